Context: an optimization exercise on an open-source flow, tuned for small area and few clock cycles per item. The choices shown serve that exercise and are no tape-out recipe. At most, simulation tests tie the RTL to the original design; equivalence was not proved. Order is by start time. A run may have started before the one above it ended, and the first run may already hold edits. The series may have gaps, and a smaller design here may also do less where the tests do not look. Function not checked in runs 3 to 6: the RTL went through the layout flow alone.

==> design.v <==
module CRC8(CRC, BITVAL, BITSTRB, ENABLE, CLEAR);
   input        BITVAL;                             
   input        BITSTRB;                            
   input        CLEAR;                              
   input 		ENABLE;
   output [7:0] CRC;                                
   reg    [7:0] CRC;                                
   wire         inv;
   assign inv = BITVAL ^ CRC[7];                    
   always @(posedge BITSTRB) begin
      if (CLEAR) begin
         CRC <= 0;                                  
         end
      else if(ENABLE) begin
         CRC[7] <= CRC[6];
         CRC[6] <= CRC[5];
         CRC[5] <= CRC[4];
         CRC[4] <= CRC[3];
         CRC[3] <= CRC[2];
         CRC[2] <= CRC[1] ^ inv;
         CRC[1] <= CRC[0] ^ inv;
         CRC[0] <= inv;
      end
   end
endmodule
module FIFO(dataIn, dataOut, count, isEmpty, isBusy, isFull, re, we, clk, reset);
  parameter MEM_SIZE = 8;
	input [7:0] dataIn;
  output [7:0] dataOut;
  output reg [MEM_SIZE:0] count;
  output isEmpty;
  output isBusy;
  output isFull;
  input re;
  input we;
  input clk;
  input reset;
  reg [7:0] mem [0:(1<<MEM_SIZE)-1];
  reg [MEM_SIZE-1:0] first;
  reg [MEM_SIZE-1:0] last;
	assign isEmpty = (count == 0);
  assign dataOut = mem[first];  
  assign isBusy = (re == 1 || we == 1);
  assign isFull = (count == (1<<MEM_SIZE));
  wire doWrite = we && !isFull;
  wire doRead = re && !isEmpty;
  always @(posedge clk) begin
    if(doWrite && !reset) begin
      mem[last] <= dataIn;
    end
  end
  always @(posedge clk) begin
    if(reset) begin
      first <= 0;
      last <= 0;
			count <= 0;
    end
    else begin
      if(doWrite) begin
        last <= last + 1;
      end
			if(doRead) begin
        first <= first + 1;
      end
      count <= count + doWrite - doRead;
    end
  end
endmodule
module Between_to_FIFO(
  output reg isFinish,
  output [7:0] CRC,
  output [3:0] error,
  output reg [7:0] forSent,
  output reg fifo_we,
  output reg trecieve,
  input t0,
  input t1,
  input t2,
  input t3,
  input t4,
  input t5,
  input t6,
  input t7,
  input tsent,
  input fifo_busy,
  input fifo_full,
  input clk,
  input enable,
  input reset );
  reg [2:0] state;
  reg crcEnable;
  reg crcBit;
  reg [2:0] i;
  assign error = 4'b0;
  CRC8 crc(CRC, crcBit, clk, crcEnable, reset);
  always @(posedge clk) begin
    if(reset) begin
      state <= 0;
      crcEnable <= 0;
      fifo_we <= 0;
      trecieve <= 0;
      isFinish <= 1;
    end
    else if(enable) begin
			case(state)
			0 : begin
				crcEnable <= 0;
				fifo_we <= 0;
				trecieve <= 0;
				isFinish <= 1;
				state <= 1;
			end
			1 : begin
				if(tsent == 1) begin
          trecieve <= 0;
          i <= 7;
					isFinish <= 0;
          forSent <= {t0,t1,t2,t3,t4,t5,t6,t7};
          state <= 2;
        end
			end
			2 : begin
				crcBit <= forSent[i]; 
				crcEnable <= 1;
        if(i == 0) begin
          state <= 3;
        end
        else i <= i - 1;
			end
			3 : begin
				crcEnable <= 0;
        if(!fifo_busy && !fifo_full) begin
          fifo_we <= 1;
          state <= 4;
        end
			end
			4 : begin
				fifo_we <= 0;
        state <= 5;
				trecieve <= 1;
			end
			5 : begin
				if(tsent == 0) begin
					state <= 0;
					trecieve <= 0;
				end
			end
			default : state <= 0;
			endcase
    end
  end
endmodule
module FIFO_to_out(
  output reg isFinish,
  output reg fifo_re,
  output reg [7:0] out_data,
  output reg out_start,
  input fifo_busy,
  input fifo_empty,
  input [7:0] fifo_data,
  input out_finish,
  input clk,
  input enable,
  input reset,
	output reg [2:0] state );
  wire take = fifo_busy == 0 && fifo_empty == 0 && out_finish;
  always @(posedge clk) begin
    if(reset) begin
      state <= 0;
      fifo_re <= 0;
      out_start <= 0;
      isFinish <= 1;
    end
    else if(enable) begin
      if(state == 0 || state == 1) begin
				if(take) begin
					isFinish <= 0;
					fifo_re <= 1;
					out_data <= fifo_data;
					state <= 2;        
				end
				else if(state == 0) begin
					fifo_re <= 0;
					isFinish <= 1;
					state <= 1;
				end
      end
      else if(state == 2) begin
        fifo_re <= 0;
        out_start <= 1;
        state <= 3;
      end
      else if(state == 3) begin
        if(out_finish) begin
          out_start <= 0;
          state <= 0;
        end
      end
      else begin
				state <= 0;
      end
    end
  end
endmodule
module Out_to_com(
  output reg isFinish,
  output reg tx,
  input isStart,
  input [7:0] data_raw,
  input clk,
  input enable,
  input reset );
  reg [2:0] state;
  wire parBit;
	reg [7:0] data;
  reg [2:0] i;
  assign parBit = ^data;
  always @(posedge clk) begin
    if(reset) begin
      state <= 0;
      tx <= 1;
      isFinish <= 1;
    end
    else if(enable) begin
      if(state == 0) begin
        isFinish <= 1;
        if(isStart) begin
          isFinish <= 0;
					data <= data_raw;
          state <= 1;
        end
      end
      else if(state == 1) begin
        tx <= 0;
        state <= 2;        
        i <= 0;
      end
      else if(state == 2) begin
        tx <= data[i];
        if(i == 7) begin
          state <= 3;
        end
        else i <= i + 1;
      end
      else if(state == 3) begin
        tx <= parBit;
        state <= 4;
      end
      else if(state == 4) begin
        tx <= 1;
        state <= 5;
      end
      else begin
        tx <= 1;
				isFinish <= 1;
        state <= 0;
      end
    end
  end
endmodule
module Task1B(
  input clk,
  input reset,
  input t0,
  input t1,
  input t2,
  input t3,
  input t4,
  input t5,
  input t6,
  input t7,
  input tsent,
  output trecieve,
  output tx,
  output [7:0] crc );
  wire isFifoEmpty;
  wire isFifoBusy;
  wire isFifoFull;
  wire [8:0] fifoCount;
  wire fifoRe;
  wire fifoWe;
  wire isFifoToOutFinish;
  wire isOutToComFinish;
  wire isBetweenToFifoFinish;
  wire [7:0] outData;
  wire [3:0] dataError;
  wire [2:0] fifoToOutState;
  wire isOutStart;
  wire [7:0] fifoDataIn;
  wire [7:0] fifoDataOut;
  localparam UART_COUNTER_RATE = 8;
  reg [$clog2(UART_COUNTER_RATE)-1:0] clkUARTcount;
  wire uartTick = (clkUARTcount == UART_COUNTER_RATE - 1);
  wire fifoReTick = fifoRe & uartTick;
  always @(posedge clk) begin
    if(reset || uartTick) begin
      clkUARTcount <= 0;
    end
    else begin
      clkUARTcount <= clkUARTcount + 1;
    end
  end
  Between_to_FIFO betweenToFifo(
    .isFinish(isBetweenToFifoFinish),
    .CRC(crc),
    .error(dataError),
    .forSent(fifoDataIn),
    .fifo_we(fifoWe),
    .trecieve(trecieve),
    .t0(t0), .t1(t1), .t2(t2), .t3(t3), .t4(t4), .t5(t5), .t6(t6), .t7(t7),
    .tsent(tsent),
    .fifo_busy(isFifoBusy),
    .fifo_full(isFifoFull),
    .clk(clk),
    .enable(1'b1),
    .reset(reset)
  );
  FIFO_to_out fifoToOut(
    .isFinish(isFifoToOutFinish), 
    .fifo_re(fifoRe), 
    .out_data(outData), 
    .out_start(isOutStart), 
    .fifo_busy(isFifoBusy), 
    .fifo_empty(isFifoEmpty), 
    .fifo_data(fifoDataOut), 
    .out_finish(isOutToComFinish), 
    .clk(clk), 
    .enable(uartTick),
    .reset(reset),
    .state(fifoToOutState)
  );
	Out_to_com outToCom(
    .isFinish(isOutToComFinish), 
    .tx(tx), 
    .isStart(isOutStart), 
    .data_raw(outData), 
    .clk(clk), 
    .enable(uartTick),
    .reset(reset)
  );
  FIFO #(.MEM_SIZE(8)) fo(
    .dataIn(fifoDataIn), 
    .dataOut(fifoDataOut), 
    .count(fifoCount), 
    .isEmpty(isFifoEmpty), 
    .isBusy(isFifoBusy), 
    .isFull(isFifoFull), 
    .re(fifoReTick), 
    .we(fifoWe), 
    .clk(clk), 
    .reset(reset)
  );
endmodule
==> run.sh <==
#!/bin/bash
# synth_recipe.tcl (not shown) runs the flow's synth.tcl, then flattens the netlist and writes it again
# the make line also repeats each setting of config.mk as NAME=value (left out here)
make -C /OpenROAD-flow-scripts/flow DESIGN_CONFIG=/design/flow/config.mk WORK_HOME=/design/flow/orfs CLKGATE_MAP_FILE= SYNTH_SCRIPT=/design/flow/synth_recipe.tcl finish
==> config.mk <==
export PLATFORM = sky130hd
export DESIGN_NAME = Task1B
export DESIGN_NICKNAME = Task1B
export VERILOG_FILES = /design/flow/design.v
export SDC_FILE = /design/flow/constraint.sdc
export NUM_CORES = 4
export LEC_CHECK = 0
export CAP_MARGIN = 20
export CORE_MARGIN = 2
export CORE_UTILIZATION = 40
export PLACE_DENSITY = 0.6
export SLEW_MARGIN = 20
==> constraint.sdc <==
create_clock -name core_clock -period 8.0 [get_ports {clk}]
set_input_delay 1.6000 -clock core_clock [delete_from_list [all_inputs] [get_ports {clk}]]
set_output_delay 1.6000 -clock core_clock [all_outputs]
set_load 0.01 [all_outputs]
==> results of run 1 <==
-- sequential cells by signal (all words and copies together), names as in the netlist, 8 cells and up --
register / count
betweenToFifo.crc.CRC: 8
betweenToFifo.forSent: 8
fifoToOut.out_data: 8
fo.count: 9
fo.first: 8
fo.last: 8
fo.mem: 2048
outToCom.data: 8
-- logic make-up (layout without fill, tap and decap cells) --
kind of cell	Yosys count	in the layout	share of synthesized area (%)
DFF	2130	2130	76.06
muxes	665	665	14.59
and+or+nand+nor	621	621	3.204
AOI/OAI and AO/OA	436	436	3.621
buffers and inverters	276	528	1.849
xor gates and xnor gates	30	30	0.3150
adders and majority gates	24	24	0.3690
other	0	2	0
-- metrics by stage --
step | util [%] | area, um2 | worst slack (ns) | std cells | hold WS (ns)
final | 44.95 | 93180 | 3.193 | 7224 | 0.4339
after global routing | 44.95 | 93170 | 3.112 | 7222 | 0.4538
after CTS | 44.94 | 93140 | 3.249 | 7221 | 0.4387
after detailed placement | 41.81 | 86670 | 3.130 | 6834 | 0.4238
after global placement | 41.80 | 86640 | 2.843 | 6833 | 0.4087
after floorplan | - | 83430 | 3.646 | 4182 | 0.4003
-- worst max-delay path, delay by kind of cell (launching register included) --
kind	cells	cell delay, ns
simple gates	1	0.10
mux	1	0.61
buf+inv	2	1.15
flops	1	0.69
compound gates	5	1.83
-- layout by cell type, fill, tap and decap left out, types with 11 or more instances in the layout --
| master | netlist | routed |
|---|---|---|
| edfxtp_1 | 2079 | 2079 |
| mux4_2 | 433 | 433 |
| nor2_1 | 345 | 340 |
| mux2i_1 | 217 | 217 |
| clkbuf_16 | 0 | 216 |
| nand2_1 | 124 | 120 |
| a21oi_1 | 100 | 100 |
| buf_4 | 35 | 80 |
| clkinv_1 | 2 | 64 |
| a22oi_1 | 51 | 51 |
| clkbuf_1 | 108 | 50 |
| o21ai_0 | 47 | 47 |
| dfxtp_1 | 51 | 45 |
| o22ai_1 | 37 | 37 |
| a221oi_1 | 37 | 37 |
| nand3_1 | 39 | 34 |
| clkinv_2 | 0 | 33 |
| a211oi_1 | 25 | 25 |
| ha_1 | 23 | 23 |
| inv_1 | 23 | 21 |
| xnor2_1 | 21 | 21 |
| o211ai_1 | 20 | 20 |
| nand2b_1 | 19 | 19 |
| a22o_1 | 19 | 19 |
| o221ai_1 | 19 | 19 |
| clkdlybuf4s50_1 | 0 | 19 |
| nor2b_1 | 22 | 18 |
| nor3_1 | 17 | 16 |
| a31oi_1 | 14 | 14 |
| buf_12 | 1 | 13 |
| nand4_1 | 11 | 11 |
-- per-layer routing --
metal  global-route usage (%)  vias up  share of wire, %
met4                    8.696        8               4.4
li1                         -    17350                 -
met1                    31.00    22810                40
met3                    5.150      487                10
met5                   0.2526        -             0.049
met2                    33.52     2380                46
-- cell type report --
| cell class | count | share of cell area, % |
|---|---|---|
| antenna | 2 | 0.005371 |
| sequential | 2130 | 68.12 |
| tap | 2788 | 3.744 |
| timing repair buffer | 116 | 1.186 |
| clock inverter | 118 | 0.9024 |
| multi-input combinational | 1776 | 19.89 |
| inverter | 25 | 0.1034 |
| clock buffer | 269 | 6.047 |
-- Yosys cell counts (all sizes together), types with 6 or more instances --
| cell | n |
|---|---|
| mux2 | 10 |
| nand4 | 11 |
| dfxtp | 51 |
| mux2i | 217 |
| a21oi | 100 |
| nor2 | 345 |
| ha | 23 |
| o22ai | 37 |
| inv | 23 |
| nor3 | 17 |
| xnor2 | 21 |
| nand2b | 19 |
| o221ai | 19 |
| xor2 | 9 |
| a211oi | 25 |
| edfxtp | 2079 |
| mux4 | 438 |
| a2111oi | 7 |
| a31oi | 14 |
| a22oi | 51 |
| and2 | 11 |
| a32oi | 6 |
| nor3b | 7 |
| o21ai | 48 |
| or3 | 6 |
| clkbuf | 111 |
| nor2b | 22 |
| o211ai | 20 |
| a22o | 19 |
| nand3 | 39 |
| nand2 | 124 |
| buf | 140 |
| a221oi | 37 |
| o31ai | 8 |
-- worst max-delay path by stage --
| stage | from | to | slack, ns | cells after the start |
|---|---|---|---|---|
| final | fo.first[0] | fifoToOut.out_data[1] | 3.19 | 9 |
| after global routing | fo.first[0] | fifoToOut.out_data[1] | 3.11 | 9 |
| after global placement | fo.first[0] | fifoToOut.out_data[1] | 2.84 | 9 |
| after floorplan | betweenToFifo.forSent[1] | betweenToFifo.crcBit | 3.65 | 2 |
| after CTS | fo.first[0] | fifoToOut.out_data[1] | 3.25 | 9 |
| after detailed placement | reset | fo.mem[134][2] | 3.13 | 7 |
==> results.txt, run 1 <==
Reg clk slew, reported paths=0.06 ns; CTS tree=yes; Die ar.=212200 um2; Synth Register Bits=2130; Fin. Hold Viols=0; slew margin rel.=15.99%; first-pass GRT wire length=roughly 330 mm; initial antenna violation count=10; synthesized area per cell=between 15 and 20 um2; Max Clock Freq=approximately 0.21 GHz; syn nets=4217; Reg2Reg Depth=9; hold depth=1; Slowest-stage cell, CP=a2111oi_1; DR iter-0 viols=5911; minimum clock period after layout=~4.8 ns; Final #Nets=approximately 4300; skew final=0.04286 ns; core area=approximately 210000 um2; vias per cell=5.957; most frequent CP cell=a21oi_1; Hold EP=clkUARTcount[0]; wire length per cell=32.63 um; period utilization=60.09%; synth top area cells=edfxtp_1 (75%), mux4_2 (12%), mux2i_1 (2.6%); Worst Path Max Fanout=77; clock root cell=clkbuf_16; post-route ant nets=0; CP Class=reg -> reg; Starting Density=40.25%; post-CTS resize count=0; GP Congestion=0.9002; Post-synth EDFFs=2079; share of layout cells above drive strength 1=19.28%; Die Wd=460.7 um; Yosys top cell area share=74.83%; Synth cell types=78; largest net degree at the start of global routing=185; GRT Util Overall=roughly 22%; clk latency of the worst-skew pair=0.86 ns; crit end category=flip-flop; Crit path arrival time=roughly 5.4 ns; final wirelength=roughly 240 mm; maximum clock path buffer count=3; Netlist Area Pre-Place=83430 um2; postcts setup bufs=0; max cap viols=0; worst min-delay path category=reg -> reg; reg2reg start=fo.first[0]; Seq/Total Area, Yosys=76.06%; # IOs=21; DIE HEIGHT=about 460 um; FF/Latch Area=63470 um2; CTS H-Tree Depth=4; Async SR Flop Fraction=0%; vias in the first global route=41980; total iterations of the first detailed-routing run=6; Synth area leader=edfxtp_1; reg-to-reg endpoint=fifoToOut.out_data[1]; YS warnings=6; Final Slew Violations=0; Reg2Reg Setup Slack=3.19 ns; startpoint types=flip-flop; Vias=approximately 43000; Layout area overhead=11.69%; Post-DP HPWL=140.2 mm; multi-input logic area=18540 um2; crit path cell chain=buf_12 -> buf_4 -> mux4_2 -> nand2_1 -> a21oi_1 -> a2111oi_1 -> a211oi_1 -> a21oi_1 -> o41ai_1; top_reg_cell synth=edfxtp_1; status=no timing/DRC/antenna violations; hold path startpoint=clkUARTcount[0]; worst slew pin tran=1.253 ns; WP data required=about 8.6 ns; Port Buffers=20; RSZ-0062 raised after global routing=false; Gate Count Post-Synth=4182; endpoints failing setup=0; Worst path max stage delay=roughly 0.84 ns; hold buffers post-CTS=0; GRT Residual Overflow=0; CTS Buf Count=214; final setup TNS=0 ns; Rows=167; DRC viols=0; Clock Sinks=between 2000 and 2500; Filler cells=roughly 18000
Testbench counts, summed over its fixed seeds: cycles 575,984, bytes 4,800.
Power of run 1 is not shown: the default activity estimate is doubtful for this run.
==> run 2, diff against run 1 <==
==> design.v (replaced) <==
module CRC8(
  input  [7:0] crc_in,
  input  [7:0] data,
  output [7:0] crc_out );
  function [7:0] step;
    input [7:0] c;
    input [7:0] b;
    integer k;
    reg [7:0] r;
    begin
      r = c;
      for (k = 7; k >= 0; k = k - 1)
        r = {r[6:0], 1'b0} ^ ((b[k] ^ r[7]) ? 8'h07 : 8'h00);
      step = r;
    end
  endfunction
  assign crc_out = step(crc_in, data);
endmodule
module FIFO(
  input        clk,
  input        reset,
  input  [7:0] dataIn,
  input        we,           
  input        re,           
  output       wready,       
  output       rready,       
  output [7:0] dataOut );
  reg [2047:0] ring;
  reg [7:0]    wpos;
  reg [7:0]    hpos;
  reg [8:0]    count;
  wire full  = count[8];
  wire empty = (count == 9'd0);
  assign wready = (wpos[3:0] == 4'd0) && !full;
  assign rready = (hpos[4:0] == 5'd0) && !empty;
  wire doWrite = we && wready;
  wire doRead  = re && rready;
  wire [7:0] rport [0:7];
  genvar k;
  generate
    for (k = 0; k < 8; k = k + 1) begin : rp
      assign rport[k] = ring[256*k +: 8];
    end
    for (k = 0; k < 256; k = k + 1) begin : st
      if (k % 16 == 0) begin : wp
        always @(posedge clk)
          ring[8*k +: 8] <= (doWrite && wpos[7:4] == k/16) ? dataIn : ring[8*((k+255)%256) +: 8];
      end else begin : sh
        always @(posedge clk)
          ring[8*k +: 8] <= ring[8*(k-1) +: 8];
      end
    end
  endgenerate
  assign dataOut = rport[hpos[7:5]];
  always @(posedge clk) begin
    if (reset) begin
      wpos  <= 8'd1;
      hpos  <= 8'd0;
      count <= 9'd0;
    end else begin
      wpos  <= wpos + {7'd0, !doWrite};
      hpos  <= hpos + {7'd0, !doRead};
      count <= count + {8'd0, doWrite} - {8'd0, doRead};
    end
  end
endmodule
module Task1B(
  input clk,
  input reset,
  input t0,
  input t1,
  input t2,
  input t3,
  input t4,
  input t5,
  input t6,
  input t7,
  input tsent,
  output reg trecieve,
  output reg tx,
  output reg [7:0] crc );
  wire [7:0] din = {t0, t1, t2, t3, t4, t5, t6, t7};
  wire       wready, rready;
  wire [7:0] fifoOut;
  wire [7:0] crcNext;
  wire accept = tsent && !trecieve && wready;
  always @(posedge clk) begin
    if (reset) begin
      trecieve <= 1'b0;
      crc      <= 8'd0;
    end else begin
      if (accept) begin
        trecieve <= 1'b1;
        crc      <= crcNext;
      end else if (!tsent) begin
        trecieve <= 1'b0;
      end
    end
  end
  CRC8 crc8(.crc_in(crc), .data(din), .crc_out(crcNext));
  reg  [2:0] sub;         
  reg        busy;        
  reg  [3:0] bitn;        
  reg        loaded;      
  reg  [7:0] sh;
  reg        par;
  wire       tick = (sub == 3'd7);
  wire       load = !loaded && (!busy || bitn[3]) && rready;
  wire       start = tick && loaded && (!busy || bitn == 4'd11);
  always @(posedge clk) begin
    if (reset) begin
      sub    <= 3'd0;
      busy   <= 1'b0;
      bitn   <= 4'd0;
      loaded <= 1'b0;
      tx     <= 1'b1;
    end else begin
      sub <= sub + 3'd1;
      if (load) begin
        sh     <= fifoOut;
        loaded <= 1'b1;
      end
      if (start) begin
        busy   <= 1'b1;
        bitn   <= 4'd0;
        loaded <= 1'b0;
        tx     <= 1'b0;
      end else if (tick && busy) begin
        bitn <= bitn + 4'd1;
        if (bitn == 4'd11) begin
          busy <= 1'b0;
        end else if (bitn[3]) begin
          tx <= (bitn == 4'd8) ? par : 1'b1;
        end else begin
          tx  <= sh[0];
          par <= (bitn == 4'd0 ? 1'b0 : par) ^ sh[0];
          sh  <= {1'b0, sh[7:1]};
        end
      end
    end
  end
  FIFO fo(
    .clk(clk), .reset(reset),
    .dataIn(din), .we(tsent && !trecieve), .re(load),
    .wready(wready), .rready(rready), .dataOut(fifoOut));
endmodule
==> run 2 against run 1 <==
Against the previous run:
- core utilization increased by 2.3 points
- clock skew decreased by 0.023 ns
- final cell count shrank 39%
- still clean on timing, DRC and antenna
- sequential share of layout area grew 10 points
- first-iteration DRC count shrank 85%
- die area fell by 45%
- sequential cell count down 29
- final area decreased by 42%
- wire length is 73% lower
- critical endpoint is now fo.count[8]
- count of clock-buffer cells in the layout shrank 24
- synthesized area decreased by 45%
- setup slack gained 0.51 ns
==> results.txt, run 2 <==
status=no timing/DRC/antenna violations (unchanged); Port Buffers=20 (unchanged); DRC viols=0 (unchanged); CTS tree=yes (unchanged); Reg2Reg Depth=16 (was 9); startpoint types=input port (was flip-flop); Worst Path Max Fanout=13 (was 77); Post-DP HPWL=37.29 mm (was 140.2 mm); post-CTS resize count=0 (unchanged); Crit path arrival time=4.97 ns (was 5.38 ns); biggest regs=fo.ring x2048, fo.count x9 (was fo.mem x2048, fo.count x9); Synth Register Bits=2101 (was 2130); final setup TNS=0 ns (unchanged); Reg2Reg Setup Slack=4.40 ns (was 3.19 ns); clk latency of the worst-skew pair=0.75 ns (was 0.86 ns); Die ar.=117500 um2 (was 212200 um2); worst min-delay path category=reg -> reg (unchanged); Gate Count Post-Synth=2591 (was 4182); Die Wd=342.8 um (was 460.7 um); postcts setup bufs=0 (unchanged); Post-synth top cells=dfxtp_1 (2092), mux2_2 (122), nor2_1 (45), clkbuf_1 (27), xnor2_1 (25) (was edfxtp_1 (2079), mux4_2 (433), nor2_1 (345), mux2i_1 (217), nand2_1 (124)); Hold EP=fo.ring[460] (was clkUARTcount[0]); CP Class=in -> reg (was reg -> reg); Final Cell Area=53840 um2 (was 93180 um2); max layer used=met4 (was met5); dpl cells=4096 (was 6834); largest net degree at the start of global routing=41 (was 185); max reg flops=2048 (unchanged); RSZ-0062 raised after global routing=false (unchanged); DR WL met2=26.57 mm (was 107.5 mm); GRT Residual Overflow=0 (unchanged); final core utilization=47.21% (was 44.95%); met3 routed WL=3.161 mm (was 23.79 mm); total iterations of the first detailed-routing run=5 (was 6); Max Clock Freq=0.2325 GHz (was 0.2080 GHz); syn nets=2623 (was 4217); met1 WL=32.99 mm (was 94.05 mm); first-pass GRT wire length=100.3 mm (was 330.7 mm); Seq/Total Area, Yosys=91.82% (was 76.06%); Placed Area=47930 um2 (was 86670 um2); reg-to-reg endpoint=fo.count[8] (was fifoToOut.out_data[1]); initial antenna violation count=8 (was 10); wire length per cell=14.59 um (was 32.63 um); Clock Sinks=2101 (was 2130); # IOs=21 (unchanged); commonest cells after routing, fill and taps aside=dfxtp_1 (2092), clkbuf_16 (175), mux2_2 (122) (was edfxtp_1 (2079), mux4_2 (433), nor2_1 (340)); top_reg_cell synth=dfxtp_1 (was edfxtp_1); synth top area cells=dfxtp_1 (91%), mux2_2 (3.0%), edfxtp_1 (0.59%) (was edfxtp_1 (75%), mux4_2 (12%), mux2i_1 (2.6%)); Filler cells=9483 (was 17590); hold depth=0 (was 1); Async SR Flop Fraction=0% (unchanged); WP data required=8.66 ns (was 8.57 ns); vias per cell=3.935 (was 5.957); core area=114000 um2 (was 207300 um2); final wirelength=64.43 mm (was 235.7 mm); reg2reg start=fo.count[7] (was fo.first[0]); Reg clk slew, reported paths=0.07 ns (was 0.06 ns); Netlist Area Pre-Place=45910 um2 (was 83430 um2); hold buffers post-CTS=0 (unchanged); post-route ant nets=0 (unchanged); GP Congestion=0.7901 (was 0.9002); share of layout cells above drive strength 1=15.03% (was 19.28%); Synth area leader=dfxtp_1 (was edfxtp_1); skew final=0.01998 ns (was 0.04286 ns); CTS Buf Count=172 (was 214); Starting Density=40.26% (was 40.25%); vias in the first global route=17880 (was 41980); clock root cell=clkbuf_16 (unchanged); Post-synth EDFFs=9 (was 2079); hold path startpoint=fo.ring[452] (was clkUARTcount[0]); CTS H-Tree Depth=4 (unchanged); worst slew pin tran=0.7549 ns (was 1.253 ns); Rows=124 (was 167); slew margin rel.=49.60% (was 15.99%); crit end category=flip-flop (unchanged); Layout area overhead=17.28% (was 11.69%); max cap viols=0 (unchanged); Yosys top cell area share=91.23% (was 74.83%); Post-Layout Cell Count=4416 (was 7224); minimum clock period after layout=4.301 ns (was 4.807 ns); Final #Nets=2790 (was 4298); Final Slew Violations=0 (unchanged); Synth cell types=54 (was 78); DIE HEIGHT=342.8 um (was 460.7 um); GRT Util Overall=11.17% (was 22.12%); most flop-heavy register=fo.ring (was fo.mem); maximum clock path buffer count=3 (unchanged); endpoints failing setup=0 (unchanged); YS warnings=3 (was 6); period utilization=53.76% (was 60.09%); cell with the most instances after synthesis=dfxtp_1 (was edfxtp_1); Fin. Hold Viols=0 (unchanged); Vias=17380 (was 43030); most common cell after layout, fill and taps aside=dfxtp_1 (was edfxtp_1); synthesized area per cell=17.72 um2 (was 19.95 um2); FF/Latch Area=42150 um2 (was 63470 um2); multi-input logic area=3527 um2 (was 18540 um2); DR iter-0 viols=863 (was 5911)
run 2: changes by cell type after synthesis, sizes merged, moves of 34 or more:
cell	delta
buf	-130
a21oi	-82
mux4	-438
dfxtp	+2041
mux2i	-204
clkbuf	-83
nor2	-300
a221oi	-34
nand2	-88
a22oi	-48
mux2	+120
edfxtp	-2070
o21ai	-41
run 2: worst max-delay path: stages:
cell	delay (ns)
clkdlybuf4s50_1	0.67
nor4b_2	0.26
nand2_1	0.37
inv_2	0.26
ha_1	0.20
inv_1	0.07
fa_1	0.41
nand2b_1	0.17
a21oi_1	0.19
o21ai_0	0.16
a211oi_1	0.31
o21ai_0	0.13
a21oi_1	0.15
run 2: kinds of logic (layout without fill, tap and decap cells):
logic type,Yosys count,after routing,share of synthesized area [%]
AOI/OAI and AO/OA,74,74,1.063
xor gates and xnor gates,44,44,0.8558
adders and majority gates,21,21,0.5887
buffers and inverters,58,367,0.5015
DFF,2101,2101,91.82
muxes,143,143,3.472
other,0,4,0
and+or+nand+nor,150,150,1.703
run 2: area by class of cell:
type,count,area share [%]
Clock buffer,245,9.254
Sequential cell,2101,78.29
Antenna cell,4,0.01859
Timing Repair Buffer,31,0.5252
Clock inverter,71,1.708
Tap cell,1512,3.514
Multi-Input combinational cell,432,6.551
Inverter,20,0.1394
run 2: how the worst max path moves through the flow:
stage | startpoint | end
2_1_floorplan | tsent | fo.count[8]
3_3_place_gp | tsent | fo.count[8]
3_5_place_dp | tsent | fo.count[8]
4_1_cts | tsent | fo.count[8]
5_1_grt | tsent | fo.count[8]
6_report | tsent | fo.count[8]
run 2: stage by stage:
step / setup WS [ns] / hold slack (ns)
after global placement: 2.992 / 0.3097
after floorplan: 4.376 / 0.3096
after detailed placement: 3.012 / 0.3121
final: 3.699 / 0.3079
after CTS: 3.813 / 0.3007
after global routing: 3.507 / 0.3052
run 2: routing by layer:
| layer | track usage [%] | vias up |
|---|---|---|
| met3 | 2.743 | 144 |
| met5 | 0 | - |
| li1 | - | 8622 |
| met2 | 16.00 | 347 |
| met4 | 4.560 | 0 |
| met1 | 16.13 | 8263 |
Testbench counts for the RTL of run 2, summed over its fixed seeds: cycles 465,776, bytes 4,800.
Power of run 2 is not shown: the default activity estimate is doubtful for this run.
==> run 3, diff against run 2 <==
--- a/design.v
+++ b/design.v
@@ -105,7 +105,7 @@
   reg  [7:0] sh;
   reg        par;
   wire       tick = (sub == 3'd7);
-  wire       load = !loaded && (!busy || bitn[3]) && rready;
+  wire       load = !loaded && (!busy || bitn[3] || (bitn == 4'd7 && tick)) && rready;
   wire       start = tick && loaded && (!busy || bitn == 4'd11);
   always @(posedge clk) begin
     if (reset) begin
@@ -134,7 +134,7 @@
         end else begin
           tx  <= sh[0];
           par <= (bitn == 4'd0 ? 1'b0 : par) ^ sh[0];
-          sh  <= {1'b0, sh[7:1]};
+          if (!load) sh <= {1'b0, sh[7:1]};
         end
       end
     end
--- a/config.mk
+++ b/config.mk
@@ -7,6 +7,8 @@
 export LEC_CHECK = 0
 export CAP_MARGIN = 20
 export CORE_MARGIN = 2
-export CORE_UTILIZATION = 40
-export PLACE_DENSITY = 0.6
+export CORE_UTILIZATION = 70
+export CTS_BUF_LIST = sky130_fd_sc_hd__clkbuf_8
+export CTS_CLUSTER_SIZE = 40
+export PLACE_DENSITY = 0.8
 export SLEW_MARGIN = 20
==> run 3 against run 2 <==
Against the previous run:
- first-iteration DRC count increased by 18%
- worst hold slack got worse by 0.037 ns
- wire length increased by 27%
- setup slack got worse by 0.38 ns
- final area decreased by 2.3%
- count of clock-buffer cells in the layout increased by 113
- final cell count decreased by 12%
- largest cell class unchanged
==> results.txt, run 3 <==
first-pass GRT wire length=125.4 mm (was 100.3 mm); period utilization=58.50% (was 53.76%); endpoints failing setup=0 (unchanged); most frequent CP cell=ha_1; top_reg_cell synth=dfxtp_1 (unchanged); Gate Count Post-Synth=2572 (was 2591); final wirelength=81.90 mm (was 64.43 mm); CTS Buf Count=293 (was 172); DRC viols=0 (unchanged); synthesized area per cell=17.83 um2 (was 17.72 um2); skew final=0.05969 ns (was 0.01998 ns); Simple-Gate Fraction of Synth Area=1.482% (was 1.703%); Async SR Flop Fraction=0% (unchanged); final setup TNS=0 ns (unchanged); crit end category=flip-flop (unchanged); Clock Sinks=2101 (unchanged); DIE HEIGHT=260.0 um (was 342.8 um); minimum clock period after layout=4.680 ns (was 4.301 ns); Starting Density=71.01% (was 40.26%); Netlist Area Pre-Place=45860 um2 (was 45910 um2); Worst Path Max Fanout=19 (was 13); clock root cell=clkbuf_8 (was clkbuf_16); synth top area cells=dfxtp_1 (91%), mux2_2 (3.4%), edfxtp_1 (0.59%) (was dfxtp_1 (91%), mux2_2 (3.0%), edfxtp_1 (0.59%)); Slowest-stage cell, CP=or4_4 (was clkdlybuf4s50_1); DR iter-0 viols=1020 (was 863); Port Buffers=20 (unchanged); biggest regs=fo.ring x2048, fo.count x9 (unchanged); startpoint types=flip-flop (was input port); clk latency of the worst-skew pair=0.89 ns (was 0.75 ns); YS warnings=3 (unchanged); Vias=19090 (was 17380); largest net degree at the start of global routing=40 (was 41); total iterations of the first detailed-routing run=5 (unchanged); vias in the first global route=21600 (was 17880); Crit path arrival time=5.48 ns (was 4.97 ns); post-synthesis adder-cell area fraction=0.5893% (was 0.5887%); xor and xnor area share after synthesis=0.8403% (was 0.8558%); Die ar.=67580 um2 (was 117500 um2); CP top delay family=compound AO/OA/AOI/OAI gates (was buffers and inverters); worst min-delay path category=reg -> reg (unchanged); Post-synth top cells=dfxtp_1 (2092), mux2_2 (138), nor2_1 (46), nand2_1 (32), clkbuf_1 (27) (was dfxtp_1 (2092), mux2_2 (122), nor2_1 (45), clkbuf_1 (27), xnor2_1 (25)); cell with the most instances after synthesis=dfxtp_1 (unchanged); Rows=93 (was 124); Synth area leader=dfxtp_1 (unchanged); Worst path max stage delay=0.53 ns (was 0.67 ns); hold buffers post-CTS=0 (unchanged); Post-synth EDFFs=9 (unchanged); Synth Area in Compound Gates=0.8240% (was 1.063%); initial antenna violation count=5 (was 8); syn nets=2604 (was 2623); GRT Residual Overflow=0 (unchanged); Fin. Hold Viols=0 (unchanged); post-route ant nets=0 (unchanged); crit path cell chain=ha_1 -> ha_1 -> a31oi_1 -> or4_4 -> a31oi_4 -> ha_1 -> inv_1 -> ha_1 -> inv_1 -> fa_1 -> nand2b_1 -> a21oi_1 -> o21ai_0 -> a211oi_1 -> o21ai_0 -> a21oi_1 (was clkdlybuf4s50_1 -> nor4b_2 -> nand2_1 -> inv_2 -> ha_1 -> inv_1 -> fa_1 -> nand2b_1 -> a21oi_1 -> o21ai_0 -> a211oi_1 -> o21ai_0 -> a21oi_1); CTS H-Tree Depth=5 (was 4); postcts setup bufs=0 (unchanged); worst path bufs/invs=2 (was 3); Final Cell Area=52590 um2 (was 53840 um2); max reg flops=2048 (unchanged); post-CTS resize count=0 (unchanged); Post-DP HPWL=40.07 mm (was 37.29 mm); Placed Area=47010 um2 (was 47930 um2); Max Clock Freq=0.2137 GHz (was 0.2325 GHz); core area=64580 um2 (was 114000 um2); Synth Register Bits=2101 (unchanged); Final Slew Violations=0 (unchanged); Layout area overhead=14.68% (was 17.28%); vias per cell=4.889 (was 3.935); most common cell after layout, fill and taps aside=dfxtp_1 (unchanged); most flop-heavy register=fo.ring (unchanged); wire length per cell=20.98 um (was 14.59 um); Final #Nets=2889 (was 2790); GRT Util Overall=25.27% (was 11.17%); WP data required=8.80 ns (was 8.66 ns); Filler cells=2533 (was 9483); mux share of post-synthesis cell area=3.863% (was 3.472%); CP Class=reg -> reg (was in -> reg); commonest cells after routing, fill and taps aside=dfxtp_1 (2092), clkbuf_8 (358), mux2_2 (138) (was dfxtp_1 (2092), clkbuf_16 (175), mux2_2 (122)); share of layout cells above drive strength 1=18.37% (was 15.03%); # IOs=21 (unchanged); CTS tree=yes (unchanged); slew margin rel.=23.22% (was 49.60%); max cap viols=0 (unchanged); combinational family with the most area after synthesis=multiplexers (unchanged); RSZ-0062 raised after global routing=false (unchanged); status=no timing/DRC/antenna violations (unchanged); GP Congestion=0.7695 (was 0.7901); Yosys top cell area share=91.32% (was 91.23%); Synth cell types=50 (was 54); worst slew pin tran=1.148 ns (was 0.7549 ns); Seq/Total Area, Yosys=91.91% (was 91.82%); Reg clk slew, reported paths=0.07 ns (about the same); Die Wd=260.0 um (was 342.8 um); maximum clock path buffer count=4 (was 3)
==> run 3: cell count changes after synthesis, sizes merged, moves of 4 or more <==
cell / previous run / this run
o21ai: 7 / 21
a31oi: 10 / 2
mux2i: 13 / 6
nor2b: 19 / 10
mux2: 130 / 138
nand2b: 9 / 5
nand2: 36 / 32
mux4: 0 / 7
o22ai: 9 / 5
o221ai: 7 / 1
==> run 3: cell type report <==
cell class                      count  area (um2)  area share (%)
Clock inverter                    128       658.1           1.251
Antenna cell                        1       2.502        0.004758
Timing Repair Buffer               25       222.7          0.4235
Inverter                           20       75.07          0.1427
Tap cell                          855        1070           2.034
Sequential cell                  2101       42150           80.15
Clock buffer                      358        4927           9.369
Multi-Input combinational cell    416        3485           6.626
==> run 3: cells by family after synthesis <==
kind of cell             Yosys count
XOR/XNOR                          44
adder cells (fa/ha/maj)           21
buffers and inverters             55
multiplexers                     151
AO/OA/AOI/OAI                     63
flip-flops                      2101
AND/OR/NAND/NOR                  137
==> run 3: stage by stage <==
stage | worst slack (ns) | util [%] | std cells | hold slack [ns]
6_report | 3.320 | 81.43 | 3904 | 0.2712
5_1_grt | 3.140 | 81.43 | 3904 | 0.2754
4_1_cts | 3.522 | 81.45 | 3903 | 0.2674
3_5_place_dp | 3.187 | 72.80 | 3417 | 0.3121
3_3_place_gp | 3.382 | 72.80 | 3417 | 0.3096
2_1_floorplan | 4.376 | - | 2572 | 0.3096
==> run 3: worst register-to-register path, stage by stage (launching register included) <==
cell and delay (ns):
dfxtp_1 0.36, ha_1 0.17, ha_1 0.35, a31oi_1 0.14
or4_4 0.53, a31oi_4 0.53, ha_1 0.36, inv_1 0.08
ha_1 0.19, inv_1 0.08, fa_1 0.44, nand2b_1 0.17
a21oi_1 0.22, o21ai_0 0.19, a211oi_1 0.45, o21ai_0 0.17
a21oi_1 0.17
==> run 3: per-layer routing <==
metal | routed length (um) | up-vias | track usage, %
li1 | - | 8786 | -
met1 | 34000 | 9348 | 31.25
met2 | 40320 | 698 | 41.42
met3 | 4212 | 255 | 6.306
met4 | 3366 | 0 | 13.01
met5 | 0 | - | 0
==> run 3: final timing paths <==
path / from / end / slack [ns] / depth (start not counted)
setup reg to reg: sub[0] / fo.count[8] / 3.32 / 16
setup / recovery: sub[0] / fo.count[8] / 3.32 / 16
hold / removal: fo.ring[824] / fo.ring[832] / 0.27 / 0
hold reg to reg: fo.ring[824] / fo.ring[832] / 0.27 / 0
Power of run 3 is not shown: the default activity estimate is doubtful for this run.
==> run 4, diff against run 3 <==
--- a/config.mk
+++ b/config.mk
@@ -9,6 +9,7 @@
 export CORE_MARGIN = 2
 export CORE_UTILIZATION = 70
 export CTS_BUF_LIST = sky130_fd_sc_hd__clkbuf_8
-export CTS_CLUSTER_SIZE = 40
+export CTS_CLUSTER_DIAMETER = 50
+export CTS_CLUSTER_SIZE = 20
 export PLACE_DENSITY = 0.8
 export SLEW_MARGIN = 20
==> run 4 against run 3 <==
Against the previous run:
- still clean on timing, DRC and antenna
- final area shrank 6.9%
- non-clock buffer count unchanged
- maximum frequency rose by 5.1%
- synthesized cell count unchanged
- setup slack gained 0.23 ns
- critical path type unchanged
- critical endpoint unchanged
- largest cell class unchanged
- highest routed layer unchanged
==> results.txt, run 4 <==
worst slew pin tran=1.170 ns (was 1.148 ns); Seq/Total Area, Yosys=91.91% (unchanged); clk latency of the worst-skew pair=0.78 ns (was 0.89 ns); skew final=0.04572 ns (was 0.05969 ns); WP data required=8.70 ns (was 8.80 ns); largest net degree at the start of global routing=40 (unchanged); syn nets=2604 (unchanged); Slowest-stage cell, CP=or4_4 (unchanged); most frequent CP cell=ha_1 (unchanged); vias in the first global route=18030 (was 21600); share of layout cells above drive strength 1=11.10% (was 18.37%); post-route ant nets=0 (unchanged); clock root cell=clkbuf_8 (unchanged); GP Congestion=0.7695 (unchanged); CP Class=reg -> reg (unchanged); max reg flops=2048 (unchanged); maximum clock path buffer count=3 (was 4); Fin. Hold Viols=0 (unchanged); final setup TNS=0 ns (unchanged); CTS tree=yes (unchanged); Post-DP HPWL=40.07 mm (unchanged); CTS Buf Count=119 (was 293); Final #Nets=2715 (was 2889); startpoint types=flip-flop (unchanged); period utilization=55.67% (was 58.50%); Die ar.=67580 um2 (unchanged); max cap viols=0 (unchanged); Max Clock Freq=0.2245 GHz (was 0.2137 GHz); initial antenna violation count=4 (was 5); most common cell after layout, fill and taps aside=dfxtp_1 (unchanged); Crit path arrival time=5.15 ns (was 5.48 ns); Die Wd=260.0 um (unchanged); Synth cell types=50 (unchanged); vias per cell=4.770 (was 4.889); Worst path max stage delay=0.53 ns (about the same); first-pass GRT wire length=101.3 mm (was 125.4 mm); Reg clk slew, reported paths=0.12 ns (was 0.07 ns); postcts setup bufs=0 (unchanged); top_reg_cell synth=dfxtp_1 (unchanged); biggest regs=fo.ring x2048, fo.count x9 (unchanged); synthesized area per cell=17.83 um2 (unchanged); most flop-heavy register=fo.ring (unchanged); synth top area cells=dfxtp_1 (91%), mux2_2 (3.4%), edfxtp_1 (0.59%) (unchanged); # IOs=21 (unchanged); DIE HEIGHT=260.0 um (unchanged); slew margin rel.=21.77% (was 23.22%); Worst Path Max Fanout=19 (unchanged); hold path startpoint=fo.ring[1041] (was fo.ring[824]); wire length per cell=18.51 um (was 20.98 um); total iterations of the first detailed-routing run=5 (unchanged); DR iter-0 viols=778 (was 1020); commonest cells after routing, fill and taps aside=dfxtp_1 (2092), mux2_2 (138), clkbuf_8 (125) (was dfxtp_1 (2092), clkbuf_8 (358), mux2_2 (138)); GRT Util Overall=20.07% (was 25.27%); Async SR Flop Fraction=0% (unchanged); Netlist Area Pre-Place=45860 um2 (unchanged); Clock Sinks=2101 (unchanged); DRC viols=0 (unchanged); Port Buffers=20 (unchanged); crit path cell chain=ha_1 -> ha_1 -> a31oi_1 -> or4_4 -> a31oi_4 -> ha_1 -> inv_1 -> ha_1 -> inv_1 -> fa_1 -> nand2b_1 -> a21oi_1 -> o21ai_0 -> a211oi_1 -> o21ai_0 -> a21oi_1 (unchanged); worst setup path start=sub[0] (unchanged); Gate Count Post-Synth=2572 (unchanged); endpoints failing setup=0 (unchanged); Starting Density=71.01% (unchanged); GRT Residual Overflow=0 (unchanged); crit end category=flip-flop (unchanged); core area=64580 um2 (unchanged); Post-synth top cells=dfxtp_1 (2092), mux2_2 (138), nor2_1 (46), nand2_1 (32), clkbuf_1 (27) (unchanged); Synth Register Bits=2101 (unchanged); minimum clock period after layout=4.454 ns (was 4.680 ns); Vias=17030 (was 19090); Yosys top cell area share=91.32% (unchanged); hold buffers post-CTS=0 (unchanged); status=no timing/DRC/antenna violations (unchanged); worst min-delay path category=reg -> reg (unchanged); cell with the most instances after synthesis=dfxtp_1 (unchanged); reg2reg start=sub[0] (unchanged); Final Slew Violations=0 (unchanged); post-CTS resize count=0 (unchanged); YS warnings=3 (unchanged); Rows=93 (unchanged); Layout area overhead=6.756% (was 14.68%); RSZ-0062 raised after global routing=false (unchanged); Post-synth EDFFs=9 (unchanged); CTS H-Tree Depth=3 (was 5); final wirelength=66.09 mm (was 81.90 mm); Synth area leader=dfxtp_1 (unchanged)
run 4: layer usage:
layer,vias to the layer above,GRT usage [%],wire [um]
li1,8290,-,-
met1,8285,27.34,30470
met2,324,32.68,31100
met3,130,3.402,2554
met4,0,7.583,1958
met5,-,0,0
run 4: worst paths after layout:
| check | endpoint | slack [ns] | cells after the start |
|---|---|---|---|
| setup / recovery | fo.count[8] | 3.55 | 16 |
| hold / removal | fo.ring[1049] | 0.31 | 0 |
| setup reg to reg | fo.count[8] | 3.55 | 16 |
| hold reg to reg | fo.ring[1049] | 0.31 | 0 |
run 4: logic make-up after synthesis:
family / after synthesis / share of synthesized area, %
muxes: 151 / 3.863
buffers and inverters: 55 / 0.4883
and+or+nand+nor: 137 / 1.482
AOI/OAI and AO/OA: 63 / 0.8240
xor gates and xnor gates: 44 / 0.8403
adders and majority gates: 21 / 0.5893
DFF: 2101 / 91.91
run 4: cell type report:
class	instances	area [um2]
diodes	4	10.01
clock buffers	125	1720
clock inverters	24	214.0
fillers	3307	15620
inverters	20	75.07
multi-input cells	416	3485
flip-flops and latches	2101	42150
well taps	855	1070
repair buffers	25	232.7
run 4: per-stage QoR:
stage	std cells	setup WS, ns	instance area (um2)	util [%]	hold slack (ns)
global route	3567	3.245	48950	75.80	0.3010
global placement	3417	3.382	47020	72.80	0.3096
finish	3570	3.546	48960	75.81	0.3052
CTS	3566	3.782	48950	75.79	0.2949
floorplan	2572	4.376	45860	-	0.3096
detailed placement	3417	3.187	47010	72.80	0.3121
run 4: critical path: cells and delay by family (launching register included):
family	cells	cell delay [ns]
AOI/OAI and AO/OA	7	1.83
DFF	1	0.37
buffers and inverters	2	0.13
adders and majority gates	5	1.35
and+or+nand+nor	2	0.69
Power of run 4 is not shown: the default activity estimate is doubtful for this run.
==> run 5, diff against run 4 <==
--- a/design.v
+++ b/design.v
@@ -26,12 +26,13 @@
   output       rready,       
   output [7:0] dataOut );
   reg [2047:0] ring;
-  reg [7:0]    wpos;
+  reg [7:0]    tpos;
   reg [7:0]    hpos;
-  reg [8:0]    count;
-  wire full  = count[8];
-  wire empty = (count == 9'd0);
-  assign wready = (wpos[3:0] == 4'd0) && !full;
+  reg          wlast;
+  wire same  = (tpos == hpos);
+  wire full  = same && wlast;
+  wire empty = same && !wlast;
+  assign wready = (tpos[3:0] == 4'd15) && !full;
   assign rready = (hpos[4:0] == 5'd0) && !empty;
   wire doWrite = we && wready;
   wire doRead  = re && rready;
@@ -44,7 +45,7 @@
     for (k = 0; k < 256; k = k + 1) begin : st
       if (k % 16 == 0) begin : wp
         always @(posedge clk)
-          ring[8*k +: 8] <= (doWrite && wpos[7:4] == k/16) ? dataIn : ring[8*((k+255)%256) +: 8];
+          ring[8*k +: 8] <= (doWrite && tpos[7:4] == (k+255)%256/16) ? dataIn : ring[8*((k+255)%256) +: 8];
       end else begin : sh
         always @(posedge clk)
           ring[8*k +: 8] <= ring[8*(k-1) +: 8];
@@ -54,13 +55,13 @@
   assign dataOut = rport[hpos[7:5]];
   always @(posedge clk) begin
     if (reset) begin
-      wpos  <= 8'd1;
+      tpos  <= 8'd0;
       hpos  <= 8'd0;
-      count <= 9'd0;
+      wlast <= 1'b0;
     end else begin
-      wpos  <= wpos + {7'd0, !doWrite};
+      tpos  <= tpos + {7'd0, !doWrite};
       hpos  <= hpos + {7'd0, !doRead};
-      count <= count + {8'd0, doWrite} - {8'd0, doRead};
+      if (doWrite != doRead) wlast <= doWrite;
     end
   end
 endmodule
--- a/config.mk
+++ b/config.mk
@@ -7,9 +7,9 @@
 export LEC_CHECK = 0
 export CAP_MARGIN = 20
 export CORE_MARGIN = 2
-export CORE_UTILIZATION = 70
+export CORE_UTILIZATION = 85
 export CTS_BUF_LIST = sky130_fd_sc_hd__clkbuf_8
-export CTS_CLUSTER_DIAMETER = 50
-export CTS_CLUSTER_SIZE = 20
-export PLACE_DENSITY = 0.8
+export CTS_CLUSTER_DIAMETER = 45
+export CTS_CLUSTER_SIZE = 24
+export PLACE_DENSITY = 0.9
 export SLEW_MARGIN = 20
==> run 5 against run 4 <==
Against the previous run:
- the run now fails in detailed placement
- synthesized cell count down 1.1%
- synthesized area fell by 0.28%
==> results.txt, run 5 <==
Port Buffers=20 (unchanged); status=stopped before the end (was no timing/DRC/antenna violations); GP Congestion=0.8692 (was 0.7695); cell with the most instances after synthesis=dfxtp_1 (unchanged); Synth Register Bits=2093 (was 2101); Seq/Total Area, Yosys=91.82% (was 91.91%); Err=Error: detail_place.tcl, 38 bad optional access; Async SR Flop Fraction=0% (unchanged); top_reg_cell synth=dfxtp_1 (unchanged); Post-synth top cells=dfxtp_1 (2084), mux2_2 (124), nor2_1 (42), xnor2_1 (24), a21oi_1 (22) (was dfxtp_1 (2092), mux2_2 (138), nor2_1 (46), nand2_1 (32), clkbuf_1 (27)); synthesized area per cell=17.98 um2 (was 17.83 um2); Synth cell types=62 (was 50); Fail Step=detailed placement; Post-synth EDFFs=9 (unchanged); Rows=85 (was 93); YS warnings=3 (unchanged); Synth area leader=dfxtp_1 (unchanged); Yosys top cell area share=91.23% (was 91.32%); Die Wd=236.0 um (was 260.0 um); Starting Density=85.48% (was 71.01%); # IOs=21 (unchanged); synth top area cells=dfxtp_1 (91%), mux2_2 (3.1%), edfxtp_1 (0.59%) (was dfxtp_1 (91%), mux2_2 (3.4%), edfxtp_1 (0.59%)); Gate Count Post-Synth=2543 (was 2572); Netlist Area Pre-Place=45730 um2 (was 45860 um2); syn nets=2562 (was 2604); DIE HEIGHT=236.0 um (was 260.0 um)
## run 5: changes by cell type after synthesis, moves of 11 or more
cell	previous run	this run
mux2_4	0	11
clkbuf_1	27	14
nand2_1	32	15
ha_1	20	8
mux2_2	138	124
## run 5: how the worst max path moves through the flow
stage / cells past startpoint / slack (ns) / endpoint / startpoint
after floorplan: 10 / 4.79 / fo.tpos[6] / tsent
after global placement: 10 / 3.40 / fo.tpos[6] / tsent
## run 5: metrics by stage
stage | std cells | cell area, um2 | hold slack, ns
after floorplan | 2543 | 45730 | 0.3096
after global placement | 3227 | 46580 | 0.3097
## run 5: cell families after synthesis
group                      synth area share [%]
buffers and inverters                    0.6977
xor gates and xnor gates                 0.8673
muxes                                     3.590
and+or+nand+nor                           1.647
AOI/OAI and AO/OA                         1.157
DFF                                       91.82
adders and majority gates                0.2189
==> run 6, diff against run 5 <==
--- a/config.mk
+++ b/config.mk
@@ -9,7 +9,7 @@
 export CORE_MARGIN = 2
 export CORE_UTILIZATION = 85
 export CTS_BUF_LIST = sky130_fd_sc_hd__clkbuf_8
-export CTS_CLUSTER_DIAMETER = 45
-export CTS_CLUSTER_SIZE = 24
+export CTS_CLUSTER_DIAMETER = 50
+export CTS_CLUSTER_SIZE = 20
 export PLACE_DENSITY = 0.9
 export SLEW_MARGIN = 20
==> run 6 against run 5 <==
Against the previous run:
- synthesized area unchanged
- synthesized cell count unchanged
- the run again fails in detailed placement
==> results.txt, run 6 <==
top_reg_cell synth=dfxtp_1 (unchanged); Post-synth EDFFs=9 (unchanged); Fail Step=detailed placement (unchanged); synth top area cells=dfxtp_1 (91%), mux2_2 (3.1%), edfxtp_1 (0.59%) (unchanged); # IOs=21 (unchanged); post-synthesis adder-cell area fraction=0.2189% (unchanged); Die Wd=236.0 um (unchanged); Post-synth top cells=dfxtp_1 (2084), mux2_2 (124), nor2_1 (42), xnor2_1 (24), a21oi_1 (22) (unchanged); Netlist Area Pre-Place=45730 um2 (unchanged); Port Buffers=20 (unchanged); YS warnings=3 (unchanged); GP Congestion=0.8692 (unchanged); syn nets=2562 (unchanged); DIE HEIGHT=236.0 um (unchanged); status=stopped before the end (unchanged); xor and xnor area share after synthesis=0.8673% (unchanged); Starting Density=85.48% (unchanged); Synth cell types=62 (unchanged); Async SR Flop Fraction=0% (unchanged); combinational family with the most area after synthesis=multiplexers (unchanged); Seq/Total Area, Yosys=91.82% (unchanged); synthesized area per cell=17.98 um2 (unchanged); mux share of post-synthesis cell area=3.590% (unchanged); Simple-Gate Fraction of Synth Area=1.647% (unchanged); Err=Error: detail_place.tcl, 38 bad optional access (unchanged); Synth Area in Compound Gates=1.157% (unchanged); cell with the most instances after synthesis=dfxtp_1 (unchanged); Synth area leader=dfxtp_1 (unchanged); Synth Register Bits=2093 (unchanged); Rows=85 (unchanged); Yosys top cell area share=91.23% (unchanged); Gate Count Post-Synth=2543 (unchanged)
## run 6: cell counts after synthesis
Identical to the previous run, type by type.
## run 6: cell families after synthesis
| logic type | Yosys count |
|---|---|
| DFF | 2093 |
| muxes | 143 |
| and+or+nand+nor | 128 |
| AOI/OAI and AO/OA | 78 |
| buffers and inverters | 51 |
| xor gates and xnor gates | 42 |
| adders and majority gates | 8 |
## run 6: worst max path at each step
stage | to | slack [ns] | start
3_3_place_gp | fo.tpos[6] | 3.40 | tsent
2_1_floorplan | fo.tpos[6] | 4.79 | tsent
## run 6: per-stage QoR
stage	cells	setup slack [ns]	hold slack, ns
after global placement	3227	3.397	0.3097
after floorplan	2543	4.785	0.3096
==> run 7, diff against run 6 <==
--- a/design.v
+++ b/design.v
@@ -43,9 +43,12 @@
       assign rport[k] = ring[256*k +: 8];
     end
     for (k = 0; k < 256; k = k + 1) begin : st
-      if (k % 16 == 0) begin : wp
+      if (k % 32 == 0) begin : wpe
         always @(posedge clk)
-          ring[8*k +: 8] <= (doWrite && tpos[7:4] == (k+255)%256/16) ? dataIn : ring[8*((k+255)%256) +: 8];
+          ring[8*k +: 8] <= ~((doWrite && tpos[7:4] == (k+255)%256/16) ? ~dataIn : ring[8*((k+255)%256) +: 8]);
+      end else if (k % 16 == 0) begin : wpo
+        always @(posedge clk)
+          ring[8*k +: 8] <= ~((doWrite && tpos[7:4] == (k+255)%256/16) ? dataIn : ring[8*((k+255)%256) +: 8]);
       end else begin : sh
         always @(posedge clk)
           ring[8*k +: 8] <= ring[8*(k-1) +: 8];
==> config.mk (replaced) <==
export PLATFORM = sky130hd
export DESIGN_NAME = Task1B
export DESIGN_NICKNAME = Task1B
export VERILOG_FILES = /design/flow/design.v
export SDC_FILE = /design/flow/constraint.sdc
export NUM_CORES = 4
export LEC_CHECK = 0
export ABC_AREA = 1
export CAP_MARGIN = 20
export CORE_MARGIN = 2
export CORE_UTILIZATION = 70
export CTS_BUF_LIST = sky130_fd_sc_hd__clkbuf_16
export CTS_CLUSTER_DIAMETER = 40
export CTS_CLUSTER_SIZE = 30
export PLACE_DENSITY = 0.8
export SLEW_MARGIN = 20
==> run 7 against run 6 <==
Against the previous run:
- now clean on timing, DRC and antenna
- synthesized area grew 0.89%
- synthesized cell count grew 17%
==> results.txt, run 7 <==
status=no timing/DRC/antenna violations (was stopped before the end); Die Wd=260.7 um (was 236.0 um); hold buffers post-CTS=0; CP Class=reg -> reg; most common cell after layout, fill and taps aside=dfxtp_1; crit end category=flip-flop; post-synthesis adder-cell area fraction=0.2169% (was 0.2189%); hold_ws=~0.29 ns; syn nets=2999 (was 2562); slew margin rel.=18.09%; vias in the first global route=21560; GRT Util Overall=26.18%; post-CTS resize count=0; Synth Area in Compound Gates=1.774% (was 1.157%); largest net degree at the start of global routing=27; Gate Count Post-Synth=2980 (was 2543); commonest cells after routing, fill and taps aside=dfxtp_1 (2084), nand2_1 (302), inv_1 (193); max cap viols=0; first-pass GRT wire length=129.0 mm; core area=about 66000 um2; Port Buffers=20 (unchanged); Crit path arrival time=between 4 and 5 ns; Post-synth EDFFs=9 (unchanged); Layout area overhead=13.02%; Filler cells=3107; Post-DP HPWL=roughly 43 mm; Seq/Total Area, Yosys=91.01% (was 91.82%); Final Slew Violations=0; CTS Buf Count=138; share of layout cells above drive strength 1=around 8.3%; dpl cells=3837; Placed Area=between 40000 and 50000 um2; Starting Density=70.43% (was 85.48%); # IOs=21 (unchanged); top_reg_cell synth=dfxtp_1 (unchanged); CTS tree=yes; Yosys top cell area share=90.42% (was 91.23%); YS warnings=3 (unchanged); wire length per cell=21.17 um; Max Clock Freq=around 0.27 GHz; xor and xnor area share after synthesis=0.3417% (was 0.8673%); DR iter-0 viols=between 1000 and 1500; Synth Register Bits=2093 (unchanged); Fin. Hold Viols=0; Simple-Gate Fraction of Synth Area=4.591% (was 1.647%); GP Congestion=0.8279 (was 0.8692); Synth cell types=29 (was 62); worst min-delay path category=reg -> reg; RSZ-0062 raised after global routing=false; Final Cell Area=around 52000 um2; clock root cell=clkbuf_16; max reg flops=2048; cell with the most instances after synthesis=dfxtp_1 (unchanged); Synth area leader=dfxtp_1 (unchanged); Rows=94 (was 85); minimum clock period after layout=3.690 ns; Final #Nets=between 3000 and 4000; clk latency of the worst-skew pair=between 0.7 and 0.8 ns; Reg2Reg Depth=13; CTS H-Tree Depth=4; post-route ant nets=0; final setup TNS=0 ns; most flop-heavy register=fo.ring; Clock Sinks=between 2000 and 2500; total iterations of the first detailed-routing run=5; hold depth=0; initial antenna violation count=4; skew final=0.06638 ns; worst slew pin tran=1.224 ns; synthesized area per cell=15.48 um2 (was 17.98 um2); endpoints failing setup=0; Vias=19950; period utilization=46.13%; DIE HEIGHT=260.7 um (was 236.0 um); final wirelength=86.64 mm; mux share of post-synthesis cell area=0% (was 3.590%); Post-Layout Cell Count=4092; vias per cell=4.875; DRC viols=0; Netlist Area Pre-Place=46140 um2 (was 45730 um2); maximum clock path buffer count=3; GRT Residual Overflow=0; startpoint types=flip-flop; WP data required=8.60 ns; Async SR Flop Fraction=0% (unchanged); combinational family with the most area after synthesis=simple AND/OR/NAND/NOR gates (was multiplexers); Reg clk slew, reported paths=0.08 ns; Post-synth top cells=dfxtp_1 (2084), nand2_1 (302), inv_1 (186), o21ai_0 (107), nor2_1 (79) (was dfxtp_1 (2084), mux2_2 (124), nor2_1 (42), xnor2_1 (24), a21oi_1 (22)); Worst Path Max Fanout=23; postcts setup bufs=0; Die ar.=67980 um2; synth top area cells=dfxtp_1 (90%), nand2_1 (2.5%), inv_1 (1.5%) (was dfxtp_1 (91%), mux2_2 (3.1%), edfxtp_1 (0.59%))
==> run 7: cell types whose count changed after synthesis, sizes merged, moves of 6 or more <==
cell,change
buf,+7
nand4,+7
nor2b,-18
clkbuf,-6
o21ai,+118
xor2,-8
nor2,+37
mux2,-135
inv,+176
or3,-6
mux2i,-8
nand3,+45
xnor2,-14
nand2,+289
==> run 7: per-layer routing <==
metal	wire [um]	track usage [%]
met2	43720	45.70
met3	3833	5.099
met1	35580	31.67
met4	3508	11.43
met5	0	0
==> run 7: cells by family (layout without fill, tap and decap cells) <==
kind of cell,count (synthesis),count (layout)
DFF,2093,2093
other,0,1
buffers and inverters,223,470
xor gates and xnor gates,18,18
and+or+nand+nor,476,476
adders and majority gates,8,8
AOI/OAI and AO/OA,162,162
==> run 7: area by class of cell <==
type / instances / area [um2] / area share [%]
Sequential cell: 2093 / 41990 / 80.52
Clock buffer: 146 / 3654 / 7.006
Multi-Input combinational cell: 664 / 3197 / 6.130
Clock inverter: 108 / 1257 / 2.411
Tap cell: 864 / 1081 / 2.073
Inverter: 188 / 705.7 / 1.353
Timing Repair Buffer: 28 / 260.3 / 0.4991
Antenna cell: 1 / 2.502 / 0.004799
==> run 7: critical path, cell delays in order (launching register included) <==
cell and delay (ns):
dfxtp_1 0.55, inv_1 0.35, nand2_1 0.08, nand2_1 0.07, nand2_1 0.05, nor2_1 0.18, nand3_2 0.73, nand2_2 0.43
ha_1 0.24, nand3_1 0.15, nor4_1 0.35, nand2_1 0.12, o21ai_0 0.17, a21oi_1 0.06
==> run 7: final timing paths <==
path	start	to	slack [ns]
max	fo.hpos[5]	fo.tpos[7]	4.31
max reg2reg	fo.hpos[5]	fo.tpos[7]	4.31
min	fo.ring[579]	fo.ring[587]	0.29
min reg2reg	fo.ring[579]	fo.ring[587]	0.29
==> run 7: through the flow <==
stage                     worst slack [ns]  utilization, %
after global placement               3.834           72.10
final                                4.310           79.60
after global routing                 4.072           79.60
after CTS                            4.378           79.60
after detailed placement             3.832           72.10
after floorplan                      4.814               -
Testbench counts for the RTL of run 7, summed over its fixed seeds: cycles 460,976, bytes 4,800.
Power of run 7 is not shown: the default activity estimate is doubtful for this run.
==> run 8, diff against run 7 <==
--- a/config.mk
+++ b/config.mk
@@ -9,8 +9,8 @@
 export CAP_MARGIN = 20
 export CORE_MARGIN = 2
 export CORE_UTILIZATION = 70
-export CTS_BUF_LIST = sky130_fd_sc_hd__clkbuf_16
+export CTS_BUF_LIST = sky130_fd_sc_hd__clkbuf_8
 export CTS_CLUSTER_DIAMETER = 40
-export CTS_CLUSTER_SIZE = 30
+export CTS_CLUSTER_SIZE = 16
 export PLACE_DENSITY = 0.8
 export SLEW_MARGIN = 20
==> run 8 against run 7 <==
Against the previous run:
- core utilization fell by 3.1 points
- critical path depth did not move
- via count fell by 3.4%
- synthesized cell count did not move
==> results.txt, run 8 <==
status=no timing/DRC/antenna violations (unchanged); CP Class=reg -> reg (unchanged); minimum clock period after layout=3.735 ns (was 3.690 ns); clock root cell=clkbuf_8 (was clkbuf_16); Final #Nets=3155 (was 3132); Crit path arrival time=4.40 ns (was 4.29 ns); Async SR Flop Fraction=0% (unchanged); endpoints failing setup=0 (unchanged); GP Congestion=0.8279 (unchanged); max reg flops=2048 (unchanged); crit end category=flip-flop (unchanged); Seq/Total Area, Yosys=91.01% (unchanged); Worst Path Max Fanout=23 (unchanged); post-route ant nets=0 (unchanged); largest net degree at the start of global routing=27 (unchanged); Netlist Area Pre-Place=46140 um2 (unchanged); worst slew pin tran=1.196 ns (was 1.224 ns); syn nets=2999 (unchanged); Synth Register Bits=2093 (unchanged); synth top area cells=dfxtp_1 (90%), nand2_1 (2.5%), inv_1 (1.5%) (unchanged); DIE HEIGHT=260.7 um (unchanged); most flop-heavy register=fo.ring (unchanged); CTS H-Tree Depth=4 (unchanged); first-pass GRT wire length=113.2 mm (was 129.0 mm); core area=65510 um2 (unchanged); final wirelength=75.53 mm (was 86.64 mm); top_reg_cell synth=dfxtp_1 (unchanged); WP data required=8.67 ns (was 8.60 ns); total iterations of the first detailed-routing run=5 (unchanged); most common cell after layout, fill and taps aside=dfxtp_1 (unchanged); Port Buffers=20 (unchanged); RSZ-0062 raised after global routing=false (unchanged); slew margin rel.=19.96% (was 18.09%); synthesized area per cell=15.48 um2 (unchanged); Rows=94 (unchanged); hold_ws=0.2943 ns (was 0.2921 ns); Clock Sinks=2093 (unchanged); Yosys top cell area share=90.42% (unchanged); # IOs=21 (unchanged); Final Slew Violations=0 (unchanged); Post-synth EDFFs=9 (unchanged); Reg clk slew, reported paths=0.09 ns (was 0.08 ns); share of layout cells above drive strength 1=7.512% (was 8.336%); initial antenna violation count=6 (was 4); Gate Count Post-Synth=2980 (unchanged); Die ar.=67980 um2 (unchanged); skew final=0.05727 ns (was 0.06638 ns); GRT Residual Overflow=0 (unchanged); maximum clock path buffer count=3 (unchanged); Die Wd=260.7 um (unchanged); postcts setup bufs=0 (unchanged); Vias=19260 (was 19950); YS warnings=3 (unchanged); commonest cells after routing, fill and taps aside=dfxtp_1 (2084), nand2_1 (302), inv_1 (195) (was dfxtp_1 (2084), nand2_1 (302), inv_1 (193)); final setup TNS=0 ns (unchanged); Synth cell types=29 (unchanged); DR iter-0 viols=1111 (was 1363); vias per cell=4.745 (was 4.875); Max Clock Freq=0.2677 GHz (was 0.2710 GHz); startpoint types=flip-flop (unchanged); vias in the first global route=20110 (was 21560); cell with the most instances after synthesis=dfxtp_1 (unchanged); wire length per cell=18.60 um (was 21.17 um); GRT Util Overall=22.82% (was 26.18%); max cap viols=0 (unchanged); period utilization=46.69% (was 46.13%); Starting Density=70.43% (unchanged); DRC viols=0 (unchanged); Layout area overhead=8.678% (was 13.02%); Fin. Hold Viols=0 (unchanged); Post-synth top cells=dfxtp_1 (2084), nand2_1 (302), inv_1 (186), o21ai_0 (107), nor2_1 (79) (unchanged); hold buffers post-CTS=0 (unchanged); clk latency of the worst-skew pair=0.83 ns (was 0.76 ns); Synth area leader=dfxtp_1 (unchanged); CTS Buf Count=161 (was 138); CTS tree=yes (unchanged); worst min-delay path category=reg -> reg (unchanged); Post-DP HPWL=43.40 mm (unchanged); post-CTS resize count=0 (unchanged)
[run 8: cell counts after synthesis]
Identical to the previous run, type by type.
[run 8: stage by stage]
step | cell area, um2 | worst slack [ns] | cells | utilization, %
floorplan | 46140 | 4.814 | 2980 | -
global route | 50140 | 4.013 | 4060 | 76.54
detailed placement | 47230 | 3.832 | 3837 | 72.10
finish | 50140 | 4.265 | 4060 | 76.54
global placement | 47230 | 3.834 | 3837 | 72.10
CTS | 50140 | 4.321 | 4059 | 76.54
[run 8: worst max-delay path: stages (launching register included)]
cell and delay, ns:
dfxtp_1 0.55, inv_1 0.34, nand2_1 0.08, nand2_1 0.07, nand2_1 0.05, nor2_1 0.18, nand3_2 0.73, nand2_2 0.44
ha_1 0.24, nand3_1 0.14, nor4_1 0.37, nand2_1 0.13, o21ai_0 0.17, a21oi_1 0.06
[run 8: kinds of logic after synthesis]
group | share of synthesized area [%]
adders and majority gates | 0.2170
DFF | 91.01
and+or+nand+nor | 4.591
buffers and inverters | 2.069
xor gates and xnor gates | 0.3417
AOI/OAI and AO/OA | 1.774
[run 8: area by class of cell]
type                            count  area (um2)
Antenna cell                        1       2.502
Multi-Input combinational cell    664        3197
Sequential cell                  2093       41990
Inverter                          188       705.7
Clock inverter                     45       470.5
Timing Repair Buffer               28       260.3
Fill cell                        3411       15370
Tap cell                          864        1081
Clock buffer                      177        2436
[run 8: final timing paths]
| kind | start | slack [ns] | to | cells after the start |
|---|---|---|---|---|
| worst min-delay path | fo.ring[1611] | 0.29 | fo.ring[1619] | 0 |
| worst min register to register | fo.ring[1611] | 0.29 | fo.ring[1619] | 0 |
| worst max register to register | fo.hpos[5] | 4.26 | fo.tpos[7] | 13 |
| worst max-delay path | fo.hpos[5] | 4.26 | fo.tpos[7] | 13 |
[run 8: per-layer routing]
metal  wire, um  GRT usage (%)  vias to the layer above
li1           -              -                     9428
met1      32840          29.12                     9261
met2      36470          37.60                      410
met3       3433          4.944                      165
met4       2782          10.37                        0
met5          0              0                        -
Power of run 8 is not shown: the default activity estimate is doubtful for this run.
==> run 9, diff against run 8 <==
==> config.mk (replaced) <==
export PLATFORM = sky130hd
export DESIGN_NAME = Task1B
export DESIGN_NICKNAME = Task1B
export VERILOG_FILES = /design/flow/design.v
export SDC_FILE = /design/flow/constraint.sdc
export NUM_CORES = 4
export LEC_CHECK = 0
export CAP_MARGIN = 20
export CORE_MARGIN = 2
export CORE_UTILIZATION = 60
export CTS_BUF_LIST = sky130_fd_sc_hd__clkbuf_8
export CTS_CLUSTER_DIAMETER = 50
export CTS_CLUSTER_SIZE = 20
export PLACE_DENSITY = 0.7
export SLEW_MARGIN = 20
==> run 9 against run 8 <==
Against the previous run:
- setup slack improved by 0.19 ns
- sequential cell count stayed put
- final area down 1.9%
- synthesized area decreased by 1.3%
- die area rose by 15%
- global-route usage decreased by 6.6 points
- critical path depth down 12
==> results.txt, run 9 <==
Post-synth top cells=dfxtp_1 (2084), mux2i_1 (148), nor2_1 (36), xnor2_1 (22), inv_1 (21) (was dfxtp_1 (2084), nand2_1 (302), inv_1 (186), o21ai_0 (107), nor2_1 (79)); hold buffers post-CTS=0 (unchanged); Starting Density=60.24% (was 70.43%); synth top area cells=dfxtp_1 (92%), mux2i_1 (3.3%), edfxtp_1 (0.59%) (was dfxtp_1 (90%), nand2_1 (2.5%), inv_1 (1.5%)); syn nets=2560 (was 2999); hold path startpoint=fo.ring[1349] (was fo.ring[1611]); CP top delay family=buffers and inverters (was simple AND/OR/NAND/NOR gates); Worst path max stage delay=0.64 ns (was 0.73 ns); crit path cell chain=clkdlybuf4s50_1 (was inv_1 -> nand2_1 -> nand2_1 -> nand2_1 -> nor2_1 -> nand3_2 -> nand2_2 -> ha_1 -> nand3_1 -> nor4_1 -> nand2_1 -> o21ai_0 -> a21oi_1); initial antenna violation count=9 (was 6); max reg flops=2048 (unchanged); status=no timing/DRC/antenna violations (unchanged); post-route ant nets=0 (unchanged); crit end category=output port (was flip-flop); Max Clock Freq=0.2818 GHz (was 0.2677 GHz); CTS Buf Count=131 (was 161); Gate Count Post-Synth=2541 (was 2980); wire length per cell=16.65 um (was 18.60 um); commonest cells after routing, fill and taps aside=dfxtp_1 (2084), mux2i_1 (148), clkbuf_8 (141) (was dfxtp_1 (2084), nand2_1 (302), inv_1 (195)); Async SR Flop Fraction=0% (unchanged); worst slew pin tran=0.7431 ns (was 1.196 ns); endpoints failing setup=0 (unchanged); Port Buffers=20 (unchanged); Rows=101 (was 94); Final #Nets=2691 (was 3155); vias in the first global route=16920 (was 20110); Post-synth EDFFs=9 (unchanged); Slowest-stage cell, CP=clkdlybuf4s50_1 (was nand3_2); GP Congestion=0.8078 (was 0.8279); xor and xnor area share after synthesis=0.9097% (was 0.3417%); Synth cell types=49 (was 29); mux share of post-synthesis cell area=3.254% (was 0%); clock root cell=clkbuf_8 (unchanged); synthesized area per cell=17.92 um2 (was 15.48 um2); total iterations of the first detailed-routing run=7 (was 5); most common cell after layout, fill and taps aside=dfxtp_1 (unchanged); CP Class=reg -> out (was reg -> reg); first-pass GRT wire length=93.94 mm (was 113.2 mm); post-CTS resize count=0 (unchanged); final setup TNS=0 ns (unchanged); Worst Path Max Fanout=3 (was 23); reg-to-reg endpoint=fo.hpos[6] (was fo.tpos[7]); multi-input logic area=3264 um2 (was 3197 um2); Reg2Reg Depth=11 (was 13); Filler cells=5108 (was 3411); combinational family with the most area after synthesis=multiplexers (was simple AND/OR/NAND/NOR gates); Reg2Reg Setup Slack=4.94 ns (was 4.26 ns); DRC viols=0 (unchanged); Fin. Hold Viols=0 (unchanged); slew margin rel.=50.36% (was 19.96%); CTS H-Tree Depth=4 (unchanged); Synth area leader=dfxtp_1 (unchanged); hold depth=0 (unchanged); worst path bufs/invs=1 (unchanged); Clock Sinks=2093 (unchanged); core area=75570 um2 (was 65510 um2); top_reg_cell synth=dfxtp_1 (unchanged); max cap viols=0 (unchanged); GRT Residual Overflow=0 (unchanged); CTS tree=yes (unchanged); most flop-heavy register=fo.ring (unchanged); Synth Register Bits=2093 (unchanged); RSZ-0062 raised after global routing=false (unchanged); maximum clock path buffer count=3 (unchanged); skew final=0.03714 ns (was 0.05727 ns); Layout area overhead=8.037% (was 8.678%); Crit path arrival time=1.95 ns (was 4.40 ns); clk latency of the worst-skew pair=0.81 ns (was 0.83 ns); Synth Area in Compound Gates=1.053% (was 1.774%); Simple-Gate Fraction of Synth Area=1.715% (was 4.591%); final wirelength=61.63 mm (was 75.53 mm); post-synthesis adder-cell area fraction=0.2199% (was 0.2169%); WP data required=6.40 ns (was 8.67 ns); Yosys top cell area share=91.64% (was 90.42%); Hold EP=fo.ring[1357] (was fo.ring[1619]); worst min-delay path category=reg -> reg (unchanged); Post-DP HPWL=37.92 mm (was 43.40 mm); period utilization=44.35% (was 46.69%); Die ar.=78090 um2 (was 67980 um2); Die Wd=279.5 um (was 260.7 um); Reg clk slew, reported paths=0.11 ns (was 0.09 ns); DIE HEIGHT=279.5 um (was 260.7 um); DR iter-0 viols=875 (was 1111); FF/Latch Area=41990 um2 (unchanged); startpoint types=flip-flop (unchanged); GRT Util Overall=16.24% (was 22.82%); minimum clock period after layout=3.548 ns (was 3.735 ns); YS warnings=3 (unchanged); cell with the most instances after synthesis=dfxtp_1 (unchanged); Vias=16580 (was 19260); postcts setup bufs=0 (unchanged); vias per cell=4.481 (was 4.745); Final Slew Violations=0 (unchanged); share of layout cells above drive strength 1=7.650% (was 7.512%); Netlist Area Pre-Place=45520 um2 (was 46140 um2); reg2reg start=sub[0] (was fo.hpos[5]); # IOs=21 (unchanged); largest net degree at the start of global routing=33 (was 27); Seq/Total Area, Yosys=92.24% (was 91.01%)
[run 9: metal layers]
layer | share of wire [%] | wire (um) | vias up | GRT usage [%]
met1 | 49 | 30190 | 7887 | 22.41
met4 | 3.2 | 1982 | 0 | 7.185
li1 | - | - | 8274 | -
met2 | 44 | 26910 | 280 | 24.76
met5 | 0 | 0 | - | 0
met3 | 4.1 | 2544 | 142 | 3.720
[run 9: cells by family (layout without fill, tap and decap cells)]
kind of cell | count (synthesis) | in the layout
AOI/OAI and AO/OA | 67 | 67
xor gates and xnor gates | 44 | 44
other | 0 | 4
DFF | 2093 | 2093
and+or+nand+nor | 126 | 126
buffers and inverters | 55 | 233
muxes | 148 | 148
adders and majority gates | 8 | 8
[run 9: worst max-delay path by stage]
| stage | startpoint | end | slack [ns] | depth (start not counted) |
|---|---|---|---|---|
| after global placement | tsent | fo.tpos[6] | 3.85 | 11 |
| after floorplan | t6 | crc[2] | 4.99 | 6 |
| after detailed placement | tsent | fo.ring[1926] | 3.85 | 7 |
| final | trecieve | trecieve | 4.45 | 1 |
| after global routing | trecieve | trecieve | 4.36 | 1 |
| after CTS | trecieve | trecieve | 4.35 | 1 |
[run 9: cell type report]
cell class	instances	share of cell area (%)
Antenna cell	4	0.02035
Sequential cell	2093	85.38
Clock inverter	39	0.7963
Tap cell	978	2.488
Inverter	23	0.1755
Timing Repair Buffer	30	0.5597
Multi-Input combinational cell	393	6.637
Clock buffer	141	3.946
[run 9: metrics by stage]
| step | setup slack, ns | instance area [um2] | utilization [%] | hold WS (ns) | std cells |
|---|---|---|---|---|---|
| 4_1_cts | 4.354 | 49170 | 65.07 | 0.3102 | 3697 |
| 5_1_grt | 4.357 | 49170 | 65.07 | 0.2991 | 3698 |
| 3_3_place_gp | 3.853 | 46840 | 61.98 | 0.3096 | 3517 |
| 2_1_floorplan | 4.985 | 45520 | - | 0.3096 | 2541 |
| 6_report | 4.452 | 49180 | 65.08 | 0.3103 | 3701 |
| 3_5_place_dp | 3.849 | 46840 | 61.98 | 0.3121 | 3517 |
Power of run 9 is not shown: the default activity estimate is doubtful for this run.
==> run 10, diff against run 9 <==
--- a/config.mk
+++ b/config.mk
@@ -7,9 +7,9 @@
 export LEC_CHECK = 0
 export CAP_MARGIN = 20
 export CORE_MARGIN = 2
-export CORE_UTILIZATION = 60
+export CORE_UTILIZATION = 70
 export CTS_BUF_LIST = sky130_fd_sc_hd__clkbuf_8
 export CTS_CLUSTER_DIAMETER = 50
-export CTS_CLUSTER_SIZE = 20
-export PLACE_DENSITY = 0.7
+export CTS_CLUSTER_SIZE = 18
+export PLACE_DENSITY = 0.8
 export SLEW_MARGIN = 20
==> run 10 against run 9 <==
Against the previous run:
- register-to-register slack got worse by 0.12 ns
- via count is 2.0% higher
- sequential cell count stayed put
- setup slack better by 0.11 ns
- count of clock-buffer cells in the layout increased by 6
- sequential share of layout area up 0.54 points
- global-route usage rose by 5.7 points
- non-clock buffer count down 2
- synthesized area is the same
- core utilization is 11 points higher
- wire length increased by 16%
==> results.txt, run 10 <==
CP top delay family=buffers and inverters (unchanged); Rows=93 (was 101); period utilization=42.94% (was 44.35%); CTS tree=yes (unchanged); first-pass GRT wire length=107.0 mm (was 93.94 mm); Port Buffers=20 (unchanged); initial antenna violation count=11 (was 9); startpoint types=flip-flop (unchanged); Die ar.=67090 um2 (was 78090 um2); synth top area cells=dfxtp_1 (92%), mux2i_1 (3.3%), edfxtp_1 (0.59%) (unchanged); vias in the first global route=18220 (was 16920); Netlist Area Pre-Place=45520 um2 (unchanged); YS warnings=3 (unchanged); combinational family with the most area after synthesis=multiplexers (unchanged); final wirelength=71.60 mm (was 61.63 mm); post-synthesis adder-cell area fraction=0.2199% (unchanged); cell with the most instances after synthesis=dfxtp_1 (unchanged); GP Congestion=0.8238 (was 0.8078); Synth Register Bits=2093 (unchanged); CP Class=reg -> out (unchanged); commonest cells after routing, fill and taps aside=dfxtp_1 (2084), mux2i_1 (148), clkbuf_8 (147) (was dfxtp_1 (2084), mux2i_1 (148), clkbuf_8 (141)); DIE HEIGHT=259.0 um (was 279.5 um); post-CTS resize count=0 (unchanged); Gate Count Post-Synth=2541 (unchanged); largest net degree at the start of global routing=33 (unchanged); worst setup path start=crc[6] (was trecieve); GRT Util Overall=21.97% (was 16.24%); mux share of post-synthesis cell area=3.254% (unchanged); Vias=16920 (was 16580); total iterations of the first detailed-routing run=5 (was 7); Post-synth EDFFs=9 (unchanged); Slowest-stage cell, CP=clkdlybuf4s50_1 (unchanged); # IOs=21 (unchanged); reg2reg start=sub[0] (unchanged); CTS H-Tree Depth=4 (unchanged); worst min-delay path category=reg -> reg (unchanged); Layout area overhead=7.363% (was 8.037%); Synth area leader=dfxtp_1 (unchanged); Synth cell types=49 (unchanged); Yosys top cell area share=91.64% (unchanged); clk latency of the worst-skew pair=0.80 ns (was 0.81 ns); minimum clock period after layout=3.435 ns (was 3.548 ns); post-route ant nets=0 (unchanged); maximum clock path buffer count=3 (unchanged); Reg clk slew, reported paths=0.12 ns (was 0.11 ns); Clock Sinks=2093 (unchanged); vias per cell=4.747 (was 4.481); Post-DP HPWL=42.92 mm (was 37.92 mm); Final #Nets=2695 (was 2691); share of layout cells above drive strength 1=7.280% (was 7.650%); endpoints failing setup=0 (unchanged); Fin. Hold Viols=0 (unchanged); DRC viols=0 (unchanged); Max Clock Freq=0.2911 GHz (was 0.2818 GHz); top_reg_cell synth=dfxtp_1 (unchanged); final setup TNS=0 ns (unchanged); skew final=0.03397 ns (was 0.03714 ns); clock root cell=clkbuf_8 (unchanged); most flop-heavy register=fo.ring (unchanged); worst path bufs/invs=1 (unchanged); Post-synth top cells=dfxtp_1 (2084), mux2i_1 (148), nor2_1 (36), xnor2_1 (22), inv_1 (21) (unchanged); Final Slew Violations=0 (unchanged); max cap viols=0 (unchanged); status=no timing/DRC/antenna violations (unchanged); Post-Layout Cell Count=3564 (was 3701); Async SR Flop Fraction=0% (unchanged); CTS Buf Count=137 (was 131); RSZ-0062 raised after global routing=false (unchanged); worst slew pin tran=0.9140 ns (was 0.7431 ns); Seq/Total Area, Yosys=92.24% (unchanged); xor and xnor area share after synthesis=0.9097% (unchanged); DR iter-0 viols=952 (was 875); hold buffers post-CTS=0 (unchanged); crit path cell chain=clkdlybuf4s50_1 (unchanged); wire length per cell=20.09 um (was 16.65 um); postcts setup bufs=0 (unchanged); Worst path max stage delay=0.59 ns (was 0.64 ns); most common cell after layout, fill and taps aside=dfxtp_1 (unchanged); synthesized area per cell=17.92 um2 (unchanged); WP data required=6.40 ns (about the same); Starting Density=70.75% (was 60.24%); Simple-Gate Fraction of Synth Area=1.715% (unchanged); Crit path arrival time=1.84 ns (was 1.95 ns); Synth Area in Compound Gates=1.053% (unchanged); hold path startpoint=fo.ring[543] (was fo.ring[1349]); Worst Path Max Fanout=5 (was 3); GRT Residual Overflow=0 (unchanged); max reg flops=2048 (unchanged); core area=64350 um2 (was 75570 um2); syn nets=2560 (unchanged); crit end category=output port (unchanged); Die Wd=259.0 um (was 279.5 um); slew margin rel.=38.88% (was 50.36%); dpl cells=3391 (was 3517)
-- run 10: cell count changes in the layout (fill, tap and decap cells not counted), moves of 2 or more --
cell / delta
inv_6: -4
clkinv_2: -3
clkbuf_8: +6
buf_4: -3
clkinv_8: -4
inv_8: -6
inv_4: +2
clkinvlp_4: +4
inv_12: -3
inv_1: -2
-- run 10: cell type report --
cell class	instances	area (um2)
sequential	2093	41990
antenna	3	7.507
clock inverter	22	153.9
clock buffer	147	2023
timing repair buffer	28	280.3
tap	855	1070
inverter	23	86.33
fill	3218	15470
multi-input combinational	393	3264
-- run 10: worst paths after layout --
path | cells after the start | end | slack [ns]
worst min register to register | 0 | fo.ring[551] | 0.30
worst min-delay path | 0 | fo.ring[551] | 0.30
worst max register to register | 11 | fo.hpos[6] | 4.82
worst max-delay path | 1 | crc[6] | 4.56
-- run 10: layer usage --
| layer | part of all wire, % | up-vias | wire, um | global-route usage, % |
|---|---|---|---|---|
| li1 | - | 8261 | - | - |
| met3 | 3.4 | 128 | 2454 | 4.003 |
| met1 | 43 | 8209 | 31010 | 27.65 |
| met2 | 51 | 317 | 36290 | 37.92 |
| met5 | 0.018 | - | 13 | 0 |
| met4 | 2.6 | 2 | 1838 | 8.590 |
-- run 10: through the flow --
stage                     setup WS (ns)  instance area (um2)  hold slack [ns]  util (%)
final                             4.565                48880           0.3014     75.96
after global routing              4.475                48870           0.3248     75.95
after CTS                         4.200                48840           0.3078     75.90
after detailed placement          3.344                46660           0.3121     72.52
after global placement            3.454                46660           0.3097     72.52
after floorplan                   4.985                45520           0.3096         -
-- run 10: cell families (layout without fill, tap and decap cells) --
family | after synthesis | after routing
muxes | 148 | 148
AOI/OAI and AO/OA | 67 | 67
and+or+nand+nor | 126 | 126
DFF | 2093 | 2093
other | 0 | 3
xor gates and xnor gates | 44 | 44
adders and majority gates | 8 | 8
buffers and inverters | 55 | 220
Power of run 10 is not shown: the default activity estimate is doubtful for this run.
==> run 11, diff against run 10 <==
--- a/config.mk
+++ b/config.mk
@@ -8,8 +8,8 @@
 export CAP_MARGIN = 20
 export CORE_MARGIN = 2
 export CORE_UTILIZATION = 70
-export CTS_BUF_LIST = sky130_fd_sc_hd__clkbuf_8
-export CTS_CLUSTER_DIAMETER = 50
-export CTS_CLUSTER_SIZE = 18
+export CTS_BUF_LIST = sky130_fd_sc_hd__clkbuf_16
+export CTS_CLUSTER_DIAMETER = 60
+export CTS_CLUSTER_SIZE = 32
 export PLACE_DENSITY = 0.8
 export SLEW_MARGIN = 20
==> run 11 against run 10 <==
Against the previous run:
- synthesized cell count unchanged
- critical path depth increased by 6
- core utilization about the same
- maximum frequency decreased by 1.7%
- non-clock buffer count unchanged
- wire length increased by 6.3%
- final area about the same
- sequential share of layout area about the same
- via count decreased by 0.89%
- setup slack got worse by 0.060 ns
- still clean on timing, DRC and antenna
- die area unchanged
- count of clock-buffer cells in the layout decreased by 66
- highest routed layer unchanged
==> results.txt, run 11 <==
status=no timing/DRC/antenna violations (unchanged); top_reg_cell synth=dfxtp_1 (unchanged); commonest cells after routing, fill and taps aside=dfxtp_1 (2084), mux2i_1 (148), clkbuf_16 (81) (was dfxtp_1 (2084), mux2i_1 (148), clkbuf_8 (147)); DR iter-0 viols=1079 (was 952); Filler cells=3291 (was 3218); Gate Count Post-Synth=2541 (unchanged); Crit path arrival time=4.08 ns (was 1.84 ns); Synth area leader=dfxtp_1 (unchanged); max reg flops=2048 (unchanged); clk latency of the worst-skew pair=0.67 ns (was 0.80 ns); Worst Path Max Fanout=17 (was 5); hold depth=0 (unchanged); clock root cell=clkbuf_16 (was clkbuf_8); post-CTS resize count=0 (unchanged); skew final=0.03856 ns (was 0.03397 ns); Post-synth top cells=dfxtp_1 (2084), mux2i_1 (148), nor2_1 (36), xnor2_1 (22), inv_1 (21) (unchanged); synth top area cells=dfxtp_1 (92%), mux2i_1 (3.3%), edfxtp_1 (0.59%) (unchanged); GRT Residual Overflow=0 (unchanged); n_diodes=0 (was 3); max cap viols=0 (unchanged); hold buffers post-CTS=0 (unchanged); CTS tree=yes (unchanged); first-pass GRT wire length=112.4 mm (was 107.0 mm); Final Slew Violations=0 (unchanged); vias per cell=4.805 (was 4.747); synthesized area per cell=17.92 um2 (unchanged); startpoint types=input port (was flip-flop); Netlist Area Pre-Place=45520 um2 (unchanged); Starting Density=70.75% (unchanged); maximum clock path buffer count=3 (unchanged); Synth cell types=49 (unchanged); Clock Sinks=2093 (unchanged); Synth Register Bits=2093 (unchanged); vias in the first global route=18170 (was 18220); syn nets=2560 (unchanged); period utilization=43.70% (was 42.94%); GP Congestion=0.8238 (unchanged); Die Wd=259.0 um (unchanged); slew margin rel.=38.99% (was 38.88%); Yosys top cell area share=91.64% (unchanged); Fin. Hold Viols=0 (unchanged); Reg clk slew, reported paths=0.11 ns (was 0.12 ns); largest net degree at the start of global routing=34 (was 33); worst min-delay path category=reg -> reg (unchanged); post-route ant nets=0 (unchanged); minimum clock period after layout=3.496 ns (was 3.435 ns); # IOs=21 (unchanged); Async SR Flop Fraction=0% (unchanged); Port Buffers=20 (unchanged); hold path startpoint=fo.ring[570] (was fo.ring[543]); initial antenna violation count=8 (was 11); Final #Nets=2635 (was 2695); crit end category=flip-flop (was output port); YS warnings=3 (unchanged); multi-input logic area=3264 um2 (unchanged); worst slew pin tran=0.9122 ns (was 0.9140 ns); core area=64350 um2 (unchanged); share of layout cells above drive strength 1=4.670% (was 7.280%); DIE HEIGHT=259.0 um (unchanged); Post-synth EDFFs=9 (unchanged); cell with the most instances after synthesis=dfxtp_1 (unchanged); reg2reg start=sub[0] (unchanged); Post-DP HPWL=42.92 mm (unchanged); CTS H-Tree Depth=3 (was 4); RSZ-0062 raised after global routing=false (unchanged); postcts setup bufs=0 (unchanged); Reg2Reg Depth=11 (unchanged); WP data required=8.58 ns (was 6.40 ns); Layout area overhead=7.360% (was 7.363%); Max Clock Freq=0.2860 GHz (was 0.2911 GHz); final setup TNS=0 ns (unchanged); CTS Buf Count=77 (was 137); worst setup path start=tsent (was crc[6]); most common cell after layout, fill and taps aside=dfxtp_1 (unchanged); FF/Latch Area=41990 um2 (unchanged); CP Class=in -> reg (was reg -> out); DRC viols=0 (unchanged); Rows=93 (unchanged); total iterations of the first detailed-routing run=5 (unchanged); Die ar.=67090 um2 (unchanged); GRT Util Overall=23.19% (was 21.97%); wire length per cell=21.82 um (was 20.09 um); Seq/Total Area, Yosys=92.24% (unchanged); endpoints failing setup=0 (unchanged); Vias=16770 (was 16920); most flop-heavy register=fo.ring (unchanged); final wirelength=76.13 mm (was 71.60 mm)
[run 11: path summary, 6_finish.rpt]
path,end,slack (ns)
max,fo.ring[1926],4.50
min,fo.ring[578],0.32
max reg2reg,fo.hpos[6],4.85
min reg2reg,fo.ring[578],0.32
[run 11: metrics by stage]
stage | instance area [um2] | instances | util, % | hold WS, ns | worst slack [ns]
6_report | 48870 | 3489 | 75.95 | 0.3177 | 4.504
5_1_grt | 48870 | 3489 | 75.95 | 0.3180 | 4.439
4_1_cts | 48850 | 3488 | 75.91 | 0.3243 | 4.013
3_5_place_dp | 46660 | 3391 | 72.52 | 0.3121 | 3.344
3_3_place_gp | 46660 | 3391 | 72.52 | 0.3097 | 3.454
2_1_floorplan | 45520 | 2541 | - | 0.3096 | 4.985
[run 11: logic make-up (layout without fill, tap and decap cells)]
family / Yosys count / after routing / synth area share, %
adder cells (fa/ha/maj): 8 / 8 / 0.2199
flip-flops: 2093 / 2093 / 92.24
buffers and inverters: 55 / 148 / 0.6102
multiplexers: 148 / 148 / 3.254
XOR/XNOR: 44 / 44 / 0.9097
AND/OR/NAND/NOR: 126 / 126 / 1.715
AO/OA/AOI/OAI: 67 / 67 / 1.053
[run 11: per-layer routing]
layer	GRT usage, %	vias to the layer above	share of wire, %
met4	7.820	2	3.2
met1	28.98	8203	42
met5	0	-	0.016
met2	41.53	265	52
met3	3.310	152	2.8
li1	-	8144	-
[run 11: layout make-up]
type                       count  area share, %
tap                          855          2.189
inverter                      23         0.1766
timing repair buffer          28         0.5734
clock buffer                  81          4.147
sequential                  2093          85.91
multi-input combinational    393          6.679
clock inverter                16         0.3200
[run 11: worst max-delay path, cell delays in order]
cell             delay (ns)
clkdlybuf4s50_1        0.48
and4b_1                0.23
nand2_1                0.11
a31oi_4                0.46
buf_16                 0.24
nand4_2                0.56
mux2i_1                0.38
Power of run 11 is not shown: the default activity estimate is doubtful for this run.
==> run 12, diff against run 11 <==
==> flow/run.sh (new file) <==
#!/bin/bash
# Standard layout, with the clock tree options passed straight to CTS.
cp standard.sh standard_copy.sh.txt
export CTS_ARGS="-sink_clustering_enable -repair_clock_nets -sink_clustering_size 18 -sink_clustering_max_diameter 50 -buf_list sky130_fd_sc_hd__clkbuf_8"
bash standard.sh > standard.log 2>&1
==> standard.sh (new file) <==
#!/bin/bash
# synth_recipe.tcl (not shown) runs the flow's synth.tcl, then flattens the netlist and writes it again
# the make line also repeats each setting of config.mk as NAME=value (left out here)
make -C /OpenROAD-flow-scripts/flow DESIGN_CONFIG=/design/flow/config.mk WORK_HOME=/design/flow/orfs CLKGATE_MAP_FILE= SYNTH_SCRIPT=/design/flow/synth_recipe.tcl "${@:-finish}"
--- a/config.mk
+++ b/config.mk
@@ -8,8 +8,8 @@
 export CAP_MARGIN = 20
 export CORE_MARGIN = 2
 export CORE_UTILIZATION = 70
-export CTS_BUF_LIST = sky130_fd_sc_hd__clkbuf_16
-export CTS_CLUSTER_DIAMETER = 60
-export CTS_CLUSTER_SIZE = 32
+export CTS_BUF_LIST = sky130_fd_sc_hd__clkbuf_8
+export CTS_CLUSTER_DIAMETER = 50
+export CTS_CLUSTER_SIZE = 18
 export PLACE_DENSITY = 0.8
 export SLEW_MARGIN = 20
removed: run.sh
==> run 12 against run 11 <==
Against the previous run:
- still clean
- count of clock-buffer cells in the layout up 66
- final cell count is 2.1% higher
- sequential share of layout area hardly changed
- first-iteration DRC count fell by 12%
- core utilization about the same
- synthesized area did not move
- sequential cell count is the same
- final area barely moved
- setup slack improved by 0.060 ns
==> results.txt, run 12 <==
syn nets=2560 (unchanged); max cap viols=0 (unchanged); crit path cell chain=clkdlybuf4s50_1 (was clkdlybuf4s50_1 -> and4b_1 -> nand2_1 -> a31oi_4 -> buf_16 -> nand4_2 -> mux2i_1); Port Buffers=20 (unchanged); Fin. Hold Viols=0 (unchanged); Max Clock Freq=0.2911 GHz (was 0.2860 GHz); DIE HEIGHT=259.0 um (unchanged); max reg flops=2048 (unchanged); Crit path arrival time=1.84 ns (was 4.08 ns); hold buffers post-CTS=0 (unchanged); postcts setup bufs=0 (unchanged); Worst path max stage delay=0.59 ns (was 0.56 ns); Die ar.=67090 um2 (unchanged); final setup TNS=0 ns (unchanged); Post-synth EDFFs=9 (unchanged); Synth Register Bits=2093 (unchanged); first-pass GRT wire length=107.0 mm (was 112.4 mm); most common cell after layout, fill and taps aside=dfxtp_1 (unchanged); dpl cells=3391 (unchanged); vias per cell=4.747 (was 4.805); CTS Buf Count=137 (was 77); worst slew pin tran=0.9140 ns (was 0.9122 ns); maximum clock path buffer count=3 (unchanged); post-route ant nets=0 (unchanged); skew final=0.03397 ns (was 0.03856 ns); initial antenna violation count=11 (was 8); RSZ-0062 raised after global routing=false (unchanged); Vias=16920 (was 16770); WP data required=6.40 ns (was 8.58 ns); CTS H-Tree Depth=4 (was 3); most flop-heavy register=fo.ring (unchanged); largest net degree at the start of global routing=33 (was 34); Gate Count Post-Synth=2541 (unchanged); cell with the most instances after synthesis=dfxtp_1 (unchanged); synth top area cells=dfxtp_1 (92%), mux2i_1 (3.3%), edfxtp_1 (0.59%) (unchanged); # IOs=21 (unchanged); Synth area leader=dfxtp_1 (unchanged); clk latency of the worst-skew pair=0.80 ns (was 0.67 ns); status=no timing/DRC/antenna violations (unchanged); final wirelength=71.60 mm (was 76.13 mm); CTS tree=yes (unchanged); Layout area overhead=7.363% (was 7.360%); commonest cells after routing, fill and taps aside=dfxtp_1 (2084), mux2i_1 (148), clkbuf_8 (147) (was dfxtp_1 (2084), mux2i_1 (148), clkbuf_16 (81)); startpoint types=flip-flop (was input port); share of layout cells above drive strength 1=7.280% (was 4.670%); slew margin rel.=38.88% (was 38.99%); reg-to-reg endpoint=fo.hpos[6] (unchanged); DR iter-0 viols=952 (was 1079); wire length per cell=20.09 um (was 21.82 um); DRC viols=0 (unchanged); Netlist Area Pre-Place=45520 um2 (unchanged); Starting Density=70.75% (unchanged); clock root cell=clkbuf_8 (was clkbuf_16); Reg2Reg Depth=11 (unchanged); Die Wd=259.0 um (unchanged); CP top delay family=buffers and inverters (was simple AND/OR/NAND/NOR gates); Worst Path Max Fanout=5 (was 17); GP Congestion=0.8238 (unchanged); Slowest-stage cell, CP=clkdlybuf4s50_1 (was nand4_2); minimum clock period after layout=3.435 ns (was 3.496 ns); synthesized area per cell=17.92 um2 (unchanged); setup slack at placement=3.344 ns (unchanged); total iterations of the first detailed-routing run=5 (unchanged); worst path bufs/invs=1 (was 2); GRT Residual Overflow=0 (unchanged); reg2reg start=sub[0] (unchanged); vias in the first global route=18220 (was 18170); Async SR Flop Fraction=0% (unchanged); endpoints failing setup=0 (unchanged); Post-Layout Cell Count=3564 (was 3489); Hold EP=fo.ring[551] (was fo.ring[578]); Reg clk slew, reported paths=0.12 ns (was 0.11 ns); Yosys top cell area share=91.64% (unchanged); Rows=93 (unchanged); post-CTS resize count=0 (unchanged); worst min-delay path category=reg -> reg (unchanged); hold path startpoint=fo.ring[543] (was fo.ring[570]); crit end category=output port (was flip-flop); period utilization=42.94% (was 43.70%); Seq/Total Area, Yosys=92.24% (unchanged); Final Slew Violations=0 (unchanged); GRT Util Overall=21.97% (was 23.19%); Final #Nets=2695 (was 2635); top_reg_cell synth=dfxtp_1 (unchanged); Reg2Reg Setup Slack=4.82 ns (was 4.85 ns); YS warnings=3 (unchanged); CP Class=reg -> out (was in -> reg); final worst slack=4.565 ns (was 4.504 ns); Clock Sinks=2093 (unchanged); Post-DP HPWL=42.92 mm (unchanged); hold depth=0 (unchanged); core area=64350 um2 (unchanged); Synth cell types=49 (unchanged); Post-synth top cells=dfxtp_1 (2084), mux2i_1 (148), nor2_1 (36), xnor2_1 (22), inv_1 (21) (unchanged); worst setup path start=crc[6] (was tsent)
run 12: cell counts after synthesis:
No cell type changed its count.
run 12: how the worst max path moves through the flow:
stage / end / slack, ns / cells past startpoint
floorplan: crc[2] / 4.99 / 6
global placement: fo.tpos[6] / 3.45 / 10
detailed placement: fo.tpos[6] / 3.34 / 10
CTS: fo.tpos[6] / 4.20 / 10
global route: crc[6] / 4.47 / 1
finish: crc[6] / 4.56 / 1
run 12: cell type report:
cell class	count	area [um2]
Clock buffer	147	2023
Inverter	23	86.33
Antenna cell	3	7.507
Clock inverter	22	153.9
Tap cell	855	1070
Multi-Input combinational cell	393	3264
Timing Repair Buffer	28	280.3
Fill cell	3218	15470
Sequential cell	2093	41990
run 12: cell families after synthesis:
logic type | after synthesis | share of synthesized area, %
flip-flops | 2093 | 92.24
buffers and inverters | 55 | 0.6102
adder cells (fa/ha/maj) | 8 | 0.2199
AND/OR/NAND/NOR | 126 | 1.715
XOR/XNOR | 44 | 0.9097
multiplexers | 148 | 3.254
AO/OA/AOI/OAI | 67 | 1.053
run 12: metrics by stage:
step,util [%],area [um2],hold WS [ns]
2_1_floorplan,-,45520,0.3096
3_3_place_gp,72.52,46660,0.3097
3_5_place_dp,72.52,46660,0.3121
4_1_cts,75.90,48840,0.3078
5_1_grt,75.95,48870,0.3248
6_report,75.96,48880,0.3014
run 12: layer usage:
| layer | vias to the layer above | wire length [um] | GRT usage, % |
|---|---|---|---|
| li1 | 8261 | - | - |
| met1 | 8209 | 31010 | 27.65 |
| met2 | 317 | 36290 | 37.92 |
| met3 | 128 | 2454 | 4.003 |
| met4 | 2 | 1838 | 8.590 |
| met5 | - | 13 | 0 |
Power of run 12 is not shown: the default activity estimate is doubtful for this run.
==> run 13, diff against run 12 <==
==> flow/run.sh (replaced) <==
#!/bin/bash
# Standard layout; the port buffers are the smallest buffer cell instead of
# clkdlybuf4s50_1. Each tool's output goes to standard.log.
export BUFFER_PORTS_ARGS="-buffer_cell sky130_fd_sc_hd__buf_1"
bash standard.sh > standard.log 2>&1
==> run 13 against run 12 <==
Against the previous run:
- still clean on timing, DRC and antenna
- non-clock buffer count up 3
- final cell count up 0.20%
- core utilization about the same
- register-to-register slack better by 0.09 ns
- count of clock-buffer cells in the layout down 4
- synthesized cell count unchanged
- setup slack better by 0.35 ns
- critical path depth up 10
- via count down 0.38%
- critical path type is now reg -> reg
==> results.txt, run 13 <==
Async SR Flop Fraction=0% (unchanged); GP Congestion=0.8314 (was 0.8238); RSZ-0062 raised after global routing=false (unchanged); Vias=16850 (was 16920); Starting Density=70.75% (unchanged); clock root cell=clkbuf_8 (unchanged); Final Slew Violations=0 (unchanged); Reg2Reg Depth=11 (unchanged); vias in the first global route=18100 (was 18220); # IOs=21 (unchanged); Yosys top cell area share=91.64% (unchanged); postcts setup bufs=0 (unchanged); most common cell after layout, fill and taps aside=dfxtp_1 (unchanged); largest net degree at the start of global routing=33 (unchanged); initial antenna violation count=12 (was 11); Max Clock Freq=0.3239 GHz (was 0.2911 GHz); top_reg_cell synth=dfxtp_1 (unchanged); worst min-delay path category=reg -> reg (unchanged); Die Wd=259.0 um (unchanged); YS warnings=3 (unchanged); GRT met1 Usage=27.73% (was 27.65%); DIE HEIGHT=259.0 um (unchanged); period utilization=38.60% (was 42.94%); final core utilization=75.94% (was 75.96%); status=no timing/DRC/antenna violations (unchanged); GRT Residual Overflow=0 (unchanged); Worst path max stage delay=0.48 ns (was 0.59 ns); Final #Nets=2699 (was 2695); hold buffers post-CTS=0 (unchanged); maximum clock path buffer count=3 (unchanged); DR iter-0 viols=865 (was 952); Netlist Area Pre-Place=45520 um2 (unchanged); endpoints failing setup=0 (unchanged); Die ar.=67090 um2 (unchanged); Gate Count Post-Synth=2541 (unchanged); DRC viols=0 (unchanged); synthesized area per cell=17.92 um2 (unchanged); share of layout cells above drive strength 1=7.377% (was 7.280%); Worst Path Max Fanout=12 (was 5); syn nets=2560 (unchanged); Rows=93 (unchanged); wire length per cell=19.63 um (was 20.09 um); cell with the most instances after synthesis=dfxtp_1 (unchanged); total iterations of the first detailed-routing run=5 (unchanged); core area=64350 um2 (unchanged); startpoint types=flip-flop (unchanged); commonest cells after routing, fill and taps aside=dfxtp_1 (2084), mux2i_1 (148), clkbuf_8 (143) (was dfxtp_1 (2084), mux2i_1 (148), clkbuf_8 (147)); Fin. Hold Viols=0 (unchanged); GRT Util Overall=21.59% (was 21.97%); Layout area overhead=7.341% (was 7.363%); most frequent CP cell=ha_1; max reg flops=2048 (unchanged); hold depth=0 (unchanged); Reg clk slew, reported paths=0.11 ns (was 0.12 ns); crit path cell chain=ha_1 -> ha_1 -> and3_1 -> o311ai_0 -> a31o_2 -> ha_1 -> ha_1 -> and3_1 -> nand3_1 -> xor2_1 -> nor2_1 (was clkdlybuf4s50_1); post-route ant nets=0 (unchanged); final wirelength=70.08 mm (was 71.60 mm); synth top area cells=dfxtp_1 (92%), mux2i_1 (3.3%), edfxtp_1 (0.59%) (unchanged); dpl cells=3394 (was 3391); CTS Buf Count=138 (was 137); WP data required=8.68 ns (was 6.40 ns); Seq/Total Area, Yosys=92.24% (unchanged); Synth Register Bits=2093 (unchanged); final setup TNS=0 ns (unchanged); Crit path arrival time=3.76 ns (was 1.84 ns); Post-Layout Cell Count=3571 (was 3564); crit end category=flip-flop (was output port); most flop-heavy register=fo.ring (unchanged); GRT Max-Usage Layer=met2 (unchanged); M3 GR Usage=4.364% (was 4.003%); CTS tree=yes (unchanged); Slowest-stage cell, CP=a31o_2 (was clkdlybuf4s50_1); Synth cell types=49 (unchanged); Clock Sinks=2093 (unchanged); minimum clock period after layout=3.088 ns (was 3.435 ns); clk latency of the worst-skew pair=0.81 ns (was 0.80 ns); first-pass GRT wire length=105.5 mm (was 107.0 mm); post-CTS resize count=0 (unchanged); Post-DP HPWL=41.86 mm (was 42.92 mm); CP Class=reg -> reg (was reg -> out); vias per cell=4.719 (was 4.747); Post-synth top cells=dfxtp_1 (2084), mux2i_1 (148), nor2_1 (36), xnor2_1 (22), inv_1 (21) (unchanged); met2 Use GR=36.52% (was 37.92%); Post-synth EDFFs=9 (unchanged); Synth area leader=dfxtp_1 (unchanged); max cap viols=0 (unchanged); Port Buffers=20 (unchanged); worst slew pin tran=0.8759 ns (was 0.9140 ns); CTS H-Tree Depth=4 (unchanged); slew margin rel.=41.61% (was 38.88%); skew final=0.02988 ns (was 0.03397 ns)
run 13: path summary, 6_finish.rpt:
check | startpoint | end | slack, ns
setup reg to reg | sub[0] | fo.hpos[6] | 4.91
hold reg to reg | fo.ring[733] | fo.ring[741] | 0.30
setup / recovery | sub[0] | fo.hpos[6] | 4.91
hold / removal | fo.ring[733] | fo.ring[741] | 0.30
run 13: kinds of logic (layout without fill, tap and decap cells):
| logic type | after synthesis | after routing | share of synthesized area [%] |
|---|---|---|---|
| multiplexers | 148 | 148 | 3.254 |
| buffers and inverters | 55 | 225 | 0.6102 |
| other | 0 | 5 | 0 |
| AO/OA/AOI/OAI | 67 | 67 | 1.053 |
| XOR/XNOR | 44 | 44 | 0.9097 |
| flip-flops | 2093 | 2093 | 92.24 |
| AND/OR/NAND/NOR | 126 | 126 | 1.715 |
| adder cells (fa/ha/maj) | 8 | 8 | 0.2199 |
run 13: routing by layer:
metal  vias up  part of all wire, %
met4         4                  2.4
met2       305                   50
li1       8284                    -
met3       118                  3.7
met1      8142                   44
met5         -                0.066
run 13: worst max-delay path: cells and delay by family (launching register included):
kind,cells,cell delay (ns)
AND/OR/NAND/NOR,4,0.60
flip-flops,1,0.33
adder cells (fa/ha/maj),4,0.94
AO/OA/AOI/OAI,2,0.94
XOR/XNOR,1,0.16
run 13: stage by stage:
step / worst slack, ns / hold WS, ns / cell area (um2)
after floorplan: 4.985 / 0.3096 / 45520
after global placement: 3.830 / 0.3095 / 46560
after detailed placement: 3.698 / 0.3121 / 46560
after CTS: 4.571 / 0.3104 / 48830
after global routing: 4.636 / 0.3120 / 48860
final: 4.912 / 0.3041 / 48870
run 13: final cells by class:
cell class              count  area (um2)
diodes                      5       12.51
clock buffers             143        1968
clock inverters            28       296.5
fillers                  3182       15480
inverters                  23       86.33
multi-input cells         393        3264
flip-flops and latches   2093       41990
well taps                 855        1070
repair buffers             31       177.7
Power of run 13 is not shown: the default activity estimate is doubtful for this run.
==> run 14, diff against run 13 <==
==> run.sh (new file) <==
#!/bin/bash
# synth_recipe.tcl (not shown) runs the flow's synth.tcl, then flattens the netlist and writes it again
# the make line also repeats each setting of config.mk as NAME=value (left out here)
make -C /OpenROAD-flow-scripts/flow DESIGN_CONFIG=/design/flow/config.mk WORK_HOME=/design/flow/orfs CLKGATE_MAP_FILE= SYNTH_SCRIPT=/design/flow/synth_recipe.tcl finish
--- a/config.mk
+++ b/config.mk
@@ -5,11 +5,11 @@
 export SDC_FILE = /design/flow/constraint.sdc
 export NUM_CORES = 4
 export LEC_CHECK = 0
-export CAP_MARGIN = 20
+export CAP_MARGIN = 0
 export CORE_MARGIN = 2
 export CORE_UTILIZATION = 70
 export CTS_BUF_LIST = sky130_fd_sc_hd__clkbuf_8
 export CTS_CLUSTER_DIAMETER = 50
 export CTS_CLUSTER_SIZE = 18
 export PLACE_DENSITY = 0.8
-export SLEW_MARGIN = 20
+export SLEW_MARGIN = 0
removed: flow/run.sh
removed: standard.sh
==> run 14 against run 13 <==
Against the previous run:
- worst hold slack about the same
- non-clock buffer count fell by 4
- final cell count decreased by 0.25%
==> results.txt, run 14 <==
GP Congestion=0.8238 (was 0.8314); crit end category=flip-flop (unchanged); most frequent CP cell=ha_1 (unchanged); Worst Path Max Fanout=29 (was 12); synthesized area per cell=17.92 um2 (unchanged); GRT Util Overall=21.97% (was 21.59%); Final #Nets=2694 (was 2699); Post-synth EDFFs=9 (unchanged); # IOs=21 (unchanged); most common cell after layout, fill and taps aside=dfxtp_1 (unchanged); wire length per cell=20.07 um (was 19.63 um); RSZ-0062 raised after global routing=false (unchanged); maximum clock path buffer count=3 (unchanged); worst path bufs/invs=2 (was 0); CTS tree=yes (unchanged); worst slew pin tran=1.162 ns (was 0.8759 ns); commonest cells after routing, fill and taps aside=dfxtp_1 (2084), mux2i_1 (148), clkbuf_8 (147) (was dfxtp_1 (2084), mux2i_1 (148), clkbuf_8 (143)); Filler cells=3220 (was 3182); Gate Count Post-Synth=2541 (unchanged); post-route ant nets=0 (unchanged); Netlist Area Pre-Place=45520 um2 (unchanged); Worst path max stage delay=0.92 ns (was 0.48 ns); final wirelength=71.51 mm (was 70.08 mm); Reg clk slew, reported paths=0.11 ns (about the same); vias per cell=4.748 (was 4.719); total iterations of the first detailed-routing run=8 (was 5); skew final=0.03234 ns (was 0.02988 ns); DIE HEIGHT=259.0 um (unchanged); max reg flops=2048 (unchanged); Layout area overhead=7.297% (was 7.341%); WP data required=8.67 ns (was 8.68 ns); Final Slew Violations=0 (unchanged); syn nets=2560 (unchanged); Synth Register Bits=2093 (unchanged); Max Clock Freq=0.2583 GHz (was 0.3239 GHz); CP top delay family=compound AO/OA/AOI/OAI gates (was adder cells); GRT Residual Overflow=0 (unchanged); Die Wd=259.0 um (unchanged); clk latency of the worst-skew pair=0.80 ns (was 0.81 ns); initial antenna violation count=11 (was 12); minimum clock period after layout=3.871 ns (was 3.088 ns); clock root cell=clkbuf_8 (unchanged); CTS Buf Count=137 (was 138); Post-DP HPWL=42.92 mm (was 41.86 mm); vias in the first global route=18220 (was 18100); Port Buffers=20 (unchanged); DR iter-0 viols=856 (was 865); Seq/Total Area, Yosys=92.24% (unchanged); Post-synth top cells=dfxtp_1 (2084), mux2i_1 (148), nor2_1 (36), xnor2_1 (22), inv_1 (21) (unchanged); post-CTS resize count=0 (unchanged); synth top area cells=dfxtp_1 (92%), mux2i_1 (3.3%), edfxtp_1 (0.59%) (unchanged); Clock Sinks=2093 (unchanged); hold_ws=0.3046 ns (was 0.3041 ns); startpoint types=input port (was flip-flop); most flop-heavy register=fo.ring (unchanged); first-pass GRT wire length=107.0 mm (was 105.5 mm); share of layout cells above drive strength 1=7.246% (was 7.377%); status=no timing/DRC/antenna violations (unchanged); largest net degree at the start of global routing=33 (unchanged); crit path cell chain=clkdlybuf4s50_1 -> and4b_1 -> nand2_1 -> a31oi_4 -> inv_1 -> ha_1 -> ha_1 -> nand3_1 -> xor2_1 -> nor2_1 (was ha_1 -> ha_1 -> and3_1 -> o311ai_0 -> a31o_2 -> ha_1 -> ha_1 -> and3_1 -> nand3_1 -> xor2_1 -> nor2_1); Yosys top cell area share=91.64% (unchanged); Rows=93 (unchanged); period utilization=48.39% (was 38.60%); CTS H-Tree Depth=4 (unchanged); Die ar.=67090 um2 (unchanged); Synth cell types=49 (unchanged); cell with the most instances after synthesis=dfxtp_1 (unchanged); core area=64350 um2 (unchanged); Starting Density=70.75% (unchanged); Fin. Hold Viols=0 (unchanged); CP Class=in -> reg (was reg -> reg); Slowest-stage cell, CP=a31oi_4 (was a31o_2); Crit path arrival time=4.54 ns (was 3.76 ns); top_reg_cell synth=dfxtp_1 (unchanged); Async SR Flop Fraction=0% (unchanged); max cap viols=0 (unchanged); final setup TNS=0 ns (unchanged); YS warnings=3 (unchanged); slew margin rel.=22.55% (was 41.61%); Vias=16910 (was 16850); endpoints failing setup=0 (unchanged); postcts setup bufs=0 (unchanged); DRC viols=0 (unchanged); worst min-delay path category=reg -> reg (unchanged); Synth area leader=dfxtp_1 (unchanged); hold buffers post-CTS=0 (unchanged)
-- run 14: changes by cell type in the layout (fill, tap and decap cells not counted), sizes merged, moves of 3 or more --
cell / change
bufinv: -4
clkdlybuf4s50: +20
buf: -24
clkbuf: +4
diode: -3
-- run 14: final timing paths --
kind,to,cells past startpoint,start,slack [ns]
worst max-delay path,fo.tpos[6],10,tsent,4.13
worst min-delay path,fo.ring[551],0,fo.ring[543],0.30
worst max register to register,fo.tpos[6],10,fo.hpos[7],4.75
worst min register to register,fo.ring[551],0,fo.ring[543],0.30
-- run 14: through the flow --
stage | worst slack (ns) | cells | util [%] | cell area (um2)
floorplan | 4.985 | 2541 | - | 45520
global placement | 3.454 | 3391 | 72.52 | 46660
detailed placement | 3.344 | 3391 | 72.52 | 46660
CTS | 4.200 | 3560 | 75.90 | 48840
global route | 3.941 | 3561 | 75.90 | 48840
finish | 4.129 | 3562 | 75.91 | 48850
-- run 14: area by class of cell --
class / count / area (um2) / share of cell area, %
timing repair buffer: 27 / 252.7 / 0.5174
inverter: 23 / 86.33 / 0.1767
clock buffer: 147 / 2023 / 4.142
clock inverter: 22 / 153.9 / 0.3151
antenna: 2 / 5.005 / 0.01025
multi-input combinational: 393 / 3264 / 6.683
tap: 855 / 1070 / 2.190
sequential: 2093 / 41990 / 85.97
-- run 14: worst register-to-register path, stage by stage, from the launching register on --
cell,delay [ns]
dfxtp_1,0.32
buf_4,0.36
xor2_1,0.22
nor4_2,0.10
a31oi_4,0.94
inv_1,0.31
ha_1,0.32
ha_1,0.25
nand3_1,0.10
xor2_1,0.18
nor2_1,0.05
-- run 14: cells by family (layout without fill, tap and decap cells) --
logic type | count (synthesis) | count (layout) | synth area share [%]
AOI/OAI and AO/OA | 67 | 67 | 1.053
xor gates and xnor gates | 44 | 44 | 0.9097
adders and majority gates | 8 | 8 | 0.2199
buffers and inverters | 55 | 219 | 0.6102
DFF | 2093 | 2093 | 92.24
muxes | 148 | 148 | 3.254
other | 0 | 2 | 0
and+or+nand+nor | 126 | 126 | 1.715
-- run 14: layer usage --
metal | GRT usage, % | up-vias | share of wire (%)
met5 | 0 | - | 0.018
met4 | 8.590 | 2 | 2.7
met3 | 4.003 | 137 | 3.3
met2 | 37.92 | 310 | 51
met1 | 27.65 | 8205 | 43
li1 | - | 8257 | -
Power of run 14 is not shown: the default activity estimate is doubtful for this run.
==> run 15, diff against run 14 <==
--- a/config.mk
+++ b/config.mk
@@ -9,7 +9,7 @@
 export CORE_MARGIN = 2
 export CORE_UTILIZATION = 70
 export CTS_BUF_LIST = sky130_fd_sc_hd__clkbuf_8
-export CTS_CLUSTER_DIAMETER = 50
-export CTS_CLUSTER_SIZE = 18
-export PLACE_DENSITY = 0.8
+export CTS_CLUSTER_DIAMETER = 45
+export CTS_CLUSTER_SIZE = 20
+export PLACE_DENSITY = 0.9
 export SLEW_MARGIN = 0
==> run 15 against run 14 <==
Against the previous run:
- maximum frequency up 12%
- synthesized area unchanged
- non-clock buffer count up 1
- sequential share of layout area down 1.0 points
- worst hold slack better by 0.012 ns
- register-to-register slack worse by 0.14 ns
- sequential cell count unchanged
- final cell count up 1.1%
- critical path depth down 9
- synthesized cell count unchanged
- clock skew down 0.0038 ns
- via count up 4.7%
==> results.txt, run 15 <==
most common cell after layout, fill and taps aside=dfxtp_1 (unchanged); total iterations of the first detailed-routing run=8 (unchanged); Layout area overhead=8.561% (was 7.297%); wire length per cell=22.60 um (was 20.07 um); GRT Residual Overflow=0 (unchanged); core area=64350 um2 (unchanged); Reg clk slew, reported paths=0.11 ns (about the same); postcts setup bufs=0 (unchanged); Vias=17700 (was 16910); multi-input logic area=3264 um2 (unchanged); max cap viols=0 (unchanged); WP data required=6.40 ns (was 8.67 ns); Port Buffers=20 (unchanged); endpoints failing setup=0 (unchanged); crit end category=output port (was flip-flop); most flop-heavy register=fo.ring (unchanged); Rows=93 (unchanged); Synth area leader=dfxtp_1 (unchanged); Synth cell types=49 (unchanged); CP Class=reg -> out (was in -> reg); Reg2Reg Setup Slack=4.61 ns (was 4.75 ns); Die ar.=67090 um2 (unchanged); slew margin rel.=39.32% (was 22.55%); Seq/Total Area, Yosys=92.24% (unchanged); CTS H-Tree Depth=4 (unchanged); share of layout cells above drive strength 1=8.197% (was 7.246%); Yosys top cell area share=91.64% (unchanged); vias per cell=4.915 (was 4.748); clock root cell=clkbuf_8 (unchanged); combinational family with the most area after synthesis=multiplexers (unchanged); worst slew pin tran=0.9084 ns (was 1.162 ns); final wirelength=81.41 mm (was 71.51 mm); worst path bufs/invs=1 (was 2); Post-synth top cells=dfxtp_1 (2084), mux2i_1 (148), nor2_1 (36), xnor2_1 (22), inv_1 (21) (unchanged); DR iter-0 viols=1158 (was 856); Post-synth EDFFs=9 (unchanged); Hold EP=fo.ring[1360] (was fo.ring[551]); CTS tree=yes (unchanged); Crit path arrival time=1.84 ns (was 4.54 ns); Filler cells=2931 (was 3220); Simple-Gate Fraction of Synth Area=1.715% (unchanged); initial antenna violation count=7 (was 11); largest net degree at the start of global routing=33 (unchanged); Max Clock Freq=0.2903 GHz (was 0.2583 GHz); clk latency of the worst-skew pair=0.81 ns (was 0.80 ns); hold buffers post-CTS=0 (unchanged); first-pass GRT wire length=120.2 mm (was 107.0 mm); Final Slew Violations=0 (unchanged); Worst path max stage delay=0.59 ns (was 0.92 ns); Die Wd=259.0 um (unchanged); top_reg_cell synth=dfxtp_1 (unchanged); CP top delay family=buffers and inverters (was compound AO/OA/AOI/OAI gates); reg-to-reg endpoint=fo.hpos[6] (was fo.tpos[6]); mux share of post-synthesis cell area=3.254% (unchanged); syn nets=2560 (unchanged); Netlist Area Pre-Place=45520 um2 (unchanged); Gate Count Post-Synth=2541 (unchanged); GRT Util Overall=24.99% (was 21.97%); Worst Path Max Fanout=4 (was 29); minimum clock period after layout=3.444 ns (was 3.871 ns); synth top area cells=dfxtp_1 (92%), mux2i_1 (3.3%), edfxtp_1 (0.59%) (unchanged); # IOs=21 (unchanged); Starting Density=70.75% (unchanged); Async SR Flop Fraction=0% (unchanged); Post-DP HPWL=49.20 mm (was 42.92 mm); YS warnings=3 (unchanged); startpoint types=flip-flop (was input port); post-synthesis adder-cell area fraction=0.2199% (unchanged); FF/Latch Area=41990 um2 (unchanged); period utilization=43.05% (was 48.39%); RSZ-0062 raised after global routing=false (unchanged); post-CTS resize count=0 (unchanged); post-route ant nets=0 (unchanged); Synth Area in Compound Gates=1.053% (unchanged); maximum clock path buffer count=3 (unchanged); commonest cells after routing, fill and taps aside=dfxtp_1 (2084), clkbuf_8 (155), mux2i_1 (148) (was dfxtp_1 (2084), mux2i_1 (148), clkbuf_8 (147)); Fin. Hold Viols=0 (unchanged); Clock Sinks=2093 (unchanged); Reg2Reg Depth=9 (was 10); final setup TNS=0 ns (unchanged); DIE HEIGHT=259.0 um (unchanged); hold path startpoint=fo.ring[1352] (was fo.ring[543]); worst min-delay path category=reg -> reg (unchanged); CTS Buf Count=134 (was 137); status=no timing/DRC/antenna violations (unchanged); max reg flops=2048 (unchanged); hold depth=0 (unchanged); Final #Nets=2692 (was 2694); Synth Register Bits=2093 (unchanged); DRC viols=0 (unchanged); cell with the most instances after synthesis=dfxtp_1 (unchanged); vias in the first global route=19210 (was 18220); xor and xnor area share after synthesis=0.9097% (unchanged); synthesized area per cell=17.92 um2 (unchanged); reg2reg start=fo.hpos[5] (was fo.hpos[7]); skew final=0.02856 ns (was 0.03234 ns); Slowest-stage cell, CP=clkdlybuf4s50_1 (was a31oi_4); GP Congestion=0.8092 (was 0.8238); crit path cell chain=clkdlybuf4s50_1 (was clkdlybuf4s50_1 -> and4b_1 -> nand2_1 -> a31oi_4 -> inv_1 -> ha_1 -> ha_1 -> nand3_1 -> xor2_1 -> nor2_1)
==> run 15: cell type report <==
| cell class | instances | share of cell area (%) |
|---|---|---|
| sequential | 2093 | 84.96 |
| clock inverter | 53 | 1.238 |
| timing repair buffer | 28 | 0.5266 |
| antenna | 2 | 0.01013 |
| multi-input combinational | 393 | 6.605 |
| tap | 855 | 2.165 |
| clock buffer | 155 | 4.317 |
| inverter | 23 | 0.1747 |
==> run 15: per-layer routing <==
metal  vias up  part of all wire, %  global-route usage, %
li1       8288                    -                      -
met1      8656                   40                  29.44
met2       534                   52                  44.56
met3       221                  4.3                  4.882
met4         4                  3.6                  10.90
met5         -                0.037                      0
==> run 15: stage by stage <==
| stage | setup slack (ns) | utilization (%) | std cells | hold slack [ns] | cell area [um2] |
|---|---|---|---|---|---|
| after global placement | 3.909 | 72.53 | 3392 | 0.3096 | 46670 |
| after global routing | 4.478 | 76.80 | 3600 | 0.3112 | 49420 |
| after detailed placement | 3.898 | 72.53 | 3392 | 0.3121 | 46670 |
| after CTS | 4.501 | 76.80 | 3600 | 0.3169 | 49420 |
| after floorplan | 4.985 | - | 2541 | 0.3096 | 45520 |
| final | 4.556 | 76.80 | 3602 | 0.3168 | 49420 |
==> run 15: worst max path at each step <==
stage,from,endpoint,depth (start not counted)
6_report,crc[4],crc[4],1
5_1_grt,fo.hpos[5],fo.hpos[6],9
4_1_cts,crc[4],crc[4],1
3_5_place_dp,tsent,fo.tpos[6],11
3_3_place_gp,tsent,fo.tpos[6],11
2_1_floorplan,t6,crc[2],6
==> run 15: kinds of logic after synthesis <==
| family | count (synthesis) |
|---|---|
| AOI/OAI and AO/OA | 67 |
| xor gates and xnor gates | 44 |
| adders and majority gates | 8 |
| buffers and inverters | 55 |
| DFF | 2093 |
| muxes | 148 |
| and+or+nand+nor | 126 |
Power of run 15 is not shown: the default activity estimate is doubtful for this run.
==> run 16, diff against run 15 <==
--- a/config.mk
+++ b/config.mk
@@ -9,7 +9,7 @@
 export CORE_MARGIN = 2
 export CORE_UTILIZATION = 70
 export CTS_BUF_LIST = sky130_fd_sc_hd__clkbuf_8
-export CTS_CLUSTER_DIAMETER = 45
-export CTS_CLUSTER_SIZE = 20
+export CTS_CLUSTER_DIAMETER = 50
+export CTS_CLUSTER_SIZE = 18
 export PLACE_DENSITY = 0.9
 export SLEW_MARGIN = 0
==> run 16 against run 15 <==
Against the previous run:
- highest routed layer unchanged
- critical path type is now reg -> reg
- first-iteration DRC count is 16% lower
- setup slack worse by 0.11 ns
- still clean
- maximum frequency is 3.1% lower
==> results.txt, run 16 <==
Hold EP=fo.ring[1360] (unchanged); Die ar.=67090 um2 (unchanged); Reg clk slew, reported paths=0.11 ns (about the same); DIE HEIGHT=259.0 um (unchanged); # IOs=21 (unchanged); synth top area cells=dfxtp_1 (92%), mux2i_1 (3.3%), edfxtp_1 (0.59%) (unchanged); final wirelength=79.56 mm (was 81.41 mm); hold path startpoint=fo.ring[1352] (unchanged); Synth area leader=dfxtp_1 (unchanged); vias per cell=4.886 (was 4.915); Netlist Area Pre-Place=45520 um2 (unchanged); worst min-delay path category=reg -> reg (unchanged); most common cell after layout, fill and taps aside=dfxtp_1 (unchanged); Final Slew Violations=0 (unchanged); Reg2Reg Depth=9 (unchanged); most flop-heavy register=fo.ring (unchanged); period utilization=44.44% (was 43.05%); Gate Count Post-Synth=2541 (unchanged); final setup TNS=0 ns (unchanged); Layout area overhead=7.239% (was 8.561%); Yosys top cell area share=91.64% (unchanged); commonest cells after routing, fill and taps aside=dfxtp_1 (2084), mux2i_1 (148), clkbuf_8 (142) (was dfxtp_1 (2084), clkbuf_8 (155), mux2i_1 (148)); GRT Residual Overflow=0 (unchanged); final core utilization=75.87% (was 76.80%); GRT Util Overall=24.37% (was 24.99%); Async SR Flop Fraction=0% (unchanged); CP top delay family=simple AND/OR/NAND/NOR gates (was buffers and inverters); Post-synth EDFFs=9 (unchanged); Slowest-stage cell, CP=dfxtp_1 (was clkdlybuf4s50_1); Worst Path Max Fanout=22 (was 4); Fin. Hold Viols=0 (unchanged); minimum clock period after layout=3.556 ns (was 3.444 ns); Post-synth top cells=dfxtp_1 (2084), mux2i_1 (148), nor2_1 (36), xnor2_1 (22), inv_1 (21) (unchanged); crit path cell chain=xor2_1 -> nor4_2 -> a31o_2 -> ha_1 -> ha_1 -> and3_1 -> nand3_1 -> xor2_1 -> nor2_1 (was clkdlybuf4s50_1); RSZ-0062 raised after global routing=false (unchanged); Seq/Total Area, Yosys=92.24% (unchanged); DRC viols=0 (unchanged); status=no timing/DRC/antenna violations (unchanged); share of layout cells above drive strength 1=7.034% (was 8.197%); max cap viols=0 (unchanged); GP Congestion=0.8092 (unchanged); top_reg_cell synth=dfxtp_1 (unchanged); startpoint types=flip-flop (unchanged); CTS tree=yes (unchanged); clock root cell=clkbuf_8 (unchanged); Vias=17400 (was 17700); clk latency of the worst-skew pair=0.81 ns (about the same); Die Wd=259.0 um (unchanged); worst slew pin tran=1.026 ns (was 0.9084 ns); Synth cell types=49 (unchanged); Starting Density=70.75% (unchanged); slew margin rel.=31.52% (was 39.32%); Crit path arrival time=4.28 ns (was 1.84 ns); CP Class=reg -> reg (was reg -> out); skew final=0.02576 ns (was 0.02856 ns); reg2reg start=fo.hpos[5] (unchanged); post-CTS resize count=0 (unchanged); initial antenna violation count=6 (was 7); hold depth=0 (unchanged); post-route ant nets=0 (unchanged); Synth Register Bits=2093 (unchanged); postcts setup bufs=0 (unchanged); Final #Nets=2694 (was 2692); worst path bufs/invs=0 (was 1); max reg flops=2048 (unchanged); CTS H-Tree Depth=4 (unchanged); largest net degree at the start of global routing=33 (unchanged); first-pass GRT wire length=116.8 mm (was 120.2 mm); vias in the first global route=18840 (was 19210); core area=64350 um2 (unchanged); total iterations of the first detailed-routing run=5 (was 8); Reg2Reg Setup Slack=4.44 ns (was 4.61 ns); syn nets=2560 (unchanged); Clock Sinks=2093 (unchanged); Max Clock Freq=0.2812 GHz (was 0.2903 GHz); crit end category=flip-flop (was output port); cell with the most instances after synthesis=dfxtp_1 (unchanged); endpoints failing setup=0 (unchanged); Rows=93 (unchanged); YS warnings=3 (unchanged); CTS Buf Count=136 (was 134); synthesized area per cell=17.92 um2 (unchanged); maximum clock path buffer count=3 (unchanged); WP data required=8.72 ns (was 6.40 ns); Worst path max stage delay=1.01 ns (was 0.59 ns); reg-to-reg endpoint=fo.hpos[6] (unchanged); Post-DP HPWL=49.20 mm (unchanged); DR iter-0 viols=969 (was 1158); hold buffers post-CTS=0 (unchanged); Port Buffers=20 (unchanged); wire length per cell=22.34 um (was 22.60 um)
-- run 16: cell counts after synthesis --
Identical to the previous run, type by type.
-- run 16: worst max path at each step --
stage / slack (ns) / endpoint / from / cells after the start
6_report: 4.44 / fo.hpos[6] / fo.hpos[5] / 9
5_1_grt: 4.34 / fo.hpos[6] / fo.hpos[5] / 9
4_1_cts: 4.45 / crc[4] / crc[4] / 1
3_5_place_dp: 3.90 / fo.tpos[6] / tsent / 11
3_3_place_gp: 3.91 / fo.tpos[6] / tsent / 11
2_1_floorplan: 4.99 / crc[2] / t6 / 6
-- run 16: cells by family (layout without fill, tap and decap cells) --
logic type / count (synthesis) / after routing / share of synthesized area [%]
muxes: 148 / 148 / 3.254
buffers and inverters: 55 / 215 / 0.6102
adders and majority gates: 8 / 8 / 0.2199
and+or+nand+nor: 126 / 126 / 1.715
DFF: 2093 / 2093 / 92.24
xor gates and xnor gates: 44 / 44 / 0.9097
AOI/OAI and AO/OA: 67 / 67 / 1.053
other: 0 / 6 / 0
-- run 16: stage by stage --
stage | cells | area, um2 | hold WS (ns) | setup slack [ns]
floorplan | 2541 | 45520 | 0.3096 | 4.985
global placement | 3392 | 46670 | 0.3096 | 3.909
detailed placement | 3392 | 46670 | 0.3121 | 3.898
CTS | 3556 | 48800 | 0.3144 | 4.454
global route | 3556 | 48800 | 0.3067 | 4.342
finish | 3562 | 48820 | 0.3139 | 4.444
-- run 16: metal layers --
metal  GRT usage, %  share of wire, %
met5              0             0.016
met4          9.313               3.1
met3          5.136               4.4
met1          28.57                40
met2          43.93                53
-- run 16: area by class of cell --
| cell class | count | area (um2) |
|---|---|---|
| Antenna cell | 6 | 15.01 |
| Clock buffer | 142 | 1954 |
| Clock inverter | 22 | 178.9 |
| Fill cell | 3041 | 15530 |
| Inverter | 23 | 86.33 |
| Multi-Input combinational cell | 393 | 3264 |
| Sequential cell | 2093 | 41990 |
| Tap cell | 855 | 1070 |
| Timing Repair Buffer | 28 | 260.3 |
Power of run 16 is not shown: the default activity estimate is doubtful for this run.
==> run 17, diff against run 16 <==
--- a/design.v
+++ b/design.v
@@ -103,19 +103,17 @@
   end
   CRC8 crc8(.crc_in(crc), .data(din), .crc_out(crcNext));
   reg  [2:0] sub;         
-  reg        busy;        
-  reg  [3:0] bitn;        
+  reg  [3:0] bitn;
   reg        loaded;      
   reg  [7:0] sh;
   reg        par;
   wire       tick = (sub == 3'd7);
-  wire       load = !loaded && (!busy || bitn[3] || (bitn == 4'd7 && tick)) && rready;
-  wire       start = tick && loaded && (!busy || bitn == 4'd11);
+  wire       load = !loaded && (bitn[3] || (bitn == 4'd7 && tick)) && rready;
+  wire       start = tick && loaded && bitn == 4'd11;
   always @(posedge clk) begin
     if (reset) begin
       sub    <= 3'd0;
-      busy   <= 1'b0;
-      bitn   <= 4'd0;
+      bitn   <= 4'd11;
       loaded <= 1'b0;
       tx     <= 1'b1;
     end else begin
@@ -125,20 +123,17 @@
         loaded <= 1'b1;
       end
       if (start) begin
-        busy   <= 1'b1;
         bitn   <= 4'd0;
         loaded <= 1'b0;
         tx     <= 1'b0;
-      end else if (tick && busy) begin
+        par    <= 1'b0;
+      end else if (tick && bitn != 4'd11) begin
         bitn <= bitn + 4'd1;
-        if (bitn == 4'd11) begin
-          busy <= 1'b0;
-        end else if (bitn[3]) begin
+        if (bitn[3]) begin
           tx <= (bitn == 4'd8) ? par : 1'b1;
         end else begin
-          tx  <= sh[0];
-          par <= (bitn == 4'd0 ? 1'b0 : par) ^ sh[0];
-          if (!load) sh <= {1'b0, sh[7:1]};
+          tx  <= sh[bitn[2:0]];
+          par <= par ^ sh[bitn[2:0]];
         end
       end
     end
--- a/config.mk
+++ b/config.mk
@@ -5,11 +5,11 @@
 export SDC_FILE = /design/flow/constraint.sdc
 export NUM_CORES = 4
 export LEC_CHECK = 0
-export CAP_MARGIN = 0
+export CAP_MARGIN = 20
 export CORE_MARGIN = 2
 export CORE_UTILIZATION = 70
 export CTS_BUF_LIST = sky130_fd_sc_hd__clkbuf_8
 export CTS_CLUSTER_DIAMETER = 50
 export CTS_CLUSTER_SIZE = 18
 export PLACE_DENSITY = 0.9
-export SLEW_MARGIN = 0
+export SLEW_MARGIN = 20
==> run 17 against run 16 <==
Against the previous run:
- count of clock-buffer cells in the layout down 2
- critical path depth down 8
- still clean
- highest routed layer unchanged
- setup slack better by 0.13 ns
- maximum frequency up 3.7%
- clock skew down 0.00078 ns
- largest cell class unchanged
- sequential share of layout area up 0.17 points
- wire length down 5.0%
- via count up 0.31%
- register-to-register slack better by 0.46 ns
==> results.txt, run 17 <==
Fin. Hold Viols=0 (unchanged); Rows=93 (unchanged); endpoints failing setup=0 (unchanged); Clock Sinks=2092 (was 2093); crit end category=output port (was flip-flop); Reg clk slew, reported paths=0.10 ns (was 0.11 ns); vias in the first global route=18500 (was 18840); hold depth=0 (unchanged); reg-to-reg endpoint=fo.ring[1156] (was fo.hpos[6]); Reg2Reg Depth=6 (was 9); worst slew pin tran=1.156 ns (was 1.026 ns); RSZ-0062 raised after global routing=false (unchanged); FF/Latch Area=41970 um2 (was 41990 um2); DIE HEIGHT=258.5 um (was 259.0 um); synthesized area per cell=17.57 um2 (was 17.92 um2); first-pass GRT wire length=111.1 mm (was 116.8 mm); max reg flops=2048 (unchanged); post-route ant nets=0 (unchanged); CP Class=reg -> out (was reg -> reg); Synth Register Bits=2092 (was 2093); Die Wd=258.5 um (was 259.0 um); max cap viols=0 (unchanged); skew final=0.02498 ns (was 0.02576 ns); Crit path arrival time=1.83 ns (was 4.28 ns); Die ar.=66830 um2 (was 67090 um2); commonest cells after routing, fill and taps aside=dfxtp_1 (2083), clkbuf_8 (140), nor2_1 (84) (was dfxtp_1 (2084), mux2i_1 (148), clkbuf_8 (142)); Synth cell types=50 (was 49); Post-synth EDFFs=9 (unchanged); Post-synth top cells=dfxtp_1 (2083), nor2_1 (84), mux2i_1 (82), a21oi_1 (66) (was dfxtp_1 (2084), mux2i_1 (148), nor2_1 (36), xnor2_1 (22), inv_1 (21)); GP Congestion=0.9270 (was 0.8092); Post-DP HPWL=50.67 mm (was 49.20 mm); GRT Util Overall=23.17% (was 24.37%); crit path cell chain=clkdlybuf4s50_1 (was xor2_1 -> nor4_2 -> a31o_2 -> ha_1 -> ha_1 -> and3_1 -> nand3_1 -> xor2_1 -> nor2_1); Netlist Area Pre-Place=45340 um2 (was 45520 um2); most flop-heavy register=fo.ring (unchanged); total iterations of the first detailed-routing run=6 (was 5); top_reg_cell synth=dfxtp_1 (unchanged); Gate Count Post-Synth=2581 (was 2541); Seq/Total Area, Yosys=92.56% (was 92.24%); worst min-delay path category=reg -> reg (unchanged); Hold EP=fo.ring[1048] (was fo.ring[1360]); Starting Density=70.59% (was 70.75%); largest net degree at the start of global routing=38 (was 33); slew margin rel.=22.71% (was 31.52%); CTS H-Tree Depth=4 (unchanged); share of layout cells above drive strength 1=7.355% (was 7.034%); maximum clock path buffer count=3 (unchanged); cell with the most instances after synthesis=dfxtp_1 (unchanged); clk latency of the worst-skew pair=0.80 ns (was 0.81 ns); Synth area leader=dfxtp_1 (unchanged); synth top area cells=dfxtp_1 (92%), mux2i_1 (1.8%), a21oi_1 (0.73%) (was dfxtp_1 (92%), mux2i_1 (3.3%), edfxtp_1 (0.59%)); initial antenna violation count=9 (was 6); Reg2Reg Setup Slack=4.90 ns (was 4.44 ns); final setup TNS=0 ns (unchanged); YS warnings=3 (unchanged); Filler cells=3135 (was 3041); status=no timing/DRC/antenna violations (unchanged); post-CTS resize count=0 (unchanged); Max Clock Freq=0.2917 GHz (was 0.2812 GHz); Port Buffers=20 (unchanged); Final #Nets=2724 (was 2694); period utilization=42.86% (was 44.44%); Layout area overhead=7.404% (was 7.239%); syn nets=2600 (was 2560); minimum clock period after layout=3.429 ns (was 3.556 ns); DR iter-0 viols=1049 (was 969); clock root cell=clkbuf_8 (unchanged); worst path bufs/invs=1 (was 0); Worst Path Max Fanout=2 (was 22); CTS Buf Count=138 (was 136); Slowest-stage cell, CP=clkdlybuf4s50_1 (was dfxtp_1); vias per cell=4.860 (was 4.886); WP data required=6.40 ns (was 8.72 ns); CTS tree=yes (unchanged); hold path startpoint=fo.ring[1040] (was fo.ring[1352]); core area=64230 um2 (was 64350 um2); Vias=17460 (was 17400); Async SR Flop Fraction=0% (unchanged); CP top delay family=buffers and inverters (was simple AND/OR/NAND/NOR gates); most common cell after layout, fill and taps aside=dfxtp_1 (unchanged); wire length per cell=21.03 um (was 22.34 um); Final Slew Violations=0 (unchanged); multi-input logic area=3148 um2 (was 3264 um2); hold buffers post-CTS=0 (unchanged); DRC viols=0 (unchanged); startpoint types=flip-flop (unchanged); Worst path max stage delay=0.58 ns (was 1.01 ns); # IOs=21 (unchanged); Yosys top cell area share=91.97% (was 91.64%); reg2reg start=fo.hpos[5] (unchanged); final wirelength=75.55 mm (was 79.56 mm); postcts setup bufs=0 (unchanged); GRT Residual Overflow=0 (unchanged)
-- run 17: cell type report --
| cell class | instances | area share [%] |
|---|---|---|
| Tap cell | 855 | 2.197 |
| Antenna cell | 4 | 0.02055 |
| Clock inverter | 28 | 0.5061 |
| Clock buffer | 140 | 3.957 |
| Timing Repair Buffer | 28 | 0.5241 |
| Inverter | 18 | 0.1490 |
| Multi-Input combinational cell | 427 | 6.464 |
| Sequential cell | 2092 | 86.18 |
-- run 17: stage by stage --
step | utilization, % | worst slack [ns] | instance area, um2 | hold slack [ns] | std cells
global route | 75.80 | 4.516 | 48690 | 0.3134 | 3588
CTS | 75.75 | 4.470 | 48660 | 0.3136 | 3588
global placement | 72.37 | 3.774 | 46480 | 0.3095 | 3420
detailed placement | 72.37 | 3.618 | 46480 | 0.3121 | 3420
finish | 75.82 | 4.571 | 48700 | 0.3163 | 3592
floorplan | - | 4.632 | 45340 | 0.3096 | 2581
-- run 17: cell families (layout without fill, tap and decap cells) --
kind of cell | count (synthesis) | in the layout | synth area share, %
XOR/XNOR | 41 | 41 | 0.8223
adder cells (fa/ha/maj) | 8 | 8 | 0.2208
buffers and inverters | 62 | 214 | 0.5933
other | 0 | 4 | 0
flip-flops | 2092 | 2092 | 92.56
AND/OR/NAND/NOR | 170 | 170 | 1.990
AO/OA/AOI/OAI | 115 | 115 | 1.578
multiplexers | 93 | 93 | 2.232
-- run 17: worst max path at each step --
stage,slack (ns),endpoint,from,depth (start not counted)
floorplan,4.63,fo.tpos[4],tsent,11
global placement,3.77,crc[3],t0,6
detailed placement,3.62,fo.ring[128],tsent,7
CTS,4.47,tx,tx,1
global route,4.52,tx,tx,1
finish,4.57,tx,tx,1
-- run 17: routing by layer --
metal	vias up	global-route usage (%)	part of all wire (%)
met4	4	10.10	3.6
met5	-	0	0.040
li1	8366	-	-
met2	472	40.44	51
met3	189	4.519	4.7
met1	8427	28.16	41
Testbench counts for the RTL of run 17, summed over its fixed seeds: cycles 460,976, bytes 4,800.
Power of run 17 is not shown: the default activity estimate is doubtful for this run.
==> run 18, diff against run 17 <==
--- a/config.mk
+++ b/config.mk
@@ -11,5 +11,5 @@
 export CTS_BUF_LIST = sky130_fd_sc_hd__clkbuf_8
 export CTS_CLUSTER_DIAMETER = 50
 export CTS_CLUSTER_SIZE = 18
-export PLACE_DENSITY = 0.9
+export PLACE_DENSITY = 0.8
 export SLEW_MARGIN = 20
==> run 18 against run 17 <==
Against the previous run:
- final area barely moved
- critical path type is now in -> reg
- synthesized cell count did not move
- still clean
- register-to-register slack improved by 0.04 ns
- critical path depth rose by 6
- first-iteration DRC count fell by 7.2%
- via count fell by 2.2%
- global-route usage fell by 1.8 points
==> results.txt, run 18 <==
Rows=93 (unchanged); hold buffers post-CTS=0 (unchanged); endpoints failing setup=0 (unchanged); Netlist Area Pre-Place=45340 um2 (unchanged); Filler cells=3378 (was 3135); post-route ant nets=0 (unchanged); CP Class=in -> reg (was reg -> out); Post-synth EDFFs=9 (unchanged); startpoint types=input port (was flip-flop); Max Clock Freq=0.2849 GHz (was 0.2917 GHz); Worst Path Max Fanout=27 (was 2); GP Congestion=0.8898 (was 0.9270); Post-DP HPWL=44.98 mm (was 50.67 mm); top_reg_cell synth=dfxtp_1 (unchanged); worst slew pin tran=1.034 ns (was 1.156 ns); worst min-delay path category=reg -> reg (unchanged); DIE HEIGHT=258.5 um (unchanged); Synth area leader=dfxtp_1 (unchanged); status=no timing/DRC/antenna violations (unchanged); post-CTS resize count=0 (unchanged); most common cell after layout, fill and taps aside=dfxtp_1 (unchanged); CTS H-Tree Depth=4 (unchanged); Reg clk slew, reported paths=0.10 ns (about the same); GRT Util Overall=21.33% (was 23.17%); Synth cell types=50 (unchanged); Starting Density=70.59% (unchanged); Gate Count Post-Synth=2581 (unchanged); final wirelength=69.35 mm (was 75.55 mm); Clock Sinks=2092 (unchanged); total iterations of the first detailed-routing run=7 (was 6); initial antenna violation count=10 (was 9); vias per cell=4.754 (was 4.860); max reg flops=2048 (unchanged); RSZ-0062 raised after global routing=false (unchanged); syn nets=2600 (unchanged); commonest cells after routing, fill and taps aside=dfxtp_1 (2083), clkbuf_8 (140), nor2_1 (84) (unchanged); DR iter-0 viols=973 (was 1049); DRC viols=0 (unchanged); # IOs=21 (unchanged); synth top area cells=dfxtp_1 (92%), mux2i_1 (1.8%), a21oi_1 (0.73%) (unchanged); Async SR Flop Fraction=0% (unchanged); minimum clock period after layout=3.510 ns (was 3.429 ns); Seq/Total Area, Yosys=92.56% (unchanged); Post-synth top cells=dfxtp_1 (2083), nor2_1 (84), mux2i_1 (82), a21oi_1 (66) (unchanged); Die Wd=258.5 um (unchanged); Die ar.=66830 um2 (unchanged); skew final=0.03458 ns (was 0.02498 ns); Vias=17070 (was 17460); CTS Buf Count=136 (was 138); first-pass GRT wire length=103.4 mm (was 111.1 mm); share of layout cells above drive strength 1=7.030% (was 7.355%); maximum clock path buffer count=3 (unchanged); GRT Residual Overflow=0 (unchanged); max cap viols=0 (unchanged); Port Buffers=20 (unchanged); final setup TNS=0 ns (unchanged); CTS tree=yes (unchanged); most flop-heavy register=fo.ring (unchanged); cell with the most instances after synthesis=dfxtp_1 (unchanged); clock root cell=clkbuf_8 (unchanged); YS warnings=3 (unchanged); clk latency of the worst-skew pair=0.78 ns (was 0.80 ns); vias in the first global route=18080 (was 18500); crit end category=flip-flop (was output port); Final #Nets=2726 (was 2724); Fin. Hold Viols=0 (unchanged); Synth Register Bits=2092 (unchanged); slew margin rel.=29.96% (was 22.71%); postcts setup bufs=0 (unchanged); largest net degree at the start of global routing=38 (unchanged); period utilization=43.88% (was 42.86%); core area=64230 um2 (unchanged); Final Slew Violations=0 (unchanged); wire length per cell=19.31 um (was 21.03 um); WP data required=8.70 ns (was 6.40 ns); Crit path arrival time=4.21 ns (was 1.83 ns); Yosys top cell area share=91.97% (unchanged); Layout area overhead=7.354% (was 7.404%); synthesized area per cell=17.57 um2 (unchanged)
-- run 18: cell count changes in the layout (fill, tap and decap cells not counted), sizes merged --
| cell | delta |
|---|---|
| clkinvlp | -6 |
| buf | +2 |
| bufinv | +2 |
| inv | +1 |
| clkinv | -3 |
| diode | +1 |
| clkdlybuf4s50 | +1 |
| clkbuf | +1 |
-- run 18: layout make-up --
class	count	area (um2)	share of cell area [%]
antenna	5	12.51	0.02570
clock buffer	140	1927	3.958
clock inverter	22	203.9	0.4190
inverter	18	72.57	0.1491
multi-input combinational	427	3133	6.436
sequential	2092	41970	86.22
tap	855	1070	2.198
timing repair buffer	32	287.8	0.5912
-- run 18: cells by family after synthesis --
logic type                 count (synthesis)  synth area share [%]
DFF                                     2092                 92.56
and+or+nand+nor                          170                 1.990
muxes                                     93                 2.232
AOI/OAI and AO/OA                        115                 1.578
xor gates and xnor gates                  41                0.8223
adders and majority gates                  8                0.2208
buffers and inverters                     62                0.5933
-- run 18: metrics by stage --
| stage | utilization [%] | area [um2] | setup slack (ns) | hold WS (ns) | cells |
|---|---|---|---|---|---|
| after floorplan | - | 45340 | 4.632 | 0.3096 | 2581 |
| after global placement | 72.40 | 46500 | 3.694 | 0.3097 | 3423 |
| after detailed placement | 72.40 | 46500 | 3.496 | 0.3121 | 3423 |
| after CTS | 75.72 | 48640 | 4.367 | 0.3076 | 3585 |
| after global routing | 75.77 | 48670 | 4.384 | 0.3081 | 3588 |
| final | 75.78 | 48680 | 4.490 | 0.3095 | 3591 |
-- run 18: metal layers --
metal,wire length [um],vias up,track usage [%]
met3,3188,134,4.284
met1,30850,8190,27.99
li1,-,8361,-
met2,33040,385,34.93
met4,2256,2,9.168
met5,10,-,0
-- run 18: critical path, cell delays in order --
cell and delay (ns):
clkdlybuf4s50_1 0.58, and4b_1 0.25, nand2_1 0.11, a31oi_4 0.37, inv_6 0.22, nor4_4 0.76
mux2i_1 0.30
-- run 18: worst paths after layout --
| kind | endpoint | depth (start not counted) | from | slack, ns |
|---|---|---|---|---|
| worst max register to register | fo.ring[1159] | 6 | fo.hpos[5] | 4.94 |
| worst min-delay path | fo.ring[1148] | 0 | fo.ring[1140] | 0.31 |
| worst min register to register | fo.ring[1148] | 0 | fo.ring[1140] | 0.31 |
| worst max-delay path | fo.ring[1159] | 7 | tsent | 4.49 |
Power of run 18 is not shown: the default activity estimate is doubtful for this run.
==> run 19, diff against run 18 <==
--- a/config.mk
+++ b/config.mk
@@ -11,5 +11,7 @@
 export CTS_BUF_LIST = sky130_fd_sc_hd__clkbuf_8
 export CTS_CLUSTER_DIAMETER = 50
 export CTS_CLUSTER_SIZE = 18
+export GPL_ROUTABILITY_DRIVEN = 0
+export GPL_TIMING_DRIVEN = 0
 export PLACE_DENSITY = 0.8
 export SLEW_MARGIN = 20
==> run 19 against run 18 <==
Against the previous run:
- still clean on timing, DRC and antenna
- synthesized cell count unchanged
- global-route usage down 0.34 points
- count of clock-buffer cells in the layout is 1 lower
- final cell count grew 0.81%
- maximum frequency decreased by 16%
- worst hold slack improved by 0.0090 ns
- first-iteration DRC count grew 6.6%
- clock skew is 0.0075 ns lower
- synthesized area is the same
- setup slack lost 0.66 ns
==> results.txt, run 19 <==
status=no timing/DRC/antenna violations (unchanged); synthesized area per cell=17.57 um2 (unchanged); CTS H-Tree Depth=4 (unchanged); syn nets=2600 (unchanged); Synth Register Bits=2092 (unchanged); minimum clock period after layout=4.175 ns (was 3.510 ns); CTS tree=yes (unchanged); CP Class=in -> reg (unchanged); Final Slew Violations=0 (unchanged); GRT Util Overall=20.99% (was 21.33%); Reg clk slew, reported paths=0.10 ns (about the same); Starting Density=70.59% (unchanged); hold buffers post-CTS=0 (unchanged); Max Clock Freq=0.2395 GHz (was 0.2849 GHz); Post-synth top cells=dfxtp_1 (2083), nor2_1 (84), mux2i_1 (82), a21oi_1 (66) (unchanged); DR iter-0 viols=1037 (was 973); slew margin rel.=23.50% (was 29.96%); share of layout cells above drive strength 1=7.280% (was 7.030%); final wirelength=68.18 mm (was 69.35 mm); worst min-delay path category=reg -> reg (unchanged); top_reg_cell synth=dfxtp_1 (unchanged); WP data required=8.69 ns (was 8.70 ns); Vias=17410 (was 17070); commonest cells after routing, fill and taps aside=dfxtp_1 (2083), clkbuf_8 (139), nor2_1 (84) (was dfxtp_1 (2083), clkbuf_8 (140), nor2_1 (84)); final setup TNS=0 ns (unchanged); first-pass GRT wire length=103.6 mm (was 103.4 mm); clock root cell=clkbuf_8 (unchanged); vias in the first global route=18210 (was 18080); Layout area overhead=7.426% (was 7.354%); total iterations of the first detailed-routing run=10 (was 7); Clock Sinks=2092 (unchanged); Worst path max stage delay=0.74 ns (was 0.76 ns); # IOs=21 (unchanged); Die ar.=66830 um2 (unchanged); clk latency of the worst-skew pair=0.79 ns (was 0.78 ns); Async SR Flop Fraction=0% (unchanged); endpoints failing setup=0 (unchanged); CTS Buf Count=136 (unchanged); Final #Nets=2751 (was 2726); worst slew pin tran=1.139 ns (was 1.034 ns); post-route ant nets=0 (unchanged); Crit path arrival time=4.86 ns (was 4.21 ns); Filler cells=3279 (was 3378); Yosys top cell area share=91.97% (unchanged); DIE HEIGHT=258.5 um (unchanged); period utilization=52.18% (was 43.88%); Fin. Hold Viols=0 (unchanged); GRT Residual Overflow=0 (unchanged); Rows=93 (unchanged); max cap viols=0 (unchanged); wire length per cell=18.83 um (was 19.31 um); synth top area cells=dfxtp_1 (92%), mux2i_1 (1.8%), a21oi_1 (0.73%) (unchanged); RSZ-0062 raised after global routing=false (unchanged); core area=64230 um2 (unchanged); Worst Path Max Fanout=10 (was 27); most common cell after layout, fill and taps aside=dfxtp_1 (unchanged); Slowest-stage cell, CP=nor4b_1 (was nor4_4); maximum clock path buffer count=3 (unchanged); max reg flops=2048 (unchanged); startpoint types=input port (unchanged); postcts setup bufs=0 (unchanged); Synth area leader=dfxtp_1 (unchanged); most flop-heavy register=fo.ring (unchanged); post-CTS resize count=0 (unchanged); crit end category=flip-flop (unchanged); Gate Count Post-Synth=2581 (unchanged); Port Buffers=11 (was 20); Die Wd=258.5 um (unchanged); Netlist Area Pre-Place=45340 um2 (unchanged); Synth cell types=50 (unchanged); largest net degree at the start of global routing=20 (was 38); YS warnings=3 (unchanged); crit path cell chain=clkdlybuf4s50_1 -> and4b_1 -> nand2_1 -> a31oi_4 -> inv_6 -> buf_6 -> nor4b_1 -> buf_2 -> mux2i_1 (was clkdlybuf4s50_1 -> and4b_1 -> nand2_1 -> a31oi_4 -> inv_6 -> nor4_4 -> mux2i_1); Post-DP HPWL=43.69 mm (was 44.98 mm); Seq/Total Area, Yosys=92.56% (unchanged); skew final=0.02706 ns (was 0.03458 ns); vias per cell=4.809 (was 4.754); initial antenna violation count=12 (was 10); Post-synth EDFFs=9 (unchanged); cell with the most instances after synthesis=dfxtp_1 (unchanged); DRC viols=0 (unchanged)
==> run 19: through the flow <==
stage / setup WS (ns) / util (%) / hold WS, ns / instances / instance area [um2]
2_1_floorplan: 4.632 / - / 0.3096 / 2581 / 45340
3_3_place_gp: 3.170 / 72.43 / 0.3096 / 3447 / 46520
3_5_place_dp: 3.069 / 72.49 / 0.3121 / 3448 / 46560
4_1_cts: 3.941 / 75.78 / 0.3083 / 3615 / 48680
5_1_grt: 3.861 / 75.83 / 0.3128 / 3618 / 48700
6_report: 3.825 / 75.83 / 0.3185 / 3620 / 48710
==> run 19: cell type report <==
class,count,area [um2],share of cell area [%]
Sequential cell,2092,41970,86.17
Inverter,18,72.57,0.1490
Antenna cell,4,10.01,0.02055
Clock inverter,28,203.9,0.4187
Buffer,44,196.4,0.4033
Tap cell,855,1070,2.196
Timing Repair Buffer,13,125.1,0.2569
Multi-Input combinational cell,427,3148,6.463
Clock buffer,139,1913,3.928
==> run 19: cell families (layout without fill, tap and decap cells) <==
family / count (synthesis) / after routing / share of synthesized area [%]
buffers and inverters: 62 / 242 / 0.5933
AO/OA/AOI/OAI: 115 / 115 / 1.578
adder cells (fa/ha/maj): 8 / 8 / 0.2208
other: 0 / 4 / 0
flip-flops: 2092 / 2092 / 92.56
AND/OR/NAND/NOR: 170 / 170 / 1.990
XOR/XNOR: 41 / 41 / 0.8223
multiplexers: 93 / 93 / 2.232
==> run 19: worst paths after layout <==
kind / startpoint / endpoint / slack, ns / cells after the start
hold / removal: fo.ring[1963] / fo.ring[1971] / 0.32 / 0
setup reg to reg: fo.hpos[4] / fo.ring[129] / 4.87 / 8
hold reg to reg: fo.ring[1963] / fo.ring[1971] / 0.32 / 0
setup / recovery: tsent / fo.ring[129] / 3.83 / 9
==> run 19: layer usage <==
layer  vias to the layer above  global-route usage (%)  wire length, um
li1                       8418                       -                -
met1                      8378                   26.81            29430
met2                       426                   34.25            32660
met3                       184                   4.098             2841
met4                         2                   11.19             3235
met5                         -                       0               12
==> run 19: critical path: cells and delay by family <==
family	cells	cell delay, ns
AOI/OAI and AO/OA	1	0.41
buffers and inverters	4	1.43
muxes	1	0.27
and+or+nand+nor	3	1.14
Power of run 19 is not shown: the default activity estimate is doubtful for this run.

separate check: timing with driven ports:
Ports are ideal in the flow. The routed layouts listed here were re-timed in OpenROAD. Step 1 sets driving cells, clkbuf_16 on the clock port and buf_2 on the other inputs (assumed; they add their load-dependent delay and slew). Step 2 times the ports against the registers' clock, not the clock port: input delays grow and output delays shrink by t, the midpoint of the rising clock arrivals with the driver on. Slacks: ideal ports / drivers / drivers and shift; pairs: ideal ports / drivers.
run	t, ns	slack for setup (ns)	worst register clock-pin slew, ns
run 1	0.938	3.193 / 3.193 / 3.003	0.07 / 0.07
run 2	0.803	3.699 / 3.738 / 2.934	0.07 / 0.07
run 3	0.934	3.320 / 3.320 / 2.654	0.10 / 0.10
run 4	0.808	3.546 / 3.546 / 2.822	0.12 / 0.12
run 7	0.787	4.310 / 4.310 / 3.683	0.11 / 0.11
run 8	0.863	4.265 / 4.265 / 3.774	0.11 / 0.11
run 9	0.845	4.452 / 4.393 / 3.838	0.11 / 0.11
run 10	0.840	4.565 / 4.501 / 3.876	0.12 / 0.12
run 11	0.720	4.504 / 4.539 / 3.819	0.12 / 0.12
run 12	0.840	4.565 / 4.501 / 3.876	0.12 / 0.12
run 13	0.856	4.912 / 4.905 / 4.118	0.12 / 0.12
run 14	0.839	4.129 / 4.162 / 3.323	0.11 / 0.11
run 15	0.851	4.556 / 4.495 / 3.851	0.12 / 0.12
run 16	0.855	4.444 / 4.444 / 3.892	0.12 / 0.12
run 17	0.851	4.571 / 4.512 / 3.782	0.11 / 0.11
run 18	0.831	4.490 / 4.494 / 3.689	0.11 / 0.11
run 19	0.833	3.825 / 3.858 / 3.026	0.11 / 0.11
After both steps every run listed still meets setup and hold. The setup slack of run 14, which loses most, moves by +0.033 ns with the drivers and by -0.806 ns with both steps.
